What follows belongs to an exercise in optimizing a design on an open flow for small area; a production flow would make more cautious choices.
At most, simulation tests tie the RTL to the original design; equivalence was not proved.
Order is by start time. A run may have started before the one above it ended, and the first run may already hold edits.
Some runs may be left out. An edit can pass the tests and still lose a function that they never use.
Function not checked in run 3: the RTL went through the layout flow alone.

File: flow/constraint.sdc
create_clock -name core_clock -period 8.5 [get_ports {clock}]
set_input_delay 1.7000 -clock core_clock [delete_from_list [all_inputs] [get_ports {clock}]]
set_output_delay 1.7000 -clock core_clock [all_outputs]
set_load 0.01 [all_outputs]
File: flow/run.sh
#!/bin/bash
# synth_recipe.tcl (not shown) runs the flow's synth.tcl, then flattens the netlist and writes it again
# the make line also repeats each setting of config.mk as NAME=value (left out here)
make -C /OpenROAD-flow-scripts/flow DESIGN_CONFIG=/design/flow/config.mk WORK_HOME=/design/flow/orfs CLKGATE_MAP_FILE= SYNTH_SCRIPT=/design/flow/synth_recipe.tcl finish
File: flow/config.mk
export PLATFORM = sky130hd
export DESIGN_NAME = Multiplier_Pipeline
export DESIGN_NICKNAME = Multiplier_Pipeline
export VERILOG_FILES = /design/flow/design.v
export SDC_FILE = /design/flow/constraint.sdc
export NUM_CORES = 4
export LEC_CHECK = 0
export CAP_MARGIN = 20
export CORE_MARGIN = 2
export CORE_UTILIZATION = 40
export SLEW_MARGIN = 20
File: flow/design.v
`default_nettype none
module Delay_Line 
#(
    parameter       DEPTH           = 0, 
    parameter       WIDTH           = 0
) 
(
    /*verilator lint_off UNUSED*/
    input   wire                    clock,
    /*verilator lint_on UNUSED*/
    input   wire    [WIDTH-1:0]     in,
    output  reg     [WIDTH-1:0]     out
);
    localparam ZERO = {WIDTH{1'b0}};
    generate
        if (DEPTH == 0) begin
            always @(*) begin
                out = in;
            end
        end
        else begin
            integer i;
            reg [WIDTH-1:0] stage [DEPTH-1:0];
            always @(posedge clock) begin
                stage[0] <= in;
                for(i = 1; i < DEPTH; i = i + 1) begin
                    stage[i] <= stage[i-1];
                end
            end
            always @(*) begin
                out = stage[DEPTH-1];
            end
        end
    endgenerate
endmodule
`default_nettype none
module UpDown_Counter
#(
    parameter WORD_WIDTH      = 0,
    parameter INITIAL_COUNT   = 0   
)
(
    input   wire                        clock,
    input   wire                        up_down,         
    input   wire                        run,             
    input   wire                        wren,            
    input   wire    [WORD_WIDTH-1:0]    write_data,
    output  reg     [WORD_WIDTH-1:0]    count,
    output  reg     [WORD_WIDTH-1:0]    next_count       
);
    localparam ZERO         = {WORD_WIDTH{1'b0}};
    localparam ONE          = {{WORD_WIDTH-1{1'b0}},1'b1};
    localparam MINUS_ONE    = ~ZERO;
    reg [WORD_WIDTH-1:0] increment;
    always @(*) begin
        increment   = (up_down == 1'b1) ? ONE : MINUS_ONE;
        next_count  = (wren    == 1'b1) ? write_data : (count + increment);
    end
    always @(posedge clock) begin
        count <= ((run == 1'b1) || (wren == 1'b1)) ? next_count : count;
    end
endmodule
`default_nettype none
module Thread_Number
#(
    parameter   INITIAL_THREAD                  = 0,
    parameter   THREAD_COUNT                    = 0,
    parameter   THREAD_COUNT_WIDTH              = 0  
)
(
    input   wire                                clock,
    output  wire    [THREAD_COUNT_WIDTH-1:0]    current_thread,
    output  wire    [THREAD_COUNT_WIDTH-1:0]    next_thread
);
    localparam ZERO        = {THREAD_COUNT_WIDTH{1'b0}};
    localparam LAST_THREAD = THREAD_COUNT - 1;
    reg last_thread;
    always @(*) begin
        last_thread = (current_thread == LAST_THREAD [THREAD_COUNT_WIDTH-1:0]);
    end
    UpDown_Counter
    #(
        .WORD_WIDTH     (THREAD_COUNT_WIDTH),
        .INITIAL_COUNT  (INITIAL_THREAD)
    )
    Thread
    (
        .clock          (clock),
        .up_down        (1'b1),          
        .run            (1'b1),          
        .wren           (last_thread),   
        .write_data     (ZERO),
        .count          (current_thread),
        .next_count     (next_thread)
    );
endmodule
`default_nettype none
module RAM_SDP 
#(
    parameter       WORD_WIDTH          = 0,
    parameter       ADDR_WIDTH          = 0,
    parameter       DEPTH               = 0,
    parameter       RAMSTYLE            = "",
    parameter       READ_NEW_DATA       = 0,
    parameter       USE_INIT_FILE       = 0,
    parameter       INIT_FILE           = ""
)
(
    input  wire                         clock,
    input  wire                         wren,
    input  wire     [ADDR_WIDTH-1:0]    write_addr,
    input  wire     [WORD_WIDTH-1:0]    write_data,
    input  wire                         rden,
    input  wire     [ADDR_WIDTH-1:0]    read_addr, 
    output reg      [WORD_WIDTH-1:0]    read_data
);
    localparam ZERO = {WORD_WIDTH{1'b0}};
    reg [WORD_WIDTH-1:0] ram [DEPTH-1:0];
    generate
        if (READ_NEW_DATA == 0) begin
            always @(posedge clock) begin
                if(wren == 1'b1) begin
                    ram[write_addr] <= write_data;
                end
                if(rden == 1'b1) begin
                    read_data <= ram[read_addr];
                end
            end
        end
        /*verilator lint_off BLKSEQ*/
        else begin
            always @(posedge clock) begin
                if(wren == 1'b1) begin
                    ram[write_addr] = write_data;
                end
                if(rden == 1'b1) begin
                    read_data = ram[read_addr];
                end
            end
        end
        /*verilator lint_on BLKSEQ*/
    endgenerate
endmodule
`default_nettype none
module RAM_SDP_Multithreaded
#(
    parameter       WORD_WIDTH              = 0,
    parameter       ADDR_WIDTH              = 0,
    parameter       THREAD_DEPTH            = 0,  
    parameter       RAMSTYLE                = "",
    parameter       READ_NEW_DATA           = 0,
    parameter       USE_INIT_FILE           = 0,
    parameter       INIT_FILE               = "",
    parameter       THREAD_COUNT            = 0,
    parameter       THREAD_COUNT_WIDTH      = 0,
    parameter       INITIAL_THREAD_READ     = 0,
    parameter       INITIAL_THREAD_WRITE    = 0
)
(
    input  wire                             clock,
    input  wire                             wren,
    input  wire     [ADDR_WIDTH-1:0]        write_addr,
    input  wire     [WORD_WIDTH-1:0]        write_data,
    input  wire                             rden,
    input  wire     [ADDR_WIDTH-1:0]        read_addr, 
    output wire     [WORD_WIDTH-1:0]        read_data
);
    localparam RAM_ADDR_WIDTH = ADDR_WIDTH   + THREAD_COUNT_WIDTH;
    localparam RAM_DEPTH      = THREAD_DEPTH * THREAD_COUNT;
    localparam [THREAD_COUNT_WIDTH-1:0] READ_OFFSET = (INITIAL_THREAD_READ - INITIAL_THREAD_WRITE + THREAD_COUNT) % THREAD_COUNT;
    wire [THREAD_COUNT_WIDTH-1:0] write_thread;
    Thread_Number
    #(
        .INITIAL_THREAD     (INITIAL_THREAD_WRITE),
        .THREAD_COUNT       (THREAD_COUNT),
        .THREAD_COUNT_WIDTH (THREAD_COUNT_WIDTH)
    )
    TN_WRITE
    (
        .clock              (clock),
        .current_thread     (write_thread),
        /*verilator lint_off PINCONNECTEMPTY*/
        .next_thread        ()
        /*verilator lint_on PINCONNECTEMPTY*/
    );
    reg [THREAD_COUNT_WIDTH-1:0] read_thread;
    always @(*) begin
        read_thread = write_thread + READ_OFFSET;
    end
    reg [RAM_ADDR_WIDTH-1:0] ram_read_addr;
    reg [RAM_ADDR_WIDTH-1:0] ram_write_addr;
    always @(*) begin
        ram_read_addr   = {read_thread,  read_addr};
        ram_write_addr  = {write_thread, write_addr};
    end
    RAM_SDP
    #(
        .WORD_WIDTH     (WORD_WIDTH),
        .ADDR_WIDTH     (RAM_ADDR_WIDTH),
        .DEPTH          (RAM_DEPTH),
        .RAMSTYLE       (RAMSTYLE),
        .READ_NEW_DATA  (READ_NEW_DATA),
        .USE_INIT_FILE  (USE_INIT_FILE),
        .INIT_FILE      (INIT_FILE)
    )
    RAM
    (
        .clock          (clock),
        .wren           (wren),
        .write_addr     (ram_write_addr),
        .write_data     (write_data),
        .rden           (rden),
        .read_addr      (ram_read_addr), 
        .read_data      (read_data)
    );
endmodule
`default_nettype none
module Address_Range_Decoder_Static
#(
    parameter       ADDR_WIDTH          = 0,
    parameter       ADDR_BASE           = 0,
    parameter       ADDR_BOUND          = 0
)
(
    input   wire                        enable,
    input   wire    [ADDR_WIDTH-1:0]    addr,
    output  reg                         hit 
);
    localparam ADDR_COUNT = ADDR_BOUND - ADDR_BASE + 1;
    localparam COUNT_ZERO = {ADDR_COUNT{1'b0}};
    integer                     i;
    reg     [ADDR_COUNT-1:0]    per_addr_match;
    always @(*) begin
        for(i = ADDR_BASE; i <= ADDR_BOUND; i = i + 1) begin : addr_decode
            per_addr_match[i-ADDR_BASE] = (addr == i[ADDR_WIDTH-1:0]);
        end
    end
    reg hit_raw;
    always @(*) begin : is_hit
        hit_raw = | per_addr_match;
        hit     = hit_raw & enable;
    end 
endmodule
`default_nettype none
module Address_Range_Translator
#(
    parameter       ADDR_COUNT          = 0,
    parameter       ADDR_BASE           = 0,
    parameter       ADDR_WIDTH          = 0,
    parameter       REGISTERED          = 0
)
(
    /*verilator lint_off UNUSED*/
    input   wire                        clock,
    /*verilator lint_on UNUSED*/
    input   wire    [ADDR_WIDTH-1:0]    raw_address,
    output  reg     [ADDR_WIDTH-1:0]    translated_address
);
    reg     [ADDR_WIDTH-1:0]    cooked_address;
    generate
        if (REGISTERED == 1) begin
            always @(posedge clock) begin
                cooked_address <= raw_address;
            end
        end
        else begin
            always @(*) begin
                cooked_address = raw_address;
            end
        end
    endgenerate
    localparam ADDR_DEPTH = 2**ADDR_WIDTH;
    localparam [ADDR_WIDTH-1:0] BASE = ADDR_BASE[ADDR_WIDTH-1:0];
    reg [ADDR_WIDTH-1:0] offset;
    always @(*) begin
        offset             = cooked_address - BASE;
        translated_address = ({{32-ADDR_WIDTH{1'b0}}, offset} < ADDR_COUNT) ? offset : {ADDR_WIDTH{1'b0}};
    end
endmodule
`default_nettype none
module Memory_Mapper
#(
    parameter       ADDR_WIDTH              = 0,
    parameter       ADDR_BASE               = 0,
    parameter       ADDR_BOUND              = 0,
    parameter       ADDR_WIDTH_LSB          = 0,
    parameter       REGISTERED              = 0  
)
(
    input   wire                            clock,
    input   wire                            enable,
    input   wire    [ADDR_WIDTH-1:0]        addr,
    output  wire    [ADDR_WIDTH_LSB-1:0]    addr_translated_lsb,
    output  reg                             addr_valid
);
    localparam ADDR_COUNT    = ADDR_BOUND - ADDR_BASE + 1;
    localparam ADDR_BASE_LSB = ADDR_BASE [ADDR_WIDTH_LSB-1:0];
    Address_Range_Translator
    #(
        .ADDR_COUNT         (ADDR_COUNT),
        .ADDR_BASE          (ADDR_BASE_LSB),
        .ADDR_WIDTH         (ADDR_WIDTH_LSB),
        .REGISTERED         (REGISTERED)
    )
    ART
    (
        .clock              (clock),
        .raw_address        (addr [ADDR_WIDTH_LSB-1:0]),
        .translated_address (addr_translated_lsb)
    );
    wire addr_valid_raw;
    Address_Range_Decoder_Static
    #(
        .ADDR_WIDTH (ADDR_WIDTH),
        .ADDR_BASE  (ADDR_BASE),
        .ADDR_BOUND (ADDR_BOUND)
    )
    ARDS
    (
        .enable     (enable),
        .addr       (addr),
        .hit        (addr_valid_raw)
    );
    generate
        if (REGISTERED == 1'b1) begin
            always @(posedge clock) begin
                addr_valid <= addr_valid_raw;
            end
        end
        else begin
            always @(*) begin
                addr_valid = addr_valid_raw;
            end
        end
    endgenerate
endmodule
`default_nettype none
module Multiplier_Generic
#(
    parameter WORD_WIDTH                = 0,
    parameter PIPELINE_DEPTH            = 0
)
(
    input   wire                        clock,
    input   wire                        is_signed,
    input   wire    [WORD_WIDTH-1:0]    A,
    input   wire    [WORD_WIDTH-1:0]    B,
    output  wire    [WORD_WIDTH-1:0]    R_low,
    output  wire    [WORD_WIDTH-1:0]    R_high
);
    localparam OUTPUT_WIDTH = WORD_WIDTH * 2;
    localparam RESULT_ZERO  = {OUTPUT_WIDTH{1'b0}};
    reg [OUTPUT_WIDTH-1:0] result;
    always @(*) begin
        if (is_signed == 1'b1) begin
            result = $signed(A) * $signed(B);
        end
        else begin
            result = A * B;
        end
    end
    Delay_Line
    #(
        .DEPTH  (PIPELINE_DEPTH),
        .WIDTH  (OUTPUT_WIDTH)
    )
    pipeline_stages
    (
        .clock  (clock),
        .in     (result),
        .out    ({R_high, R_low})
    );
endmodule
`default_nettype none
module Multiplier_Pipeline
#(
    parameter WORD_WIDTH                    = 36,
    parameter CONFIG_ADDR                   = 4000,
    parameter CONFIG_ADDR_WIDTH             = 12,
    parameter THREAD_COUNT                  = 8,
    parameter RAMSTYLE                      = "MLAB"
)
(
    input   wire                            clock,
    input   wire    [CONFIG_ADDR_WIDTH-1:0] config_addr,
    input   wire                            config_signed,  
    input   wire                            config_enable,
    input   wire    [WORD_WIDTH-1:0]        A,
    input   wire                            A_wren,
    input   wire    [WORD_WIDTH-1:0]        B,
    input   wire                            B_wren,
    output  wire    [WORD_WIDTH-1:0]        R_low,
    output  wire    [WORD_WIDTH-1:0]        R_high
);
function integer clog2;
    input integer value;
    begin
        value = value - 1;
        for (clog2 = 0; value > 0; clog2 = clog2 + 1) begin
            value = value >> 1;
        end
    end
endfunction
    localparam THREAD_COUNT_WIDTH   = clog2(THREAD_COUNT);
    localparam WORD_ZERO            = {WORD_WIDTH{1'b0}};
    localparam DELAY_DEPTH          = THREAD_COUNT / 2;      
    wire config_index;
    wire config_valid;
    Memory_Mapper
    #(
        .ADDR_WIDTH             (CONFIG_ADDR_WIDTH),
        .ADDR_BASE              (CONFIG_ADDR),
        .ADDR_BOUND             (CONFIG_ADDR),
        .ADDR_WIDTH_LSB         (1),
        .REGISTERED             (0)              
    )
    config_address
    (
        .clock                  (clock),         
        .enable                 (config_enable),
        .addr                   (config_addr),
        .addr_translated_lsb    (config_index),
        .addr_valid             (config_valid)
    );
    wire is_signed;
    RAM_SDP_Multithreaded
    #(
        .WORD_WIDTH             (1),
        .ADDR_WIDTH             (1),
        .THREAD_DEPTH           (2),
        .RAMSTYLE               ("logic"),
        .READ_NEW_DATA          (0),
        .USE_INIT_FILE          (0),
        .INIT_FILE              (),
        .THREAD_COUNT           (THREAD_COUNT),
        .THREAD_COUNT_WIDTH     (THREAD_COUNT_WIDTH),
        .INITIAL_THREAD_READ    (THREAD_COUNT-1),
        .INITIAL_THREAD_WRITE   (0)
    )
    config_data
    (
        .clock                  (clock),
        .wren                   (config_valid),
        .write_addr             (config_index),
        .write_data             (config_signed),
        .rden                   (1'b1),
        .read_addr              (1'b0),
        .read_data              (is_signed)
    );
    wire [WORD_WIDTH-1:0] A_latched;
    RAM_SDP_Multithreaded
    #(
        .WORD_WIDTH             (WORD_WIDTH),
        .ADDR_WIDTH             (1),
        .THREAD_DEPTH           (2),
        .RAMSTYLE               (RAMSTYLE),
        .READ_NEW_DATA          (0),
        .USE_INIT_FILE          (0),
        .INIT_FILE              (),
        .THREAD_COUNT           (THREAD_COUNT),
        .THREAD_COUNT_WIDTH     (THREAD_COUNT_WIDTH),
        .INITIAL_THREAD_READ    (THREAD_COUNT-1),
        .INITIAL_THREAD_WRITE   (0)
    )
    A_Latch
    (
        .clock                  (clock),
        .wren                   (A_wren),
        .write_addr             (1'b0),
        .write_data             (A),
        .rden                   (1'b1),
        .read_addr              (1'b0),
        .read_data              (A_latched)
    );
    wire [WORD_WIDTH-1:0] B_latched;
    RAM_SDP_Multithreaded
    #(
        .WORD_WIDTH             (WORD_WIDTH),
        .ADDR_WIDTH             (1),
        .THREAD_DEPTH           (2),
        .RAMSTYLE               (RAMSTYLE),
        .READ_NEW_DATA          (0),
        .USE_INIT_FILE          (0),
        .INIT_FILE              (),
        .THREAD_COUNT           (THREAD_COUNT),
        .THREAD_COUNT_WIDTH     (THREAD_COUNT_WIDTH),
        .INITIAL_THREAD_READ    (THREAD_COUNT-1),
        .INITIAL_THREAD_WRITE   (0)
    )
    B_Latch
    (
        .clock                  (clock),
        .wren                   (B_wren),
        .write_addr             (1'b0),
        .write_data             (B),
        .rden                   (1'b1),
        .read_addr              (1'b0),
        .read_data              (B_latched)
    );
    localparam INPUT_LATCH_DELAY = 2;
    localparam INPUT_DELAY_DEPTH = DELAY_DEPTH - INPUT_LATCH_DELAY;
    localparam INPUT_DELAY_WIDTH = WORD_WIDTH + WORD_WIDTH + 1;
    wire [WORD_WIDTH-1:0] A_input;
    wire [WORD_WIDTH-1:0] B_input;
    wire                  is_signed_input;
    Delay_Line
    #(
        .DEPTH  (INPUT_DELAY_DEPTH), 
        .WIDTH  (INPUT_DELAY_WIDTH)
    ) 
    input_operands_control
    (
        .clock  (clock),
        .in     ({A_latched, B_latched, is_signed}),
        .out    ({A_input,   B_input,   is_signed_input})
    );
    wire [WORD_WIDTH-1:0] R_low_internal;
    wire [WORD_WIDTH-1:0] R_high_internal;
        Multiplier_Generic
        #(
            .WORD_WIDTH             (WORD_WIDTH),
            .PIPELINE_DEPTH         (0)
        )
        Multiplier
        (
            .clock                  (clock),
            .is_signed              (is_signed_input),
            .A                      (A_input),
            .B                      (B_input),
            .R_low                  (R_low_internal),
            .R_high                 (R_high_internal)
        );
    localparam OUTPUT_DELAY_DEPTH = DELAY_DEPTH;
    localparam OUTPUT_DELAY_WIDTH = WORD_WIDTH + WORD_WIDTH;
    Delay_Line 
    #(
        .DEPTH  (OUTPUT_DELAY_DEPTH), 
        .WIDTH  (OUTPUT_DELAY_WIDTH)
    ) 
    output_results
    (
        .clock  (clock),
        .in     ({R_high_internal, R_low_internal}),
        .out    ({R_high,          R_low})
    );
endmodule
function integer clog2;
    input integer value;
    begin
        value = value - 1;
        for (clog2 = 0; value > 0; clog2 = clog2 + 1) begin
            value = value >> 1;
        end
    end
endfunction
==> flow_metrics.py, run 1 <==
metrics = {
    "routing": {
        "via_per_inst": 4.92,
        "wl_um": 240000,
        "ant_nets": 0,
        "dr.pass1.iters": 6,
        "vias": 57400,
        "wl_per_cell_um": 20.6,
        "drc_errors": 0,
        "first_iter_violations": 3916,
    },
    "cells_and_area": {
        "area_growth_pct": 11.6,
        "fin_cells": 11700,
        "final_cell_area_um2": 105000,
        "final_util_pct": 44.8,
        "final_nets": 10700,
        "final_cell_mix": "inv_1 (1912), fa_1 (1731), nand2_1 (859), and2_1 (597), edfxtp_1 (584)",
        "top_regs": "A_Latch.RAM.ram x288, B_Latch.RAM.ram x288, output_results.genblk1.stage x288",
        "mostFrequentLayoutCell": "inv_1",
        "drive_gt1_share_pct": 9.67,
    },
    "cts": {
        "insertion_delay_ns": 0.80,
        "htree_num_levels": 3,
        "root_buffer": "clkbuf_16",
        "clk_pin_slew_worst_paths_ns": 0.06,
        "cts_buffer_depth": 3,
        "cts_tree": "yes",
        "clock_sinks": 1100,
        "numCtsBuffers": 114,
        "cts_hold_buf": 0,
    },
    "placement": {
        "place.gp.congestion": 0.964,
        "postPlaceCellArea_um2": 101000,
        "placedCellCount": 11400,
        "dp_hpwl_um": 197000,
        "port_buffers": 160,
    },
    "logic_synthesis": {
        "ys_ff_latch": 1100,
        "synthArstFlopShare_pct": 0,
        "ys.flop_type": "edfxtp_1",
        "synth_cells": 8244,
        "synth_edf_count": 584,
        "synth_area_per_cell_um2": 11.4,
        "synth_seq_area_share_pct": 29.6,
        "synth_warnings": 15,
        "synth_area_um2": 94200,
        "synth_cell_types": 81,
    },
    "global_routing": {
        "grtUsageTotal_pct": 20.7,
        "grt_start_max_net_pins": 58,
        "antenna_found_initial": 29,
        "gr-total-overflow": 0,
        "grt_pass1_vias": 63400,
        "grt_pass1_wl_um": 378000,
    },
    "sta": {
        "max_freq_mhz": 122,
        "finalSetupTns_ns": 0,
        "maxSlewHeadroom_pct": 27.0,
        "clock_skew_ns": 0.112,
        "drv_slew": 0,
        "finalSetupViolCount": 0,
        "period_share_pct": 96.4,
        "worst_pin_slew_ns": 1.09,
        "hold_violations": 0,
        "period_minus_slack_ns": 8.20,
    },
    "critical_path": {
        "startpoint_type": "register",
        "crit_fanout": 12,
        "cp-end-kind": "register",
        "crit_required_ns": 9.10,
        "worst-setup-path-type": "reg2reg",
        "regToRegStartpoint": "input_operands_control.genblk1.stage[1][9]",
        "r2r_slack_ns": 0.30,
        "regToRegEndpoint": "output_results.genblk1.stage[0][70]",
        "cp.arrival_ns": 8.80,
        "crit_path_end": "output_results.genblk1.stage[0][70]",
        "r2r.worst_path.cells": 23,
        "crit_start": "input_operands_control.genblk1.stage[1][9]",
    },
    "floorplanning": {
        "core_um2": 235000,
        "pin_count": 161,
        "die_x_um": 489,
        "rows": 178,
        "die_area_um2": 239000,
        "initial_core_util_pct": 40.1,
        "fp.dieH_um": 489,
    },
    "run": {
        "maxCapViolations": 0,
    },
    "run_status": {
        "status": "complete, no violations",
    },
    "hold_path": {
        "hold_class": "reg2reg",
    },
}
layout make-up:
cell class / instances / area (um2)
multi-input cells: 4844 / 58000
well taps: 3150 / 3940
repair buffers: 443 / 4080
inverters: 1914 / 7190
diodes: 4 / 10.0
clock buffers: 163 / 3340
clock inverters: 55 / 611
flip-flops and latches: 1100 / 27900
fillers: 21700 / 130000
worst min path at each step:
stage | start | to | slack, ns | cells past startpoint
3_5_place_dp | B_Latch.RAM.read_data[28] | input_operands_control.genblk1.stage[0][29] | 0.31 | 0
4_1_cts | input_operands_control.genblk1.stage[0][35] | input_operands_control.genblk1.stage[1][35] | 0.27 | 0
5_1_grt | output_results.genblk1.stage[0][33] | output_results.genblk1.stage[1][33] | 0.27 | 0
6_report | output_results.genblk1.stage[0][33] | output_results.genblk1.stage[1][33] | 0.26 | 0
2_1_floorplan | config_data.RAM.read_data | input_operands_control.genblk1.stage[0][0] | 0.31 | 0
3_3_place_gp | config_data.RAM.read_data | input_operands_control.genblk1.stage[0][0] | 0.31 | 0
through the flow:
| stage | hold slack, ns | setup slack [ns] |
|---|---|---|
| floorplan | 0.310 | 0.153 |
| global placement | 0.310 | 0.0168 |
| detailed placement | 0.312 | -0.0429 |
| CTS | 0.269 | 0.0196 |
| global route | 0.270 | -0.0429 |
| finish | 0.263 | 0.305 |
critical path: stages (launching register included):
cell and delay [ns]:
dfxtp_1 0.52, buf_4 0.26, and2_1 0.20, fa_1 0.47, fa_1 0.51, fa_2 0.62, clkinvlp_4 0.17, buf_4 0.19
fa_1 0.48, inv_1 0.27, fa_1 0.50, fa_1 0.58, fa_1 0.45, fa_1 0.48, ha_1 0.39, nor2b_1 0.17
o21ai_0 0.19, nand2b_1 0.16, or3_1 0.40, o21a_2 0.26, a31o_1 0.26, a41oi_2 0.22, xor2_1 0.17, mux2i_1 0.10
Yosys cell counts (14+ instances only):
library cell	count	share of area, %
inv_1	1914	7.6
fa_1	1740	37
nand2_1	859	3.4
and2_1	598	4.0
edfxtp_1	584	19
dfxtp_1	516	11
ha_1	418	5.6
clkbuf_1	356	1.4
a21oi_1	187	0.99
mux4_2	146	3.5
nor2_1	99	0.39
o21ai_0	98	0.52
xnor2_1	93	0.86
a21o_1	81	0.65
mux2_2	76	0.91
xor2_1	61	0.57
nor2b_1	55	0.37
nand4_1	35	0.23
nor3_1	31	0.16
nand3_1	30	0.16
o21bai_1	25	0.20
and3_1	19	0.13
nand2b_1	19	0.13
a31oi_1	16	0.11
o21a_1	16	0.13
buf_1	14	0.056
per-layer routing:
metal	wire length [um]	track usage (%)	up-vias
li1	-	-	25400
met1	109000	29.7	29900
met2	104000	31.2	1770
met3	21400	5.46	304
met4	5050	4.97	42
met5	387	0.423	-
kinds of logic (layout without fill, tap and decap cells):
logic type | Yosys count | after routing | synth area share (%)
AO/OA/AOI/OAI | 531 | 531 | 3.62
XOR/XNOR | 154 | 154 | 1.43
adder cells (fa/ha/maj) | 2158 | 2158 | 42.5
buffers and inverters | 2300 | 2575 | 9.20
flip-flops | 1100 | 1100 | 29.6
multiplexers | 232 | 232 | 4.51
other | 0 | 4 | 0
AND/OR/NAND/NOR | 1769 | 1769 | 9.14
what timing repair did:
| item | in CTS | in global routing |
|---|---|---|
| setup endpoints to repair | 8 | 27 |
| resized for setup | 6 | 109 |
| pin swaps | 0 | 16 |
| setup buffers | 0 | 7 |
Power of run 1 is not shown: default switching activity piles up to over one toggle a cycle in this logic, so the estimate is an artifact.
==> inputs of run 2 (changes only) <==
--- a/flow/design.v
+++ b/flow/design.v
@@ -351,13 +351,11 @@
     localparam OUTPUT_WIDTH = WORD_WIDTH * 2;
     localparam RESULT_ZERO  = {OUTPUT_WIDTH{1'b0}};
     reg [OUTPUT_WIDTH-1:0] result;
+    wire signed [WORD_WIDTH:0] A_ext = {is_signed & A[WORD_WIDTH-1], A};
+    wire signed [WORD_WIDTH:0] B_ext = {is_signed & B[WORD_WIDTH-1], B};
+    wire signed [2*WORD_WIDTH+1:0] product = A_ext * B_ext;
     always @(*) begin
-        if (is_signed == 1'b1) begin
-            result = $signed(A) * $signed(B);
-        end
-        else begin
-            result = A * B;
-        end
+        result = product[OUTPUT_WIDTH-1:0];
     end
     Delay_Line
     #(
@@ -392,156 +390,37 @@
     output  wire    [WORD_WIDTH-1:0]        R_low,
     output  wire    [WORD_WIDTH-1:0]        R_high
 );
-function integer clog2;
-    input integer value;
-    begin
-        value = value - 1;
-        for (clog2 = 0; value > 0; clog2 = clog2 + 1) begin
-            value = value >> 1;
+    wire config_write = config_enable & (config_addr == CONFIG_ADDR[CONFIG_ADDR_WIDTH-1:0]);
+    reg [WORD_WIDTH-1:0] ring_A [THREAD_COUNT-1:0];
+    reg [WORD_WIDTH-1:0] ring_B [THREAD_COUNT-1:0];
+    reg                  ring_S [THREAD_COUNT-1:0];
+    integer i;
+    always @(posedge clock) begin
+        ring_A[0] <= ring_A[THREAD_COUNT-1];
+        ring_B[0] <= ring_B[THREAD_COUNT-1];
+        ring_S[0] <= ring_S[THREAD_COUNT-1];
+        ring_A[1] <= A_wren       ? A             : ring_A[0];
+        ring_B[1] <= B_wren       ? B             : ring_B[0];
+        ring_S[1] <= config_write ? config_signed : ring_S[0];
+        for (i = 2; i < THREAD_COUNT; i = i + 1) begin
+            ring_A[i] <= ring_A[i-1];
+            ring_B[i] <= ring_B[i-1];
+            ring_S[i] <= ring_S[i-1];
         end
     end
-endfunction
-    localparam THREAD_COUNT_WIDTH   = clog2(THREAD_COUNT);
-    localparam WORD_ZERO            = {WORD_WIDTH{1'b0}};
-    localparam DELAY_DEPTH          = THREAD_COUNT / 2;      
-    wire config_index;
-    wire config_valid;
-    Memory_Mapper
-    #(
-        .ADDR_WIDTH             (CONFIG_ADDR_WIDTH),
-        .ADDR_BASE              (CONFIG_ADDR),
-        .ADDR_BOUND             (CONFIG_ADDR),
-        .ADDR_WIDTH_LSB         (1),
-        .REGISTERED             (0)              
-    )
-    config_address
-    (
-        .clock                  (clock),         
-        .enable                 (config_enable),
-        .addr                   (config_addr),
-        .addr_translated_lsb    (config_index),
-        .addr_valid             (config_valid)
-    );
-    wire is_signed;
-    RAM_SDP_Multithreaded
-    #(
-        .WORD_WIDTH             (1),
-        .ADDR_WIDTH             (1),
-        .THREAD_DEPTH           (2),
-        .RAMSTYLE               ("logic"),
-        .READ_NEW_DATA          (0),
-        .USE_INIT_FILE          (0),
-        .INIT_FILE              (),
-        .THREAD_COUNT           (THREAD_COUNT),
-        .THREAD_COUNT_WIDTH     (THREAD_COUNT_WIDTH),
-        .INITIAL_THREAD_READ    (THREAD_COUNT-1),
-        .INITIAL_THREAD_WRITE   (0)
-    )
-    config_data
-    (
-        .clock                  (clock),
-        .wren                   (config_valid),
-        .write_addr             (config_index),
-        .write_data             (config_signed),
-        .rden                   (1'b1),
-        .read_addr              (1'b0),
-        .read_data              (is_signed)
-    );
-    wire [WORD_WIDTH-1:0] A_latched;
-    RAM_SDP_Multithreaded
+    Multiplier_Generic
     #(
         .WORD_WIDTH             (WORD_WIDTH),
-        .ADDR_WIDTH             (1),
-        .THREAD_DEPTH           (2),
-        .RAMSTYLE               (RAMSTYLE),
-        .READ_NEW_DATA          (0),
-        .USE_INIT_FILE          (0),
-        .INIT_FILE              (),
-        .THREAD_COUNT           (THREAD_COUNT),
-        .THREAD_COUNT_WIDTH     (THREAD_COUNT_WIDTH),
-        .INITIAL_THREAD_READ    (THREAD_COUNT-1),
-        .INITIAL_THREAD_WRITE   (0)
+        .PIPELINE_DEPTH         (0)
     )
-    A_Latch
+    Multiplier
     (
         .clock                  (clock),
-        .wren                   (A_wren),
-        .write_addr             (1'b0),
-        .write_data             (A),
-        .rden                   (1'b1),
-        .read_addr              (1'b0),
-        .read_data              (A_latched)
-    );
-    wire [WORD_WIDTH-1:0] B_latched;
-    RAM_SDP_Multithreaded
-    #(
-        .WORD_WIDTH             (WORD_WIDTH),
-        .ADDR_WIDTH             (1),
-        .THREAD_DEPTH           (2),
-        .RAMSTYLE               (RAMSTYLE),
-        .READ_NEW_DATA          (0),
-        .USE_INIT_FILE          (0),
-        .INIT_FILE              (),
-        .THREAD_COUNT           (THREAD_COUNT),
-        .THREAD_COUNT_WIDTH     (THREAD_COUNT_WIDTH),
-        .INITIAL_THREAD_READ    (THREAD_COUNT-1),
-        .INITIAL_THREAD_WRITE   (0)
-    )
-    B_Latch
-    (
-        .clock                  (clock),
-        .wren                   (B_wren),
-        .write_addr             (1'b0),
-        .write_data             (B),
-        .rden                   (1'b1),
-        .read_addr              (1'b0),
-        .read_data              (B_latched)
-    );
-    localparam INPUT_LATCH_DELAY = 2;
-    localparam INPUT_DELAY_DEPTH = DELAY_DEPTH - INPUT_LATCH_DELAY;
-    localparam INPUT_DELAY_WIDTH = WORD_WIDTH + WORD_WIDTH + 1;
-    wire [WORD_WIDTH-1:0] A_input;
-    wire [WORD_WIDTH-1:0] B_input;
-    wire                  is_signed_input;
-    Delay_Line
-    #(
-        .DEPTH  (INPUT_DELAY_DEPTH), 
-        .WIDTH  (INPUT_DELAY_WIDTH)
-    ) 
-    input_operands_control
-    (
-        .clock  (clock),
-        .in     ({A_latched, B_latched, is_signed}),
-        .out    ({A_input,   B_input,   is_signed_input})
-    );
-    wire [WORD_WIDTH-1:0] R_low_internal;
-    wire [WORD_WIDTH-1:0] R_high_internal;
-        Multiplier_Generic
-        #(
-            .WORD_WIDTH             (WORD_WIDTH),
-            .PIPELINE_DEPTH         (0)
-        )
-        Multiplier
-        (
-            .clock                  (clock),
-            .is_signed              (is_signed_input),
-            .A                      (A_input),
-            .B                      (B_input),
-            .R_low                  (R_low_internal),
-            .R_high                 (R_high_internal)
-        );
-    localparam OUTPUT_DELAY_DEPTH = DELAY_DEPTH;
-    localparam OUTPUT_DELAY_WIDTH = WORD_WIDTH + WORD_WIDTH;
-    Delay_Line 
-    #(
-        .DEPTH  (OUTPUT_DELAY_DEPTH), 
-        .WIDTH  (OUTPUT_DELAY_WIDTH)
-    ) 
-    output_results
-    (
-        .clock  (clock),
-        .in     ({R_high_internal, R_low_internal}),
-        .out    ({R_high,          R_low})
+        .is_signed              (ring_S[0]),
+        .A                      (ring_A[0]),
+        .B                      (ring_B[0]),
+        .R_low                  (R_low),
+        .R_high                 (R_high)
     );
 endmodule
 function integer clog2;
==> run 2 against run 1 <==
Now fails the layout checks on negative setup slack. Clock skew down 0.049 ns. Cell count is 27% lower. Area after synthesis decreased by 37%. Flip-flop and latch count down 516. Maximum frequency shrank 18%. Die area decreased by 37%. Critical endpoint is now R_high[35].
==> flow_metrics.py, run 2 <==
metrics = {
    "cells_and_area": {
        "multi_input_area_um2": 43500,
        "area_growth_pct": 25.6,
        "final_util_pct": 50.5,
        "register_area_um2": 11800,
        "diodes": 0,
        "mostFrequentLayoutCell": "fa_1",
        "final_nets": 8293,
        "final_cell_mix": "fa_1 (1353), inv_1 (1261), nand2_1 (983), buf_4 (603), dfxtp_1 (531)",
        "nFillCells": 13200,
        "drive_gt1_share_pct": 23.6,
        "top_regs": "ring_A x288, ring_B x288, ring_S x8",
    },
    "global_routing": {
        "grt_pass1_wl_um": 260000,
        "grtUsageTotal_pct": 22.4,
        "grt_pass1_vias": 46300,
        "gr-total-overflow": 0,
        "antenna_found_initial": 4,
        "grt_start_max_net_pins": 39,
    },
    "sta": {
        "rsz0062_at_grt": "yes",
        "drv_slew": 0,
        "max_freq_mhz": 99.6,
        "finalSetupViolCount": 55,
        "hold_violations": 0,
        "worst_slack_ns": -1.54,
        "worst_pin_slew_ns": 1.08,
        "period_minus_slack_ns": 10.04,
        "maxSlewHeadroom_pct": 28.2,
        "clock_skew_ns": 0.0630,
        "period_share_pct": 118,
    },
    "floorplanning": {
        "pin_count": 161,
        "core_um2": 147000,
        "die_x_um": 389,
        "fp.dieH_um": 389,
        "die_area_um2": 151000,
        "rows": 141,
        "initial_core_util_pct": 40.2,
    },
    "critical_path": {
        "cp-end-kind": "output pin",
        "startpoint_type": "register",
        "cp_slowest_stage_delay_ns": 0.58,
        "crit_fanout": 6,
        "crit_start": "ring_A[0][15]",
        "crit_required_ns": 6.80,
        "crit_slowest_cell": "fa_2",
        "cp.arrival_ns": 8.34,
        "worst-setup-path-type": "reg2out",
        "regToRegStartpoint": "ring_A[0][22]",
        "crit_path_frequent_cell": "fa_1",
    },
    "logic_synthesis": {
        "synth_cell_types": 63,
        "synth_seq_area_share_pct": 19.7,
        "ys.flop_type": "dfxtp_1",
        "synth_area_per_cell_um2": 10.2,
        "synth_cells": 5810,
        "synth.area.top_cells": "fa_1 (48%), dfxtp_1 (20%), inv_1 (8.5%)",
        "synth_top_area_share_pct": 48.3,
        "synth_warnings": 9,
        "synth_area_um2": 59300,
        "synth.most_common_cell": "fa_1",
        "ys_ff_latch": 584,
        "synth_area_leader_cell": "fa_1",
        "synth_edf_count": 0,
        "synth_common_cells": "fa_1 (1433), inv_1 (1336), nand2_1 (1030)",
        "synthArstFlopShare_pct": 0,
    },
    "placement": {
        "pre_cts_ws_ns": -1.95,
        "port_buffers": 160,
        "place.gp.congestion": 0.911,
        "dp_hpwl_um": 134000,
    },
    "routing": {
        "wl_per_cell_um": 19.3,
        "dr.pass1.iters": 5,
        "wl_um": 164000,
        "ant_nets": 0,
        "via_per_inst": 4.80,
        "drc_errors": 0,
        "first_iter_violations": 2039,
        "vias": 40900,
    },
    "cts": {
        "root_buffer": "clkbuf_16",
        "clk_pin_slew_worst_paths_ns": 0.07,
        "htree_num_levels": 2,
        "cts_tree": "yes",
        "cts_buffer_depth": 3,
        "insertion_delay_ns": 0.62,
        "numCtsBuffers": 55,
        "cts_hold_buf": 0,
        "clock_sinks": 584,
    },
    "hold_path": {
        "min_from": "ring_B[5][34]",
        "hold_class": "reg2reg",
    },
    "run_status": {
        "checkFailReasons": "negative setup slack",
        "status": "complete, but fails checks",
    },
    "run": {
        "maxCapViolations": 0,
    },
}
## run 2: cell types whose count changed after synthesis, sizes merged, moves of 53 or more
cell	before	now
edfxtp	584	0
inv	1914	1336
fa	1740	1433
and2	598	332
ha	418	226
nand2	859	1030
mux4	146	0
a21oi	199	84
o21ai	112	30
dfxtp	516	584
a21o	81	28
## run 2: cell families after synthesis
group / Yosys count / synth area share (%)
adders and majority gates: 1659 / 53.1
xor gates and xnor gates: 89 / 1.31
AOI/OAI and AO/OA: 219 / 2.47
and+or+nand+nor: 1522 / 11.5
DFF: 584 / 19.7
buffers and inverters: 1664 / 10.6
muxes: 73 / 1.39
## run 2: stage by stage
stage                     hold WS, ns  TNS, ns  area [um2]  cells
final                           0.286   -54.84       74500   8521
after detailed placement        0.312   -69.06       68600   8243
after global routing            0.290   -70.10       74500   8521
after CTS                       0.290   -56.06       73200   8451
after global placement          0.310   -67.77       68600   8243
after floorplan                 0.310    -6.54       60200   5810
## run 2: final cells by class
class                           instances  area share [%]
Timing Repair Buffer                 1006            13.1
Inverter                             1336            6.76
Tap cell                             1930            3.24
Multi-Input combinational cell       3562            58.4
Clock buffer                           75            2.16
Sequential cell                       584            15.9
Clock inverter                         28           0.468
## run 2: layer usage
metal | track usage, % | wire, um | up-vias
li1 | - | - | 18000
met1 | 26.5 | 61800 | 21200
met2 | 40.2 | 83600 | 1249
met3 | 2.42 | 8130 | 397
met4 | 11.6 | 10600 | 4
met5 | 0 | 26 | -
## run 2: final timing paths
| path | to | slack [ns] | cells past startpoint |
|---|---|---|---|
| worst max-delay path | R_high[35] | -1.54 | 26 |
| worst min-delay path | ring_B[6][34] | 0.29 | 0 |
| worst max register to register | ring_A[1][22] | 7.18 | 5 |
| worst min register to register | ring_B[6][34] | 0.29 | 0 |
## run 2: timing repair
action,CTS,global route
gates cloned,8,2
endpoints found under the setup margin,58,60
setup buffers,103,86
pin swaps,186,206
gates resized for setup,694,251
## run 2: critical path: cells and delay by family, from the launching register on
| kind | cells | cell delay, ns |
|---|---|---|
| xor gates and xnor gates | 1 | 0.13 |
| DFF | 1 | 0.42 |
| and+or+nand+nor | 2 | 0.13 |
| adders and majority gates | 9 | 4.47 |
| buffers and inverters | 6 | 0.61 |
| AOI/OAI and AO/OA | 8 | 1.94 |
Power of run 2 is left out for the same reason.
## Run 3: large edit since run 2, in outline
flow/design.v: 434 -> 3200 lines; modules unchanged: 8
  Multiplier_Generic: edited, 34 -> 2771 lines, shown in part
  Add_Full: new, 11 lines
  Add_Half: new, 10 lines
  Add_Full_One: new, 10 lines
  Multiplier_Pipeline: edited, 53 -> 51 lines
==> module Multiplier_Generic, changes in run 3, first 47 of 2795 lines <==
@@ -1,34 +1,2771 @@
 module Multiplier_Generic
 #(
-    parameter WORD_WIDTH                = 0,
-    parameter PIPELINE_DEPTH            = 0
+    parameter WORD_WIDTH                = 36
 )
 (
-    input   wire                        clock,
     input   wire                        is_signed,
     input   wire    [WORD_WIDTH-1:0]    A,
     input   wire    [WORD_WIDTH-1:0]    B,
     output  wire    [WORD_WIDTH-1:0]    R_low,
     output  wire    [WORD_WIDTH-1:0]    R_high
 );
-    localparam OUTPUT_WIDTH = WORD_WIDTH * 2;
-    localparam RESULT_ZERO  = {OUTPUT_WIDTH{1'b0}};
-    reg [OUTPUT_WIDTH-1:0] result;
-    wire signed [WORD_WIDTH:0] A_ext = {is_signed & A[WORD_WIDTH-1], A};
-    wire signed [WORD_WIDTH:0] B_ext = {is_signed & B[WORD_WIDTH-1], B};
-    wire signed [2*WORD_WIDTH+1:0] product = A_ext * B_ext;
-    always @(*) begin
-        result = product[OUTPUT_WIDTH-1:0];
-    end
-    Delay_Line
-    #(
-        .DEPTH  (PIPELINE_DEPTH),
-        .WIDTH  (OUTPUT_WIDTH)
-    )
-    pipeline_stages
-    (
-        .clock  (clock),
-        .in     (result),
-        .out    ({R_high, R_low})
-    );
+    wire a_top = is_signed & A[35];
+    wire one_0 = B[0] ^ 1'b0;
+    wire two_0 = (B[1] & ~B[0] & ~1'b0) | (~B[1] & B[0] & 1'b0);
+    wire neg_0 = B[1];
+    wire pp_0_0 = ((one_0 & A[0]) | (two_0 & 1'b0)) ^ neg_0;
+    wire pp_0_1 = ((one_0 & A[1]) | (two_0 & A[0])) ^ neg_0;
+    wire pp_0_2 = ((one_0 & A[2]) | (two_0 & A[1])) ^ neg_0;
+    wire pp_0_3 = ((one_0 & A[3]) | (two_0 & A[2])) ^ neg_0;
+    wire pp_0_4 = ((one_0 & A[4]) | (two_0 & A[3])) ^ neg_0;
+    wire pp_0_5 = ((one_0 & A[5]) | (two_0 & A[4])) ^ neg_0;
+    wire pp_0_6 = ((one_0 & A[6]) | (two_0 & A[5])) ^ neg_0;
+    wire pp_0_7 = ((one_0 & A[7]) | (two_0 & A[6])) ^ neg_0;
==> module Add_Full as of run 3 <==
module Add_Full
(
    input   wire    a,
    input   wire    b,
    input   wire    c,
    output  wire    s,
    output  wire    co
);
    assign s  = a ^ b ^ c;
    assign co = (a & b) | (a & c) | (b & c);
endmodule
==> module Add_Half as of run 3 <==
module Add_Half
(
    input   wire    a,
    input   wire    b,
    output  wire    s,
    output  wire    co
);
    assign s  = a ^ b;
    assign co = a & b;
endmodule
==> module Add_Full_One as of run 3 <==
module Add_Full_One
(
    input   wire    a,
    input   wire    b,
    output  wire    s,
    output  wire    co
);
    assign s  = ~(a ^ b);
    assign co = a | b;
endmodule
==> module Multiplier_Pipeline, changes in run 3 <==
@@ -38,12 +38,10 @@
     end
     Multiplier_Generic
     #(
-        .WORD_WIDTH             (WORD_WIDTH),
-        .PIPELINE_DEPTH         (0)
+        .WORD_WIDTH             (WORD_WIDTH)
     )
     Multiplier
     (
-        .clock                  (clock),
         .is_signed              (ring_S[0]),
         .A                      (ring_A[0]),
         .B                      (ring_B[0]),
--- a/flow/config.mk
+++ b/flow/config.mk
@@ -5,7 +5,9 @@
 export SDC_FILE = /design/flow/constraint.sdc
 export NUM_CORES = 4
 export LEC_CHECK = 0
+export ABC_AREA = 1
 export CAP_MARGIN = 20
 export CORE_MARGIN = 2
 export CORE_UTILIZATION = 40
 export SLEW_MARGIN = 20
+export SYNTH_HIERARCHICAL = 1
==> run 3 against run 2 <==
Now clean on timing, DRC and antenna. Maximum frequency is 19% higher. Register-to-register slack got worse by 0.11 ns. Non-clock buffer count fell by 499. Clock skew is essentially flat. Sequential share of layout area grew 7.3 points. Synthesized cell count fell by 31%. Critical path type unchanged. Critical endpoint is now R_high[33]. Largest cell class unchanged.
==> flow_metrics.py, run 3 <==
metrics = {
    "cts": {
        "clock_sinks": 584,
        "cts_buffer_depth": 3,
        "htree_num_levels": 2,
        "cts_tree": "yes",
        "insertion_delay_ns": 0.64,
        "clk_pin_slew_worst_paths_ns": 0.11,
        "numCtsBuffers": 50,
        "root_buffer": "clkbuf_16",
    },
    "placement": {
        "place.gp.congestion": 0.983,
        "postPlaceCellArea_um2": 46600,
        "placedCellCount": 5486,
        "port_buffers": 160,
        "dp_hpwl_um": 95200,
    },
    "run_status": {
        "status": "complete, no violations",
    },
    "logic_synthesis": {
        "synth_warnings": 13,
        "synthArstFlopShare_pct": 0,
        "ys_ff_latch": 584,
        "synth_cell_types": 38,
        "synth_top_area_share_pct": 28.2,
        "synth_area_um2": 42500,
        "synth.most_common_cell": "xor2_1",
        "synth_area_per_cell_um2": 10.5,
        "synth_cells": 4036,
        "synth_seq_area_share_pct": 27.5,
        "ys.flop_type": "dfxtp_1",
        "synth_common_cells": "xor2_1 (694), o22ai_1 (647), fa_1 (598)",
        "synth_edf_count": 0,
        "synth_area_leader_cell": "fa_1",
        "synth.area.top_cells": "fa_1 (28%), dfxtp_1 (28%), xor2_1 (14%)",
    },
    "cells_and_area": {
        "mostFrequentLayoutCell": "xor2_1",
        "drive_gt1_share_pct": 23.5,
        "final_cell_area_um2": 50900,
        "top_regs": "ring_A x288, ring_B x288, ring_S x8",
        "final_cell_mix": "xor2_1 (658), o22ai_1 (569), dfxtp_1 (550), fa_1 (510), buf_4 (259)",
        "area_growth_pct": 19.8,
        "fin_cells": 5627,
        "final_util_pct": 48.3,
        "nFillCells": 9502,
        "final_nets": 5025,
    },
    "floorplanning": {
        "pin_count": 161,
        "die_x_um": 330,
        "rows": 119,
        "fp.dieH_um": 330,
        "initial_core_util_pct": 40.3,
        "die_area_um2": 109000,
        "core_um2": 105000,
    },
    "global_routing": {
        "grt.busiest_layer": "met2",
        "met3_usage_pct": 6.78,
        "grt.met2_usage_pct": 36.5,
        "grt_pass1_wl_um": 197000,
        "gr-total-overflow": 0,
        "use_met1_pct": 32.0,
        "grtUsageTotal_pct": 23.9,
        "antenna_found_initial": 2,
        "grt_start_max_net_pins": 40,
        "grt_pass1_vias": 31500,
    },
    "sta": {
        "maxSlewHeadroom_pct": 44.3,
        "whs_ns": 0.287,
        "worst_pin_slew_ns": 0.833,
        "period_share_pct": 99.2,
        "max_freq_mhz": 119,
        "rsz0062_at_grt": "yes",
        "hold_violations": 0,
        "clock_skew_ns": 0.0627,
        "finalSetupViolCount": 0,
        "drv_slew": 0,
        "period_minus_slack_ns": 8.43,
    },
    "critical_path": {
        "cp.arrival_ns": 6.73,
        "cp-end-kind": "output pin",
        "crit_fanout": 12,
        "worst-setup-path-type": "reg2out",
        "crit_slowest_cell": "fa_1",
        "startpoint_type": "register",
        "cp_slowest_stage_delay_ns": 0.61,
        "crit_required_ns": 6.80,
    },
    "routing": {
        "dr.pass1.iters": 8,
        "drc_errors": 0,
        "vias": 31300,
        "first_iter_violations": 3090,
        "via_per_inst": 5.56,
        "ant_nets": 0,
        "wl_um": 133000,
        "wl_per_cell_um": 23.6,
    },
    "run": {
        "maxCapViolations": 0,
    },
    "hold_path": {
        "hold_class": "reg2reg",
    },
}
[run 3: modules after synthesis, one instance, submodules excluded, excerpt]
module,flip-flops and latches,copies in the design
Add_Full,0,598
Multiplier_Pipeline,584,1
Add_Full_One,0,14
Add_Half,0,121
[run 3: cells by family after synthesis]
| group | after synthesis | share of synthesized area, % |
|---|---|---|
| XOR/XNOR | 705 | 14.5 |
| multiplexers | 72 | 2.44 |
| AO/OA/AOI/OAI | 773 | 11.2 |
| flip-flops | 584 | 27.5 |
| adder cells (fa/ha/maj) | 740 | 32.4 |
| other | 1 | 0.00883 |
| buffers and inverters | 665 | 7.13 |
| AND/OR/NAND/NOR | 496 | 4.73 |
[run 3: path summary, 6_finish.rpt]
kind,slack [ns],from,endpoint,cells past startpoint
worst max-delay path,0.07,ring_B[0][21],R_high[33],28
worst min register to register,0.29,ring_B[7][18],ring_B[0][18],0
worst max register to register,7.07,ring_B[0][35],ring_B[1][35],3
worst min-delay path,0.29,ring_B[7][18],ring_B[0][18],0
[run 3: cell type report]
cell class | count | area [um2] | area share [%]
Tap cell | 1391 | 1740 | 3.42
Timing Repair Buffer | 507 | 4940 | 9.70
Clock buffer | 66 | 1390 | 2.73
Clock inverter | 25 | 383 | 0.753
Multi-Input combinational cell | 2788 | 29600 | 58.2
Antenna cell | 1 | 2.50 | 0.00492
Sequential cell | 584 | 11800 | 23.1
Inverter | 265 | 1040 | 2.04
[run 3: layer usage]
metal,part of all wire (%),vias up,routed length [um]
met5,0.12,-,154
met4,4.8,6,6430
met3,11,436,14400
met2,44,1779,58400
met1,40,15500,53600
li1,-,13600,-
[run 3: metrics by stage]
stage	setup TNS, ns	setup slack [ns]
after floorplan	0	0.869
after global placement	0	0.0445
after detailed placement	-0.0917	-0.0917
after CTS	-0.0135	-0.0135
after global routing	-1.45	-0.137
final	0	0.0692
[run 3: what timing repair did]
action / 4_1_cts / 5_1_grt
pin swaps: 26 / 143
hold endpoints to repair: 0 / 0
setup endpoints to repair: 40 / 46
hold buffers: 0 / 0
buffers inserted: 13 / 28
resized for setup: 165 / 424
gates cloned: 2 / 7
[run 3: worst max-delay path, delay by kind of cell (launching register included)]
kind                       cells  cell delay (ns)
buffers and inverters          5             0.77
AOI/OAI and AO/OA              4             0.57
adders and majority gates      7             3.30
xor gates and xnor gates       1             0.24
and+or+nand+nor               11             0.86
DFF                            1             0.37
Power of run 3 is left out for the same reason.
==> inputs of run 4 (changes only) <==
--- a/flow/design.v
+++ b/flow/design.v
@@ -2608,501 +2608,347 @@
     Add_Half u_cp_70 (.a(fc1340), .b(fs1341), .s(cp_70), .co(cg_70));
     wire cp_71, cg_71;
     Add_Half u_cp_71 (.a(fc1342), .b(fs1343), .s(cp_71), .co(cg_71));
-    wire pg_s0_1 = 1'b0 | (pp_0_1 & cg_0);
-    wire pp_s0_1 = pp_0_1 & cp_0;
-    wire pg_s0_3 = cg_3 | (cp_3 & cg_2);
-    wire pp_s0_3 = cp_3 & cp_2;
-    wire pg_s0_5 = cg_5 | (cp_5 & cg_4);
-    wire pp_s0_5 = cp_5 & cp_4;
-    wire pg_s0_7 = cg_7 | (cp_7 & cg_6);
-    wire pp_s0_7 = cp_7 & cp_6;
-    wire pg_s0_9 = cg_9 | (cp_9 & cg_8);
-    wire pp_s0_9 = cp_9 & cp_8;
-    wire pg_s0_11 = cg_11 | (cp_11 & cg_10);
-    wire pp_s0_11 = cp_11 & cp_10;
-    wire pg_s0_13 = cg_13 | (cp_13 & cg_12);
-    wire pp_s0_13 = cp_13 & cp_12;
-    wire pg_s0_15 = cg_15 | (cp_15 & cg_14);
-    wire pp_s0_15 = cp_15 & cp_14;
-    wire pg_s0_17 = cg_17 | (cp_17 & cg_16);
-    wire pp_s0_17 = cp_17 & cp_16;
-    wire pg_s0_19 = cg_19 | (cp_19 & cg_18);
-    wire pp_s0_19 = cp_19 & cp_18;
-    wire pg_s0_21 = cg_21 | (cp_21 & cg_20);
-    wire pp_s0_21 = cp_21 & cp_20;
-    wire pg_s0_23 = cg_23 | (cp_23 & cg_22);
-    wire pp_s0_23 = cp_23 & cp_22;
-    wire pg_s0_25 = cg_25 | (cp_25 & cg_24);
-    wire pp_s0_25 = cp_25 & cp_24;
-    wire pg_s0_27 = cg_27 | (cp_27 & cg_26);
-    wire pp_s0_27 = cp_27 & cp_26;
-    wire pg_s0_29 = cg_29 | (cp_29 & cg_28);
-    wire pp_s0_29 = cp_29 & cp_28;
-    wire pg_s0_31 = cg_31 | (cp_31 & cg_30);
-    wire pp_s0_31 = cp_31 & cp_30;
-    wire pg_s0_33 = cg_33 | (cp_33 & cg_32);
-    wire pp_s0_33 = cp_33 & cp_32;
-    wire pg_s0_35 = cg_35 | (cp_35 & cg_34);
-    wire pp_s0_35 = cp_35 & cp_34;
-    wire pg_s0_37 = cg_37 | (cp_37 & cg_36);
-    wire pp_s0_37 = cp_37 & cp_36;
-    wire pg_s0_39 = cg_39 | (cp_39 & cg_38);
-    wire pp_s0_39 = cp_39 & cp_38;
-    wire pg_s0_41 = cg_41 | (cp_41 & cg_40);
-    wire pp_s0_41 = cp_41 & cp_40;
-    wire pg_s0_43 = cg_43 | (cp_43 & cg_42);
-    wire pp_s0_43 = cp_43 & cp_42;
-    wire pg_s0_45 = cg_45 | (cp_45 & cg_44);
-    wire pp_s0_45 = cp_45 & cp_44;
-    wire pg_s0_47 = cg_47 | (cp_47 & cg_46);
-    wire pp_s0_47 = cp_47 & cp_46;
-    wire pg_s0_49 = cg_49 | (cp_49 & cg_48);
-    wire pp_s0_49 = cp_49 & cp_48;
-    wire pg_s0_51 = cg_51 | (cp_51 & cg_50);
-    wire pp_s0_51 = cp_51 & cp_50;
-    wire pg_s0_53 = cg_53 | (cp_53 & cg_52);
-    wire pp_s0_53 = cp_53 & cp_52;
-    wire pg_s0_55 = cg_55 | (cp_55 & cg_54);
-    wire pp_s0_55 = cp_55 & cp_54;
-    wire pg_s0_57 = cg_57 | (cp_57 & cg_56);
-    wire pp_s0_57 = cp_57 & cp_56;
-    wire pg_s0_59 = cg_59 | (cp_59 & cg_58);
-    wire pp_s0_59 = cp_59 & cp_58;
-    wire pg_s0_61 = cg_61 | (cp_61 & cg_60);
-    wire pp_s0_61 = cp_61 & cp_60;
-    wire pg_s0_63 = cg_63 | (cp_63 & cg_62);
-    wire pp_s0_63 = cp_63 & cp_62;
-    wire pg_s0_65 = cg_65 | (cp_65 & cg_64);
-    wire pp_s0_65 = cp_65 & cp_64;
-    wire pg_s0_67 = cg_67 | (cp_67 & cg_66);
-    wire pp_s0_67 = cp_67 & cp_66;
-    wire pg_s0_69 = cg_69 | (cp_69 & cg_68);
-    wire pp_s0_69 = cp_69 & cp_68;
-    wire pg_s0_71 = cg_71 | (cp_71 & cg_70);
-    wire pp_s0_71 = cp_71 & cp_70;
-    wire pg_s1_2 = cg_2 | (cp_2 & pg_s0_1);
-    wire pp_s1_2 = cp_2 & pp_s0_1;
-    wire pg_s1_3 = pg_s0_3 | (pp_s0_3 & pg_s0_1);
-    wire pp_s1_3 = pp_s0_3 & pp_s0_1;
-    wire pg_s1_6 = cg_6 | (cp_6 & pg_s0_5);
-    wire pp_s1_6 = cp_6 & pp_s0_5;
-    wire pg_s1_7 = pg_s0_7 | (pp_s0_7 & pg_s0_5);
-    wire pp_s1_7 = pp_s0_7 & pp_s0_5;
-    wire pg_s1_10 = cg_10 | (cp_10 & pg_s0_9);
-    wire pp_s1_10 = cp_10 & pp_s0_9;
-    wire pg_s1_11 = pg_s0_11 | (pp_s0_11 & pg_s0_9);
-    wire pp_s1_11 = pp_s0_11 & pp_s0_9;
-    wire pg_s1_14 = cg_14 | (cp_14 & pg_s0_13);
-    wire pp_s1_14 = cp_14 & pp_s0_13;
-    wire pg_s1_15 = pg_s0_15 | (pp_s0_15 & pg_s0_13);
-    wire pp_s1_15 = pp_s0_15 & pp_s0_13;
-    wire pg_s1_18 = cg_18 | (cp_18 & pg_s0_17);
-    wire pp_s1_18 = cp_18 & pp_s0_17;
-    wire pg_s1_19 = pg_s0_19 | (pp_s0_19 & pg_s0_17);
-    wire pp_s1_19 = pp_s0_19 & pp_s0_17;
-    wire pg_s1_22 = cg_22 | (cp_22 & pg_s0_21);
-    wire pp_s1_22 = cp_22 & pp_s0_21;
-    wire pg_s1_23 = pg_s0_23 | (pp_s0_23 & pg_s0_21);
-    wire pp_s1_23 = pp_s0_23 & pp_s0_21;
-    wire pg_s1_26 = cg_26 | (cp_26 & pg_s0_25);
-    wire pp_s1_26 = cp_26 & pp_s0_25;
-    wire pg_s1_27 = pg_s0_27 | (pp_s0_27 & pg_s0_25);
-    wire pp_s1_27 = pp_s0_27 & pp_s0_25;
-    wire pg_s1_30 = cg_30 | (cp_30 & pg_s0_29);
-    wire pp_s1_30 = cp_30 & pp_s0_29;
-    wire pg_s1_31 = pg_s0_31 | (pp_s0_31 & pg_s0_29);
-    wire pp_s1_31 = pp_s0_31 & pp_s0_29;
-    wire pg_s1_34 = cg_34 | (cp_34 & pg_s0_33);
-    wire pp_s1_34 = cp_34 & pp_s0_33;
-    wire pg_s1_35 = pg_s0_35 | (pp_s0_35 & pg_s0_33);
-    wire pp_s1_35 = pp_s0_35 & pp_s0_33;
-    wire pg_s1_38 = cg_38 | (cp_38 & pg_s0_37);
-    wire pp_s1_38 = cp_38 & pp_s0_37;
-    wire pg_s1_39 = pg_s0_39 | (pp_s0_39 & pg_s0_37);
-    wire pp_s1_39 = pp_s0_39 & pp_s0_37;
-    wire pg_s1_42 = cg_42 | (cp_42 & pg_s0_41);
-    wire pp_s1_42 = cp_42 & pp_s0_41;
-    wire pg_s1_43 = pg_s0_43 | (pp_s0_43 & pg_s0_41);
-    wire pp_s1_43 = pp_s0_43 & pp_s0_41;
-    wire pg_s1_46 = cg_46 | (cp_46 & pg_s0_45);
-    wire pp_s1_46 = cp_46 & pp_s0_45;
-    wire pg_s1_47 = pg_s0_47 | (pp_s0_47 & pg_s0_45);
-    wire pp_s1_47 = pp_s0_47 & pp_s0_45;
-    wire pg_s1_50 = cg_50 | (cp_50 & pg_s0_49);
-    wire pp_s1_50 = cp_50 & pp_s0_49;
-    wire pg_s1_51 = pg_s0_51 | (pp_s0_51 & pg_s0_49);
-    wire pp_s1_51 = pp_s0_51 & pp_s0_49;
-    wire pg_s1_54 = cg_54 | (cp_54 & pg_s0_53);
-    wire pp_s1_54 = cp_54 & pp_s0_53;
-    wire pg_s1_55 = pg_s0_55 | (pp_s0_55 & pg_s0_53);
-    wire pp_s1_55 = pp_s0_55 & pp_s0_53;
-    wire pg_s1_58 = cg_58 | (cp_58 & pg_s0_57);
-    wire pp_s1_58 = cp_58 & pp_s0_57;
-    wire pg_s1_59 = pg_s0_59 | (pp_s0_59 & pg_s0_57);
-    wire pp_s1_59 = pp_s0_59 & pp_s0_57;
-    wire pg_s1_62 = cg_62 | (cp_62 & pg_s0_61);
-    wire pp_s1_62 = cp_62 & pp_s0_61;
-    wire pg_s1_63 = pg_s0_63 | (pp_s0_63 & pg_s0_61);
-    wire pp_s1_63 = pp_s0_63 & pp_s0_61;
-    wire pg_s1_66 = cg_66 | (cp_66 & pg_s0_65);
-    wire pp_s1_66 = cp_66 & pp_s0_65;
-    wire pg_s1_67 = pg_s0_67 | (pp_s0_67 & pg_s0_65);
-    wire pp_s1_67 = pp_s0_67 & pp_s0_65;
-    wire pg_s1_70 = cg_70 | (cp_70 & pg_s0_69);
-    wire pp_s1_70 = cp_70 & pp_s0_69;
-    wire pg_s1_71 = pg_s0_71 | (pp_s0_71 & pg_s0_69);
-    wire pp_s1_71 = pp_s0_71 & pp_s0_69;
-    wire pg_s2_4 = cg_4 | (cp_4 & pg_s1_3);
-    wire pp_s2_4 = cp_4 & pp_s1_3;
-    wire pg_s2_5 = pg_s0_5 | (pp_s0_5 & pg_s1_3);
-    wire pp_s2_5 = pp_s0_5 & pp_s1_3;
-    wire pg_s2_6 = pg_s1_6 | (pp_s1_6 & pg_s1_3);
-    wire pp_s2_6 = pp_s1_6 & pp_s1_3;
-    wire pg_s2_7 = pg_s1_7 | (pp_s1_7 & pg_s1_3);
-    wire pp_s2_7 = pp_s1_7 & pp_s1_3;
-    wire pg_s2_12 = cg_12 | (cp_12 & pg_s1_11);
-    wire pp_s2_12 = cp_12 & pp_s1_11;
-    wire pg_s2_13 = pg_s0_13 | (pp_s0_13 & pg_s1_11);
-    wire pp_s2_13 = pp_s0_13 & pp_s1_11;
-    wire pg_s2_14 = pg_s1_14 | (pp_s1_14 & pg_s1_11);
-    wire pp_s2_14 = pp_s1_14 & pp_s1_11;
-    wire pg_s2_15 = pg_s1_15 | (pp_s1_15 & pg_s1_11);
-    wire pp_s2_15 = pp_s1_15 & pp_s1_11;
-    wire pg_s2_20 = cg_20 | (cp_20 & pg_s1_19);
-    wire pp_s2_20 = cp_20 & pp_s1_19;
-    wire pg_s2_21 = pg_s0_21 | (pp_s0_21 & pg_s1_19);
-    wire pp_s2_21 = pp_s0_21 & pp_s1_19;
-    wire pg_s2_22 = pg_s1_22 | (pp_s1_22 & pg_s1_19);
-    wire pp_s2_22 = pp_s1_22 & pp_s1_19;
-    wire pg_s2_23 = pg_s1_23 | (pp_s1_23 & pg_s1_19);
-    wire pp_s2_23 = pp_s1_23 & pp_s1_19;
-    wire pg_s2_28 = cg_28 | (cp_28 & pg_s1_27);
-    wire pp_s2_28 = cp_28 & pp_s1_27;
-    wire pg_s2_29 = pg_s0_29 | (pp_s0_29 & pg_s1_27);
-    wire pp_s2_29 = pp_s0_29 & pp_s1_27;
-    wire pg_s2_30 = pg_s1_30 | (pp_s1_30 & pg_s1_27);
-    wire pp_s2_30 = pp_s1_30 & pp_s1_27;
-    wire pg_s2_31 = pg_s1_31 | (pp_s1_31 & pg_s1_27);
-    wire pp_s2_31 = pp_s1_31 & pp_s1_27;
-    wire pg_s2_36 = cg_36 | (cp_36 & pg_s1_35);
-    wire pp_s2_36 = cp_36 & pp_s1_35;
-    wire pg_s2_37 = pg_s0_37 | (pp_s0_37 & pg_s1_35);
-    wire pp_s2_37 = pp_s0_37 & pp_s1_35;
-    wire pg_s2_38 = pg_s1_38 | (pp_s1_38 & pg_s1_35);
-    wire pp_s2_38 = pp_s1_38 & pp_s1_35;
-    wire pg_s2_39 = pg_s1_39 | (pp_s1_39 & pg_s1_35);
-    wire pp_s2_39 = pp_s1_39 & pp_s1_35;
-    wire pg_s2_44 = cg_44 | (cp_44 & pg_s1_43);
-    wire pp_s2_44 = cp_44 & pp_s1_43;
-    wire pg_s2_45 = pg_s0_45 | (pp_s0_45 & pg_s1_43);
-    wire pp_s2_45 = pp_s0_45 & pp_s1_43;
-    wire pg_s2_46 = pg_s1_46 | (pp_s1_46 & pg_s1_43);
-    wire pp_s2_46 = pp_s1_46 & pp_s1_43;
-    wire pg_s2_47 = pg_s1_47 | (pp_s1_47 & pg_s1_43);
-    wire pp_s2_47 = pp_s1_47 & pp_s1_43;
-    wire pg_s2_52 = cg_52 | (cp_52 & pg_s1_51);
-    wire pp_s2_52 = cp_52 & pp_s1_51;
-    wire pg_s2_53 = pg_s0_53 | (pp_s0_53 & pg_s1_51);
-    wire pp_s2_53 = pp_s0_53 & pp_s1_51;
-    wire pg_s2_54 = pg_s1_54 | (pp_s1_54 & pg_s1_51);
-    wire pp_s2_54 = pp_s1_54 & pp_s1_51;
-    wire pg_s2_55 = pg_s1_55 | (pp_s1_55 & pg_s1_51);
-    wire pp_s2_55 = pp_s1_55 & pp_s1_51;
-    wire pg_s2_60 = cg_60 | (cp_60 & pg_s1_59);
-    wire pp_s2_60 = cp_60 & pp_s1_59;
-    wire pg_s2_61 = pg_s0_61 | (pp_s0_61 & pg_s1_59);
-    wire pp_s2_61 = pp_s0_61 & pp_s1_59;
-    wire pg_s2_62 = pg_s1_62 | (pp_s1_62 & pg_s1_59);
-    wire pp_s2_62 = pp_s1_62 & pp_s1_59;
-    wire pg_s2_63 = pg_s1_63 | (pp_s1_63 & pg_s1_59);
-    wire pp_s2_63 = pp_s1_63 & pp_s1_59;
-    wire pg_s2_68 = cg_68 | (cp_68 & pg_s1_67);
-    wire pp_s2_68 = cp_68 & pp_s1_67;
-    wire pg_s2_69 = pg_s0_69 | (pp_s0_69 & pg_s1_67);
-    wire pp_s2_69 = pp_s0_69 & pp_s1_67;
-    wire pg_s2_70 = pg_s1_70 | (pp_s1_70 & pg_s1_67);
-    wire pp_s2_70 = pp_s1_70 & pp_s1_67;
-    wire pg_s2_71 = pg_s1_71 | (pp_s1_71 & pg_s1_67);
-    wire pp_s2_71 = pp_s1_71 & pp_s1_67;
-    wire pg_s3_8 = cg_8 | (cp_8 & pg_s2_7);
-    wire pp_s3_8 = cp_8 & pp_s2_7;
-    wire pg_s3_9 = pg_s0_9 | (pp_s0_9 & pg_s2_7);
-    wire pp_s3_9 = pp_s0_9 & pp_s2_7;
-    wire pg_s3_10 = pg_s1_10 | (pp_s1_10 & pg_s2_7);
-    wire pp_s3_10 = pp_s1_10 & pp_s2_7;
-    wire pg_s3_11 = pg_s1_11 | (pp_s1_11 & pg_s2_7);
-    wire pp_s3_11 = pp_s1_11 & pp_s2_7;
-    wire pg_s3_12 = pg_s2_12 | (pp_s2_12 & pg_s2_7);
-    wire pp_s3_12 = pp_s2_12 & pp_s2_7;
-    wire pg_s3_13 = pg_s2_13 | (pp_s2_13 & pg_s2_7);
-    wire pp_s3_13 = pp_s2_13 & pp_s2_7;
-    wire pg_s3_14 = pg_s2_14 | (pp_s2_14 & pg_s2_7);
-    wire pp_s3_14 = pp_s2_14 & pp_s2_7;
-    wire pg_s3_15 = pg_s2_15 | (pp_s2_15 & pg_s2_7);
-    wire pp_s3_15 = pp_s2_15 & pp_s2_7;
-    wire pg_s3_24 = cg_24 | (cp_24 & pg_s2_23);
-    wire pp_s3_24 = cp_24 & pp_s2_23;
-    wire pg_s3_25 = pg_s0_25 | (pp_s0_25 & pg_s2_23);
-    wire pp_s3_25 = pp_s0_25 & pp_s2_23;
-    wire pg_s3_26 = pg_s1_26 | (pp_s1_26 & pg_s2_23);
-    wire pp_s3_26 = pp_s1_26 & pp_s2_23;
-    wire pg_s3_27 = pg_s1_27 | (pp_s1_27 & pg_s2_23);
-    wire pp_s3_27 = pp_s1_27 & pp_s2_23;
-    wire pg_s3_28 = pg_s2_28 | (pp_s2_28 & pg_s2_23);
-    wire pp_s3_28 = pp_s2_28 & pp_s2_23;
-    wire pg_s3_29 = pg_s2_29 | (pp_s2_29 & pg_s2_23);
-    wire pp_s3_29 = pp_s2_29 & pp_s2_23;
-    wire pg_s3_30 = pg_s2_30 | (pp_s2_30 & pg_s2_23);
-    wire pp_s3_30 = pp_s2_30 & pp_s2_23;
-    wire pg_s3_31 = pg_s2_31 | (pp_s2_31 & pg_s2_23);
-    wire pp_s3_31 = pp_s2_31 & pp_s2_23;
-    wire pg_s3_40 = cg_40 | (cp_40 & pg_s2_39);
-    wire pp_s3_40 = cp_40 & pp_s2_39;
-    wire pg_s3_41 = pg_s0_41 | (pp_s0_41 & pg_s2_39);
-    wire pp_s3_41 = pp_s0_41 & pp_s2_39;
-    wire pg_s3_42 = pg_s1_42 | (pp_s1_42 & pg_s2_39);
-    wire pp_s3_42 = pp_s1_42 & pp_s2_39;
-    wire pg_s3_43 = pg_s1_43 | (pp_s1_43 & pg_s2_39);
-    wire pp_s3_43 = pp_s1_43 & pp_s2_39;
-    wire pg_s3_44 = pg_s2_44 | (pp_s2_44 & pg_s2_39);
-    wire pp_s3_44 = pp_s2_44 & pp_s2_39;
-    wire pg_s3_45 = pg_s2_45 | (pp_s2_45 & pg_s2_39);
-    wire pp_s3_45 = pp_s2_45 & pp_s2_39;
-    wire pg_s3_46 = pg_s2_46 | (pp_s2_46 & pg_s2_39);
-    wire pp_s3_46 = pp_s2_46 & pp_s2_39;
-    wire pg_s3_47 = pg_s2_47 | (pp_s2_47 & pg_s2_39);
-    wire pp_s3_47 = pp_s2_47 & pp_s2_39;
-    wire pg_s3_56 = cg_56 | (cp_56 & pg_s2_55);
-    wire pp_s3_56 = cp_56 & pp_s2_55;
-    wire pg_s3_57 = pg_s0_57 | (pp_s0_57 & pg_s2_55);
-    wire pp_s3_57 = pp_s0_57 & pp_s2_55;
-    wire pg_s3_58 = pg_s1_58 | (pp_s1_58 & pg_s2_55);
-    wire pp_s3_58 = pp_s1_58 & pp_s2_55;
-    wire pg_s3_59 = pg_s1_59 | (pp_s1_59 & pg_s2_55);
-    wire pp_s3_59 = pp_s1_59 & pp_s2_55;
-    wire pg_s3_60 = pg_s2_60 | (pp_s2_60 & pg_s2_55);
-    wire pp_s3_60 = pp_s2_60 & pp_s2_55;
-    wire pg_s3_61 = pg_s2_61 | (pp_s2_61 & pg_s2_55);
-    wire pp_s3_61 = pp_s2_61 & pp_s2_55;
-    wire pg_s3_62 = pg_s2_62 | (pp_s2_62 & pg_s2_55);
-    wire pp_s3_62 = pp_s2_62 & pp_s2_55;
-    wire pg_s3_63 = pg_s2_63 | (pp_s2_63 & pg_s2_55);
-    wire pp_s3_63 = pp_s2_63 & pp_s2_55;
-    wire pg_s4_16 = cg_16 | (cp_16 & pg_s3_15);
-    wire pp_s4_16 = cp_16 & pp_s3_15;
-    wire pg_s4_17 = pg_s0_17 | (pp_s0_17 & pg_s3_15);
-    wire pp_s4_17 = pp_s0_17 & pp_s3_15;
-    wire pg_s4_18 = pg_s1_18 | (pp_s1_18 & pg_s3_15);
-    wire pp_s4_18 = pp_s1_18 & pp_s3_15;
-    wire pg_s4_19 = pg_s1_19 | (pp_s1_19 & pg_s3_15);
-    wire pp_s4_19 = pp_s1_19 & pp_s3_15;
-    wire pg_s4_20 = pg_s2_20 | (pp_s2_20 & pg_s3_15);
-    wire pp_s4_20 = pp_s2_20 & pp_s3_15;
-    wire pg_s4_21 = pg_s2_21 | (pp_s2_21 & pg_s3_15);
-    wire pp_s4_21 = pp_s2_21 & pp_s3_15;
-    wire pg_s4_22 = pg_s2_22 | (pp_s2_22 & pg_s3_15);
-    wire pp_s4_22 = pp_s2_22 & pp_s3_15;
-    wire pg_s4_23 = pg_s2_23 | (pp_s2_23 & pg_s3_15);
-    wire pp_s4_23 = pp_s2_23 & pp_s3_15;
-    wire pg_s4_24 = pg_s3_24 | (pp_s3_24 & pg_s3_15);
-    wire pp_s4_24 = pp_s3_24 & pp_s3_15;
-    wire pg_s4_25 = pg_s3_25 | (pp_s3_25 & pg_s3_15);
-    wire pp_s4_25 = pp_s3_25 & pp_s3_15;
-    wire pg_s4_26 = pg_s3_26 | (pp_s3_26 & pg_s3_15);
-    wire pp_s4_26 = pp_s3_26 & pp_s3_15;
-    wire pg_s4_27 = pg_s3_27 | (pp_s3_27 & pg_s3_15);
-    wire pp_s4_27 = pp_s3_27 & pp_s3_15;
-    wire pg_s4_28 = pg_s3_28 | (pp_s3_28 & pg_s3_15);
-    wire pp_s4_28 = pp_s3_28 & pp_s3_15;
-    wire pg_s4_29 = pg_s3_29 | (pp_s3_29 & pg_s3_15);
-    wire pp_s4_29 = pp_s3_29 & pp_s3_15;
-    wire pg_s4_30 = pg_s3_30 | (pp_s3_30 & pg_s3_15);
-    wire pp_s4_30 = pp_s3_30 & pp_s3_15;
-    wire pg_s4_31 = pg_s3_31 | (pp_s3_31 & pg_s3_15);
-    wire pp_s4_31 = pp_s3_31 & pp_s3_15;
-    wire pg_s4_48 = cg_48 | (cp_48 & pg_s3_47);
-    wire pp_s4_48 = cp_48 & pp_s3_47;
-    wire pg_s4_49 = pg_s0_49 | (pp_s0_49 & pg_s3_47);
-    wire pp_s4_49 = pp_s0_49 & pp_s3_47;
-    wire pg_s4_50 = pg_s1_50 | (pp_s1_50 & pg_s3_47);
-    wire pp_s4_50 = pp_s1_50 & pp_s3_47;
-    wire pg_s4_51 = pg_s1_51 | (pp_s1_51 & pg_s3_47);
-    wire pp_s4_51 = pp_s1_51 & pp_s3_47;
-    wire pg_s4_52 = pg_s2_52 | (pp_s2_52 & pg_s3_47);
-    wire pp_s4_52 = pp_s2_52 & pp_s3_47;
-    wire pg_s4_53 = pg_s2_53 | (pp_s2_53 & pg_s3_47);
-    wire pp_s4_53 = pp_s2_53 & pp_s3_47;
-    wire pg_s4_54 = pg_s2_54 | (pp_s2_54 & pg_s3_47);
-    wire pp_s4_54 = pp_s2_54 & pp_s3_47;
-    wire pg_s4_55 = pg_s2_55 | (pp_s2_55 & pg_s3_47);
-    wire pp_s4_55 = pp_s2_55 & pp_s3_47;
-    wire pg_s4_56 = pg_s3_56 | (pp_s3_56 & pg_s3_47);
-    wire pp_s4_56 = pp_s3_56 & pp_s3_47;
-    wire pg_s4_57 = pg_s3_57 | (pp_s3_57 & pg_s3_47);
-    wire pp_s4_57 = pp_s3_57 & pp_s3_47;
-    wire pg_s4_58 = pg_s3_58 | (pp_s3_58 & pg_s3_47);
-    wire pp_s4_58 = pp_s3_58 & pp_s3_47;
-    wire pg_s4_59 = pg_s3_59 | (pp_s3_59 & pg_s3_47);
-    wire pp_s4_59 = pp_s3_59 & pp_s3_47;
-    wire pg_s4_60 = pg_s3_60 | (pp_s3_60 & pg_s3_47);
-    wire pp_s4_60 = pp_s3_60 & pp_s3_47;
-    wire pg_s4_61 = pg_s3_61 | (pp_s3_61 & pg_s3_47);
-    wire pp_s4_61 = pp_s3_61 & pp_s3_47;
-    wire pg_s4_62 = pg_s3_62 | (pp_s3_62 & pg_s3_47);
-    wire pp_s4_62 = pp_s3_62 & pp_s3_47;
-    wire pg_s4_63 = pg_s3_63 | (pp_s3_63 & pg_s3_47);
-    wire pp_s4_63 = pp_s3_63 & pp_s3_47;
-    wire pg_s5_32 = cg_32 | (cp_32 & pg_s4_31);
-    wire pp_s5_32 = cp_32 & pp_s4_31;
-    wire pg_s5_33 = pg_s0_33 | (pp_s0_33 & pg_s4_31);
-    wire pp_s5_33 = pp_s0_33 & pp_s4_31;
-    wire pg_s5_34 = pg_s1_34 | (pp_s1_34 & pg_s4_31);
-    wire pp_s5_34 = pp_s1_34 & pp_s4_31;
-    wire pg_s5_35 = pg_s1_35 | (pp_s1_35 & pg_s4_31);
-    wire pp_s5_35 = pp_s1_35 & pp_s4_31;
-    wire pg_s5_36 = pg_s2_36 | (pp_s2_36 & pg_s4_31);
-    wire pp_s5_36 = pp_s2_36 & pp_s4_31;
-    wire pg_s5_37 = pg_s2_37 | (pp_s2_37 & pg_s4_31);
-    wire pp_s5_37 = pp_s2_37 & pp_s4_31;
-    wire pg_s5_38 = pg_s2_38 | (pp_s2_38 & pg_s4_31);
-    wire pp_s5_38 = pp_s2_38 & pp_s4_31;
-    wire pg_s5_39 = pg_s2_39 | (pp_s2_39 & pg_s4_31);
-    wire pp_s5_39 = pp_s2_39 & pp_s4_31;
-    wire pg_s5_40 = pg_s3_40 | (pp_s3_40 & pg_s4_31);
-    wire pp_s5_40 = pp_s3_40 & pp_s4_31;
-    wire pg_s5_41 = pg_s3_41 | (pp_s3_41 & pg_s4_31);
-    wire pp_s5_41 = pp_s3_41 & pp_s4_31;
-    wire pg_s5_42 = pg_s3_42 | (pp_s3_42 & pg_s4_31);
-    wire pp_s5_42 = pp_s3_42 & pp_s4_31;
-    wire pg_s5_43 = pg_s3_43 | (pp_s3_43 & pg_s4_31);
-    wire pp_s5_43 = pp_s3_43 & pp_s4_31;
-    wire pg_s5_44 = pg_s3_44 | (pp_s3_44 & pg_s4_31);
-    wire pp_s5_44 = pp_s3_44 & pp_s4_31;
-    wire pg_s5_45 = pg_s3_45 | (pp_s3_45 & pg_s4_31);
-    wire pp_s5_45 = pp_s3_45 & pp_s4_31;
-    wire pg_s5_46 = pg_s3_46 | (pp_s3_46 & pg_s4_31);
-    wire pp_s5_46 = pp_s3_46 & pp_s4_31;
-    wire pg_s5_47 = pg_s3_47 | (pp_s3_47 & pg_s4_31);
-    wire pp_s5_47 = pp_s3_47 & pp_s4_31;
-    wire pg_s5_48 = pg_s4_48 | (pp_s4_48 & pg_s4_31);
-    wire pp_s5_48 = pp_s4_48 & pp_s4_31;
-    wire pg_s5_49 = pg_s4_49 | (pp_s4_49 & pg_s4_31);
-    wire pp_s5_49 = pp_s4_49 & pp_s4_31;
-    wire pg_s5_50 = pg_s4_50 | (pp_s4_50 & pg_s4_31);
-    wire pp_s5_50 = pp_s4_50 & pp_s4_31;
-    wire pg_s5_51 = pg_s4_51 | (pp_s4_51 & pg_s4_31);
-    wire pp_s5_51 = pp_s4_51 & pp_s4_31;
-    wire pg_s5_52 = pg_s4_52 | (pp_s4_52 & pg_s4_31);
-    wire pp_s5_52 = pp_s4_52 & pp_s4_31;
-    wire pg_s5_53 = pg_s4_53 | (pp_s4_53 & pg_s4_31);
-    wire pp_s5_53 = pp_s4_53 & pp_s4_31;
-    wire pg_s5_54 = pg_s4_54 | (pp_s4_54 & pg_s4_31);
-    wire pp_s5_54 = pp_s4_54 & pp_s4_31;
-    wire pg_s5_55 = pg_s4_55 | (pp_s4_55 & pg_s4_31);
-    wire pp_s5_55 = pp_s4_55 & pp_s4_31;
-    wire pg_s5_56 = pg_s4_56 | (pp_s4_56 & pg_s4_31);
-    wire pp_s5_56 = pp_s4_56 & pp_s4_31;
-    wire pg_s5_57 = pg_s4_57 | (pp_s4_57 & pg_s4_31);
-    wire pp_s5_57 = pp_s4_57 & pp_s4_31;
-    wire pg_s5_58 = pg_s4_58 | (pp_s4_58 & pg_s4_31);
-    wire pp_s5_58 = pp_s4_58 & pp_s4_31;
-    wire pg_s5_59 = pg_s4_59 | (pp_s4_59 & pg_s4_31);
-    wire pp_s5_59 = pp_s4_59 & pp_s4_31;
-    wire pg_s5_60 = pg_s4_60 | (pp_s4_60 & pg_s4_31);
-    wire pp_s5_60 = pp_s4_60 & pp_s4_31;
-    wire pg_s5_61 = pg_s4_61 | (pp_s4_61 & pg_s4_31);
-    wire pp_s5_61 = pp_s4_61 & pp_s4_31;
-    wire pg_s5_62 = pg_s4_62 | (pp_s4_62 & pg_s4_31);
-    wire pp_s5_62 = pp_s4_62 & pp_s4_31;
-    wire pg_s5_63 = pg_s4_63 | (pp_s4_63 & pg_s4_31);
-    wire pp_s5_63 = pp_s4_63 & pp_s4_31;
-    wire pg_s6_64 = cg_64 | (cp_64 & pg_s5_63);
-    wire pp_s6_64 = cp_64 & pp_s5_63;
-    wire pg_s6_65 = pg_s0_65 | (pp_s0_65 & pg_s5_63);
-    wire pp_s6_65 = pp_s0_65 & pp_s5_63;
-    wire pg_s6_66 = pg_s1_66 | (pp_s1_66 & pg_s5_63);
-    wire pp_s6_66 = pp_s1_66 & pp_s5_63;
-    wire pg_s6_67 = pg_s1_67 | (pp_s1_67 & pg_s5_63);
-    wire pp_s6_67 = pp_s1_67 & pp_s5_63;
-    wire pg_s6_68 = pg_s2_68 | (pp_s2_68 & pg_s5_63);
-    wire pp_s6_68 = pp_s2_68 & pp_s5_63;
-    wire pg_s6_69 = pg_s2_69 | (pp_s2_69 & pg_s5_63);
-    wire pp_s6_69 = pp_s2_69 & pp_s5_63;
-    wire pg_s6_70 = pg_s2_70 | (pp_s2_70 & pg_s5_63);
-    wire pp_s6_70 = pp_s2_70 & pp_s5_63;
-    wire pg_s6_71 = pg_s2_71 | (pp_s2_71 & pg_s5_63);
-    wire pp_s6_71 = pp_s2_71 & pp_s5_63;
+    wire pg_u0_1 = 1'b0 | (pp_0_1 & cg_0);
+    wire pp_u0_1 = pp_0_1 & cp_0;
+    wire pg_u0_3 = cg_3 | (cp_3 & cg_2);
+    wire pp_u0_3 = cp_3 & cp_2;
+    wire pg_u0_5 = cg_5 | (cp_5 & cg_4);
+    wire pp_u0_5 = cp_5 & cp_4;
+    wire pg_u0_7 = cg_7 | (cp_7 & cg_6);
+    wire pp_u0_7 = cp_7 & cp_6;
+    wire pg_u0_9 = cg_9 | (cp_9 & cg_8);
+    wire pp_u0_9 = cp_9 & cp_8;
+    wire pg_u0_11 = cg_11 | (cp_11 & cg_10);
+    wire pp_u0_11 = cp_11 & cp_10;
+    wire pg_u0_13 = cg_13 | (cp_13 & cg_12);
+    wire pp_u0_13 = cp_13 & cp_12;
+    wire pg_u0_15 = cg_15 | (cp_15 & cg_14);
+    wire pp_u0_15 = cp_15 & cp_14;
+    wire pg_u0_17 = cg_17 | (cp_17 & cg_16);
+    wire pp_u0_17 = cp_17 & cp_16;
+    wire pg_u0_19 = cg_19 | (cp_19 & cg_18);
+    wire pp_u0_19 = cp_19 & cp_18;
+    wire pg_u0_21 = cg_21 | (cp_21 & cg_20);
+    wire pp_u0_21 = cp_21 & cp_20;
+    wire pg_u0_23 = cg_23 | (cp_23 & cg_22);
+    wire pp_u0_23 = cp_23 & cp_22;
+    wire pg_u0_25 = cg_25 | (cp_25 & cg_24);
+    wire pp_u0_25 = cp_25 & cp_24;
+    wire pg_u0_27 = cg_27 | (cp_27 & cg_26);
+    wire pp_u0_27 = cp_27 & cp_26;
+    wire pg_u0_29 = cg_29 | (cp_29 & cg_28);
+    wire pp_u0_29 = cp_29 & cp_28;
+    wire pg_u0_31 = cg_31 | (cp_31 & cg_30);
+    wire pp_u0_31 = cp_31 & cp_30;
+    wire pg_u0_33 = cg_33 | (cp_33 & cg_32);
+    wire pp_u0_33 = cp_33 & cp_32;
+    wire pg_u0_35 = cg_35 | (cp_35 & cg_34);
+    wire pp_u0_35 = cp_35 & cp_34;
+    wire pg_u0_37 = cg_37 | (cp_37 & cg_36);
+    wire pp_u0_37 = cp_37 & cp_36;
+    wire pg_u0_39 = cg_39 | (cp_39 & cg_38);
+    wire pp_u0_39 = cp_39 & cp_38;
+    wire pg_u0_41 = cg_41 | (cp_41 & cg_40);
+    wire pp_u0_41 = cp_41 & cp_40;
+    wire pg_u0_43 = cg_43 | (cp_43 & cg_42);
+    wire pp_u0_43 = cp_43 & cp_42;
+    wire pg_u0_45 = cg_45 | (cp_45 & cg_44);
+    wire pp_u0_45 = cp_45 & cp_44;
+    wire pg_u0_47 = cg_47 | (cp_47 & cg_46);
+    wire pp_u0_47 = cp_47 & cp_46;
+    wire pg_u0_49 = cg_49 | (cp_49 & cg_48);
+    wire pp_u0_49 = cp_49 & cp_48;
+    wire pg_u0_51 = cg_51 | (cp_51 & cg_50);
+    wire pp_u0_51 = cp_51 & cp_50;
+    wire pg_u0_53 = cg_53 | (cp_53 & cg_52);
+    wire pp_u0_53 = cp_53 & cp_52;
+    wire pg_u0_55 = cg_55 | (cp_55 & cg_54);
+    wire pp_u0_55 = cp_55 & cp_54;
+    wire pg_u0_57 = cg_57 | (cp_57 & cg_56);
+    wire pp_u0_57 = cp_57 & cp_56;
+    wire pg_u0_59 = cg_59 | (cp_59 & cg_58);
+    wire pp_u0_59 = cp_59 & cp_58;
+    wire pg_u0_61 = cg_61 | (cp_61 & cg_60);
+    wire pp_u0_61 = cp_61 & cp_60;
+    wire pg_u0_63 = cg_63 | (cp_63 & cg_62);
+    wire pp_u0_63 = cp_63 & cp_62;
+    wire pg_u0_65 = cg_65 | (cp_65 & cg_64);
+    wire pp_u0_65 = cp_65 & cp_64;
+    wire pg_u0_67 = cg_67 | (cp_67 & cg_66);
+    wire pp_u0_67 = cp_67 & cp_66;
+    wire pg_u0_69 = cg_69 | (cp_69 & cg_68);
+    wire pp_u0_69 = cp_69 & cp_68;
+    wire pg_u0_71 = cg_71 | (cp_71 & cg_70);
+    wire pp_u0_71 = cp_71 & cp_70;
+    wire pg_u1_3 = pg_u0_3 | (pp_u0_3 & pg_u0_1);
+    wire pp_u1_3 = pp_u0_3 & pp_u0_1;
+    wire pg_u1_7 = pg_u0_7 | (pp_u0_7 & pg_u0_5);
+    wire pp_u1_7 = pp_u0_7 & pp_u0_5;
+    wire pg_u1_11 = pg_u0_11 | (pp_u0_11 & pg_u0_9);
+    wire pp_u1_11 = pp_u0_11 & pp_u0_9;
+    wire pg_u1_15 = pg_u0_15 | (pp_u0_15 & pg_u0_13);
+    wire pp_u1_15 = pp_u0_15 & pp_u0_13;
+    wire pg_u1_19 = pg_u0_19 | (pp_u0_19 & pg_u0_17);
+    wire pp_u1_19 = pp_u0_19 & pp_u0_17;
+    wire pg_u1_23 = pg_u0_23 | (pp_u0_23 & pg_u0_21);
+    wire pp_u1_23 = pp_u0_23 & pp_u0_21;
+    wire pg_u1_27 = pg_u0_27 | (pp_u0_27 & pg_u0_25);
+    wire pp_u1_27 = pp_u0_27 & pp_u0_25;
+    wire pg_u1_31 = pg_u0_31 | (pp_u0_31 & pg_u0_29);
+    wire pp_u1_31 = pp_u0_31 & pp_u0_29;
+    wire pg_u1_35 = pg_u0_35 | (pp_u0_35 & pg_u0_33);
+    wire pp_u1_35 = pp_u0_35 & pp_u0_33;
+    wire pg_u1_39 = pg_u0_39 | (pp_u0_39 & pg_u0_37);
+    wire pp_u1_39 = pp_u0_39 & pp_u0_37;
+    wire pg_u1_43 = pg_u0_43 | (pp_u0_43 & pg_u0_41);
+    wire pp_u1_43 = pp_u0_43 & pp_u0_41;
+    wire pg_u1_47 = pg_u0_47 | (pp_u0_47 & pg_u0_45);
+    wire pp_u1_47 = pp_u0_47 & pp_u0_45;
+    wire pg_u1_51 = pg_u0_51 | (pp_u0_51 & pg_u0_49);
+    wire pp_u1_51 = pp_u0_51 & pp_u0_49;
+    wire pg_u1_55 = pg_u0_55 | (pp_u0_55 & pg_u0_53);
+    wire pp_u1_55 = pp_u0_55 & pp_u0_53;
+    wire pg_u1_59 = pg_u0_59 | (pp_u0_59 & pg_u0_57);
+    wire pp_u1_59 = pp_u0_59 & pp_u0_57;
+    wire pg_u1_63 = pg_u0_63 | (pp_u0_63 & pg_u0_61);
+    wire pp_u1_63 = pp_u0_63 & pp_u0_61;
+    wire pg_u1_67 = pg_u0_67 | (pp_u0_67 & pg_u0_65);
+    wire pp_u1_67 = pp_u0_67 & pp_u0_65;
+    wire pg_u1_71 = pg_u0_71 | (pp_u0_71 & pg_u0_69);
+    wire pp_u1_71 = pp_u0_71 & pp_u0_69;
+    wire pg_u2_7 = pg_u1_7 | (pp_u1_7 & pg_u1_3);
+    wire pp_u2_7 = pp_u1_7 & pp_u1_3;
+    wire pg_u2_15 = pg_u1_15 | (pp_u1_15 & pg_u1_11);
+    wire pp_u2_15 = pp_u1_15 & pp_u1_11;
+    wire pg_u2_23 = pg_u1_23 | (pp_u1_23 & pg_u1_19);
+    wire pp_u2_23 = pp_u1_23 & pp_u1_19;
+    wire pg_u2_31 = pg_u1_31 | (pp_u1_31 & pg_u1_27);
+    wire pp_u2_31 = pp_u1_31 & pp_u1_27;
+    wire pg_u2_39 = pg_u1_39 | (pp_u1_39 & pg_u1_35);
+    wire pp_u2_39 = pp_u1_39 & pp_u1_35;
+    wire pg_u2_47 = pg_u1_47 | (pp_u1_47 & pg_u1_43);
+    wire pp_u2_47 = pp_u1_47 & pp_u1_43;
+    wire pg_u2_55 = pg_u1_55 | (pp_u1_55 & pg_u1_51);
+    wire pp_u2_55 = pp_u1_55 & pp_u1_51;
+    wire pg_u2_63 = pg_u1_63 | (pp_u1_63 & pg_u1_59);
+    wire pp_u2_63 = pp_u1_63 & pp_u1_59;
+    wire pg_u2_71 = pg_u1_71 | (pp_u1_71 & pg_u1_67);
+    wire pp_u2_71 = pp_u1_71 & pp_u1_67;
+    wire pg_u3_15 = pg_u2_15 | (pp_u2_15 & pg_u2_7);
+    wire pp_u3_15 = pp_u2_15 & pp_u2_7;
+    wire pg_u3_31 = pg_u2_31 | (pp_u2_31 & pg_u2_23);
+    wire pp_u3_31 = pp_u2_31 & pp_u2_23;
+    wire pg_u3_47 = pg_u2_47 | (pp_u2_47 & pg_u2_39);
+    wire pp_u3_47 = pp_u2_47 & pp_u2_39;
+    wire pg_u3_63 = pg_u2_63 | (pp_u2_63 & pg_u2_55);
+    wire pp_u3_63 = pp_u2_63 & pp_u2_55;
+    wire pg_u4_31 = pg_u3_31 | (pp_u3_31 & pg_u3_15);
+    wire pp_u4_31 = pp_u3_31 & pp_u3_15;
+    wire pg_u4_63 = pg_u3_63 | (pp_u3_63 & pg_u3_47);
+    wire pp_u4_63 = pp_u3_63 & pp_u3_47;
+    wire pg_u5_63 = pg_u4_63 | (pp_u4_63 & pg_u4_31);
+    wire pp_u5_63 = pp_u4_63 & pp_u4_31;
+    wire pg_d9_47 = pg_u3_47 | (pp_u3_47 & pg_u4_31);
+    wire pp_d9_47 = pp_u3_47 & pp_u4_31;
+    wire pg_d10_23 = pg_u2_23 | (pp_u2_23 & pg_u3_15);
+    wire pp_d10_23 = pp_u2_23 & pp_u3_15;
+    wire pg_d10_39 = pg_u2_39 | (pp_u2_39 & pg_u4_31);
+    wire pp_d10_39 = pp_u2_39 & pp_u4_31;
+    wire pg_d10_55 = pg_u2_55 | (pp_u2_55 & pg_d9_47);
+    wire pp_d10_55 = pp_u2_55 & pp_d9_47;
+    wire pg_d10_71 = pg_u2_71 | (pp_u2_71 & pg_u5_63);
+    wire pp_d10_71 = pp_u2_71 & pp_u5_63;
+    wire pg_d11_11 = pg_u1_11 | (pp_u1_11 & pg_u2_7);
+    wire pp_d11_11 = pp_u1_11 & pp_u2_7;
+    wire pg_d11_19 = pg_u1_19 | (pp_u1_19 & pg_u3_15);
+    wire pp_d11_19 = pp_u1_19 & pp_u3_15;
+    wire pg_d11_27 = pg_u1_27 | (pp_u1_27 & pg_d10_23);
+    wire pp_d11_27 = pp_u1_27 & pp_d10_23;
+    wire pg_d11_35 = pg_u1_35 | (pp_u1_35 & pg_u4_31);
+    wire pp_d11_35 = pp_u1_35 & pp_u4_31;
+    wire pg_d11_43 = pg_u1_43 | (pp_u1_43 & pg_d10_39);
+    wire pp_d11_43 = pp_u1_43 & pp_d10_39;
+    wire pg_d11_51 = pg_u1_51 | (pp_u1_51 & pg_d9_47);
+    wire pp_d11_51 = pp_u1_51 & pp_d9_47;
+    wire pg_d11_59 = pg_u1_59 | (pp_u1_59 & pg_d10_55);
+    wire pp_d11_59 = pp_u1_59 & pp_d10_55;
+    wire pg_d11_67 = pg_u1_67 | (pp_u1_67 & pg_u5_63);
+    wire pp_d11_67 = pp_u1_67 & pp_u5_63;
+    wire pg_d12_5 = pg_u0_5 | (pp_u0_5 & pg_u1_3);
+    wire pp_d12_5 = pp_u0_5 & pp_u1_3;
+    wire pg_d12_9 = pg_u0_9 | (pp_u0_9 & pg_u2_7);
+    wire pp_d12_9 = pp_u0_9 & pp_u2_7;
+    wire pg_d12_13 = pg_u0_13 | (pp_u0_13 & pg_d11_11);
+    wire pp_d12_13 = pp_u0_13 & pp_d11_11;
+    wire pg_d12_17 = pg_u0_17 | (pp_u0_17 & pg_u3_15);
+    wire pp_d12_17 = pp_u0_17 & pp_u3_15;
+    wire pg_d12_21 = pg_u0_21 | (pp_u0_21 & pg_d11_19);
+    wire pp_d12_21 = pp_u0_21 & pp_d11_19;
+    wire pg_d12_25 = pg_u0_25 | (pp_u0_25 & pg_d10_23);
+    wire pp_d12_25 = pp_u0_25 & pp_d10_23;
+    wire pg_d12_29 = pg_u0_29 | (pp_u0_29 & pg_d11_27);
+    wire pp_d12_29 = pp_u0_29 & pp_d11_27;
+    wire pg_d12_33 = pg_u0_33 | (pp_u0_33 & pg_u4_31);
+    wire pp_d12_33 = pp_u0_33 & pp_u4_31;
+    wire pg_d12_37 = pg_u0_37 | (pp_u0_37 & pg_d11_35);
+    wire pp_d12_37 = pp_u0_37 & pp_d11_35;
+    wire pg_d12_41 = pg_u0_41 | (pp_u0_41 & pg_d10_39);
+    wire pp_d12_41 = pp_u0_41 & pp_d10_39;
+    wire pg_d12_45 = pg_u0_45 | (pp_u0_45 & pg_d11_43);
+    wire pp_d12_45 = pp_u0_45 & pp_d11_43;
+    wire pg_d12_49 = pg_u0_49 | (pp_u0_49 & pg_d9_47);
+    wire pp_d12_49 = pp_u0_49 & pp_d9_47;
+    wire pg_d12_53 = pg_u0_53 | (pp_u0_53 & pg_d11_51);
+    wire pp_d12_53 = pp_u0_53 & pp_d11_51;
+    wire pg_d12_57 = pg_u0_57 | (pp_u0_57 & pg_d10_55);
+    wire pp_d12_57 = pp_u0_57 & pp_d10_55;
+    wire pg_d12_61 = pg_u0_61 | (pp_u0_61 & pg_d11_59);
+    wire pp_d12_61 = pp_u0_61 & pp_d11_59;
+    wire pg_d12_65 = pg_u0_65 | (pp_u0_65 & pg_u5_63);
+    wire pp_d12_65 = pp_u0_65 & pp_u5_63;
+    wire pg_d12_69 = pg_u0_69 | (pp_u0_69 & pg_d11_67);
+    wire pp_d12_69 = pp_u0_69 & pp_d11_67;
+    wire pg_d13_2 = cg_2 | (cp_2 & pg_u0_1);
+    wire pp_d13_2 = cp_2 & pp_u0_1;
+    wire pg_d13_4 = cg_4 | (cp_4 & pg_u1_3);
+    wire pp_d13_4 = cp_4 & pp_u1_3;
+    wire pg_d13_6 = cg_6 | (cp_6 & pg_d12_5);
+    wire pp_d13_6 = cp_6 & pp_d12_5;
+    wire pg_d13_8 = cg_8 | (cp_8 & pg_u2_7);
+    wire pp_d13_8 = cp_8 & pp_u2_7;
+    wire pg_d13_10 = cg_10 | (cp_10 & pg_d12_9);
+    wire pp_d13_10 = cp_10 & pp_d12_9;
+    wire pg_d13_12 = cg_12 | (cp_12 & pg_d11_11);
+    wire pp_d13_12 = cp_12 & pp_d11_11;
+    wire pg_d13_14 = cg_14 | (cp_14 & pg_d12_13);
+    wire pp_d13_14 = cp_14 & pp_d12_13;
+    wire pg_d13_16 = cg_16 | (cp_16 & pg_u3_15);
+    wire pp_d13_16 = cp_16 & pp_u3_15;
+    wire pg_d13_18 = cg_18 | (cp_18 & pg_d12_17);
+    wire pp_d13_18 = cp_18 & pp_d12_17;
+    wire pg_d13_20 = cg_20 | (cp_20 & pg_d11_19);
+    wire pp_d13_20 = cp_20 & pp_d11_19;
+    wire pg_d13_22 = cg_22 | (cp_22 & pg_d12_21);
+    wire pp_d13_22 = cp_22 & pp_d12_21;
+    wire pg_d13_24 = cg_24 | (cp_24 & pg_d10_23);
+    wire pp_d13_24 = cp_24 & pp_d10_23;
+    wire pg_d13_26 = cg_26 | (cp_26 & pg_d12_25);
+    wire pp_d13_26 = cp_26 & pp_d12_25;
+    wire pg_d13_28 = cg_28 | (cp_28 & pg_d11_27);
+    wire pp_d13_28 = cp_28 & pp_d11_27;
+    wire pg_d13_30 = cg_30 | (cp_30 & pg_d12_29);
+    wire pp_d13_30 = cp_30 & pp_d12_29;
+    wire pg_d13_32 = cg_32 | (cp_32 & pg_u4_31);
+    wire pp_d13_32 = cp_32 & pp_u4_31;
+    wire pg_d13_34 = cg_34 | (cp_34 & pg_d12_33);
+    wire pp_d13_34 = cp_34 & pp_d12_33;
+    wire pg_d13_36 = cg_36 | (cp_36 & pg_d11_35);
+    wire pp_d13_36 = cp_36 & pp_d11_35;
+    wire pg_d13_38 = cg_38 | (cp_38 & pg_d12_37);
+    wire pp_d13_38 = cp_38 & pp_d12_37;
+    wire pg_d13_40 = cg_40 | (cp_40 & pg_d10_39);
+    wire pp_d13_40 = cp_40 & pp_d10_39;
+    wire pg_d13_42 = cg_42 | (cp_42 & pg_d12_41);
+    wire pp_d13_42 = cp_42 & pp_d12_41;
+    wire pg_d13_44 = cg_44 | (cp_44 & pg_d11_43);
+    wire pp_d13_44 = cp_44 & pp_d11_43;
+    wire pg_d13_46 = cg_46 | (cp_46 & pg_d12_45);
+    wire pp_d13_46 = cp_46 & pp_d12_45;
+    wire pg_d13_48 = cg_48 | (cp_48 & pg_d9_47);
+    wire pp_d13_48 = cp_48 & pp_d9_47;
+    wire pg_d13_50 = cg_50 | (cp_50 & pg_d12_49);
+    wire pp_d13_50 = cp_50 & pp_d12_49;
+    wire pg_d13_52 = cg_52 | (cp_52 & pg_d11_51);
+    wire pp_d13_52 = cp_52 & pp_d11_51;
+    wire pg_d13_54 = cg_54 | (cp_54 & pg_d12_53);
+    wire pp_d13_54 = cp_54 & pp_d12_53;
+    wire pg_d13_56 = cg_56 | (cp_56 & pg_d10_55);
+    wire pp_d13_56 = cp_56 & pp_d10_55;
+    wire pg_d13_58 = cg_58 | (cp_58 & pg_d12_57);
+    wire pp_d13_58 = cp_58 & pp_d12_57;
+    wire pg_d13_60 = cg_60 | (cp_60 & pg_d11_59);
+    wire pp_d13_60 = cp_60 & pp_d11_59;
+    wire pg_d13_62 = cg_62 | (cp_62 & pg_d12_61);
+    wire pp_d13_62 = cp_62 & pp_d12_61;
+    wire pg_d13_64 = cg_64 | (cp_64 & pg_u5_63);
+    wire pp_d13_64 = cp_64 & pp_u5_63;
+    wire pg_d13_66 = cg_66 | (cp_66 & pg_d12_65);
+    wire pp_d13_66 = cp_66 & pp_d12_65;
+    wire pg_d13_68 = cg_68 | (cp_68 & pg_d11_67);
+    wire pp_d13_68 = cp_68 & pp_d11_67;
+    wire pg_d13_70 = cg_70 | (cp_70 & pg_d12_69);
+    wire pp_d13_70 = cp_70 & pp_d12_69;
     wire sum_1 = pp_0_1 ^ cg_0;
-    wire sum_2 = cp_2 ^ pg_s0_1;
-    wire sum_3 = cp_3 ^ pg_s1_2;
-    wire sum_4 = cp_4 ^ pg_s1_3;
-    wire sum_5 = cp_5 ^ pg_s2_4;
-    wire sum_6 = cp_6 ^ pg_s2_5;
-    wire sum_7 = cp_7 ^ pg_s2_6;
-    wire sum_8 = cp_8 ^ pg_s2_7;
-    wire sum_9 = cp_9 ^ pg_s3_8;
-    wire sum_10 = cp_10 ^ pg_s3_9;
-    wire sum_11 = cp_11 ^ pg_s3_10;
-    wire sum_12 = cp_12 ^ pg_s3_11;
-    wire sum_13 = cp_13 ^ pg_s3_12;
-    wire sum_14 = cp_14 ^ pg_s3_13;
-    wire sum_15 = cp_15 ^ pg_s3_14;
-    wire sum_16 = cp_16 ^ pg_s3_15;
-    wire sum_17 = cp_17 ^ pg_s4_16;
-    wire sum_18 = cp_18 ^ pg_s4_17;
-    wire sum_19 = cp_19 ^ pg_s4_18;
-    wire sum_20 = cp_20 ^ pg_s4_19;
-    wire sum_21 = cp_21 ^ pg_s4_20;
-    wire sum_22 = cp_22 ^ pg_s4_21;
-    wire sum_23 = cp_23 ^ pg_s4_22;
-    wire sum_24 = cp_24 ^ pg_s4_23;
-    wire sum_25 = cp_25 ^ pg_s4_24;
-    wire sum_26 = cp_26 ^ pg_s4_25;
-    wire sum_27 = cp_27 ^ pg_s4_26;
-    wire sum_28 = cp_28 ^ pg_s4_27;
-    wire sum_29 = cp_29 ^ pg_s4_28;
-    wire sum_30 = cp_30 ^ pg_s4_29;
-    wire sum_31 = cp_31 ^ pg_s4_30;
-    wire sum_32 = cp_32 ^ pg_s4_31;
-    wire sum_33 = cp_33 ^ pg_s5_32;
-    wire sum_34 = cp_34 ^ pg_s5_33;
-    wire sum_35 = cp_35 ^ pg_s5_34;
-    wire sum_36 = cp_36 ^ pg_s5_35;
-    wire sum_37 = cp_37 ^ pg_s5_36;
-    wire sum_38 = cp_38 ^ pg_s5_37;
-    wire sum_39 = cp_39 ^ pg_s5_38;
-    wire sum_40 = cp_40 ^ pg_s5_39;
-    wire sum_41 = cp_41 ^ pg_s5_40;
-    wire sum_42 = cp_42 ^ pg_s5_41;
-    wire sum_43 = cp_43 ^ pg_s5_42;
-    wire sum_44 = cp_44 ^ pg_s5_43;
-    wire sum_45 = cp_45 ^ pg_s5_44;
-    wire sum_46 = cp_46 ^ pg_s5_45;
-    wire sum_47 = cp_47 ^ pg_s5_46;
-    wire sum_48 = cp_48 ^ pg_s5_47;
-    wire sum_49 = cp_49 ^ pg_s5_48;
-    wire sum_50 = cp_50 ^ pg_s5_49;
-    wire sum_51 = cp_51 ^ pg_s5_50;
-    wire sum_52 = cp_52 ^ pg_s5_51;
-    wire sum_53 = cp_53 ^ pg_s5_52;
-    wire sum_54 = cp_54 ^ pg_s5_53;
-    wire sum_55 = cp_55 ^ pg_s5_54;
-    wire sum_56 = cp_56 ^ pg_s5_55;
-    wire sum_57 = cp_57 ^ pg_s5_56;
-    wire sum_58 = cp_58 ^ pg_s5_57;
-    wire sum_59 = cp_59 ^ pg_s5_58;
-    wire sum_60 = cp_60 ^ pg_s5_59;
-    wire sum_61 = cp_61 ^ pg_s5_60;
-    wire sum_62 = cp_62 ^ pg_s5_61;
-    wire sum_63 = cp_63 ^ pg_s5_62;
-    wire sum_64 = cp_64 ^ pg_s5_63;
-    wire sum_65 = cp_65 ^ pg_s6_64;
-    wire sum_66 = cp_66 ^ pg_s6_65;
-    wire sum_67 = cp_67 ^ pg_s6_66;
-    wire sum_68 = cp_68 ^ pg_s6_67;
-    wire sum_69 = cp_69 ^ pg_s6_68;
-    wire sum_70 = cp_70 ^ pg_s6_69;
-    wire sum_71 = cp_71 ^ pg_s6_70;
+    wire sum_2 = cp_2 ^ pg_u0_1;
+    wire sum_3 = cp_3 ^ pg_d13_2;
+    wire sum_4 = cp_4 ^ pg_u1_3;
+    wire sum_5 = cp_5 ^ pg_d13_4;
+    wire sum_6 = cp_6 ^ pg_d12_5;
+    wire sum_7 = cp_7 ^ pg_d13_6;
+    wire sum_8 = cp_8 ^ pg_u2_7;
+    wire sum_9 = cp_9 ^ pg_d13_8;
+    wire sum_10 = cp_10 ^ pg_d12_9;
+    wire sum_11 = cp_11 ^ pg_d13_10;
+    wire sum_12 = cp_12 ^ pg_d11_11;
+    wire sum_13 = cp_13 ^ pg_d13_12;
+    wire sum_14 = cp_14 ^ pg_d12_13;
+    wire sum_15 = cp_15 ^ pg_d13_14;
+    wire sum_16 = cp_16 ^ pg_u3_15;
+    wire sum_17 = cp_17 ^ pg_d13_16;
+    wire sum_18 = cp_18 ^ pg_d12_17;
+    wire sum_19 = cp_19 ^ pg_d13_18;
+    wire sum_20 = cp_20 ^ pg_d11_19;
+    wire sum_21 = cp_21 ^ pg_d13_20;
+    wire sum_22 = cp_22 ^ pg_d12_21;
+    wire sum_23 = cp_23 ^ pg_d13_22;
+    wire sum_24 = cp_24 ^ pg_d10_23;
+    wire sum_25 = cp_25 ^ pg_d13_24;
+    wire sum_26 = cp_26 ^ pg_d12_25;
+    wire sum_27 = cp_27 ^ pg_d13_26;
+    wire sum_28 = cp_28 ^ pg_d11_27;
+    wire sum_29 = cp_29 ^ pg_d13_28;
+    wire sum_30 = cp_30 ^ pg_d12_29;
+    wire sum_31 = cp_31 ^ pg_d13_30;
+    wire sum_32 = cp_32 ^ pg_u4_31;
+    wire sum_33 = cp_33 ^ pg_d13_32;
+    wire sum_34 = cp_34 ^ pg_d12_33;
+    wire sum_35 = cp_35 ^ pg_d13_34;
+    wire sum_36 = cp_36 ^ pg_d11_35;
+    wire sum_37 = cp_37 ^ pg_d13_36;
+    wire sum_38 = cp_38 ^ pg_d12_37;
+    wire sum_39 = cp_39 ^ pg_d13_38;
+    wire sum_40 = cp_40 ^ pg_d10_39;
+    wire sum_41 = cp_41 ^ pg_d13_40;
+    wire sum_42 = cp_42 ^ pg_d12_41;
+    wire sum_43 = cp_43 ^ pg_d13_42;
+    wire sum_44 = cp_44 ^ pg_d11_43;
+    wire sum_45 = cp_45 ^ pg_d13_44;
+    wire sum_46 = cp_46 ^ pg_d12_45;
+    wire sum_47 = cp_47 ^ pg_d13_46;
+    wire sum_48 = cp_48 ^ pg_d9_47;
+    wire sum_49 = cp_49 ^ pg_d13_48;
+    wire sum_50 = cp_50 ^ pg_d12_49;
+    wire sum_51 = cp_51 ^ pg_d13_50;
+    wire sum_52 = cp_52 ^ pg_d11_51;
+    wire sum_53 = cp_53 ^ pg_d13_52;
+    wire sum_54 = cp_54 ^ pg_d12_53;
+    wire sum_55 = cp_55 ^ pg_d13_54;
+    wire sum_56 = cp_56 ^ pg_d10_55;
+    wire sum_57 = cp_57 ^ pg_d13_56;
+    wire sum_58 = cp_58 ^ pg_d12_57;
+    wire sum_59 = cp_59 ^ pg_d13_58;
+    wire sum_60 = cp_60 ^ pg_d11_59;
+    wire sum_61 = cp_61 ^ pg_d13_60;
+    wire sum_62 = cp_62 ^ pg_d12_61;
+    wire sum_63 = cp_63 ^ pg_d13_62;
+    wire sum_64 = cp_64 ^ pg_u5_63;
+    wire sum_65 = cp_65 ^ pg_d13_64;
+    wire sum_66 = cp_66 ^ pg_d12_65;
+    wire sum_67 = cp_67 ^ pg_d13_66;
+    wire sum_68 = cp_68 ^ pg_d11_67;
+    wire sum_69 = cp_69 ^ pg_d13_68;
+    wire sum_70 = cp_70 ^ pg_d12_69;
+    wire sum_71 = cp_71 ^ pg_d13_70;
     wire [71:0] result = {sum_71, sum_70, sum_69, sum_68, sum_67, sum_66, sum_65, sum_64, sum_63, sum_62, sum_61, sum_60, sum_59, sum_58, sum_57, sum_56, sum_55, sum_54, sum_53, sum_52, sum_51, sum_50, sum_49, sum_48, sum_47, sum_46, sum_45, sum_44, sum_43, sum_42, sum_41, sum_40, sum_39, sum_38, sum_37, sum_36, sum_35, sum_34, sum_33, sum_32, sum_31, sum_30, sum_29, sum_28, sum_27, sum_26, sum_25, sum_24, sum_23, sum_22, sum_21, sum_20, sum_19, sum_18, sum_17, sum_16, sum_15, sum_14, sum_13, sum_12, sum_11, sum_10, sum_9, sum_8, sum_7, sum_6, sum_5, sum_4, sum_3, sum_2, sum_1, cp_0};
     assign {R_high, R_low} = result;
 endmodule
@@ -3176,18 +3022,28 @@
             ring_S[i] <= ring_S[i-1];
         end
     end
+    wire [WORD_WIDTH-1:0] R_low_next;
+    wire [WORD_WIDTH-1:0] R_high_next;
     Multiplier_Generic
     #(
         .WORD_WIDTH             (WORD_WIDTH)
     )
     Multiplier
     (
-        .is_signed              (ring_S[0]),
-        .A                      (ring_A[0]),
-        .B                      (ring_B[0]),
-        .R_low                  (R_low),
-        .R_high                 (R_high)
+        .is_signed              (ring_S[THREAD_COUNT-1]),
+        .A                      (ring_A[THREAD_COUNT-1]),
+        .B                      (ring_B[THREAD_COUNT-1]),
+        .R_low                  (R_low_next),
+        .R_high                 (R_high_next)
     );
+    reg [WORD_WIDTH-1:0] R_low_reg;
+    reg [WORD_WIDTH-1:0] R_high_reg;
+    always @(posedge clock) begin
+        R_low_reg  <= R_low_next;
+        R_high_reg <= R_high_next;
+    end
+    assign R_low  = R_low_reg;
+    assign R_high = R_high_reg;
 endmodule
 function integer clog2;
     input integer value;
==> run 4 against run 3 <==
Core utilization is 3.6 points lower. Die area is 1.6% higher. Area after synthesis is 1.6% higher. Non-clock buffer count decreased by 235. Count of clock-buffer cells in the layout increased by 27. Sequential share of layout area increased by 4.4 points. Critical path depth shrank 1. Highest routed layer unchanged.
==> flow_metrics.py, run 4 <==
metrics = {
    "critical_path": {
        "startpoint_type": "register",
        "cp.arrival_ns": 8.14,
        "worst-setup-path-type": "reg2reg",
        "cp-end-kind": "register",
        "regToRegStartpoint": "ring_B[7][23]",
        "regToRegEndpoint": "R_high_reg[35]",
        "cp.depth": 27,
        "crit_fanout": 16,
        "cp.buffers_inverters": 3,
        "cp_slowest_stage_delay_ns": 0.80,
        "crit_start": "ring_B[7][23]",
        "crit_slowest_cell": "o21ai_4",
        "crit_required_ns": 9.06,
        "crit_path_frequent_cell": "fa_1",
        "r2r_slack_ns": 0.92,
        "crit_path_end": "R_high_reg[35]",
        "crit_family": "adder cells",
        "r2r.worst_path.cells": 27,
    },
    "placement": {
        "postPlaceCellArea_um2": 45500,
        "pre_cts_ws_ns": 1.18,
        "place.gp.congestion": 0.954,
        "dp_hpwl_um": 93100,
        "port_buffers": 160,
    },
    "sta": {
        "max_freq_mhz": 132,
        "maxSlewHeadroom_pct": 29.3,
        "worst_slack_ns": 0.919,
        "worst_pin_slew_ns": 1.06,
        "period_share_pct": 89.2,
        "hold_violations": 0,
        "rsz0062_at_grt": "no",
        "period_minus_slack_ns": 7.58,
        "finalSetupViolCount": 0,
        "drv_slew": 0,
        "clock_skew_ns": 0.0343,
        "finalSetupTns_ns": 0,
    },
    "floorplanning": {
        "die_x_um": 332,
        "initial_core_util_pct": 40.3,
        "die_area_um2": 111000,
        "core_um2": 107000,
        "rows": 120,
        "pin_count": 161,
        "fp.dieH_um": 332,
    },
    "logic_synthesis": {
        "synth_seq_area_share_pct": 30.4,
        "ys.flop_type": "dfxtp_1",
        "synth_common_cells": "xor2_1 (665), dfxtp_1 (656), o22ai_1 (647)",
        "synth_warnings": 13,
        "synth_cells": 3842,
        "synth_top_area_share_pct": 30.4,
        "synth_edf_count": 0,
        "synth_area_um2": 43200,
        "synth.area.top_cells": "dfxtp_1 (30%), fa_1 (28%), xor2_1 (13%)",
        "synthArstFlopShare_pct": 0,
        "synth_cell_types": 42,
        "synth_area_per_cell_um2": 11.2,
        "synth.most_common_cell": "xor2_1",
        "synth_area_leader_cell": "dfxtp_1",
        "ys_ff_latch": 656,
    },
    "cts": {
        "cts_setup_buffers": 0,
        "cts-resized-gates": 0,
        "numCtsBuffers": 68,
        "cts_tree": "yes",
        "root_buffer": "clkbuf_16",
        "cts_hold_buf": 0,
        "clock_sinks": 656,
        "clk_pin_slew_worst_paths_ns": 0.06,
        "cts_buffer_depth": 3,
        "insertion_delay_ns": 0.65,
        "htree_num_levels": 3,
    },
    "run": {
        "maxCapViolations": 0,
    },
    "global_routing": {
        "grt_start_max_net_pins": 41,
        "grtUsageTotal_pct": 24.3,
        "grt_pass1_vias": 31100,
        "gr-total-overflow": 0,
        "grt_pass1_wl_um": 202000,
        "antenna_found_initial": 6,
    },
    "routing": {
        "wl_um": 135000,
        "vias": 30000,
        "drc_errors": 0,
        "first_iter_violations": 3472,
        "via_per_inst": 5.71,
        "ant_nets": 0,
        "wl_per_cell_um": 25.7,
        "dr.pass1.iters": 8,
    },
    "cells_and_area": {
        "top_regs": "ring_A x288, ring_B x288",
        "drive_gt1_share_pct": 11.2,
        "final_cell_mix": "xor2_1 (665), o22ai_1 (647), dfxtp_1 (638), fa_1 (598), ha_1 (171)",
        "final_nets": 4647,
        "final_util_pct": 44.7,
        "nFillCells": 9954,
        "area_growth_pct": 10.9,
        "mostFrequentLayoutCell": "xor2_1",
        "final_cell_area_um2": 47900,
    },
    "run_status": {
        "status": "complete, no violations",
    },
    "hold_path": {
        "min_from": "ring_B[6][0]",
        "hold_class": "reg2reg",
    },
}
==> run 4: area by class of cell <==
class	instances	area (um2)	area share, %
inverters	190	713	1.49
clock buffers	93	1930	4.02
multi-input cells	2601	27400	57.3
clock inverters	32	428	0.894
repair buffers	272	2460	5.13
diodes	1	2.50	0.00523
flip-flops and latches	656	13200	27.5
well taps	1403	1760	3.67
==> run 4: how the worst min path moves through the flow <==
stage / to / slack (ns) / cells after the start
floorplan: ring_A[2][0] / 0.31 / 0
global placement: ring_A[4][12] / 0.31 / 0
detailed placement: ring_B[7][29] / 0.31 / 0
CTS: ring_B[7][29] / 0.30 / 0
global route: ring_B[7][0] / 0.30 / 0
finish: ring_B[7][0] / 0.31 / 0
==> run 4: cell families after synthesis <==
kind of cell / synth area share (%)
compound gates: 10.9
buf+inv: 6.24
fa+ha+maj: 32.7
xor+xnor: 14.2
flops: 30.4
other cells: 0.00869
mux: 2.40
simple gates: 3.15
==> run 4: worst reg2reg max path: stages (launching register included) <==
cell	delay, ns
dfxtp_2	0.74
inv_1	0.26
o21ai_4	0.80
buf_4	0.33
o22ai_1	0.10
xor2_1	0.20
fa_1	0.50
fa_1	0.56
fa_1	0.44
fa_1	0.41
fa_1	0.56
fa_1	0.43
ha_1	0.33
nand4_1	0.26
inv_1	0.07
nand2_1	0.07
nand3_1	0.16
a21oi_1	0.27
nand2_4	0.18
nand2_4	0.11
nand2_4	0.07
nand2_2	0.07
nand2_2	0.05
nand2_1	0.07
nand2_1	0.05
ha_1	0.17
nor2_1	0.13
xnor2_1	0.12
==> run 4: per-stage QoR <==
| step | instances | hold WS [ns] |
|---|---|---|
| finish | 5248 | 0.310 |
| global route | 5247 | 0.303 |
| CTS | 5247 | 0.303 |
| detailed placement | 5122 | 0.312 |
| global placement | 5122 | 0.310 |
| floorplan | 3843 | 0.310 |
==> run 4: modules after synthesis (local to each module, per instance), a selection <==
module / cell area (um2) / cells / flops+latches
Add_Full_One: 27.5 / 5 / 0
Multiplier_Pipeline: 14400 / 758 / 656
Add_Half: 12.5 / 1 / 0
Add_Full: 20.0 / 1 / 0
==> run 4: metal layers <==
metal	up-vias	part of all wire [%]	track usage [%]
met2	1948	45	37.5
li1	12700	-	-
met4	2	6.3	13.8
met3	489	11	6.38
met1	14900	38	30.9
met5	-	0.010	0
Power of run 4 is left out for the same reason.
==> inputs of run 5 (changes only) <==
--- a/flow/config.mk
+++ b/flow/config.mk
@@ -9,5 +9,6 @@
 export CAP_MARGIN = 20
 export CORE_MARGIN = 2
 export CORE_UTILIZATION = 40
+export CTS_BUF_LIST = sky130_fd_sc_hd__clkbuf_4
 export SLEW_MARGIN = 20
 export SYNTH_HIERARCHICAL = 1
==> run 5 against run 4 <==
Register-to-register slack is essentially flat. Via count grew 2.3%. Largest cell class unchanged. Maximum frequency decreased by 0.18%. Flip-flop and latch count is the same. Core utilization shrank 0.24 points. Design area shrank 0.53%. Setup slack got worse by 0.014 ns. First-iteration DRC count shrank 8.5%. Still clean. Critical path depth is the same.
==> flow_metrics.py, run 5 <==
metrics = {
    "cts": {
        "numCtsBuffers": 164,
        "cts_buffer_depth": 3,
        "insertion_delay_ns": 1.06,
        "clock_sinks": 656,
        "clk_pin_slew_worst_paths_ns": 0.06,
        "root_buffer": "clkbuf_4",
        "htree_num_levels": 4,
        "cts_setup_buffers": 0,
        "cts_tree": "yes",
        "cts-resized-gates": 0,
        "cts_hold_buf": 0,
    },
    "sta": {
        "finalSetupTns_ns": 0,
        "worst_pin_slew_ns": 1.05,
        "clock_skew_ns": 0.0711,
        "hold_violations": 0,
        "period_share_pct": 89.4,
        "rsz0062_at_grt": "no",
        "finalSetupViolCount": 0,
        "period_minus_slack_ns": 7.59,
        "drv_slew": 0,
        "maxSlewHeadroom_pct": 29.9,
        "worst_slack_ns": 0.905,
        "max_freq_mhz": 132,
    },
    "routing": {
        "via_per_inst": 5.67,
        "ant_nets": 0,
        "vias": 30700,
        "first_iter_violations": 3176,
        "wl_um": 136000,
        "drc_errors": 0,
        "dr.pass1.iters": 8,
        "wl_per_cell_um": 25.1,
    },
    "logic_synthesis": {
        "synth.most_common_cell": "xor2_1",
        "synth_area_um2": 43200,
        "synth.area.top_cells": "dfxtp_1 (30%), fa_1 (28%), xor2_1 (13%)",
        "synth_top_area_share_pct": 30.4,
        "muxShareOfSynthArea_pct": 2.40,
        "synth_xor_area_share_pct": 14.2,
        "synth_cell_types": 42,
        "synth_common_cells": "xor2_1 (665), dfxtp_1 (656), o22ai_1 (647)",
        "synth_area_leader_cell": "dfxtp_1",
        "synth_cells": 3842,
        "synth_area_per_cell_um2": 11.2,
        "synth_edf_count": 0,
        "synth_warnings": 13,
        "synth_top_family_by_area": "adder cells",
        "synth-compound-area-share_pct": 10.9,
        "synth_seq_area_share_pct": 30.4,
        "ys.flop_type": "dfxtp_1",
        "ys_ff_latch": 656,
        "yosys.area_share.simple_pct": 3.15,
        "synthArstFlopShare_pct": 0,
        "synth_fa_ha_area_share_pct": 32.7,
    },
    "hold_path": {
        "hold_path_depth": 0,
        "hold_class": "reg2reg",
    },
    "critical_path": {
        "crit_fanout": 16,
        "cp.arrival_ns": 8.54,
        "startpoint_type": "register",
        "cp-end-kind": "register",
        "worst-setup-path-type": "reg2reg",
        "crit_required_ns": 9.44,
        "r2r.worst_path.cells": 27,
    },
    "placement": {
        "place.gp.congestion": 0.954,
        "pre_cts_ws_ns": 1.18,
        "dp_hpwl_um": 93100,
        "port_buffers": 160,
        "placedCellCount": 5122,
    },
    "run_status": {
        "status": "complete, no violations",
    },
    "floorplanning": {
        "initial_core_util_pct": 40.3,
        "core_um2": 107000,
        "die_x_um": 332,
        "pin_count": 161,
        "die_area_um2": 111000,
        "fp.dieH_um": 332,
        "rows": 120,
    },
    "cells_and_area": {
        "multi_input_area_um2": 27400,
        "drive_gt1_share_pct": 14.2,
        "final_cell_mix": "xor2_1 (665), o22ai_1 (647), dfxtp_1 (638), fa_1 (598), clkbuf_4 (229)",
        "nFillCells": 10100,
        "area_growth_pct": 10.3,
        "final_nets": 4743,
        "fin_cells": 5412,
        "register_area_um2": 13200,
        "mostFrequentLayoutCell": "xor2_1",
        "top_regs": "ring_A x288, ring_B x288",
    },
    "global_routing": {
        "grt_start_max_net_pins": 41,
        "grtUsageTotal_pct": 24.6,
        "antenna_found_initial": 6,
        "gr-total-overflow": 0,
        "grt_pass1_wl_um": 204000,
        "grt_pass1_vias": 32000,
    },
    "run": {
        "maxCapViolations": 0,
    },
}
## run 5: cell counts after synthesis
Identical to the previous run, type by type.
## run 5: routing by layer
layer	part of all wire (%)	GRT usage [%]
met1	38	30.6
met2	44	37.2
met3	11	7.87
met4	6.3	15.1
met5	0	0
## run 5: worst paths after layout
path                      start        endpoint  slack (ns)
setup reg to reg  ring_B[7][23]  R_high_reg[35]        0.91
hold / removal     ring_B[2][5]    ring_B[3][5]        0.29
setup / recovery  ring_B[7][23]  R_high_reg[35]        0.91
hold reg to reg    ring_B[2][5]    ring_B[3][5]        0.29
## run 5: modules after synthesis, one instance, submodules excluded, a selection
module | cell area, um2 | flip-flops and latches
Add_Full | 20.0 | 0
Add_Full_One | 27.5 | 0
Add_Half | 12.5 | 0
Multiplier_Pipeline | 14400 | 656
## run 5: worst max-delay path: stages, from the launching register on
cell     delay, ns
dfxtp_2       0.76
inv_1         0.24
o21ai_4       0.81
buf_4         0.33
o22ai_1       0.10
xor2_1        0.19
fa_1          0.50
fa_1          0.55
fa_1          0.44
fa_1          0.41
fa_1          0.54
fa_1          0.42
ha_1          0.37
nand4_1       0.25
inv_1         0.07
nand2_1       0.07
nand3_1       0.15
a21oi_1       0.27
nand2_4       0.18
nand2_4       0.10
nand2_4       0.07
nand2_2       0.06
nand2_2       0.05
nand2_1       0.07
nand2_1       0.05
ha_1          0.17
nor2_1        0.13
xnor2_1       0.12
## run 5: layout make-up
cell class	count	area share (%)
clock inverter	56	0.781
antenna	5	0.0263
sequential	656	27.6
multi-input combinational	2601	57.6
tap	1403	3.69
inverter	190	1.50
clock buffer	229	3.61
timing repair buffer	272	5.16
## run 5: cells by family after synthesis
kind of cell	Yosys count
AO/OA/AOI/OAI	750
XOR/XNOR	699
adder cells (fa/ha/maj)	769
buffers and inverters	586
flip-flops	656
multiplexers	72
other	1
AND/OR/NAND/NOR	309
## run 5: per-stage QoR
stage	utilization, %	cell area, um2	hold slack, ns
global route	44.5	47600	0.252
detailed placement	42.5	45500	0.312
CTS	44.5	47600	0.252
finish	44.5	47600	0.287
global placement	42.5	45500	0.310
floorplan	-	43200	0.310
Power of run 5 is left out for the same reason.
==> inputs of run 6 (changes only) <==
--- a/flow/design.v
+++ b/flow/design.v
@@ -1275,17 +1275,17 @@
     wire fs151, fc152;
     Add_Full u_fs151 (.a(pp_15_9), .b(pp_16_7), .c(pp_17_5), .s(fs151), .co(fc152));
     wire fs153, fc154;
-    Add_Full u_fs153 (.a(pp_2_36), .b(pp_3_34), .c(pp_4_32), .s(fs153), .co(fc154));
+    Add_Full_One u_fs153 (.a(pp_2_36), .b(pp_3_34), .s(fs153), .co(fc154));
     wire fs155, fc156;
-    Add_Full u_fs155 (.a(pp_5_30), .b(pp_6_28), .c(pp_7_26), .s(fs155), .co(fc156));
+    Add_Full u_fs155 (.a(pp_4_32), .b(pp_5_30), .c(pp_6_28), .s(fs155), .co(fc156));
     wire fs157, fc158;
-    Add_Full u_fs157 (.a(pp_8_24), .b(pp_9_22), .c(pp_10_20), .s(fs157), .co(fc158));
+    Add_Full u_fs157 (.a(pp_7_26), .b(pp_8_24), .c(pp_9_22), .s(fs157), .co(fc158));
     wire fs159, fc160;
-    Add_Full u_fs159 (.a(pp_11_18), .b(pp_12_16), .c(pp_13_14), .s(fs159), .co(fc160));
+    Add_Full u_fs159 (.a(pp_10_20), .b(pp_11_18), .c(pp_12_16), .s(fs159), .co(fc160));
     wire fs161, fc162;
-    Add_Full u_fs161 (.a(pp_14_12), .b(pp_15_10), .c(pp_16_8), .s(fs161), .co(fc162));
+    Add_Full u_fs161 (.a(pp_13_14), .b(pp_14_12), .c(pp_15_10), .s(fs161), .co(fc162));
     wire hs163, hc164;
-    Add_Half u_hs163 (.a(pp_17_6), .b(cr_4), .s(hs163), .co(hc164));
+    Add_Half u_hs163 (.a(pp_16_8), .b(pp_17_6), .s(hs163), .co(hc164));
     wire fs165, fc166;
     Add_Full u_fs165 (.a(se5), .b(pp_3_35), .c(pp_4_33), .s(fs165), .co(fc166));
     wire fs167, fc168;
@@ -1297,15 +1297,15 @@
     wire fs173, fc174;
     Add_Full u_fs173 (.a(pp_14_13), .b(pp_15_11), .c(pp_16_9), .s(fs173), .co(fc174));
     wire fs175, fc176;
-    Add_Full u_fs175 (.a(pp_3_36), .b(pp_4_34), .c(pp_5_32), .s(fs175), .co(fc176));
+    Add_Full_One u_fs175 (.a(pp_3_36), .b(pp_4_34), .s(fs175), .co(fc176));
     wire fs177, fc178;
-    Add_Full u_fs177 (.a(pp_6_30), .b(pp_7_28), .c(pp_8_26), .s(fs177), .co(fc178));
+    Add_Full u_fs177 (.a(pp_5_32), .b(pp_6_30), .c(pp_7_28), .s(fs177), .co(fc178));
     wire fs179, fc180;
-    Add_Full u_fs179 (.a(pp_9_24), .b(pp_10_22), .c(pp_11_20), .s(fs179), .co(fc180));
+    Add_Full u_fs179 (.a(pp_8_26), .b(pp_9_24), .c(pp_10_22), .s(fs179), .co(fc180));
     wire fs181, fc182;
-    Add_Full u_fs181 (.a(pp_12_18), .b(pp_13_16), .c(pp_14_14), .s(fs181), .co(fc182));
+    Add_Full u_fs181 (.a(pp_11_20), .b(pp_12_18), .c(pp_13_16), .s(fs181), .co(fc182));
     wire hs183, hc184;
-    Add_Half u_hs183 (.a(pp_15_12), .b(pp_16_10), .s(hs183), .co(hc184));
+    Add_Half u_hs183 (.a(pp_14_14), .b(pp_15_12), .s(hs183), .co(hc184));
     wire fs185, fc186;
     Add_Full u_fs185 (.a(se6), .b(pp_4_35), .c(pp_5_33), .s(fs185), .co(fc186));
     wire fs187, fc188;
@@ -1315,13 +1315,13 @@
     wire fs191, fc192;
     Add_Full u_fs191 (.a(pp_12_19), .b(pp_13_17), .c(pp_14_15), .s(fs191), .co(fc192));
     wire fs193, fc194;
-    Add_Full u_fs193 (.a(pp_4_36), .b(pp_5_34), .c(pp_6_32), .s(fs193), .co(fc194));
+    Add_Full_One u_fs193 (.a(pp_4_36), .b(pp_5_34), .s(fs193), .co(fc194));
     wire fs195, fc196;
-    Add_Full u_fs195 (.a(pp_7_30), .b(pp_8_28), .c(pp_9_26), .s(fs195), .co(fc196));
+    Add_Full u_fs195 (.a(pp_6_32), .b(pp_7_30), .c(pp_8_28), .s(fs195), .co(fc196));
     wire fs197, fc198;
-    Add_Full u_fs197 (.a(pp_10_24), .b(pp_11_22), .c(pp_12_20), .s(fs197), .co(fc198));
+    Add_Full u_fs197 (.a(pp_9_26), .b(pp_10_24), .c(pp_11_22), .s(fs197), .co(fc198));
     wire hs199, hc200;
-    Add_Half u_hs199 (.a(pp_13_18), .b(pp_14_16), .s(hs199), .co(hc200));
+    Add_Half u_hs199 (.a(pp_12_20), .b(pp_13_18), .s(hs199), .co(hc200));
     wire fs201, fc202;
     Add_Full u_fs201 (.a(se7), .b(pp_5_35), .c(pp_6_33), .s(fs201), .co(fc202));
     wire fs203, fc204;
@@ -1329,23 +1329,23 @@
     wire fs205, fc206;
     Add_Full u_fs205 (.a(pp_10_25), .b(pp_11_23), .c(pp_12_21), .s(fs205), .co(fc206));
     wire fs207, fc208;
-    Add_Full u_fs207 (.a(pp_5_36), .b(pp_6_34), .c(pp_7_32), .s(fs207), .co(fc208));
+    Add_Full_One u_fs207 (.a(pp_5_36), .b(pp_6_34), .s(fs207), .co(fc208));
     wire fs209, fc210;
-    Add_Full u_fs209 (.a(pp_8_30), .b(pp_9_28), .c(pp_10_26), .s(fs209), .co(fc210));
+    Add_Full u_fs209 (.a(pp_7_32), .b(pp_8_30), .c(pp_9_28), .s(fs209), .co(fc210));
     wire hs211, hc212;
-    Add_Half u_hs211 (.a(pp_11_24), .b(pp_12_22), .s(hs211), .co(hc212));
+    Add_Half u_hs211 (.a(pp_10_26), .b(pp_11_24), .s(hs211), .co(hc212));
     wire fs213, fc214;
     Add_Full u_fs213 (.a(se8), .b(pp_6_35), .c(pp_7_33), .s(fs213), .co(fc214));
     wire fs215, fc216;
     Add_Full u_fs215 (.a(pp_8_31), .b(pp_9_29), .c(pp_10_27), .s(fs215), .co(fc216));
     wire fs217, fc218;
-    Add_Full u_fs217 (.a(pp_6_36), .b(pp_7_34), .c(pp_8_32), .s(fs217), .co(fc218));
+    Add_Full_One u_fs217 (.a(pp_6_36), .b(pp_7_34), .s(fs217), .co(fc218));
     wire hs219, hc220;
-    Add_Half u_hs219 (.a(pp_9_30), .b(pp_10_28), .s(hs219), .co(hc220));
+    Add_Half u_hs219 (.a(pp_8_32), .b(pp_9_30), .s(hs219), .co(hc220));
     wire fs221, fc222;
     Add_Full u_fs221 (.a(se9), .b(pp_7_35), .c(pp_8_33), .s(fs221), .co(fc222));
     wire hs223, hc224;
-    Add_Half u_hs223 (.a(pp_7_36), .b(pp_8_34), .s(hs223), .co(hc224));
+    Add_Half u_hs223 (.a(1'b1), .b(pp_7_36), .s(hs223), .co(hc224));
     wire hs225, hc226;
     Add_Half u_hs225 (.a(pp_0_16), .b(pp_1_14), .s(hs225), .co(hc226));
     wire hs227, hc228;
@@ -1515,7 +1515,7 @@
     wire fs391, fc392;
     Add_Full u_fs391 (.a(fs145), .b(fs147), .c(fs149), .s(fs391), .co(fc392));
     wire fs393, fc394;
-    Add_Full_One u_fs393 (.a(fc142), .b(fc144), .s(fs393), .co(fc394));
+    Add_Full u_fs393 (.a(cr_4), .b(fc142), .c(fc144), .s(fs393), .co(fc394));
     wire fs395, fc396;
     Add_Full u_fs395 (.a(fc146), .b(fc148), .c(fc150), .s(fs395), .co(fc396));
     wire fs397, fc398;
@@ -1531,7 +1531,7 @@
     wire fs407, fc408;
     Add_Full u_fs407 (.a(fs167), .b(fs169), .c(fs171), .s(fs407), .co(fc408));
     wire fs409, fc410;
-    Add_Full_One u_fs409 (.a(pp_17_8), .b(cr_6), .s(fs409), .co(fc410));
+    Add_Full u_fs409 (.a(pp_16_10), .b(pp_17_8), .c(cr_6), .s(fs409), .co(fc410));
     wire fs411, fc412;
     Add_Full u_fs411 (.a(fc166), .b(fc168), .c(fc170), .s(fs411), .co(fc412));
     wire fs413, fc414;
@@ -1547,9 +1547,9 @@
     wire fs423, fc424;
     Add_Full u_fs423 (.a(fs185), .b(fs187), .c(fs189), .s(fs423), .co(fc424));
     wire fs425, fc426;
-    Add_Full u_fs425 (.a(pp_15_14), .b(pp_16_12), .c(pp_17_10), .s(fs425), .co(fc426));
+    Add_Full u_fs425 (.a(pp_14_16), .b(pp_15_14), .c(pp_16_12), .s(fs425), .co(fc426));
     wire fs427, fc428;
-    Add_Full_One u_fs427 (.a(cr_8), .b(fc186), .s(fs427), .co(fc428));
+    Add_Full u_fs427 (.a(pp_17_10), .b(cr_8), .c(fc186), .s(fs427), .co(fc428));
     wire fs429, fc430;
     Add_Full u_fs429 (.a(fc188), .b(fc190), .c(fc192), .s(fs429), .co(fc430));
     wire fs431, fc432;
@@ -1563,11 +1563,11 @@
     wire fs439, fc440;
     Add_Full u_fs439 (.a(hc200), .b(fs201), .c(fs203), .s(fs439), .co(fc440));
     wire fs441, fc442;
-    Add_Full u_fs441 (.a(pp_13_20), .b(pp_14_18), .c(pp_15_16), .s(fs441), .co(fc442));
+    Add_Full u_fs441 (.a(pp_12_22), .b(pp_13_20), .c(pp_14_18), .s(fs441), .co(fc442));
     wire fs443, fc444;
-    Add_Full u_fs443 (.a(pp_16_14), .b(pp_17_12), .c(cr_10), .s(fs443), .co(fc444));
+    Add_Full u_fs443 (.a(pp_15_16), .b(pp_16_14), .c(pp_17_12), .s(fs443), .co(fc444));
     wire fs445, fc446;
-    Add_Full_One u_fs445 (.a(fc202), .b(fc204), .s(fs445), .co(fc446));
+    Add_Full u_fs445 (.a(cr_10), .b(fc202), .c(fc204), .s(fs445), .co(fc446));
     wire fs447, fc448;
     Add_Full u_fs447 (.a(fc206), .b(fs207), .c(fs209), .s(fs447), .co(fc448));
     wire fs449, fc450;
@@ -1579,11 +1579,11 @@
     wire fs455, fc456;
     Add_Full u_fs455 (.a(fc210), .b(hc212), .c(fs213), .s(fs455), .co(fc456));
     wire fs457, fc458;
-    Add_Full u_fs457 (.a(pp_11_26), .b(pp_12_24), .c(pp_13_22), .s(fs457), .co(fc458));
+    Add_Full u_fs457 (.a(pp_10_28), .b(pp_11_26), .c(pp_12_24), .s(fs457), .co(fc458));
     wire fs459, fc460;
-    Add_Full u_fs459 (.a(pp_14_20), .b(pp_15_18), .c(pp_16_16), .s(fs459), .co(fc460));
+    Add_Full u_fs459 (.a(pp_13_22), .b(pp_14_20), .c(pp_15_18), .s(fs459), .co(fc460));
     wire fs461, fc462;
-    Add_Full_One u_fs461 (.a(pp_17_14), .b(cr_12), .s(fs461), .co(fc462));
+    Add_Full u_fs461 (.a(pp_16_16), .b(pp_17_14), .c(cr_12), .s(fs461), .co(fc462));
     wire fs463, fc464;
     Add_Full u_fs463 (.a(fc214), .b(fc216), .c(fs217), .s(fs463), .co(fc464));
     wire fs465, fc466;
@@ -1595,13 +1595,13 @@
     wire fs471, fc472;
     Add_Full u_fs471 (.a(cr_13), .b(fc218), .c(hc220), .s(fs471), .co(fc472));
     wire fs473, fc474;
-    Add_Full u_fs473 (.a(pp_9_32), .b(pp_10_30), .c(pp_11_28), .s(fs473), .co(fc474));
+    Add_Full u_fs473 (.a(pp_8_34), .b(pp_9_32), .c(pp_10_30), .s(fs473), .co(fc474));
     wire fs475, fc476;
-    Add_Full u_fs475 (.a(pp_12_26), .b(pp_13_24), .c(pp_14_22), .s(fs475), .co(fc476));
+    Add_Full u_fs475 (.a(pp_11_28), .b(pp_12_26), .c(pp_13_24), .s(fs475), .co(fc476));
     wire fs477, fc478;
-    Add_Full u_fs477 (.a(pp_15_20), .b(pp_16_18), .c(pp_17_16), .s(fs477), .co(fc478));
+    Add_Full u_fs477 (.a(pp_14_22), .b(pp_15_20), .c(pp_16_18), .s(fs477), .co(fc478));
     wire fs479, fc480;
-    Add_Full_One u_fs479 (.a(cr_14), .b(fc222), .s(fs479), .co(fc480));
+    Add_Full u_fs479 (.a(pp_17_16), .b(cr_14), .c(fc222), .s(fs479), .co(fc480));
     wire fs481, fc482;
     Add_Full u_fs481 (.a(se10), .b(pp_8_35), .c(pp_9_33), .s(fs481), .co(fc482));
     wire fs483, fc484;
@@ -1611,13 +1611,13 @@
     wire fs487, fc488;
     Add_Full u_fs487 (.a(pp_16_19), .b(pp_17_17), .c(cr_15), .s(fs487), .co(fc488));
     wire fs489, fc490;
-    Add_Full u_fs489 (.a(pp_8_36), .b(pp_9_34), .c(pp_10_32), .s(fs489), .co(fc490));
+    Add_Full_One u_fs489 (.a(pp_8_36), .b(pp_9_34), .s(fs489), .co(fc490));
     wire fs491, fc492;
-    Add_Full u_fs491 (.a(pp_11_30), .b(pp_12_28), .c(pp_13_26), .s(fs491), .co(fc492));
+    Add_Full u_fs491 (.a(pp_10_32), .b(pp_11_30), .c(pp_12_28), .s(fs491), .co(fc492));
     wire fs493, fc494;
-    Add_Full u_fs493 (.a(pp_14_24), .b(pp_15_22), .c(pp_16_20), .s(fs493), .co(fc494));
+    Add_Full u_fs493 (.a(pp_13_26), .b(pp_14_24), .c(pp_15_22), .s(fs493), .co(fc494));
     wire hs495, hc496;
-    Add_Half u_hs495 (.a(pp_17_18), .b(cr_16), .s(hs495), .co(hc496));
+    Add_Half u_hs495 (.a(pp_16_20), .b(pp_17_18), .s(hs495), .co(hc496));
     wire fs497, fc498;
     Add_Full u_fs497 (.a(se11), .b(pp_9_35), .c(pp_10_33), .s(fs497), .co(fc498));
     wire fs499, fc500;
@@ -1625,23 +1625,23 @@
     wire fs501, fc502;
     Add_Full u_fs501 (.a(pp_14_25), .b(pp_15_23), .c(pp_16_21), .s(fs501), .co(fc502));
     wire fs503, fc504;
-    Add_Full u_fs503 (.a(pp_9_36), .b(pp_10_34), .c(pp_11_32), .s(fs503), .co(fc504));
+    Add_Full_One u_fs503 (.a(pp_9_36), .b(pp_10_34), .s(fs503), .co(fc504));
     wire fs505, fc506;
-    Add_Full u_fs505 (.a(pp_12_30), .b(pp_13_28), .c(pp_14_26), .s(fs505), .co(fc506));
+    Add_Full u_fs505 (.a(pp_11_32), .b(pp_12_30), .c(pp_13_28), .s(fs505), .co(fc506));
     wire hs507, hc508;
-    Add_Half u_hs507 (.a(pp_15_24), .b(pp_16_22), .s(hs507), .co(hc508));
+    Add_Half u_hs507 (.a(pp_14_26), .b(pp_15_24), .s(hs507), .co(hc508));
     wire fs509, fc510;
     Add_Full u_fs509 (.a(se12), .b(pp_10_35), .c(pp_11_33), .s(fs509), .co(fc510));
     wire fs511, fc512;
     Add_Full u_fs511 (.a(pp_12_31), .b(pp_13_29), .c(pp_14_27), .s(fs511), .co(fc512));
     wire fs513, fc514;
-    Add_Full u_fs513 (.a(pp_10_36), .b(pp_11_34), .c(pp_12_32), .s(fs513), .co(fc514));
+    Add_Full_One u_fs513 (.a(pp_10_36), .b(pp_11_34), .s(fs513), .co(fc514));
     wire hs515, hc516;
-    Add_Half u_hs515 (.a(pp_13_30), .b(pp_14_28), .s(hs515), .co(hc516));
+    Add_Half u_hs515 (.a(pp_12_32), .b(pp_13_30), .s(hs515), .co(hc516));
     wire fs517, fc518;
     Add_Full u_fs517 (.a(se13), .b(pp_11_35), .c(pp_12_33), .s(fs517), .co(fc518));
     wire hs519, hc520;
-    Add_Half u_hs519 (.a(pp_11_36), .b(pp_12_34), .s(hs519), .co(hc520));
+    Add_Half u_hs519 (.a(1'b1), .b(pp_11_36), .s(hs519), .co(hc520));
     wire hs521, hc522;
     Add_Half u_hs521 (.a(pp_0_10), .b(pp_1_8), .s(hs521), .co(hc522));
     wire hs523, hc524;
@@ -1883,7 +1883,7 @@
     wire fs759, fc760;
     Add_Full u_fs759 (.a(fs485), .b(fs487), .c(fc480), .s(fs759), .co(fc760));
     wire fs761, fc762;
-    Add_Full_One u_fs761 (.a(fc482), .b(fc484), .s(fs761), .co(fc762));
+    Add_Full u_fs761 (.a(cr_16), .b(fc482), .c(fc484), .s(fs761), .co(fc762));
     wire fs763, fc764;
     Add_Full u_fs763 (.a(fc486), .b(fc488), .c(fs489), .s(fs763), .co(fc764));
     wire fs765, fc766;
@@ -1895,7 +1895,7 @@
     wire fs771, fc772;
     Add_Full u_fs771 (.a(fs497), .b(fs499), .c(fs501), .s(fs771), .co(fc772));
     wire fs773, fc774;
-    Add_Full_One u_fs773 (.a(pp_17_20), .b(cr_18), .s(fs773), .co(fc774));
+    Add_Full u_fs773 (.a(pp_16_22), .b(pp_17_20), .c(cr_18), .s(fs773), .co(fc774));
     wire fs775, fc776;
     Add_Full u_fs775 (.a(fc498), .b(fc500), .c(fc502), .s(fs775), .co(fc776));
     wire fs777, fc778;
@@ -1907,9 +1907,9 @@
     wire fs783, fc784;
     Add_Full u_fs783 (.a(hc508), .b(fs509), .c(fs511), .s(fs783), .co(fc784));
     wire fs785, fc786;
-    Add_Full u_fs785 (.a(pp_15_26), .b(pp_16_24), .c(pp_17_22), .s(fs785), .co(fc786));
+    Add_Full u_fs785 (.a(pp_14_28), .b(pp_15_26), .c(pp_16_24), .s(fs785), .co(fc786));
     wire fs787, fc788;
-    Add_Full_One u_fs787 (.a(cr_20), .b(fc510), .s(fs787), .co(fc788));
+    Add_Full u_fs787 (.a(pp_17_22), .b(cr_20), .c(fc510), .s(fs787), .co(fc788));
     wire fs789, fc790;
     Add_Full u_fs789 (.a(fc512), .b(fs513), .c(hs515), .s(fs789), .co(fc790));
     wire fs791, fc792;
@@ -1919,11 +1919,11 @@
     wire fs795, fc796;
     Add_Full u_fs795 (.a(fc514), .b(hc516), .c(fs517), .s(fs795), .co(fc796));
     wire fs797, fc798;
-    Add_Full u_fs797 (.a(pp_13_32), .b(pp_14_30), .c(pp_15_28), .s(fs797), .co(fc798));
+    Add_Full u_fs797 (.a(pp_12_34), .b(pp_13_32), .c(pp_14_30), .s(fs797), .co(fc798));
     wire fs799, fc800;
-    Add_Full u_fs799 (.a(pp_16_26), .b(pp_17_24), .c(cr_22), .s(fs799), .co(fc800));
+    Add_Full u_fs799 (.a(pp_15_28), .b(pp_16_26), .c(pp_17_24), .s(fs799), .co(fc800));
     wire fs801, fc802;
-    Add_Full_One u_fs801 (.a(fc518), .b(hs519), .s(fs801), .co(fc802));
+    Add_Full u_fs801 (.a(cr_22), .b(fc518), .c(hs519), .s(fs801), .co(fc802));
     wire fs803, fc804;
     Add_Full u_fs803 (.a(se14), .b(pp_12_35), .c(pp_13_33), .s(fs803), .co(fc804));
     wire fs805, fc806;
@@ -1931,23 +1931,23 @@
     wire fs807, fc808;
     Add_Full u_fs807 (.a(pp_17_25), .b(cr_23), .c(hc520), .s(fs807), .co(fc808));
     wire fs809, fc810;
-    Add_Full u_fs809 (.a(pp_12_36), .b(pp_13_34), .c(pp_14_32), .s(fs809), .co(fc810));
+    Add_Full_One u_fs809 (.a(pp_12_36), .b(pp_13_34), .s(fs809), .co(fc810));
     wire fs811, fc812;
-    Add_Full u_fs811 (.a(pp_15_30), .b(pp_16_28), .c(pp_17_26), .s(fs811), .co(fc812));
+    Add_Full u_fs811 (.a(pp_14_32), .b(pp_15_30), .c(pp_16_28), .s(fs811), .co(fc812));
     wire hs813, hc814;
-    Add_Half u_hs813 (.a(cr_24), .b(1'b1), .s(hs813), .co(hc814));
+    Add_Half u_hs813 (.a(pp_17_26), .b(cr_24), .s(hs813), .co(hc814));
     wire fs815, fc816;
     Add_Full u_fs815 (.a(se15), .b(pp_13_35), .c(pp_14_33), .s(fs815), .co(fc816));
     wire fs817, fc818;
     Add_Full u_fs817 (.a(pp_15_31), .b(pp_16_29), .c(pp_17_27), .s(fs817), .co(fc818));
     wire fs819, fc820;
-    Add_Full u_fs819 (.a(pp_13_36), .b(pp_14_34), .c(pp_15_32), .s(fs819), .co(fc820));
+    Add_Full_One u_fs819 (.a(pp_13_36), .b(pp_14_34), .s(fs819), .co(fc820));
     wire hs821, hc822;
-    Add_Half u_hs821 (.a(pp_16_30), .b(pp_17_28), .s(hs821), .co(hc822));
+    Add_Half u_hs821 (.a(pp_15_32), .b(pp_16_30), .s(hs821), .co(hc822));
     wire fs823, fc824;
     Add_Full u_fs823 (.a(se16), .b(pp_14_35), .c(pp_15_33), .s(fs823), .co(fc824));
     wire hs825, hc826;
-    Add_Half u_hs825 (.a(pp_14_36), .b(pp_15_34), .s(hs825), .co(hc826));
+    Add_Half u_hs825 (.a(1'b1), .b(pp_14_36), .s(hs825), .co(hc826));
     wire hs827, hc828;
     Add_Half u_hs827 (.a(pp_0_6), .b(pp_1_4), .s(hs827), .co(hc828));
     wire hs829, hc830;
@@ -2169,7 +2169,7 @@
     wire fs1045, fc1046;
     Add_Full u_fs1045 (.a(hc814), .b(fs815), .c(fs817), .s(fs1045), .co(fc1046));
     wire fs1047, fc1048;
-    Add_Full_One u_fs1047 (.a(cr_26), .b(fc816), .s(fs1047), .co(fc1048));
+    Add_Full u_fs1047 (.a(pp_17_28), .b(cr_26), .c(fc816), .s(fs1047), .co(fc1048));
     wire fs1049, fc1050;
     Add_Full u_fs1049 (.a(fc818), .b(fs819), .c(hs821), .s(fs1049), .co(fc1050));
     wire fs1051, fc1052;
@@ -2177,21 +2177,21 @@
     wire fs1053, fc1054;
     Add_Full u_fs1053 (.a(fc820), .b(hc822), .c(fs823), .s(fs1053), .co(fc1054));
     wire fs1055, fc1056;
-    Add_Full u_fs1055 (.a(pp_16_32), .b(pp_17_30), .c(cr_28), .s(fs1055), .co(fc1056));
+    Add_Full u_fs1055 (.a(pp_15_34), .b(pp_16_32), .c(pp_17_30), .s(fs1055), .co(fc1056));
     wire fs1057, fc1058;
-    Add_Full_One u_fs1057 (.a(fc824), .b(hs825), .s(fs1057), .co(fc1058));
+    Add_Full u_fs1057 (.a(cr_28), .b(fc824), .c(hs825), .s(fs1057), .co(fc1058));
     wire fs1059, fc1060;
     Add_Full u_fs1059 (.a(se17), .b(pp_15_35), .c(pp_16_33), .s(fs1059), .co(fc1060));
     wire fs1061, fc1062;
     Add_Full u_fs1061 (.a(pp_17_31), .b(cr_29), .c(hc826), .s(fs1061), .co(fc1062));
     wire fs1063, fc1064;
-    Add_Full u_fs1063 (.a(pp_15_36), .b(pp_16_34), .c(pp_17_32), .s(fs1063), .co(fc1064));
+    Add_Full_One u_fs1063 (.a(pp_15_36), .b(pp_16_34), .s(fs1063), .co(fc1064));
     wire hs1065, hc1066;
-    Add_Half u_hs1065 (.a(cr_30), .b(1'b1), .s(hs1065), .co(hc1066));
+    Add_Half u_hs1065 (.a(pp_17_32), .b(cr_30), .s(hs1065), .co(hc1066));
     wire fs1067, fc1068;
     Add_Full u_fs1067 (.a(se18), .b(pp_16_35), .c(pp_17_33), .s(fs1067), .co(fc1068));
     wire hs1069, hc1070;
-    Add_Half u_hs1069 (.a(pp_16_36), .b(pp_17_34), .s(hs1069), .co(hc1070));
+    Add_Half u_hs1069 (.a(1'b1), .b(pp_16_36), .s(hs1069), .co(hc1070));
     wire hs1071, hc1072;
     Add_Half u_hs1071 (.a(pp_0_4), .b(pp_1_2), .s(hs1071), .co(hc1072));
     wire hs1073, hc1074;
@@ -2321,11 +2321,11 @@
     wire fs1197, fc1198;
     Add_Full u_fs1197 (.a(cr_31), .b(fc1064), .c(hc1066), .s(fs1197), .co(fc1198));
     wire fs1199, fc1200;
-    Add_Full_One u_fs1199 (.a(cr_32), .b(fc1068), .s(fs1199), .co(fc1200));
+    Add_Full u_fs1199 (.a(pp_17_34), .b(cr_32), .c(fc1068), .s(fs1199), .co(fc1200));
     wire fs1201, fc1202;
     Add_Full u_fs1201 (.a(se19), .b(pp_17_35), .c(cr_33), .s(fs1201), .co(fc1202));
     wire hs1203, hc1204;
-    Add_Half u_hs1203 (.a(pp_17_36), .b(cr_34), .s(hs1203), .co(hc1204));
+    Add_Half u_hs1203 (.a(1'b1), .b(pp_17_36), .s(hs1203), .co(hc1204));
     wire hs1205, hc1206;
     Add_Half u_hs1205 (.a(pp_0_2), .b(pp_1_0), .s(hs1205), .co(hc1206));
     wire hs1207, hc1208;
@@ -2463,11 +2463,10 @@
     wire fs1339, fc1340;
     Add_Full u_fs1339 (.a(hc1070), .b(fs1201), .c(fc1200), .s(fs1339), .co(fc1340));
     wire fs1341, fc1342;
-    Add_Full_One u_fs1341 (.a(fc1202), .b(hs1203), .s(fs1341), .co(fc1342));
+    Add_Full u_fs1341 (.a(cr_34), .b(fc1202), .c(hs1203), .s(fs1341), .co(fc1342));
     wire fs1343, fc1344;
     Add_Full u_fs1343 (.a(se20), .b(cr_35), .c(hc1204), .s(fs1343), .co(fc1344));
-    wire cp_0, cg_0;
-    Add_Half u_cp_0 (.a(pp_0_0), .b(neg_0), .s(cp_0), .co(cg_0));
+    wire cg_0 = pp_0_0 & neg_0;
     wire cp_2, cg_2;
     Add_Half u_cp_2 (.a(neg_1), .b(hs1205), .s(cp_2), .co(cg_2));
     wire cp_3, cg_3;
@@ -2609,7 +2608,6 @@
     wire cp_71, cg_71;
     Add_Half u_cp_71 (.a(fc1342), .b(fs1343), .s(cp_71), .co(cg_71));
     wire pg_u0_1 = 1'b0 | (pp_0_1 & cg_0);
-    wire pp_u0_1 = pp_0_1 & cp_0;
     wire pg_u0_3 = cg_3 | (cp_3 & cg_2);
     wire pp_u0_3 = cp_3 & cp_2;
     wire pg_u0_5 = cg_5 | (cp_5 & cg_4);
@@ -2681,7 +2679,6 @@
     wire pg_u0_71 = cg_71 | (cp_71 & cg_70);
     wire pp_u0_71 = cp_71 & cp_70;
     wire pg_u1_3 = pg_u0_3 | (pp_u0_3 & pg_u0_1);
-    wire pp_u1_3 = pp_u0_3 & pp_u0_1;
     wire pg_u1_7 = pg_u0_7 | (pp_u0_7 & pg_u0_5);
     wire pp_u1_7 = pp_u0_7 & pp_u0_5;
     wire pg_u1_11 = pg_u0_11 | (pp_u0_11 & pg_u0_9);
@@ -2717,7 +2714,6 @@
     wire pg_u1_71 = pg_u0_71 | (pp_u0_71 & pg_u0_69);
     wire pp_u1_71 = pp_u0_71 & pp_u0_69;
     wire pg_u2_7 = pg_u1_7 | (pp_u1_7 & pg_u1_3);
-    wire pp_u2_7 = pp_u1_7 & pp_u1_3;
     wire pg_u2_15 = pg_u1_15 | (pp_u1_15 & pg_u1_11);
     wire pp_u2_15 = pp_u1_15 & pp_u1_11;
     wire pg_u2_23 = pg_u1_23 | (pp_u1_23 & pg_u1_19);
@@ -2735,7 +2731,6 @@
     wire pg_u2_71 = pg_u1_71 | (pp_u1_71 & pg_u1_67);
     wire pp_u2_71 = pp_u1_71 & pp_u1_67;
     wire pg_u3_15 = pg_u2_15 | (pp_u2_15 & pg_u2_7);
-    wire pp_u3_15 = pp_u2_15 & pp_u2_7;
     wire pg_u3_31 = pg_u2_31 | (pp_u2_31 & pg_u2_23);
     wire pp_u3_31 = pp_u2_31 & pp_u2_23;
     wire pg_u3_47 = pg_u2_47 | (pp_u2_47 & pg_u2_39);
@@ -2743,214 +2738,146 @@
     wire pg_u3_63 = pg_u2_63 | (pp_u2_63 & pg_u2_55);
     wire pp_u3_63 = pp_u2_63 & pp_u2_55;
     wire pg_u4_31 = pg_u3_31 | (pp_u3_31 & pg_u3_15);
-    wire pp_u4_31 = pp_u3_31 & pp_u3_15;
     wire pg_u4_63 = pg_u3_63 | (pp_u3_63 & pg_u3_47);
     wire pp_u4_63 = pp_u3_63 & pp_u3_47;
     wire pg_u5_63 = pg_u4_63 | (pp_u4_63 & pg_u4_31);
-    wire pp_u5_63 = pp_u4_63 & pp_u4_31;
     wire pg_d9_47 = pg_u3_47 | (pp_u3_47 & pg_u4_31);
-    wire pp_d9_47 = pp_u3_47 & pp_u4_31;
     wire pg_d10_23 = pg_u2_23 | (pp_u2_23 & pg_u3_15);
-    wire pp_d10_23 = pp_u2_23 & pp_u3_15;
     wire pg_d10_39 = pg_u2_39 | (pp_u2_39 & pg_u4_31);
-    wire pp_d10_39 = pp_u2_39 & pp_u4_31;
     wire pg_d10_55 = pg_u2_55 | (pp_u2_55 & pg_d9_47);
-    wire pp_d10_55 = pp_u2_55 & pp_d9_47;
     wire pg_d10_71 = pg_u2_71 | (pp_u2_71 & pg_u5_63);
-    wire pp_d10_71 = pp_u2_71 & pp_u5_63;
     wire pg_d11_11 = pg_u1_11 | (pp_u1_11 & pg_u2_7);
-    wire pp_d11_11 = pp_u1_11 & pp_u2_7;
     wire pg_d11_19 = pg_u1_19 | (pp_u1_19 & pg_u3_15);
-    wire pp_d11_19 = pp_u1_19 & pp_u3_15;
     wire pg_d11_27 = pg_u1_27 | (pp_u1_27 & pg_d10_23);
-    wire pp_d11_27 = pp_u1_27 & pp_d10_23;
     wire pg_d11_35 = pg_u1_35 | (pp_u1_35 & pg_u4_31);
-    wire pp_d11_35 = pp_u1_35 & pp_u4_31;
     wire pg_d11_43 = pg_u1_43 | (pp_u1_43 & pg_d10_39);
-    wire pp_d11_43 = pp_u1_43 & pp_d10_39;
     wire pg_d11_51 = pg_u1_51 | (pp_u1_51 & pg_d9_47);
-    wire pp_d11_51 = pp_u1_51 & pp_d9_47;
     wire pg_d11_59 = pg_u1_59 | (pp_u1_59 & pg_d10_55);
-    wire pp_d11_59 = pp_u1_59 & pp_d10_55;
     wire pg_d11_67 = pg_u1_67 | (pp_u1_67 & pg_u5_63);
-    wire pp_d11_67 = pp_u1_67 & pp_u5_63;
     wire pg_d12_5 = pg_u0_5 | (pp_u0_5 & pg_u1_3);
-    wire pp_d12_5 = pp_u0_5 & pp_u1_3;
     wire pg_d12_9 = pg_u0_9 | (pp_u0_9 & pg_u2_7);
-    wire pp_d12_9 = pp_u0_9 & pp_u2_7;
     wire pg_d12_13 = pg_u0_13 | (pp_u0_13 & pg_d11_11);
-    wire pp_d12_13 = pp_u0_13 & pp_d11_11;
     wire pg_d12_17 = pg_u0_17 | (pp_u0_17 & pg_u3_15);
-    wire pp_d12_17 = pp_u0_17 & pp_u3_15;
     wire pg_d12_21 = pg_u0_21 | (pp_u0_21 & pg_d11_19);
-    wire pp_d12_21 = pp_u0_21 & pp_d11_19;
     wire pg_d12_25 = pg_u0_25 | (pp_u0_25 & pg_d10_23);
-    wire pp_d12_25 = pp_u0_25 & pp_d10_23;
     wire pg_d12_29 = pg_u0_29 | (pp_u0_29 & pg_d11_27);
-    wire pp_d12_29 = pp_u0_29 & pp_d11_27;
     wire pg_d12_33 = pg_u0_33 | (pp_u0_33 & pg_u4_31);
-    wire pp_d12_33 = pp_u0_33 & pp_u4_31;
     wire pg_d12_37 = pg_u0_37 | (pp_u0_37 & pg_d11_35);
-    wire pp_d12_37 = pp_u0_37 & pp_d11_35;
     wire pg_d12_41 = pg_u0_41 | (pp_u0_41 & pg_d10_39);
-    wire pp_d12_41 = pp_u0_41 & pp_d10_39;
     wire pg_d12_45 = pg_u0_45 | (pp_u0_45 & pg_d11_43);
-    wire pp_d12_45 = pp_u0_45 & pp_d11_43;
     wire pg_d12_49 = pg_u0_49 | (pp_u0_49 & pg_d9_47);
-    wire pp_d12_49 = pp_u0_49 & pp_d9_47;
     wire pg_d12_53 = pg_u0_53 | (pp_u0_53 & pg_d11_51);
-    wire pp_d12_53 = pp_u0_53 & pp_d11_51;
     wire pg_d12_57 = pg_u0_57 | (pp_u0_57 & pg_d10_55);
-    wire pp_d12_57 = pp_u0_57 & pp_d10_55;
     wire pg_d12_61 = pg_u0_61 | (pp_u0_61 & pg_d11_59);
-    wire pp_d12_61 = pp_u0_61 & pp_d11_59;
     wire pg_d12_65 = pg_u0_65 | (pp_u0_65 & pg_u5_63);
-    wire pp_d12_65 = pp_u0_65 & pp_u5_63;
     wire pg_d12_69 = pg_u0_69 | (pp_u0_69 & pg_d11_67);
-    wire pp_d12_69 = pp_u0_69 & pp_d11_67;
     wire pg_d13_2 = cg_2 | (cp_2 & pg_u0_1);
-    wire pp_d13_2 = cp_2 & pp_u0_1;
     wire pg_d13_4 = cg_4 | (cp_4 & pg_u1_3);
-    wire pp_d13_4 = cp_4 & pp_u1_3;
     wire pg_d13_6 = cg_6 | (cp_6 & pg_d12_5);
-    wire pp_d13_6 = cp_6 & pp_d12_5;
     wire pg_d13_8 = cg_8 | (cp_8 & pg_u2_7);
-    wire pp_d13_8 = cp_8 & pp_u2_7;
     wire pg_d13_10 = cg_10 | (cp_10 & pg_d12_9);
-    wire pp_d13_10 = cp_10 & pp_d12_9;
     wire pg_d13_12 = cg_12 | (cp_12 & pg_d11_11);
-    wire pp_d13_12 = cp_12 & pp_d11_11;
     wire pg_d13_14 = cg_14 | (cp_14 & pg_d12_13);
-    wire pp_d13_14 = cp_14 & pp_d12_13;
     wire pg_d13_16 = cg_16 | (cp_16 & pg_u3_15);
-    wire pp_d13_16 = cp_16 & pp_u3_15;
     wire pg_d13_18 = cg_18 | (cp_18 & pg_d12_17);
-    wire pp_d13_18 = cp_18 & pp_d12_17;
     wire pg_d13_20 = cg_20 | (cp_20 & pg_d11_19);
-    wire pp_d13_20 = cp_20 & pp_d11_19;
     wire pg_d13_22 = cg_22 | (cp_22 & pg_d12_21);
-    wire pp_d13_22 = cp_22 & pp_d12_21;
     wire pg_d13_24 = cg_24 | (cp_24 & pg_d10_23);
-    wire pp_d13_24 = cp_24 & pp_d10_23;
     wire pg_d13_26 = cg_26 | (cp_26 & pg_d12_25);
-    wire pp_d13_26 = cp_26 & pp_d12_25;
     wire pg_d13_28 = cg_28 | (cp_28 & pg_d11_27);
-    wire pp_d13_28 = cp_28 & pp_d11_27;
     wire pg_d13_30 = cg_30 | (cp_30 & pg_d12_29);
-    wire pp_d13_30 = cp_30 & pp_d12_29;
     wire pg_d13_32 = cg_32 | (cp_32 & pg_u4_31);
-    wire pp_d13_32 = cp_32 & pp_u4_31;
     wire pg_d13_34 = cg_34 | (cp_34 & pg_d12_33);
-    wire pp_d13_34 = cp_34 & pp_d12_33;
     wire pg_d13_36 = cg_36 | (cp_36 & pg_d11_35);
-    wire pp_d13_36 = cp_36 & pp_d11_35;
     wire pg_d13_38 = cg_38 | (cp_38 & pg_d12_37);
-    wire pp_d13_38 = cp_38 & pp_d12_37;
     wire pg_d13_40 = cg_40 | (cp_40 & pg_d10_39);
-    wire pp_d13_40 = cp_40 & pp_d10_39;
     wire pg_d13_42 = cg_42 | (cp_42 & pg_d12_41);
-    wire pp_d13_42 = cp_42 & pp_d12_41;
     wire pg_d13_44 = cg_44 | (cp_44 & pg_d11_43);
-    wire pp_d13_44 = cp_44 & pp_d11_43;
     wire pg_d13_46 = cg_46 | (cp_46 & pg_d12_45);
-    wire pp_d13_46 = cp_46 & pp_d12_45;
     wire pg_d13_48 = cg_48 | (cp_48 & pg_d9_47);
-    wire pp_d13_48 = cp_48 & pp_d9_47;
     wire pg_d13_50 = cg_50 | (cp_50 & pg_d12_49);
-    wire pp_d13_50 = cp_50 & pp_d12_49;
     wire pg_d13_52 = cg_52 | (cp_52 & pg_d11_51);
-    wire pp_d13_52 = cp_52 & pp_d11_51;
     wire pg_d13_54 = cg_54 | (cp_54 & pg_d12_53);
-    wire pp_d13_54 = cp_54 & pp_d12_53;
     wire pg_d13_56 = cg_56 | (cp_56 & pg_d10_55);
-    wire pp_d13_56 = cp_56 & pp_d10_55;
     wire pg_d13_58 = cg_58 | (cp_58 & pg_d12_57);
-    wire pp_d13_58 = cp_58 & pp_d12_57;
     wire pg_d13_60 = cg_60 | (cp_60 & pg_d11_59);
-    wire pp_d13_60 = cp_60 & pp_d11_59;
     wire pg_d13_62 = cg_62 | (cp_62 & pg_d12_61);
-    wire pp_d13_62 = cp_62 & pp_d12_61;
     wire pg_d13_64 = cg_64 | (cp_64 & pg_u5_63);
-    wire pp_d13_64 = cp_64 & pp_u5_63;
     wire pg_d13_66 = cg_66 | (cp_66 & pg_d12_65);
-    wire pp_d13_66 = cp_66 & pp_d12_65;
     wire pg_d13_68 = cg_68 | (cp_68 & pg_d11_67);
-    wire pp_d13_68 = cp_68 & pp_d11_67;
     wire pg_d13_70 = cg_70 | (cp_70 & pg_d12_69);
-    wire pp_d13_70 = cp_70 & pp_d12_69;
-    wire sum_1 = pp_0_1 ^ cg_0;
-    wire sum_2 = cp_2 ^ pg_u0_1;
-    wire sum_3 = cp_3 ^ pg_d13_2;
-    wire sum_4 = cp_4 ^ pg_u1_3;
-    wire sum_5 = cp_5 ^ pg_d13_4;
-    wire sum_6 = cp_6 ^ pg_d12_5;
-    wire sum_7 = cp_7 ^ pg_d13_6;
-    wire sum_8 = cp_8 ^ pg_u2_7;
-    wire sum_9 = cp_9 ^ pg_d13_8;
-    wire sum_10 = cp_10 ^ pg_d12_9;
-    wire sum_11 = cp_11 ^ pg_d13_10;
-    wire sum_12 = cp_12 ^ pg_d11_11;
-    wire sum_13 = cp_13 ^ pg_d13_12;
-    wire sum_14 = cp_14 ^ pg_d12_13;
-    wire sum_15 = cp_15 ^ pg_d13_14;
-    wire sum_16 = cp_16 ^ pg_u3_15;
-    wire sum_17 = cp_17 ^ pg_d13_16;
-    wire sum_18 = cp_18 ^ pg_d12_17;
-    wire sum_19 = cp_19 ^ pg_d13_18;
-    wire sum_20 = cp_20 ^ pg_d11_19;
-    wire sum_21 = cp_21 ^ pg_d13_20;
-    wire sum_22 = cp_22 ^ pg_d12_21;
-    wire sum_23 = cp_23 ^ pg_d13_22;
-    wire sum_24 = cp_24 ^ pg_d10_23;
-    wire sum_25 = cp_25 ^ pg_d13_24;
-    wire sum_26 = cp_26 ^ pg_d12_25;
-    wire sum_27 = cp_27 ^ pg_d13_26;
-    wire sum_28 = cp_28 ^ pg_d11_27;
-    wire sum_29 = cp_29 ^ pg_d13_28;
-    wire sum_30 = cp_30 ^ pg_d12_29;
-    wire sum_31 = cp_31 ^ pg_d13_30;
-    wire sum_32 = cp_32 ^ pg_u4_31;
-    wire sum_33 = cp_33 ^ pg_d13_32;
-    wire sum_34 = cp_34 ^ pg_d12_33;
-    wire sum_35 = cp_35 ^ pg_d13_34;
-    wire sum_36 = cp_36 ^ pg_d11_35;
-    wire sum_37 = cp_37 ^ pg_d13_36;
-    wire sum_38 = cp_38 ^ pg_d12_37;
-    wire sum_39 = cp_39 ^ pg_d13_38;
-    wire sum_40 = cp_40 ^ pg_d10_39;
-    wire sum_41 = cp_41 ^ pg_d13_40;
-    wire sum_42 = cp_42 ^ pg_d12_41;
-    wire sum_43 = cp_43 ^ pg_d13_42;
-    wire sum_44 = cp_44 ^ pg_d11_43;
-    wire sum_45 = cp_45 ^ pg_d13_44;
-    wire sum_46 = cp_46 ^ pg_d12_45;
-    wire sum_47 = cp_47 ^ pg_d13_46;
-    wire sum_48 = cp_48 ^ pg_d9_47;
-    wire sum_49 = cp_49 ^ pg_d13_48;
-    wire sum_50 = cp_50 ^ pg_d12_49;
-    wire sum_51 = cp_51 ^ pg_d13_50;
-    wire sum_52 = cp_52 ^ pg_d11_51;
-    wire sum_53 = cp_53 ^ pg_d13_52;
-    wire sum_54 = cp_54 ^ pg_d12_53;
-    wire sum_55 = cp_55 ^ pg_d13_54;
-    wire sum_56 = cp_56 ^ pg_d10_55;
-    wire sum_57 = cp_57 ^ pg_d13_56;
-    wire sum_58 = cp_58 ^ pg_d12_57;
-    wire sum_59 = cp_59 ^ pg_d13_58;
-    wire sum_60 = cp_60 ^ pg_d11_59;
-    wire sum_61 = cp_61 ^ pg_d13_60;
-    wire sum_62 = cp_62 ^ pg_d12_61;
-    wire sum_63 = cp_63 ^ pg_d13_62;
-    wire sum_64 = cp_64 ^ pg_u5_63;
-    wire sum_65 = cp_65 ^ pg_d13_64;
-    wire sum_66 = cp_66 ^ pg_d12_65;
-    wire sum_67 = cp_67 ^ pg_d13_66;
-    wire sum_68 = cp_68 ^ pg_d11_67;
-    wire sum_69 = cp_69 ^ pg_d13_68;
-    wire sum_70 = cp_70 ^ pg_d12_69;
-    wire sum_71 = cp_71 ^ pg_d13_70;
-    wire [71:0] result = {sum_71, sum_70, sum_69, sum_68, sum_67, sum_66, sum_65, sum_64, sum_63, sum_62, sum_61, sum_60, sum_59, sum_58, sum_57, sum_56, sum_55, sum_54, sum_53, sum_52, sum_51, sum_50, sum_49, sum_48, sum_47, sum_46, sum_45, sum_44, sum_43, sum_42, sum_41, sum_40, sum_39, sum_38, sum_37, sum_36, sum_35, sum_34, sum_33, sum_32, sum_31, sum_30, sum_29, sum_28, sum_27, sum_26, sum_25, sum_24, sum_23, sum_22, sum_21, sum_20, sum_19, sum_18, sum_17, sum_16, sum_15, sum_14, sum_13, sum_12, sum_11, sum_10, sum_9, sum_8, sum_7, sum_6, sum_5, sum_4, sum_3, sum_2, sum_1, cp_0};
-    assign {R_high, R_low} = result;
+    assign R_low[0] = pp_0_0 ^ neg_0;
+    assign R_low[1] = pp_0_1 ^ cg_0;
+    assign R_low[2] = cp_2 ^ pg_u0_1;
+    assign R_low[3] = cp_3 ^ pg_d13_2;
+    assign R_low[4] = cp_4 ^ pg_u1_3;
+    assign R_low[5] = cp_5 ^ pg_d13_4;
+    assign R_low[6] = cp_6 ^ pg_d12_5;
+    assign R_low[7] = cp_7 ^ pg_d13_6;
+    assign R_low[8] = cp_8 ^ pg_u2_7;
+    assign R_low[9] = cp_9 ^ pg_d13_8;
+    assign R_low[10] = cp_10 ^ pg_d12_9;
+    assign R_low[11] = cp_11 ^ pg_d13_10;
+    assign R_low[12] = cp_12 ^ pg_d11_11;
+    assign R_low[13] = cp_13 ^ pg_d13_12;
+    assign R_low[14] = cp_14 ^ pg_d12_13;
+    assign R_low[15] = cp_15 ^ pg_d13_14;
+    assign R_low[16] = cp_16 ^ pg_u3_15;
+    assign R_low[17] = cp_17 ^ pg_d13_16;
+    assign R_low[18] = cp_18 ^ pg_d12_17;
+    assign R_low[19] = cp_19 ^ pg_d13_18;
+    assign R_low[20] = cp_20 ^ pg_d11_19;
+    assign R_low[21] = cp_21 ^ pg_d13_20;
+    assign R_low[22] = cp_22 ^ pg_d12_21;
+    assign R_low[23] = cp_23 ^ pg_d13_22;
+    assign R_low[24] = cp_24 ^ pg_d10_23;
+    assign R_low[25] = cp_25 ^ pg_d13_24;
+    assign R_low[26] = cp_26 ^ pg_d12_25;
+    assign R_low[27] = cp_27 ^ pg_d13_26;
+    assign R_low[28] = cp_28 ^ pg_d11_27;
+    assign R_low[29] = cp_29 ^ pg_d13_28;
+    assign R_low[30] = cp_30 ^ pg_d12_29;
+    assign R_low[31] = cp_31 ^ pg_d13_30;
+    assign R_low[32] = cp_32 ^ pg_u4_31;
+    assign R_low[33] = cp_33 ^ pg_d13_32;
+    assign R_low[34] = cp_34 ^ pg_d12_33;
+    assign R_low[35] = cp_35 ^ pg_d13_34;
+    assign R_high[0] = cp_36 ^ pg_d11_35;
+    assign R_high[1] = cp_37 ^ pg_d13_36;
+    assign R_high[2] = cp_38 ^ pg_d12_37;
+    assign R_high[3] = cp_39 ^ pg_d13_38;
+    assign R_high[4] = cp_40 ^ pg_d10_39;
+    assign R_high[5] = cp_41 ^ pg_d13_40;
+    assign R_high[6] = cp_42 ^ pg_d12_41;
+    assign R_high[7] = cp_43 ^ pg_d13_42;
+    assign R_high[8] = cp_44 ^ pg_d11_43;
+    assign R_high[9] = cp_45 ^ pg_d13_44;
+    assign R_high[10] = cp_46 ^ pg_d12_45;
+    assign R_high[11] = cp_47 ^ pg_d13_46;
+    assign R_high[12] = cp_48 ^ pg_d9_47;
+    assign R_high[13] = cp_49 ^ pg_d13_48;
+    assign R_high[14] = cp_50 ^ pg_d12_49;
+    assign R_high[15] = cp_51 ^ pg_d13_50;
+    assign R_high[16] = cp_52 ^ pg_d11_51;
+    assign R_high[17] = cp_53 ^ pg_d13_52;
+    assign R_high[18] = cp_54 ^ pg_d12_53;
+    assign R_high[19] = cp_55 ^ pg_d13_54;
+    assign R_high[20] = cp_56 ^ pg_d10_55;
+    assign R_high[21] = cp_57 ^ pg_d13_56;
+    assign R_high[22] = cp_58 ^ pg_d12_57;
+    assign R_high[23] = cp_59 ^ pg_d13_58;
+    assign R_high[24] = cp_60 ^ pg_d11_59;
+    assign R_high[25] = cp_61 ^ pg_d13_60;
+    assign R_high[26] = cp_62 ^ pg_d12_61;
+    assign R_high[27] = cp_63 ^ pg_d13_62;
+    assign R_high[28] = cp_64 ^ pg_u5_63;
+    assign R_high[29] = cp_65 ^ pg_d13_64;
+    assign R_high[30] = cp_66 ^ pg_d12_65;
+    assign R_high[31] = cp_67 ^ pg_d13_66;
+    assign R_high[32] = cp_68 ^ pg_d11_67;
+    assign R_high[33] = cp_69 ^ pg_d13_68;
+    assign R_high[34] = cp_70 ^ pg_d12_69;
+    assign R_high[35] = cp_71 ^ pg_d13_70;
 endmodule
 module Add_Full
 (
--- a/flow/config.mk
+++ b/flow/config.mk
@@ -8,7 +8,9 @@
 export ABC_AREA = 1
 export CAP_MARGIN = 20
 export CORE_MARGIN = 2
-export CORE_UTILIZATION = 40
-export CTS_BUF_LIST = sky130_fd_sc_hd__clkbuf_4
+export CORE_UTILIZATION = 60
+export CTS_BUF_LIST = sky130_fd_sc_hd__clkbuf_16
+export CTS_CLUSTER_DIAMETER = 100
+export CTS_CLUSTER_SIZE = 30
 export SLEW_MARGIN = 20
 export SYNTH_HIERARCHICAL = 1
==> run 6 against run 5 <==
Cell count is 14% lower. Clock skew is 0.043 ns lower. Register-to-register slack worse by 0.34 ns.
==> flow_metrics.py, run 6 <==
metrics = {
    "run_status": {
        "status": "complete, no violations",
    },
    "floorplanning": {
        "rows": 97,
        "core_um2": 70100,
        "fp.dieH_um": 270,
        "pin_count": 161,
        "die_area_um2": 73000,
        "die_x_um": 270,
        "initial_core_util_pct": 60.6,
    },
    "routing": {
        "top_layer_used": "met5",
        "vias": 30300,
        "dr_wl_met2_um": 57700,
        "wl_met1_um": 48300,
        "drc_errors": 0,
        "wl_per_cell_um": 28.1,
        "ant_nets": 0,
        "met3WireLength_um": 15600,
        "wl_um": 130000,
        "dr.pass1.iters": 6,
        "via_per_inst": 6.52,
        "first_iter_violations": 3487,
    },
    "critical_path": {
        "cp.arrival_ns": 8.42,
        "regToRegEndpoint": "R_high_reg[11]",
        "crit_slowest_cell": "dfxtp_2",
        "worst-setup-path-type": "reg2reg",
        "crit_fanout": 36,
        "regToRegStartpoint": "ring_B[7][3]",
        "crit_required_ns": 8.99,
        "cp-end-kind": "register",
        "startpoint_type": "register",
        "r2r_slack_ns": 0.56,
        "r2r.worst_path.cells": 28,
        "cp_slowest_stage_delay_ns": 0.82,
    },
    "placement": {
        "port_buffers": 160,
        "placedCellCount": 4611,
        "dp_hpwl_um": 87100,
        "pre_cts_ws_ns": 0.712,
        "place.gp.congestion": 0.988,
    },
    "logic_synthesis": {
        "synth_seq_area_share_pct": 30.9,
        "synth_area_um2": 42500,
        "synthArstFlopShare_pct": 0,
        "synth.area.top_cells": "dfxtp_1 (31%), fa_1 (28%), xor2_1 (14%)",
        "synth.most_common_cell": "xor2_1",
        "synth_cell_types": 41,
        "synth_edf_count": 0,
        "synth_cells": 3756,
        "synth_common_cells": "xor2_1 (666), dfxtp_1 (656), o22ai_1 (647)",
        "ys.flop_type": "dfxtp_1",
        "ys_ff_latch": 656,
        "synth_top_area_share_pct": 30.9,
        "synth_area_per_cell_um2": 11.3,
        "synth_area_leader_cell": "dfxtp_1",
        "synth_warnings": 13,
    },
    "global_routing": {
        "antenna_found_initial": 3,
        "grt_pass1_vias": 32600,
        "grt_start_max_net_pins": 41,
        "grtUsageTotal_pct": 36.0,
        "grt_pass1_wl_um": 199000,
        "gr-total-overflow": 0,
    },
    "cts": {
        "clock_sinks": 656,
        "numCtsBuffers": 28,
        "cts_tree": "yes",
        "insertion_delay_ns": 0.62,
        "cts-resized-gates": 0,
        "cts_buffer_depth": 3,
        "cts_setup_buffers": 0,
        "cts_hold_buf": 0,
        "root_buffer": "clkbuf_16",
        "htree_num_levels": 1,
        "clk_pin_slew_worst_paths_ns": 0.10,
    },
    "sta": {
        "hold_violations": 0,
        "rsz0062_at_grt": "no",
        "worst_pin_slew_ns": 1.19,
        "finalSetupTns_ns": 0,
        "clock_skew_ns": 0.0286,
        "period_minus_slack_ns": 7.94,
        "maxSlewHeadroom_pct": 20.7,
        "max_freq_mhz": 126,
        "drv_slew": 0,
        "finalSetupViolCount": 0,
        "worst_slack_ns": 0.564,
        "period_share_pct": 93.4,
    },
    "cells_and_area": {
        "final_nets": 4559,
        "mostFrequentLayoutCell": "xor2_1",
        "nFillCells": 5586,
        "area_growth_pct": 6.76,
        "final_util_pct": 64.7,
        "fin_cells": 4647,
        "top_regs": "ring_A x288, ring_B x288",
        "drive_gt1_share_pct": 8.12,
        "final_cell_mix": "xor2_1 (666), o22ai_1 (647), dfxtp_1 (638), fa_1 (601), ha_1 (168)",
    },
    "hold_path": {
        "hold_path_depth": 0,
        "min_from": "ring_B[1][19]",
        "hold_end": "ring_B[2][19]",
        "hold_class": "reg2reg",
    },
    "run": {
        "maxCapViolations": 0,
    },
}
## run 6: cell count changes after synthesis, sizes merged, moves of 2 or more
cell / before / now
ha: 171 / 168
buf: 246 / 176
fa: 598 / 601
clkinv: 0 / 2
o21ai: 22 / 19
a31o: 9 / 11
nor2: 124 / 122
inv: 190 / 177
a21oi: 42 / 38
clkbuf: 150 / 147
## run 6: worst max-delay path by stage
stage / from / end / cells after the start / slack [ns]
finish: ring_B[7][3] / R_high_reg[11] / 28 / 0.56
global route: ring_B[7][3] / R_high_reg[11] / 28 / 0.28
CTS: ring_B[7][3] / R_high_reg[11] / 28 / 0.68
detailed placement: ring_B[7][3] / R_high_reg[11] / 26 / 0.71
global placement: ring_B[7][3] / R_high_reg[11] / 26 / 0.80
floorplan: ring_B[7][7] / R_high_reg[35] / 29 / 2.38
## run 6: area by class of cell
class	count	area [um2]	share of cell area, %
well taps	940	1180	2.59
diodes	1	2.50	0.00551
clock inverters	6	139	0.306
repair buffers	234	2160	4.76
clock buffers	29	726	1.60
flip-flops and latches	656	13200	29.0
multi-input cells	2602	27400	60.3
inverters	179	672	1.48
## run 6: per-stage QoR
| step | instance area [um2] | hold slack [ns] |
|---|---|---|
| final | 45400 | 0.316 |
| after global routing | 45400 | 0.314 |
| after CTS | 45400 | 0.320 |
| after detailed placement | 44500 | 0.312 |
| after global placement | 44500 | 0.310 |
| after floorplan | 42500 | 0.310 |
## run 6: logic make-up (layout without fill, tap and decap cells)
logic type / after synthesis / after routing / share of synthesized area (%)
DFF: 656 / 656 / 30.9
muxes: 72 / 72 / 2.44
and+or+nand+nor: 309 / 309 / 3.06
buffers and inverters: 502 / 448 / 4.96
AOI/OAI and AO/OA: 746 / 746 / 11.0
xor gates and xnor gates: 701 / 701 / 14.4
adders and majority gates: 769 / 769 / 33.2
other: 1 / 6 / 0.00882
## run 6: Yosys stat by module (local to each module, per instance), a selection
module	times used	flops+latches	cells inside
Add_Full	601	0	1
Add_Full_One	11	0	5
Add_Half	120	0	1
Multiplier_Pipeline	1	656	758
## run 6: per-layer routing
| layer | vias to the layer above | track usage, % |
|---|---|---|
| met5 | - | 0 |
| met4 | 4 | 20.6 |
| met3 | 599 | 10.0 |
| met2 | 2221 | 55.3 |
| met1 | 15000 | 46.0 |
| li1 | 12400 | - |
## run 6: worst max-delay path, delay by kind of cell (launching register included)
kind | cells | cell delay (ns)
DFF | 1 | 0.82
adders and majority gates | 8 | 3.53
and+or+nand+nor | 15 | 1.87
xor gates and xnor gates | 2 | 0.59
AOI/OAI and AO/OA | 1 | 0.21
buffers and inverters | 2 | 0.76
Power of run 6 is left out for the same reason.
==> inputs of run 7 (changes only) <==
==> flow/flow/run.sh (new file) <==
#!/bin/bash
# The standard layout (standard.sh: standard synthesis and ORFS steps),
# with the smallest buffer (buf_1) on every input and output port instead of
# the one buffer_ports picks by default (passed to ORFS's global placement step
# through BUFFER_PORTS_ARGS). The make output goes to standard.log; ORFS's
# per-step logs stay under orfs/logs/.
set -euo pipefail
export BUFFER_PORTS_ARGS="-buffer_cell sky130_fd_sc_hd__buf_1"
bash standard.sh > standard.log 2>&1
==> flow/standard.sh (new file) <==
#!/bin/bash
# synth_recipe.tcl (not shown) runs the flow's synth.tcl, then flattens the netlist and writes it again
# the make line also repeats each setting of config.mk as NAME=value (left out here)
make -C /OpenROAD-flow-scripts/flow DESIGN_CONFIG=/design/flow/config.mk WORK_HOME=/design/flow/orfs CLKGATE_MAP_FILE= SYNTH_SCRIPT=/design/flow/synth_recipe.tcl "${@:-finish}"
removed: flow/run.sh
==> run 7 against run 6 <==
Wire length fell by 0.77%. Synthesized cell count did not move. Critical endpoint is now R_high_reg[35]. Die area did not move. Count of clock-buffer cells in the layout did not move. Flip-flop and latch count did not move. Register-to-register slack improved by 0.20 ns. Maximum frequency rose by 2.6%. Via count fell by 0.86%. Non-clock buffer count rose by 19. Design area fell by 1.7%. First-iteration DRC count rose by 3.0%.
==> flow_metrics.py, run 7 <==
metrics = {
    "routing": {
        "wl_um": 129000,
        "vias": 30100,
        "drc_errors": 0,
        "wl_per_cell_um": 27.7,
        "via_per_inst": 6.43,
        "dr.pass1.iters": 6,
        "first_iter_violations": 3590,
        "ant_nets": 0,
    },
    "critical_path": {
        "regToRegStartpoint": "ring_B[7][9]",
        "crit_path_end": "R_high_reg[35]",
        "crit_start": "ring_B[7][9]",
        "cp-end-kind": "register",
        "crit_fanout": 36,
        "r2r.worst_path.cells": 29,
        "crit_path_frequent_cell": "fa_1",
        "cp_slowest_stage_delay_ns": 0.63,
        "crit_slowest_cell": "inv_2",
        "cp.arrival_ns": 8.32,
        "worst-setup-path-type": "reg2reg",
        "startpoint_type": "register",
        "crit_required_ns": 9.08,
        "r2r_slack_ns": 0.76,
        "regToRegEndpoint": "R_high_reg[35]",
    },
    "global_routing": {
        "grt_pass1_wl_um": 198000,
        "grt_pass1_vias": 31700,
        "antenna_found_initial": 3,
        "gr-total-overflow": 0,
        "grtUsageTotal_pct": 35.7,
        "grt_start_max_net_pins": 41,
    },
    "logic_synthesis": {
        "synth.most_common_cell": "xor2_1",
        "synth_seq_area_share_pct": 30.9,
        "ys_ff_latch": 656,
        "ys.flop_type": "dfxtp_1",
        "synth_cell_types": 41,
        "synth_area_um2": 42500,
        "synth_area_leader_cell": "dfxtp_1",
        "synth_cells": 3756,
        "synth_warnings": 13,
        "synth.area.top_cells": "dfxtp_1 (31%), fa_1 (28%), xor2_1 (14%)",
        "synth_edf_count": 0,
        "synth_top_area_share_pct": 30.9,
        "synthArstFlopShare_pct": 0,
        "synth_area_per_cell_um2": 11.3,
        "synth_common_cells": "xor2_1 (666), dfxtp_1 (656), o22ai_1 (647)",
    },
    "placement": {
        "place.gp.congestion": 1.02,
        "dp_hpwl_um": 88300,
        "port_buffers": 160,
    },
    "sta": {
        "period_minus_slack_ns": 7.74,
        "period_share_pct": 91.0,
        "hold_violations": 0,
        "finalSetupTns_ns": 0,
        "max_freq_mhz": 129,
        "clock_skew_ns": 0.0367,
        "drv_slew": 0,
        "worst_pin_slew_ns": 1.26,
        "maxSlewHeadroom_pct": 15.7,
        "finalSetupViolCount": 0,
        "rsz0062_at_grt": "no",
    },
    "cells_and_area": {
        "final_cell_mix": "xor2_1 (666), o22ai_1 (647), dfxtp_1 (638), fa_1 (601), ha_1 (168)",
        "drive_gt1_share_pct": 8.72,
        "final_nets": 4579,
        "mostFrequentLayoutCell": "xor2_1",
        "top_regs": "ring_A x288, ring_B x288",
        "area_growth_pct": 4.91,
    },
    "floorplanning": {
        "core_um2": 70100,
        "die_area_um2": 73000,
        "pin_count": 161,
        "initial_core_util_pct": 60.6,
        "die_x_um": 270,
        "fp.dieH_um": 270,
        "rows": 97,
    },
    "cts": {
        "clk_pin_slew_worst_paths_ns": 0.11,
        "root_buffer": "clkbuf_16",
        "cts-resized-gates": 0,
        "clock_sinks": 656,
        "cts_setup_buffers": 0,
        "htree_num_levels": 1,
        "cts_hold_buf": 0,
        "cts_tree": "yes",
        "cts_buffer_depth": 3,
        "numCtsBuffers": 29,
        "insertion_delay_ns": 0.66,
    },
    "run": {
        "maxCapViolations": 0,
    },
    "hold_path": {
        "hold_class": "reg2reg",
    },
    "run_status": {
        "status": "complete, no violations",
    },
}
[run 7: cell types whose count changed in the layout (fill, tap and decap cells not counted), moves of 2 or more]
cell and change:
buf_2 -2, buf_1 +158, clkdlybuf4s50_1 -158, clkbuf_2 +2, buf_4 +20
[run 7: worst min path at each step]
stage	start	endpoint	slack, ns	depth (start not counted)
after floorplan	ring_A[1][0]	ring_A[2][0]	0.31	0
after detailed placement	ring_B[6][13]	ring_B[7][13]	0.31	0
after global placement	ring_B[3][29]	ring_B[4][29]	0.31	0
final	ring_B[1][17]	ring_B[2][17]	0.29	0
after CTS	ring_B[1][17]	ring_B[2][17]	0.29	0
after global routing	ring_B[1][17]	ring_B[2][17]	0.28	0
[run 7: Yosys stat by module, one instance, submodules excluded, excerpt]
module               cells inside  area (um2)
Multiplier_Pipeline           758       14400
Add_Full                        1        20.0
Add_Full_One                    5        27.5
Add_Half                        1        12.5
[run 7: layout make-up]
class	instances	area, um2
Multi-Input combinational cell	2602	27400
Clock buffer	29	726
Inverter	179	672
Sequential cell	656	13200
Antenna cell	2	5.00
Clock inverter	10	199
Timing Repair Buffer	253	1300
Tap cell	940	1180
Fill cell	5666	25500
[run 7: logic make-up after synthesis]
kind of cell	synth area share, %
adder cells (fa/ha/maj)	33.2
AO/OA/AOI/OAI	11.0
XOR/XNOR	14.4
buffers and inverters	4.96
AND/OR/NAND/NOR	3.06
other	0.00882
flip-flops	30.9
multiplexers	2.44
[run 7: stage by stage]
step           setup WS (ns)  hold slack, ns  area [um2]  util [%]  cells
4_1_cts                0.978           0.286       44600      63.6   4668
6_report               0.762           0.288       44600      63.6   4671
5_1_grt                0.416           0.284       44600      63.6   4669
3_3_place_gp            1.16           0.309       43700      62.2   4629
3_5_place_dp           0.990           0.312       43700      62.2   4629
2_1_floorplan           2.38           0.310       42500         -   3760
[run 7: layer usage]
layer  track usage, %  vias up  part of all wire (%)
li1                 -    12500                     -
met1             46.8    15000                    38
met2             55.0     2080                    44
met3             8.70      523                    11
met4             19.1        4                   6.6
met5                0        -                 0.026
[run 7: worst max-delay path: cells and delay by family (launching register included)]
kind                     cells  cell delay (ns)
AND/OR/NAND/NOR             13             1.69
adder cells (fa/ha/maj)      8             3.44
AO/OA/AOI/OAI                2             0.49
buffers and inverters        4             1.22
flip-flops                   1             0.39
XOR/XNOR                     2             0.36
Power of run 7 is left out for the same reason.
## Run 8: large edit since run 7, in outline
flow/design.v: 2983 -> 3007 lines; modules unchanged: 12
  Multiplier_Generic: edited, 2544 -> 2568 lines, shown in part
==> module Multiplier_Generic, changes in run 8, first 37 of 2692 lines <==
@@ -13,7 +13,8 @@
     wire one_0 = B[0] ^ 1'b0;
     wire two_0 = (B[1] & ~B[0] & ~1'b0) | (~B[1] & B[0] & 1'b0);
     wire neg_0 = B[1];
-    wire pp_0_0 = ((one_0 & A[0]) | (two_0 & 1'b0)) ^ neg_0;
+    wire pp_0_0 = one_0 & A[0];
+    wire nc_0 = neg_0 & ~(one_0 & A[0]);
     wire pp_0_1 = ((one_0 & A[1]) | (two_0 & A[0])) ^ neg_0;
     wire pp_0_2 = ((one_0 & A[2]) | (two_0 & A[1])) ^ neg_0;
     wire pp_0_3 = ((one_0 & A[3]) | (two_0 & A[2])) ^ neg_0;
@@ -57,7 +58,8 @@
     wire one_1 = B[2] ^ B[1];
     wire two_1 = (B[3] & ~B[2] & ~B[1]) | (~B[3] & B[2] & B[1]);
     wire neg_1 = B[3];
-    wire pp_1_0 = ((one_1 & A[0]) | (two_1 & 1'b0)) ^ neg_1;
+    wire pp_1_0 = one_1 & A[0];
+    wire nc_1 = neg_1 & ~(one_1 & A[0]);
     wire pp_1_1 = ((one_1 & A[1]) | (two_1 & A[0])) ^ neg_1;
     wire pp_1_2 = ((one_1 & A[2]) | (two_1 & A[1])) ^ neg_1;
     wire pp_1_3 = ((one_1 & A[3]) | (two_1 & A[2])) ^ neg_1;
@@ -99,7 +101,8 @@
     wire one_2 = B[4] ^ B[3];
     wire two_2 = (B[5] & ~B[4] & ~B[3]) | (~B[5] & B[4] & B[3]);
     wire neg_2 = B[5];
-    wire pp_2_0 = ((one_2 & A[0]) | (two_2 & 1'b0)) ^ neg_2;
+    wire pp_2_0 = one_2 & A[0];
+    wire nc_2 = neg_2 & ~(one_2 & A[0]);
     wire pp_2_1 = ((one_2 & A[1]) | (two_2 & A[0])) ^ neg_2;
     wire pp_2_2 = ((one_2 & A[2]) | (two_2 & A[1])) ^ neg_2;
     wire pp_2_3 = ((one_2 & A[3]) | (two_2 & A[2])) ^ neg_2;
@@ -135,13 +138,14 @@
     wire pp_2_33 = ((one_2 & A[33]) | (two_2 & A[32])) ^ neg_2;
     wire pp_2_34 = ((one_2 & A[34]) | (two_2 & A[33])) ^ neg_2;
     wire pp_2_35 = ((one_2 & A[35]) | (two_2 & A[34])) ^ neg_2;
-    wire pp_2_36 = ((one_2 & a_top) | (two_2 & A[35])) ^ neg_2;
+    wire pp_2_36 = ~(((one_2 & a_top) | (two_2 & A[35])) ^ neg_2);
     wire sg_2 = ((one_2 | two_2) & a_top) ^ neg_2;
==> flow/flow/run.sh (replaced) <==
#!/bin/bash
# The standard layout (standard.sh: standard synthesis and ORFS steps) with
# two changes:
#  - after synthesis, combinational cells that ABC mapped to a stronger drive
#    are set back to the weakest drive of the same function (downsize.tcl);
#    ORFS's placement and timing repair upsize what needs it;
#  - the smallest buffer (buf_1) on every input and output port instead of the
#    one buffer_ports picks by default (BUFFER_PORTS_ARGS, read by ORFS's
#    global placement step).
# Each tool's output goes to a log file here: synth.log, downsize.log,
# standard.log; ORFS's per-step logs stay under orfs/logs/.
set -euo pipefail
export BUFFER_PORTS_ARGS="-buffer_cell sky130_fd_sc_hd__buf_1"
bash standard.sh synth > synth.log 2>&1
RESULTS=$PWD/orfs/results/$FLOW_PLATFORM/Multiplier_Pipeline/base openroad -no_init -exit flow/downsize.tcl > downsize.log 2>&1
touch orfs/results/$FLOW_PLATFORM/Multiplier_Pipeline/base/1_synth.sdc
bash standard.sh > standard.log 2>&1
==> flow/flow/downsize.tcl (new file) <==
# Set every combinational cell that synthesis mapped to a stronger drive back to
# the weakest drive of the same function. Placement and timing repair later
# upsize whatever needs it. Registers, buffers and inverters are left alone.
read_liberty $::env(FLOW_HOME)/platforms/sky130hd/lib/sky130_fd_sc_hd__tt_025C_1v80.lib
set odb $::env(RESULTS)/1_synth.odb
read_db $odb
set n 0
foreach inst [[ord::get_db_block] getInsts] {
  set master [[$inst getMaster] getName]
  if {![regexp {^sky130_fd_sc_hd__([a-z0-9]+)_([0-9]+)$} $master -> fn drive]} { continue }
  if {$drive <= 1} { continue }
  if {[regexp {^(df|edf|sdf|dl|buf|clkbuf|inv|clkinv|bufinv|conb|tap|fill|decap|diode|clkdly|dlygate|dlymetal)} $fn]} { continue }
  foreach d {1 0} {
    set small "sky130_fd_sc_hd__${fn}_$d"
    if {[[ord::get_db] findMaster $small] ne "NULL"} {
      $inst swapMaster [[ord::get_db] findMaster $small]
      incr n
      break
    }
  }
}
puts "downsized $n instances"
write_db $odb
==> run 8 against run 7 <==
Still clean. Worst hold slack gained 0.031 ns. Register-to-register slack better by 0.11 ns. Core utilization rose by 0.25 points.
==> flow_metrics.py, run 8 <==
metrics = {
    "cts": {
        "cts_buffer_depth": 3,
        "htree_num_levels": 1,
        "cts_setup_buffers": 0,
        "clk_pin_slew_worst_paths_ns": 0.10,
        "cts_hold_buf": 0,
        "cts_tree": "yes",
        "clock_sinks": 656,
        "root_buffer": "clkbuf_16",
        "numCtsBuffers": 29,
        "insertion_delay_ns": 0.67,
        "cts-resized-gates": 0,
    },
    "critical_path": {
        "r2r_slack_ns": 0.87,
        "regToRegEndpoint": "R_high_reg[27]",
        "worst-setup-path-type": "reg2reg",
        "crit_slowest_cell": "inv_1",
        "cp_slowest_stage_delay_ns": 0.76,
        "cp.arrival_ns": 8.21,
        "cp-end-kind": "register",
        "regToRegStartpoint": "ring_B[7][23]",
        "startpoint_type": "register",
        "crit_required_ns": 9.08,
        "r2r.worst_path.cells": 29,
        "crit_fanout": 11,
        "crit_path_frequent_cell": "nand2_1",
    },
    "global_routing": {
        "antenna_found_initial": 2,
        "grtUsageTotal_pct": 34.6,
        "gr-total-overflow": 0,
        "grt_start_max_net_pins": 41,
        "grt_pass1_wl_um": 188000,
        "grt_pass1_vias": 31100,
    },
    "logic_synthesis": {
        "synth_top_area_share_pct": 31.1,
        "synthArstFlopShare_pct": 0,
        "synth_common_cells": "dfxtp_1 (656), xor2_1 (649), o22ai_1 (647)",
        "synth_cells": 3731,
        "synth_area_leader_cell": "dfxtp_1",
        "ys_ff_latch": 656,
        "synth_area_um2": 41900,
        "synth.most_common_cell": "dfxtp_1",
        "synth_warnings": 13,
        "synth.area.top_cells": "dfxtp_1 (31%), fa_1 (29%), xor2_1 (13%)",
        "synth_edf_count": 0,
        "synth_xor_area_share_pct": 14.2,
        "yosys.area_share.simple_pct": 3.11,
        "synth_cell_types": 39,
        "muxShareOfSynthArea_pct": 2.45,
        "synth_area_per_cell_um2": 11.2,
        "synth_top_family_by_area": "adder cells",
        "ys.flop_type": "dfxtp_1",
        "synth_seq_area_share_pct": 31.1,
        "synth_fa_ha_area_share_pct": 32.7,
        "ys_area_um2": 42200,
        "synth-compound-area-share_pct": 11.3,
    },
    "routing": {
        "wl_um": 123000,
        "drc_errors": 0,
        "dr.pass1.iters": 8,
        "vias": 29700,
        "wl_per_cell_um": 26.7,
        "ant_nets": 0,
        "first_iter_violations": 3340,
        "via_per_inst": 6.43,
    },
    "cells_and_area": {
        "area_growth_pct": 4.95,
        "multi_input_area_um2": 26700,
        "top_regs": "ring_A x288, ring_B x288",
        "fin_cells": 4628,
        "register_area_um2": 13200,
        "final_cell_mix": "xor2_1 (649), o22ai_1 (647), dfxtp_1 (638), fa_1 (612), buf_1 (158)",
        "mostFrequentLayoutCell": "xor2_1",
        "nFillCells": 5552,
        "drive_gt1_share_pct": 6.00,
        "diodes": 0,
        "final_nets": 4512,
    },
    "floorplanning": {
        "initial_core_util_pct": 60.8,
        "rows": 96,
        "pin_count": 161,
        "die_x_um": 268,
        "core_um2": 68800,
        "fp.dieH_um": 268,
        "die_area_um2": 71900,
    },
    "sta": {
        "period_minus_slack_ns": 7.63,
        "worst_slack_ns": 0.873,
        "finalSetupTns_ns": 0,
        "worst_pin_slew_ns": 1.11,
        "max_freq_mhz": 131,
        "hold_violations": 0,
        "rsz0062_at_grt": "no",
        "period_share_pct": 89.7,
        "maxSlewHeadroom_pct": 25.6,
        "clock_skew_ns": 0.0320,
        "finalSetupViolCount": 0,
        "drv_slew": 0,
    },
    "placement": {
        "dp_hpwl_um": 86200,
        "place.gp.congestion": 0.954,
        "port_buffers": 160,
        "pre_cts_ws_ns": 1.12,
        "placedCellCount": 4588,
    },
    "hold_path": {
        "min_from": "ring_S[1]",
        "hold_path_depth": 0,
        "hold_end": "ring_S[2]",
        "hold_class": "reg2reg",
    },
    "run": {
        "maxCapViolations": 0,
    },
    "run_status": {
        "status": "complete, no violations",
    },
}
-- run 8: changes by cell type in the layout (fill, tap and decap cells not counted), moves of 12 or more --
| cell | before | now |
|---|---|---|
| o21ai_0 | 2 | 20 |
| mux2_1 | 0 | 72 |
| inv_2 | 51 | 35 |
| mux2_4 | 60 | 0 |
| mux2_2 | 12 | 0 |
| nand2_2 | 13 | 1 |
| buf_4 | 93 | 108 |
| ha_1 | 168 | 123 |
| nor2_1 | 121 | 143 |
| xor2_1 | 666 | 649 |
-- run 8: per-layer routing --
layer	GRT usage, %	up-vias	share of wire (%)
met2	54.8	1979	46
met4	18.8	4	6.3
li1	-	12400	-
met1	44.6	14900	37
met3	7.52	511	10
met5	0	-	0.023
-- run 8: area by class of cell --
| class | instances | share of cell area (%) |
|---|---|---|
| Clock buffer | 29 | 1.65 |
| Inverter | 167 | 1.43 |
| Sequential cell | 656 | 29.9 |
| Multi-Input combinational cell | 2564 | 60.7 |
| Timing Repair Buffer | 270 | 3.31 |
| Tap cell | 931 | 2.65 |
| Clock inverter | 11 | 0.367 |
-- run 8: logic make-up (layout without fill, tap and decap cells) --
| kind of cell | after synthesis | count (layout) |
|---|---|---|
| AO/OA/AOI/OAI | 766 | 766 |
| adder cells (fa/ha/maj) | 735 | 735 |
| XOR/XNOR | 683 | 683 |
| flip-flops | 656 | 656 |
| buffers and inverters | 511 | 477 |
| AND/OR/NAND/NOR | 308 | 308 |
| multiplexers | 72 | 72 |
-- run 8: how the worst max path moves through the flow --
stage               slack [ns]  cells past startpoint           from              to
CTS                       1.07                     29  ring_B[7][17]  R_high_reg[27]
finish                    0.87                     29  ring_B[7][23]  R_high_reg[27]
floorplan                 2.37                     29   ring_B[7][1]  R_high_reg[35]
global placement          1.22                     29  ring_B[7][23]  R_high_reg[27]
global route              0.67                     29  ring_B[7][17]  R_high_reg[27]
detailed placement        1.12                     29  ring_B[7][17]  R_high_reg[27]
-- run 8: worst max-delay path: cells and delay by family (launching register included) --
kind,cells,cell delay (ns)
compound gates,2,0.31
flops,1,0.38
fa+ha+maj,8,3.46
buf+inv,4,1.41
xor+xnor,2,0.35
simple gates,13,1.62
-- run 8: Yosys stat by module, one instance, submodules excluded, a selection --
| module | cell area [um2] | times used | flops+latches |
|---|---|---|---|
| Add_Full | 20.0 | 612 | 0 |
| Multiplier_Pipeline | 14400 | 1 | 656 |
| Add_Half | 12.5 | 88 | 0 |
-- run 8: through the flow --
| stage | util (%) | hold WS, ns | instance area, um2 |
|---|---|---|---|
| floorplan | - | 0.310 | 41900 |
| global placement | 62.5 | 0.310 | 43100 |
| detailed placement | 62.6 | 0.312 | 43100 |
| CTS | 63.8 | 0.321 | 43900 |
| global route | 63.8 | 0.318 | 43900 |
| finish | 63.8 | 0.319 | 43900 |
Power of run 8 is left out for the same reason.
==> inputs of run 9 (changes only) <==
--- a/flow/config.mk
+++ b/flow/config.mk
@@ -8,9 +8,9 @@
 export ABC_AREA = 1
 export CAP_MARGIN = 20
 export CORE_MARGIN = 2
-export CORE_UTILIZATION = 60
+export CORE_UTILIZATION = 70
 export CTS_BUF_LIST = sky130_fd_sc_hd__clkbuf_16
-export CTS_CLUSTER_DIAMETER = 100
-export CTS_CLUSTER_SIZE = 30
+export CTS_CLUSTER_DIAMETER = 80
+export CTS_CLUSTER_SIZE = 36
 export SLEW_MARGIN = 20
 export SYNTH_HIERARCHICAL = 1
==> run 9 against run 8 <==
Still clean. Largest cell class unchanged. Non-clock buffer count down 7. Synthesized cell count is the same. Cell count fell by 3.7%. Global-route usage increased by 4.6 points.
==> flow_metrics.py, run 9 <==
metrics = {
    "sta": {
        "period_minus_slack_ns": 7.85,
        "maxSlewHeadroom_pct": 15.6,
        "whs_ns": 0.325,
        "finalSetupTns_ns": 0,
        "finalSetupViolCount": 0,
        "rsz0062_at_grt": "no",
        "drv_slew": 0,
        "max_freq_mhz": 127,
        "worst_pin_slew_ns": 1.27,
        "hold_violations": 0,
        "period_share_pct": 92.4,
        "clock_skew_ns": 0.0435,
    },
    "cts": {
        "insertion_delay_ns": 0.64,
        "htree_num_levels": 1,
        "root_buffer": "clkbuf_16",
        "clk_pin_slew_worst_paths_ns": 0.12,
        "clock_sinks": 656,
        "cts_hold_buf": 0,
        "numCtsBuffers": 25,
        "cts_setup_buffers": 0,
        "cts_buffer_depth": 3,
        "cts_tree": "yes",
        "cts-resized-gates": 0,
    },
    "routing": {
        "wl_per_cell_um": 27.0,
        "ant_nets": 0,
        "first_iter_violations": 3647,
        "vias": 30100,
        "wl_um": 120000,
        "via_per_inst": 6.76,
        "drc_errors": 0,
        "dr.pass1.iters": 21,
    },
    "logic_synthesis": {
        "synth_edf_count": 0,
        "synth_area_per_cell_um2": 11.2,
        "synth.most_common_cell": "dfxtp_1",
        "synth.area.top_cells": "dfxtp_1 (31%), fa_1 (29%), xor2_1 (13%)",
        "synth_area_leader_cell": "dfxtp_1",
        "synth_cell_types": 39,
        "synth_area_um2": 41900,
        "synth_common_cells": "dfxtp_1 (656), xor2_1 (649), o22ai_1 (647)",
        "ys_ff_latch": 656,
        "synth_seq_area_share_pct": 31.1,
        "synthArstFlopShare_pct": 0,
        "ys_area_um2": 42200,
        "ys.flop_type": "dfxtp_1",
        "synth_warnings": 13,
        "synth_top_area_share_pct": 31.1,
        "synth_cells": 3731,
    },
    "floorplanning": {
        "die_x_um": 249,
        "pin_count": 161,
        "initial_core_util_pct": 70.8,
        "core_um2": 59100,
        "rows": 89,
        "die_area_um2": 61800,
        "fp.dieH_um": 249,
    },
    "critical_path": {
        "cp.arrival_ns": 8.43,
        "crit_start": "ring_A[7][35]",
        "crit_fanout": 30,
        "cp.depth": 26,
        "r2r.worst_path.cells": 26,
        "crit_family": "adder cells",
        "worst-setup-path-type": "reg2reg",
        "cp.buffers_inverters": 2,
        "crit_required_ns": 9.08,
        "cp_slowest_stage_delay_ns": 0.82,
        "regToRegStartpoint": "ring_A[7][35]",
        "crit_path_frequent_cell": "nand2_1",
        "startpoint_type": "register",
        "crit_slowest_cell": "dfxtp_1",
        "cp-end-kind": "register",
    },
    "global_routing": {
        "grt_pass1_wl_um": 185000,
        "grt_start_max_net_pins": 40,
        "antenna_found_initial": 2,
        "grt_pass1_vias": 31400,
        "gr-total-overflow": 0,
        "grtUsageTotal_pct": 39.2,
    },
    "cells_and_area": {
        "nFillCells": 4162,
        "mostFrequentLayoutCell": "xor2_1",
        "area_growth_pct": 4.10,
        "drive_gt1_share_pct": 5.70,
        "top_regs": "ring_A x288, ring_B x288",
        "final_nets": 4501,
        "final_cell_mix": "xor2_1 (649), o22ai_1 (647), dfxtp_1 (638), fa_1 (612), buf_1 (158)",
        "register_area_um2": 13200,
        "multi_input_area_um2": 26600,
    },
    "placement": {
        "dp_hpwl_um": 82800,
        "place.gp.congestion": 0.953,
        "port_buffers": 160,
    },
    "hold_path": {
        "hold_path_depth": 0,
        "min_from": "ring_B[1][23]",
        "hold_class": "reg2reg",
    },
    "run": {
        "maxCapViolations": 0,
    },
    "run_status": {
        "status": "complete, no violations",
    },
}
==> run 9: changes by cell type in the layout (fill, tap and decap cells not counted), moves of 2 or more <==
cell and delta:
buf_4 -6, diode_2 +2, clkbuf_16 -4, buf_12 -2
==> run 9: kinds of logic (layout without fill, tap and decap cells) <==
| family | count (synthesis) | in the layout | share of synthesized area, % |
|---|---|---|---|
| AOI/OAI and AO/OA | 766 | 766 | 11.3 |
| xor gates and xnor gates | 683 | 683 | 14.2 |
| adders and majority gates | 735 | 735 | 32.7 |
| buffers and inverters | 511 | 464 | 5.17 |
| DFF | 656 | 656 | 31.1 |
| muxes | 72 | 72 | 2.45 |
| other | 0 | 2 | 0 |
| and+or+nand+nor | 308 | 308 | 3.11 |
==> run 9: cell type report <==
class / instances / share of cell area [%]
inverters: 167 / 1.44
multi-input cells: 2564 / 61.1
clock inverters: 9 / 0.408
diodes: 2 / 0.0115
clock buffers: 25 / 1.44
repair buffers: 263 / 3.17
flip-flops and latches: 656 / 30.2
well taps: 773 / 2.22
==> run 9: worst paths after layout <==
kind | slack (ns) | endpoint
setup reg to reg | 0.65 | R_high_reg[35]
hold reg to reg | 0.32 | ring_B[2][23]
hold / removal | 0.32 | ring_B[2][23]
setup / recovery | 0.65 | R_high_reg[35]
==> run 9: modules after synthesis, one instance, submodules excluded, excerpt <==
module / cells / times used / flops+latches
Add_Half: 1 / 88 / 0
Multiplier_Pipeline: 758 / 1 / 656
Add_Full: 1 / 612 / 0
==> run 9: metal layers <==
| layer | routed length, um | up-vias | global-route usage (%) |
|---|---|---|---|
| li1 | - | 12400 | - |
| met1 | 42900 | 14700 | 49.4 |
| met5 | 17 | - | 0 |
| met2 | 53600 | 2313 | 60.7 |
| met4 | 8830 | 2 | 22.6 |
| met3 | 15000 | 690 | 11.7 |
==> run 9: through the flow <==
step	std cells	util, %	cell area [um2]	worst slack, ns
after floorplan	3731	-	41900	2.37
after global placement	4422	72.3	42800	1.08
after detailed placement	4423	72.4	42800	1.00
after CTS	4457	73.7	43600	0.949
after global routing	4457	73.7	43600	0.339
final	4459	73.7	43600	0.647
Power of run 9 is left out for the same reason.
==> inputs of run 10 (changes only) <==
==> flow/config.mk (replaced) <==
export PLATFORM = sky130hd
export DESIGN_NAME = Multiplier_Pipeline
export DESIGN_NICKNAME = Multiplier_Pipeline
export VERILOG_FILES = /design/flow/design.v
export SDC_FILE = /design/flow/constraint.sdc
export NUM_CORES = 4
export LEC_CHECK = 0
export ABC_AREA = 1
export CAP_MARGIN = 0
export CORE_MARGIN = 2
export CORE_UTILIZATION = 60
export CTS_BUF_LIST = sky130_fd_sc_hd__clkbuf_16
export CTS_CLUSTER_DIAMETER = 100
export CTS_CLUSTER_SIZE = 30
export SLEW_MARGIN = 0
export SYNTH_HIERARCHICAL = 1
==> run 10 against run 9 <==
First-iteration DRC count decreased by 2.1%. Count of clock-buffer cells in the layout up 4. Maximum frequency grew 3.9%. Flip-flop and latch count unchanged. Non-clock buffer count is 7 higher. Die area up 16%. Highest routed layer unchanged.
==> flow_metrics.py, run 10 <==
metrics = {
    "run_status": {
        "status": "complete, no violations",
    },
    "floorplanning": {
        "pin_count": 161,
        "initial_core_util_pct": 60.8,
        "fp.dieH_um": 268,
        "die_x_um": 268,
        "core_um2": 68800,
        "die_area_um2": 71900,
        "rows": 96,
    },
    "sta": {
        "max_freq_mhz": 132,
        "finalSetupViolCount": 0,
        "finalSetupTns_ns": 0,
        "maxSlewHeadroom_pct": 7.54,
        "rsz0062_at_grt": "no",
        "worst_pin_slew_ns": 1.39,
        "period_minus_slack_ns": 7.56,
        "period_share_pct": 88.9,
        "clock_skew_ns": 0.0663,
        "drv_slew": 0,
        "hold_violations": 0,
    },
    "cells_and_area": {
        "diodes": 0,
        "final_cell_area_um2": 44000,
        "final_cell_mix": "xor2_1 (649), o22ai_1 (647), dfxtp_1 (638), fa_1 (612), buf_1 (158)",
        "mostFrequentLayoutCell": "xor2_1",
        "final_nets": 4512,
        "drive_gt1_share_pct": 6.00,
        "final_util_pct": 63.9,
        "area_growth_pct": 4.99,
        "top_regs": "ring_A x288, ring_B x288",
    },
    "logic_synthesis": {
        "synth_warnings": 13,
        "synth.area.top_cells": "dfxtp_1 (31%), fa_1 (29%), xor2_1 (13%)",
        "synth_area_per_cell_um2": 11.2,
        "ys_ff_latch": 656,
        "ys_area_um2": 42200,
        "synth_seq_area_share_pct": 31.1,
        "synth_common_cells": "dfxtp_1 (656), xor2_1 (649), o22ai_1 (647)",
        "ys.flop_type": "dfxtp_1",
        "synth_edf_count": 0,
        "synth_cell_types": 39,
        "synth_top_area_share_pct": 31.1,
        "synth_area_um2": 41900,
        "synth_area_leader_cell": "dfxtp_1",
        "synth.most_common_cell": "dfxtp_1",
        "synthArstFlopShare_pct": 0,
        "synth_cells": 3731,
    },
    "placement": {
        "place.gp.congestion": 0.954,
        "port_buffers": 160,
        "dp_hpwl_um": 86200,
        "postPlaceCellArea_um2": 43100,
    },
    "cts": {
        "cts_setup_buffers": 0,
        "cts_tree": "yes",
        "cts_buffer_depth": 3,
        "cts-resized-gates": 0,
        "clock_sinks": 656,
        "insertion_delay_ns": 0.68,
        "htree_num_levels": 1,
        "numCtsBuffers": 29,
        "clk_pin_slew_worst_paths_ns": 0.10,
        "cts_hold_buf": 0,
        "root_buffer": "clkbuf_16",
    },
    "global_routing": {
        "met3_usage_pct": 7.66,
        "grt_start_max_net_pins": 41,
        "grt_pass1_vias": 31000,
        "grtUsageTotal_pct": 34.7,
        "antenna_found_initial": 2,
        "gr-total-overflow": 0,
        "grt.busiest_layer": "met2",
        "grt_pass1_wl_um": 188000,
        "use_met1_pct": 44.6,
        "grt.met2_usage_pct": 55.0,
    },
    "critical_path": {
        "crit_path_frequent_cell": "nand2_1",
        "regToRegStartpoint": "ring_B[7][23]",
        "cp.arrival_ns": 8.12,
        "r2r_slack_ns": 0.94,
        "crit_slowest_cell": "inv_1",
        "cp-end-kind": "register",
        "cp.buffers_inverters": 4,
        "worst-setup-path-type": "reg2reg",
        "crit_family": "adder cells",
        "crit_required_ns": 9.06,
        "crit_fanout": 11,
        "crit_start": "ring_B[7][23]",
        "startpoint_type": "register",
        "cp_slowest_stage_delay_ns": 0.71,
    },
    "routing": {
        "wl_per_cell_um": 26.6,
        "via_per_inst": 6.41,
        "dr.pass1.iters": 6,
        "ant_nets": 0,
        "drc_errors": 0,
        "vias": 29700,
        "first_iter_violations": 3572,
        "wl_um": 123000,
    },
    "hold_path": {
        "hold_class": "reg2reg",
        "min_from": "ring_B[6][1]",
    },
    "run": {
        "maxCapViolations": 0,
    },
}
[run 10: cell counts after synthesis]
Identical to the previous run, type by type.
[run 10: final cells by class]
type | count | area (um2)
clock buffers | 29 | 726
clock inverters | 11 | 186
fillers | 5508 | 24900
inverters | 167 | 627
multi-input cells | 2564 | 26600
flip-flops and latches | 656 | 13200
well taps | 931 | 1160
repair buffers | 270 | 1450
[run 10: modules after synthesis, one instance, submodules excluded, a selection]
module               times used  area (um2)  cells  flip-flops and latches
Add_Full                    612        20.0      1                       0
Add_Half                     88        12.5      1                       0
Multiplier_Pipeline           1       14400    758                     656
[run 10: kinds of logic after synthesis]
kind of cell,Yosys count,synth area share [%]
xor gates and xnor gates,683,14.2
AOI/OAI and AO/OA,766,11.3
adders and majority gates,735,32.7
and+or+nand+nor,308,3.11
DFF,656,31.1
buffers and inverters,511,5.17
muxes,72,2.45
[run 10: path summary, 6_finish.rpt]
| check | to | cells past startpoint |
|---|---|---|
| worst max-delay path | R_high_reg[27] | 29 |
| worst min register to register | ring_B[7][1] | 0 |
| worst min-delay path | ring_B[7][1] | 0 |
| worst max register to register | R_high_reg[27] | 29 |
[run 10: stage by stage]
step / setup slack (ns) / hold slack [ns] / std cells
2_1_floorplan: 2.37 / 0.310 / 3731
4_1_cts: 1.10 / 0.315 / 4628
5_1_grt: 0.627 / 0.314 / 4628
3_3_place_gp: 1.22 / 0.310 / 4588
6_report: 0.944 / 0.292 / 4628
3_5_place_dp: 1.11 / 0.312 / 4588
[run 10: layer usage]
layer,up-vias,share of wire (%)
met5,-,0.011
met4,2,6.4
met3,498,11
met2,1993,46
met1,14800,37
li1,12400,-
Power of run 10 is left out for the same reason.
==> inputs of run 11 (changes only) <==
--- a/flow/config.mk
+++ b/flow/config.mk
@@ -6,11 +6,12 @@
 export NUM_CORES = 4
 export LEC_CHECK = 0
 export ABC_AREA = 1
-export CAP_MARGIN = 0
+export CAP_MARGIN = 20
 export CORE_MARGIN = 2
 export CORE_UTILIZATION = 60
 export CTS_BUF_LIST = sky130_fd_sc_hd__clkbuf_16
 export CTS_CLUSTER_DIAMETER = 100
 export CTS_CLUSTER_SIZE = 30
-export SLEW_MARGIN = 0
+export GPL_TIMING_DRIVEN = 0
+export SLEW_MARGIN = 20
 export SYNTH_HIERARCHICAL = 1
==> run 11 against run 10 <==
First-iteration DRC count is 14% higher. Core utilization is 0.78 points higher. Flip-flop and latch count did not move. Setup slack worse by 0.57 ns. Count of clock-buffer cells in the layout shrank 2. Design area is 1.2% higher. Via count is 3.8% higher. Still clean on timing, DRC and antenna. Area after synthesis stayed put. Largest cell class unchanged. Register-to-register slack worse by 0.57 ns.
==> flow_metrics.py, run 11 <==
metrics = {
    "run_status": {
        "status": "complete, no violations",
    },
    "cells_and_area": {
        "mostFrequentLayoutCell": "dfxtp_1",
        "drive_gt1_share_pct": 5.33,
        "area_growth_pct": 6.26,
        "top_regs": "ring_A x288, ring_B x288",
        "final_cell_mix": "dfxtp_1 (656), xor2_1 (649), o22ai_1 (647), fa_1 (612), buf_1 (260)",
        "final_nets": 4743,
    },
    "sta": {
        "finalSetupViolCount": 0,
        "period_minus_slack_ns": 8.13,
        "period_share_pct": 95.6,
        "maxSlewHeadroom_pct": 16.6,
        "drv_slew": 0,
        "max_freq_mhz": 123,
        "hold_violations": 0,
        "finalSetupTns_ns": 0,
        "clock_skew_ns": 0.0288,
        "rsz0062_at_grt": "no",
        "worst_slack_ns": 0.373,
        "worst_pin_slew_ns": 1.25,
    },
    "run": {
        "maxCapViolations": 0,
    },
    "global_routing": {
        "antenna_found_initial": 3,
        "grt_pass1_vias": 32200,
        "gr-total-overflow": 0,
        "grt_pass1_wl_um": 205000,
        "grtUsageTotal_pct": 39.3,
        "grt_start_max_net_pins": 31,
    },
    "critical_path": {
        "crit_slowest_cell": "o21ai_1",
        "crit_family": "adder cells",
        "r2r_slack_ns": 0.37,
        "cp.arrival_ns": 8.68,
        "cp.buffers_inverters": 3,
        "crit_required_ns": 9.05,
        "crit_path_frequent_cell": "nand2_1",
        "startpoint_type": "register",
        "worst-setup-path-type": "reg2reg",
        "crit_fanout": 10,
        "cp-end-kind": "register",
        "cp_slowest_stage_delay_ns": 0.88,
    },
    "logic_synthesis": {
        "synth_edf_count": 0,
        "synth_cells": 3731,
        "ys_ff_latch": 656,
        "synth_top_area_share_pct": 31.1,
        "synth_seq_area_share_pct": 31.1,
        "synth_area_per_cell_um2": 11.2,
        "synthArstFlopShare_pct": 0,
        "synth_area_um2": 41900,
        "ys.flop_type": "dfxtp_1",
        "synth.most_common_cell": "dfxtp_1",
        "synth_common_cells": "dfxtp_1 (656), xor2_1 (649), o22ai_1 (647)",
        "synth.area.top_cells": "dfxtp_1 (31%), fa_1 (29%), xor2_1 (13%)",
        "synth_area_leader_cell": "dfxtp_1",
        "ys_area_um2": 42200,
        "synth_warnings": 13,
        "synth_cell_types": 39,
    },
    "placement": {
        "dp_hpwl_um": 110000,
        "port_buffers": 158,
        "pre_cts_ws_ns": 0.165,
        "place.gp.congestion": 1.02,
    },
    "floorplanning": {
        "rows": 96,
        "pin_count": 161,
        "die_x_um": 268,
        "core_um2": 68800,
        "die_area_um2": 71900,
        "initial_core_util_pct": 60.8,
        "fp.dieH_um": 268,
    },
    "cts": {
        "cts_hold_buf": 0,
        "cts_buffer_depth": 3,
        "insertion_delay_ns": 0.65,
        "clk_pin_slew_worst_paths_ns": 0.11,
        "root_buffer": "clkbuf_16",
        "clock_sinks": 656,
        "cts_tree": "yes",
        "numCtsBuffers": 27,
        "htree_num_levels": 1,
    },
    "hold_path": {
        "hold_class": "reg2reg",
    },
    "routing": {
        "via_per_inst": 6.33,
        "ant_nets": 0,
        "dr.pass1.iters": 9,
        "drc_errors": 0,
        "wl_um": 140000,
        "wl_per_cell_um": 28.8,
        "first_iter_violations": 4060,
        "vias": 30800,
    },
}
==> run 11: cell counts after synthesis <==
No cell type changed its count.
==> run 11: final timing paths <==
path / cells after the start / startpoint / end
min reg2reg: 0 / ring_B[2][1] / ring_B[3][1]
max: 29 / ring_B[7][15] / R_high_reg[35]
min: 0 / ring_B[2][1] / ring_B[3][1]
max reg2reg: 29 / ring_B[7][15] / R_high_reg[35]
==> run 11: routing by layer <==
| layer | track usage, % | share of wire [%] | up-vias |
|---|---|---|---|
| met5 | 0 | 0.029 | - |
| met4 | 25.0 | 7.7 | 6 |
| met3 | 10.7 | 11 | 589 |
| met2 | 61.2 | 45 | 2122 |
| met1 | 48.7 | 36 | 15200 |
| li1 | - | - | 12900 |
==> run 11: kinds of logic (layout without fill, tap and decap cells) <==
logic type      Yosys count  count (layout)  share of synthesized area [%]
compound gates          766             766                           11.3
fa+ha+maj               735             735                           32.7
xor+xnor                683             683                           14.2
flops                   656             656                           31.1
buf+inv                 511             703                           5.17
simple gates            308             308                           3.11
mux                      72              72                           2.45
other cells               0               5                              0
==> run 11: area by class of cell <==
type                    count  area (um2)
diodes                      5        12.5
plain buffers             344        1560
clock buffers              27         676
clock inverters             6        93.8
fillers                  5467       24300
inverters                 167         627
multi-input cells        2564       26600
flip-flops and latches    656       13100
well taps                 931        1160
repair buffers            159         608
==> run 11: repair_timing <==
action	in CTS	in global routing
buffers inserted	0	0
endpoints found under the setup margin	0	12
resized for setup	0	10
==> run 11: per-stage QoR <==
step	std cells	area [um2]	utilization [%]	hold WS, ns
2_1_floorplan	3731	41900	-	0.310
3_3_place_gp	4820	43600	63.4	0.310
3_5_place_dp	4821	43700	63.4	0.312
4_1_cts	4854	44400	64.6	0.322
5_1_grt	4854	44500	64.6	0.334
6_report	4859	44500	64.7	0.317
==> run 11: worst register-to-register path, delay by kind of cell (launching register included) <==
kind | cells | cell delay, ns
AOI/OAI and AO/OA | 4 | 1.33
xor gates and xnor gates | 2 | 0.35
adders and majority gates | 8 | 3.24
buffers and inverters | 3 | 0.93
DFF | 1 | 0.34
and+or+nand+nor | 12 | 1.85
==> run 11: per-module statistics from Yosys, one instance, submodules excluded, a selection <==
module               cells  copies in the design  cell area [um2]
Add_Full                 1                   612             20.0
Multiplier_Pipeline    758                     1            14400
Add_Half                 1                    88             12.5
Power of run 11 is left out for the same reason.

## separate check: timing with driven ports
The flow's constraints put no driver on any port. The routed layouts listed below were extracted and timed again, unchanged, in two steps. Step 1 sets driving cells, clkbuf_16 on the clock port and buf_2 on the other inputs (assumed; they add their load-dependent delay and slew). Step 2 also shifts input and output timing later by t, the mid clock arrival at the registers, as if the neighbouring blocks saw the same clock. a / b / c = ideal ports / drivers / drivers and shift; a / b = the first two.
run | t (ns) | setup WS [ns] | hold WS [ns] | worst setup path after step 2
run 1 | 0.835 | 0.305 / 0.305 / 0.305 | 0.263 / 0.263 / 0.263 | register to register
run 2 | 0.654 | -1.540 / -1.605 / -0.951 | 0.286 / 0.286 / 0.286 | register to output
run 3 | 0.673 | 0.069 / 0.001 / 0.674 | 0.287 / 0.287 / 0.287 | register to output
run 4 | 0.703 | 0.919 / 0.919 / 0.919 | 0.310 / 0.310 / 0.310 | register to register
run 5 | 1.090 | 0.905 / 0.905 / 0.905 | 0.287 / 0.287 / 0.287 | register to register
run 6 | 0.683 | 0.564 / 0.564 / 0.564 | 0.316 / 0.316 / 0.316 | register to register
run 7 | 0.710 | 0.762 / 0.762 / 0.762 | 0.288 / 0.288 / 0.288 | register to register
run 8 | 0.719 | 0.873 / 0.873 / 0.873 | 0.319 / 0.319 / 0.319 | register to register
run 9 | 0.682 | 0.647 / 0.647 / 0.647 | 0.325 / 0.325 / 0.325 | register to register
run 10 | 0.717 | 0.944 / 0.944 / 0.944 | 0.292 / 0.292 / 0.292 | register to register
run 11 | 0.706 | 0.373 / 0.373 / 0.373 | 0.317 / 0.317 / 0.317 | register to register
